Background: an optimization exercise with open tools, aiming at a short achievable clock period and few clock cycles. Do not read the settings as production practice. Where RTL was checked, it was by simulation tests only, not by an equivalence proof against the original. The runs stand in the order in which they began. Some may have run side by side, so a run need not build on the results above it, and the first need not be the original design. The series may have gaps, and a smaller design here may also do less where the tests do not look. Function not checked in runs 2 to 6: the RTL went through the layout flow alone.

--- run.sh ---
#!/bin/bash
# synth_recipe.tcl (not shown) runs the flow's synth.tcl, then flattens the netlist and writes it again
# the make line also repeats each setting of config.mk as NAME=value (left out here)
make -C /OpenROAD-flow-scripts/flow DESIGN_CONFIG=/design/flow/config.mk WORK_HOME=/design/flow/orfs CLKGATE_MAP_FILE= SYNTH_SCRIPT=/design/flow/synth_recipe.tcl finish
--- design.v ---
module add1(input a,
            input b,
            input c,
            output s,
            output k);
  wire a_xor_b;
  wire and_t;
  wire and_b;
  assign a_xor_b=a ^ b;
  assign s=a_xor_b ^ c;
  assign and_t=a_xor_b & c;
  assign and_b=a & b;
  assign k=and_t | and_b;
endmodule
module dff (
  input clk, 
  input reset,
  input d,
  output reg q, 
  output q_);
  assign q_ = ~q;
  always @(posedge clk)
  begin
    if (reset) begin
      q <= 1'b0;
    end else begin
      q <= d;
    end
  end
endmodule
module jkff (
  input      clk,
  input      reset,
  input      j,
  input      k,
  output reg q,
  output     q_
);
  assign q_ = ~q;
  always @(posedge clk) begin
    if (reset) begin
      q<=0;
    end else begin
      case({j,k})
        2'b00 : q <=    q;
        2'b01 : q <= 1'b0;
        2'b10 : q <= 1'b1;
        2'b11 : q <=   ~q;
      endcase
    end
  end
endmodule
module SN74x02 #(parameter N=4) (
  input  [N-1:0] a,
  input  [N-1:0] b,
  output [N-1:0] y
);
  assign y=~(a|b);
endmodule
module SN74x08 #(parameter N=4) (
  input  [N-1:0] a,
  input  [N-1:0] b,
  output [N-1:0] y
);
  assign y=a & b;
endmodule
module SN74x86 #(parameter N=4) (
  input  [N-1:0] a,
  input  [N-1:0] b,
  output [N-1:0] y
);
  assign y=a^b;
endmodule
module SN74x157 #(
  parameter N=4
) (
  input  [N-1:0] p0,
  input  [N-1:0] p1,
  input          sel,
  input          g_,
  output [N-1:0] y
);
  wire sel0=~sel;
  wire sel1= sel;
  wire g=~g_;
  wire [N-1:0] int0;
  wire [N-1:0] int1;
  assign int0=(p0 & {N{sel0 & g}});
  assign int1=(p1 & {N{sel1 & g}});
  assign y=int0 | int1;
endmodule
module SN74x163 #(parameter N=4) (
  input  [N-1:0] d,
  input          load_,
  input          clk,
  input          clr_,
  input          p,
  input          t,
  output [N-1:0] q,
  output         rco,
  output [N-1:0] j,
  output [N-1:0] k,
  output [N-1:0] top,
  output [N-1:0] mid,
  output [N-1:0] bot,
  output         ttop,
  output [N  :0] tmid,
  output [N-1:0] q_,
  output         en
);
  genvar i;
  generate
    for(i=0;i<N;i=i+1) begin
      jkff jk(
        .j(j[i]),
        .k(k[i]),
        .clk(clk),
        .reset(1'b0),
        .q(q[i]),
        .q_(q_[i])
      );
    end
  endgenerate
   and  (en     ,p    ,t);
  nand  (ttop   ,load_,clr_);
  assign tmid[0]=en;
  generate
    for(i=0;i<N;i=i+1) begin
      and  (tmid[i+1],q[i],tmid[i]);
    end
  endgenerate
  assign rco=tmid[N];
  generate
    for(i=0;i<N;i=i+1) begin
      nand(top[i],ttop   ,bot[i]);
       or (mid[i],tmid[i],ttop  );
      nand(bot[i],d[i]   ,clr_  ,ttop);
    end
  endgenerate
  assign j = top & mid;
  assign k = mid & bot;
endmodule
module SN74x173 #(parameter N=4) (
              input  [N-1:0] d,
              input          m,
              input          n,
              input          g1_,
              input          g2_,
              input          clk,
              input          clr,
              output [N-1:0] q,
              output clk_,
              output in_en,
              output in_en_,
              output out_en,
              output [N-1:0] q_int,
              output [N-1:0] d_int,
              output [N-1:0] top,
              output [N-1:0] bot);
  assign out_en=(~m)&(~n);  
  assign in_en=(~g1_)&(~g2_);  
  assign in_en_=~in_en;
  assign clk_=~clk;
  genvar i;
  generate 
    for (i=0; i<N; i=i+1) begin
      dff flipflop(.d(d_int[i]),
                   .q(q_int[i]),
                   .clk(clk),
                   .reset(clr));
    end
  endgenerate
  assign top=q_int & {N{in_en_}};  
  assign bot=d     & {N{in_en }};  
  assign d_int=top | bot;
  assign q=out_en?q_int:{N{1'b0}};
endmodule
module SN74x283 #(parameter N=4) (
              input  [N-1:0] a,
              input  [N-1:0] b,
              input          c,
              output [N-1:0] s,
              output         k);
  wire [N:0]     w_CARRY;
  assign w_CARRY[0] = c;        
  genvar             ii;
  generate 
    for (ii=0; ii<N; ii=ii+1) 
      begin
        add1 full_adder_inst
            ( 
              .a(a[ii]),
              .b(b[ii]),
              .c(w_CARRY[ii]),
              .s(s[ii]),
              .k(w_CARRY[ii+1])
              );
      end
  endgenerate
  assign k = w_CARRY[N];
endmodule
module bus_interface #(
  parameter N=8
) (
  input  [N-1:0] a,
  input          g,
  output [N-1:0] y
);
  assign y=g?a:{N{1'b0}};
endmodule
module ram_chip #(
  parameter N=4,
  parameter A=4,
  parameter DEPTH = 1<<A  
) (
  input              clk,
  input      [A-1:0] a, 
  input              we,
  input      [N-1:0] d,
  output     [N-1:0] o
);
  reg [N-1:0] memory_array [0:DEPTH-1]; 
  always @(posedge clk)
  begin
    if(we) memory_array[a] <= d;
  end
  assign o=memory_array[a];
endmodule
module ALU #(
  parameter N=8
) (
  input  [N-1:0] a,
  input  [N-1:0] b,
  input          eo,
  input          su,
  output [N-1:0] s_int,
  output [N-1:0] bus,
  output         cf);
  wire [N-1:0] b_int;
  assign b_int=b ^ {N{su}};
  SN74x283 #(.N(N)) u21(
        .a(a    ),
        .b(b_int),
        .c(su   ),
        .s(s_int),
        .k(cf   ));
  bus_interface #(.N(N)) u17(.a(s_int),
                             .y(bus  ),
                             .g(eo   ));
endmodule
module ZeroDet #(
  parameter N=8
) (
  input [N-1:0] s,
  output        zf
);
  wire [N-1:0] tree_int;
  assign tree_int[0]=s[0];
  genvar i;
  generate
    for(i=0;i<N-1;i=i+1) begin
      assign tree_int[i+1]=tree_int[i] | s[i+1];
    end
  endgenerate
  assign zf=~tree_int[N-1];
endmodule
module ALUFlags #(
  parameter N=8
) (
  input  [N-1:0] a,
  input  [N-1:0] b,
  input          eo,
  input          su,
  input          fi_,
  input          clk,
  input          clr,
  output [N-1:0] s_int,
  output [N-1:0] bus,
  output         cf,
  output         zf,
  output         cf_int,
  output         zf_int
);
  ALU #(.N(N)) alu (
    .a(a),
    .b(b),
    .eo(eo),
    .su(su),
    .s_int(s_int),
    .bus(bus),
    .cf(cf_int)
  );
  ZeroDet #(.N(N)) zeroDet (
    .s(s_int),
    .zf(zf_int)
  );
  SN74x173 #(.N(2)) flagReg (
    .d({cf_int,zf_int}),
    .q({cf    ,zf    }),
    .m(1'b0),.n(1'b0),
    .g1_(fi_),.g2_(fi_),
    .clk(clk),.clr(clr)
  );
endmodule
module register #(
  parameter N=8
) (
  input  [N-1:0] bus,
  output [N-1:0] bus_out,
  input          clk,
  input          clr,
  input          i_,
  input          o,
  output [N-1:0] val
);
  SN74x173 #(N) u12(
    .d(bus),
    .q(val),
    .m(1'b0),.n(1'b0),
    .g1_(i_),.g2_(i_),
    .clk(clk),.clr(clr));
  bus_interface #(.N(N)) u17(.a(val),
                             .y(bus_out),
                             .g(o));
endmodule
module memory_address_register #(
  parameter A=4
) (
  input  [A-1:0] bus,
  input          mi_,
  input          clk,
  input          clr,
  output [A-1:0] a,    
  input  [A-1:0] sw_mar,  
  input          prog,
  output [A-1:0] q
);
  SN74x173 #(.N(A)) u34(
    .d(bus),
    .q(q),
    .m(1'b0),
    .n(1'b0),
    .g1_(mi_),
    .g2_(mi_),
    .clk(clk),
    .clr(clr)
  );
  SN74x157 #(.N(A)) u33(
    .p0(sw_mar),
    .p1(q),
    .sel(prog),
    .g_(1'b0),
    .y(a)
  );
endmodule
module random_access_memory #(
  parameter N=8,
  parameter A=4
) (
  input  [A-1:0] a,
  input  [N-1:0] bus,
  output [N-1:0] bus_out,
  input          ro,    
  input          prog,  
  input          clk,
  input          ri,    
  input  [N-1:0] sw_dat,
  input          sw4,   
  output [N-1:0] memval
);
  wire [N-1:0] mux2mem; 
  wire [N-1:0] mem2inv;
  wire         we;
  assign we=prog?ri:~sw4;
  ram_chip #(
    .A(A),
    .N(N)
  ) u12(
    .o(memval),
    .d(mux2mem),
    .clk(clk),
    .we(we),
    .a(a)
  );
  SN74x157 #(
    .N(N)
  ) u27(
    .p0(sw_dat),
    .p1(bus   ),
    .y(mux2mem),
    .sel(prog),
    .g_(1'b0)
  );
  bus_interface #(.N(N)) u30 (
    .a(memval),
    .g(ro),
    .y(bus_out)
  );
endmodule
module program_counter #(
  parameter A=4
) (  
  input  [A-1:0] bus,
  output [A-1:0] bus_out,
  input          clr_,
  input          clk,
  input          ce,
  input          j_,
  input          co,
  output [A-1:0] pcval
);
  SN74x163 #(.N(A)) u35(
    .clk(clk),
    .clr_(clr_),
    .p(ce),
    .t(ce),
    .load_(j_),
    .d(bus),
    .q(pcval)
  );
  bus_interface #(.N(A)) u36(
    .a(pcval),
    .g(co),
    .y(bus_out)
  );
endmodule
module control_unit #(  
  parameter N=8,
  parameter A=4,
  parameter O=N-A,
  parameter MAXPHASE=4,
  parameter T=$clog2(MAXPHASE+1)
) (
  input          clk_, 
  output         clr,
  input          sw8,  
  input          cf,
  input          zf,
  input  [O-1:0] ir,
  output         hlt,  
  output         mi,   
  output         ri,   
  output         ro,   
  output         io,   
  output         ii,   
  output         ai,   
  output         ao,   
  output         eo,   
  output         su,   
  output         bi,   
  output         oi,   
  output         ce,   
  output         co,   
  output         j,    
  output         fi,   
  output [T-1:0] t     
);
  wire                  phase_reset;
  wire                  rco;
  SN74x163 #(.N(T)) u48 (
    .clk(clk_),
    .clr_(~(clr|phase_reset)),
    .p(~hlt),  
    .t(1'b1),
    .load_(1'b1),
    .d({T{1'b1}}),
    .q(t),
	 .rco(rco)
  );
  assign clr=sw8;
  assign phase_reset=(t==MAXPHASE);
  assign hlt=    (t==2  & (ir==15)                                    );
  assign mi =    (t==0                                                )|
                 (t==2  & (ir== 1|ir== 2|ir== 3|ir== 4|ir== 5)        );
  assign ri =    (t==3  & (ir== 4)                                    );  
  assign ro =    (t==1                                                )|
                 (t==3  & (ir== 1|ir== 2|ir== 3)                      );
  assign io =    (t==2  & (ir== 1|ir== 2|ir== 3|ir== 4|ir== 5|ir== 6|ir==7|ir==8) );
  assign ii =    (t==1                                                );  
  assign ai =    (t==2  & (ir== 5)                                    )|
                 (t==3  & (ir== 1)                                    )|
                 (t==4  & (ir== 2|ir== 3)                             );
  assign ao =    (t==2  & (ir==14)                                    )|
                 (t==3  & (ir== 4)                                    );
  assign eo =    (t==4  & (ir== 2|ir== 3)                             );  
  assign su =    (t==4  & (ir== 3)                                    );  
  assign bi =    (t==3  & (ir== 2|ir== 3|ir== 4)                      );  
  assign oi =    (t==2  & (ir==14)                                    );  
  assign ce =    (t==1                                                );
  assign co =    (t==0                                                );
  assign j  =    (t==2  & (ir== 6|(ir==7&cf)|(ir==8&zf))              );  
  assign fi =    (t==4  & (ir== 2|ir== 3)                             );  
endmodule
module computer #(
  parameter N=8,    
  parameter A=4     
) (
  input          clk,
  input  [N-1:0] sw_dat,
  input  [A-1:0] sw_mar,
  input          prog,  
  input          sw4,   
  input          sw8,   
  output [N-1:0] aval,
  output [N-1:0] bval,
  output [N-1:0] irval,
  output [N-1:0] oval,
  output [N-1:0] aluval,
  output [A-1:0] marval,
  output [N-1:0] memval,
  output [A-1:0] pcval,
  output [N-1:0] outval,
  output [N-1:0] bus,
  output         cf,
  output         zf,
  output [2:0]   t,
  output         hlt,  
  output         mi,   
  output         ri,   
  output         ro,   
  output         io,   
  output         ii,   
  output         ai,   
  output         ao,   
  output         eo,   
  output         su,   
  output         bi,   
  output         oi,   
  output         ce,   
  output         co,   
  output         j,    
  output         fi,   
  output         clr
);
  wire [N-1:0] a_bus, b_bus, ir_bus, o_bus, alu_bus, ram_bus;
  wire [A-1:0] pc_bus;
  assign bus=a_bus|alu_bus|ram_bus|(ir_bus&{{(N-A){1'b0}},{A{1'b1}}})|{{(N-A){1'b0}},pc_bus};
  assign outval=oval;
  register #(.N(N)) a (
    .bus(bus),
    .bus_out(a_bus),
    .val(aval),
    .clk(clk),
    .clr(clr),
    .i_(~ai),
    .o(ao)
  );
  register #(.N(N)) b (
    .bus(bus),
    .bus_out(b_bus),
    .val(bval),
    .clk(clk),
    .clr(clr),
    .i_(~bi),
    .o(1'b0)  
  );
  register #(.N(N)) ir (
    .bus(bus),
    .bus_out(ir_bus),
    .val(irval),
    .clk(clk),
    .clr(clr),
    .i_(~ii),
    .o(io)
  );
  register #(.N(N)) o (
    .bus(bus),
    .bus_out(o_bus),
    .val(oval),
    .clk(clk),
    .clr(clr),
    .i_(~oi),
    .o(1'b0) 
  );
  ALUFlags #(.N(N)) alu (
    .a(aval),
    .b(bval),
    .eo(eo),
    .su(su),
    .fi_(~fi),
    .clk(clk),
    .clr(clr),
    .s_int(aluval),
    .bus(alu_bus),
    .cf(cf),
    .zf(zf)
  );
  memory_address_register #(.A(A)) mar (
    .bus(bus[A-1:0]),
    .mi_(~mi),
    .clk(clk),
    .clr(clr),
    .a(marval),
    .sw_mar(sw_mar),  
    .prog(prog)
  );
  random_access_memory #(.N(N),.A(A)) ram (
    .a(marval),
    .bus(bus),
    .bus_out(ram_bus),
    .ro(ro),
    .prog(prog),
    .clk(clk),
    .ri(ri),
    .sw_dat(sw_dat),
    .sw4(sw4),
    .memval(memval)
  );
  program_counter #(.A(A)) pc (  
    .bus(bus[A-1:0]),
    .bus_out(pc_bus),
    .clr_(~clr),
    .clk(clk),
    .ce(ce),
    .j_(~j),
    .co(co),
    .pcval(pcval)
  );
  control_unit #(.N(N),.A(A)) control (
    .clk_(clk),  
    .clr(clr),
    .sw8(sw8),
    .ir(irval[N-1:A]),
    .cf(cf),
    .zf(zf),
    .hlt(hlt),
    .mi(mi),  
    .ri(ri),  
    .ro(ro),  
    .io(io),  
    .ii(ii),  
    .ai(ai),  
    .ao(ao),  
    .eo(eo),  
    .su(su),  
    .bi(bi),  
    .oi(oi),  
    .ce(ce),  
    .co(co),  
    .j(j),   
    .fi(fi),
    .t(t)
  );
endmodule
module sap1 (
  input        clk,
  input        sw8,     
  input        prog,    
  input        sw4,     
  input  [3:0] sw_mar,  
  input  [7:0] sw_dat,  
  output [7:0] oval,    
  output       out_valid,  
  output       hlt,     
  output [7:0] memval   
);
  wire oi;
  reg  out_valid_q;
  computer #(.N(8),.A(4)) cpu (
    .clk(clk),
    .sw_dat(sw_dat),
    .sw_mar(sw_mar),
    .prog(prog),
    .sw4(sw4),
    .sw8(sw8),
    .oval(oval),
    .memval(memval),
    .hlt(hlt),
    .oi(oi),
    .aval(),.bval(),.irval(),.aluval(),.marval(),.pcval(),.outval(),.bus(),
    .cf(),.zf(),.t(),.mi(),.ri(),.ro(),.io(),.ii(),.ai(),.ao(),.eo(),.su(),
    .bi(),.ce(),.co(),.j(),.fi(),.clr()
  );
  always @(posedge clk) out_valid_q <= oi & ~sw8;
  assign out_valid=out_valid_q;
endmodule
--- constraint.sdc ---
create_clock -name core_clock -period 5.5 [get_ports {clk}]
set_input_delay 1.1000 -clock core_clock [delete_from_list [all_inputs] [get_ports {clk}]]
set_output_delay 1.1000 -clock core_clock [all_outputs]
set_load 0.01 [all_outputs]
--- config.mk ---
export PLATFORM = sky130hd
export DESIGN_NAME = sap1
export DESIGN_NICKNAME = sap1
export VERILOG_FILES = /design/flow/design.v
export SDC_FILE = /design/flow/constraint.sdc
export NUM_CORES = 8
export LEC_CHECK = 0
export CAP_MARGIN = 20
export CORE_MARGIN = 2
export CORE_UTILIZATION = 40
export SLEW_MARGIN = 20
==> results of run 1 <==
## per-layer routing
layer / vias to the layer above / routed length, um
met5: - / 0
met4: 0 / 540
met3: 45 / 1476
met2: 233 / 12550
met1: 3494 / 10430
li1: 3177 / -
## cell type report
cell class,instances,area share [%]
clock inverter,15,1.850
sequential,174,46.44
tap,285,3.424
clock buffer,17,4.085
inverter,42,1.514
timing repair buffer,83,6.944
multi-input combinational,494,35.74
## path summary, 6_finish.rpt
path / startpoint / end
setup / recovery: flop / cpu.ram.u12.memory_array[6][7]
hold / removal: flop / flop
setup reg to reg: flop / cpu.ram.u12.memory_array[6][7]
hold reg to reg: flop / flop
## logic make-up after synthesis
logic type | count (synthesis) | share of synthesized area [%]
simple gates | 257 | 17.71
compound gates | 199 | 17.97
flops | 174 | 52.92
buf+inv | 124 | 6.519
mux | 22 | 2.492
xor+xnor | 9 | 0.8628
fa+ha+maj | 7 | 1.534
## metrics by stage
step / util, % / hold slack [ns] / std cells / instance area (um^2)
finish: 46.28 / 0.4737 / 1110 / 10420
global route: 46.28 / 0.4944 / 1110 / 10420
CTS: 46.28 / 0.4771 / 1110 / 10420
detailed placement: 43.54 / 0.4614 / 1078 / 9797
global placement: 43.54 / 0.4440 / 1078 / 9797
floorplan: - / 0.4263 / 792 / 9143
## placed cells by master, fill, tap and decap left out, types with 26 or more instances in the layout
cell / n
edfxtp_1: 135
nor2_1: 61
buf_4: 49
nand2_1: 48
nand4b_1: 47
o41ai_1: 44
inv_1: 40
dfxtp_1: 37
clkdlybuf4s50_1: 31
and4b_1: 29
o21a_1: 26
## Yosys cell counts (all sizes together), types with 7 or more instances
cell type,count
o41ai,47
o22ai,12
inv,42
o21ai,17
nand4,26
o21a,26
a221o,8
mux2i,19
edfxtp,135
a22o,9
fa,7
nand4b,47
nand2,48
nor3b,7
a211oi,10
clkbuf,36
dfxtp,39
nor2,61
a32oi,7
a21oi,7
a41o,22
and4b,29
buf,46
## worst reg2reg max path: cells and delay by family (launching register included)
kind	cells	cell delay [ns]
compound gates	3	0.41
fa+ha+maj	7	2.69
buf+inv	6	0.80
flops	1	0.52
simple gates	4	0.48
==> results.py, run 1 <==
metrics = {
    "clocking": {
        "post_cts_buffers": 0,
        "clockBufferDepth": 2,
        "cts_buffers": 17,
        "clock_latency_ns": 0.44,
        "cts_tree": "built",
        "htreeDepth": 4,
        "cts-resized-gates": 0,
        "clk_pin_slew_worst_paths_ns": 0.08,
        "clock_sinks": 174,
        "root_buffer": "clkbuf_16",
        "ctsHoldBuffers": 0,
    },
    "layout": {
        "fill_cells": 1992,
        "finalNetCount": 835,
        "multi_input_area_um2": 3722,
        "diodes": 0,
        "regArea_um2": 4837,
        "synthToLayoutAreaGrowth_pct": 14.00,
        "final_layout_size_suffix_gt1_share_pct": 13.82,
    },
    "critical_path": {
        "cp_cell_sequence": "nor3b_1 > and2_1 > nand2_1 > buf_4 > o21ai_0 > fa_1 > fa_1 > fa_1 > fa_1 > inv_1 > fa_1 > inv_1 > fa_1 > inv_1 > fa_1 > o2bb2ai_1 > buf_4 > nor2_1 > o22ai_2 > buf_4",
        "required_ns": 5.76,
        "cpLargestDelayFamily": "adder cells",
        "path_class": "reg2reg",
        "reg2reg_slack_ns": 0.40,
        "crit_slowest_cell": "dfxtp_1",
        "cp_common_cell": "fa_1",
        "path_max_fanout": 16,
        "critical_path_depth": 20,
        "arrival_ns": 5.36,
        "cp-end-kind": "flop",
        "cp_slowest_stage_delay_ns": 0.52,
        "startpoint_type": "flop",
        "r2r_cells": 20,
        "path_buf_inv": 6,
    },
    "synthesis": {
        "syn_area_per_cell_um2": 11.54,
        "synthFlopType": "edfxtp_1",
        "synth.cell_area_um2": 9136,
        "ys_types": 69,
        "synth_seq_cells": 174,
        "yosys_warnings": 4,
        "netlist_instances": 792,
        "synth_edf_count": 135,
        "synth_top_area_share_pct": 44.37,
        "yosys.area.top_type": "edfxtp_1",
        "synthTopCellsByArea": "edfxtp_1 44%, dfxtp_1 8.5%, nand4b_1 4.5%",
        "async_reset_ff_share_pct": 0,
        "ys_seq_area_share_pct": 52.92,
    },
    "sta": {
        "max_freq_mhz": 196.0,
        "drv_slew": 0,
        "setup-tns-final_ns": 0,
        "setup_viol": 0,
        "skew_ns": 0.01640,
        "slew_headroom_pct": 30.44,
        "final_hold_viol_count": 0,
        "max_slew.worst_pin.slew_ns": 1.035,
        "timing.final.ws_setup_ns": 0.3985,
        "fin_crit_ns": 5.102,
        "rsz0062_at_grt": "false",
        "post-route-period-util_pct": 92.75,
    },
    "die": {
        "die_area_um2": 24070,
        "core_area_um2": 22500,
        "die_h_um": 155.1,
        "row_count": 55,
        "start_util_pct": 40.60,
        "die_w_um": 155.1,
        "io_pins": 34,
    },
    "grt": {
        "grt_pass1_vias": 6927,
        "grt_antenna_before_repair": 0,
        "grtUsageTotal_pct": 21.19,
        "grt_max_degree": 60,
        "use_met3_pct": 3.621,
        "grt-busiest-layer": "met2",
        "grtUsageMet2_pct": 36.78,
        "grt_use_met1_pct": 26.89,
        "grt.overflow.total": 0,
        "grt_pass1_wl_mm": 39.14,
    },
    "routing": {
        "drtIter0Drc": 554,
        "vias_per_cell": 6.260,
        "wire_per_inst_um": 22.52,
        "route.detailed.drc": 0,
        "final_antenna_net_count": 0,
        "firstDrtPassIters": 5,
        "wl_mm": 25.00,
        "vias": 6949,
    },
    "flow_run": {
        "max_cap_viol_count": 0,
    },
    "placed_design": {
        "place_ws_ns": 0.4641,
        "gp_congestion": 0.8548,
        "dpl.hpwl_mm": 16.53,
        "port_buffers": 33,
    },
    "min_path": {
        "min_path_cells": 2,
        "hp-class": "reg2reg",
    },
    "run_status": {
        "status": "timing/DRC/antenna clean",
    },
}
Testbench counts, summed over its fixed seeds: cycles 61,435.
Power of run 1 is not shown: the default activity estimate is doubtful for this run.
==> run 2, diff against run 1 <==
==> design.v (replaced) <==
module sap1 (
  input        clk,
  input        sw8,     
  input        prog,    
  input        sw4,     
  input  [3:0] sw_mar,  
  input  [7:0] sw_dat,  
  output [7:0] oval,    
  output       out_valid,  
  output       hlt,     
  output [7:0] memval   
);
  reg [7:0] mem [0:15];
  reg [7:0] ir;
  reg [3:0] pc;
  reg [7:0] a;
  reg       cf, zf;
  reg [7:0] oval_q;
  reg       outv_q;
  reg       hlt_q;
  reg [7:0] memval_q;
  wire [3:0] op = ir[7:4];
  wire [3:0] n  = ir[3:0];
  wire       run = ~sw8 & ~hlt_q;
  wire [7:0] opnd = mem[n];
  wire       is_sub = (op == 4'd3);
  wire [8:0] sum = {1'b0, a} + {1'b0, opnd ^ {8{is_sub}}} + {8'd0, is_sub};
  wire taken = (op == 4'd6) | (op == 4'd7 & cf) | (op == 4'd8 & zf);
  wire [3:0] npc = taken ? n : pc;
  wire store = run & prog & (op == 4'd4);
  wire [7:0] fetched = (store && n == npc) ? a : mem[npc];
  integer i;
  always @(posedge clk) begin
    memval_q <= mem[sw_mar];
    if (~prog & ~sw4) mem[sw_mar] <= sw_dat;
    else if (store) mem[n] <= a;
  end
  always @(posedge clk) begin
    if (sw8) begin
      a <= 8'd0; cf <= 1'b0; zf <= 1'b0;
      oval_q <= 8'd0; outv_q <= 1'b0; hlt_q <= 1'b0;
      pc <= 4'd1;
      ir <= mem[0];
    end else begin
      outv_q <= 1'b0;
      if (~hlt_q) begin
        case (op)
          4'd1: a <= opnd;
          4'd2, 4'd3: begin a <= sum[7:0]; cf <= sum[8]; zf <= (sum[7:0] == 8'd0); end
          4'd5: a <= {4'd0, n};
          4'd14: begin oval_q <= a; outv_q <= 1'b1; end
          4'd15: hlt_q <= 1'b1;
          default: ;
        endcase
        if (op != 4'd15) begin
          ir <= fetched;
          pc <= npc + 4'd1;
        end
      end
    end
  end
  assign oval = oval_q;
  assign out_valid = outv_q;
  assign hlt = hlt_q;
  assign memval = memval_q;
endmodule
==> run 2 against run 1 <==
  * Still clean on timing, DRC and antenna
  * Synthesized area grew 5.9%
  * Critical endpoint is now zf
  * Register-to-register slack gained 1.0 ns
  * Count of clock-buffer cells in the layout grew 1
  * Worst setup slack gained 1.0 ns
  * Utilization shrank 0.45 points
  * Highest routed layer unchanged
==> results.py, run 2 <==
metrics = {
    "layout": {
        "layout_common_cells": "136 x edfxtp_1, 99 x nand2_1, 79 x mux4_2, 47 x nor2_1, 35 x dfxtp_1",
        "regArea_um2": 4806,
        "finalNetCount": 786,
        "largest_reg_flops": 128,
        "final_layout_size_suffix_gt1_share_pct": 20.28,
        "regMostFlops": "mem",
        "synthToLayoutAreaGrowth_pct": 11.82,
        "diodes": 0,
        "multi_input_area_um2": 4544,
        "fill_cells": 2066,
        "final_common_cell": "edfxtp_1",
    },
    "grt": {
        "grt_pass1_vias": 6843,
        "grtUsageTotal_pct": 23.31,
        "grt_pass1_wl_mm": 44.35,
        "grt_max_degree": 51,
        "grt.overflow.total": 0,
        "grt_antenna_before_repair": 0,
    },
    "sta": {
        "drv_slew": 0,
        "setup_viol": 0,
        "post-route-period-util_pct": 74.09,
        "final_hold_viol_count": 0,
        "rsz0062_at_grt": "false",
        "max_freq_mhz": 245.4,
        "setup-tns-final_ns": 0,
        "slew_headroom_pct": 26.61,
        "timing.final.ws_setup_ns": 1.425,
        "max_slew.worst_pin.slew_ns": 1.097,
        "hold_ws_ns": 0.4959,
        "skew_ns": 0.008704,
        "fin_crit_ns": 4.075,
    },
    "die": {
        "row_count": 56,
        "core_area_um2": 23610,
        "die_area_um2": 25450,
        "die_w_um": 159.5,
        "io_pins": 34,
        "start_util_pct": 40.99,
        "die_h_um": 159.5,
    },
    "synthesis": {
        "synthTopCellsByArea": "edfxtp_1 42%, mux4_2 18%, dfxtp_1 7.4%",
        "yosys.area.top_type": "edfxtp_1",
        "synth.cell_area_um2": 9678,
        "synth_top_area_share_pct": 42.20,
        "synth_seq_cells": 172,
        "synthFlopType": "edfxtp_1",
        "ys_types": 69,
        "synth_edf_count": 136,
        "ys_seq_area_share_pct": 49.64,
        "async_reset_ff_share_pct": 0,
        "yosys_warnings": 1,
        "syn_area_per_cell_um2": 12.84,
        "yosysMostFrequentCell": "edfxtp_1",
        "synth_common_cells": "136 x edfxtp_1, 99 x nand2_1, 79 x mux4_2, 50 x nor2_1, 36 x dfxtp_1",
        "netlist_instances": 754,
    },
    "clocking": {
        "clockBufferDepth": 2,
        "root_buffer": "clkbuf_16",
        "clock_sinks": 172,
        "htreeDepth": 4,
        "clk_pin_slew_worst_paths_ns": 0.07,
        "clock_latency_ns": 0.45,
        "cts-resized-gates": 0,
        "ctsHoldBuffers": 0,
        "cts_tree": "built",
        "post_cts_buffers": 0,
        "cts_buffers": 17,
    },
    "routing": {
        "vias": 7138,
        "route.detailed.drc": 0,
        "final_antenna_net_count": 0,
        "wl_mm": 29.53,
        "drt-met1-wl_mm": 11.89,
        "wl_met3_mm": 2.837,
        "wire_per_inst_um": 27.02,
        "drtIter0Drc": 892,
        "vias_per_cell": 6.531,
        "wl_met2_mm": 14.19,
        "routed.top_layer": "met4",
        "firstDrtPassIters": 6,
    },
    "critical_path": {
        "cp_slowest_stage_delay_ns": 0.61,
        "cp_cell_sequence": "buf_4 > mux4_2 > mux4_2 > xnor2_1 > ha_1 > nand2_1 > o21ai_0 > o21a_1 > nor2_1 > xnor2_1 > nor4_1 > nand2_1 > o21ai_0",
        "arrival_ns": 4.44,
        "startpoint_type": "flop",
        "required_ns": 5.87,
        "cp-end-kind": "flop",
        "path_max_fanout": 21,
        "crit_slowest_cell": "mux4_2",
        "path_class": "reg2reg",
    },
    "placed_design": {
        "dpl.hpwl_mm": 20.45,
        "place_ws_ns": 1.326,
        "port_buffers": 33,
        "gp_congestion": 0.9085,
    },
    "run_status": {
        "status": "timing/DRC/antenna clean",
    },
    "min_path": {
        "hp-class": "reg2reg",
    },
    "flow_run": {
        "max_cap_viol_count": 0,
    },
}
[run 2: changes by cell type in the layout (fill, tap and decap cells not counted), moves of 16 or more]
cell	previous run	this run
a21oi_1	7	28
a221oi_1	0	16
a31oi_1	0	19
a41o_1	22	2
and3_1	0	21
and4b_1	29	0
buf_4	49	14
inv_1	40	7
mux4_2	0	79
nand2_1	48	99
nand4b_1	47	1
o21a_1	26	2
o41ai_1	44	0
[run 2: cell type report]
cell class	instances	share of cell area (%)
timing repair buffer	47	3.977
inverter	10	0.3700
clock buffer	18	3.966
tap	319	3.688
sequential	172	44.41
clock inverter	14	1.596
multi-input combinational	513	41.99
[run 2: metal layers]
| layer | track usage, % | vias to the layer above |
|---|---|---|
| met5 | 0 | - |
| met4 | 7.562 | 0 |
| met1 | 31.86 | 3611 |
| met3 | 4.637 | 49 |
| li1 | - | 3023 |
| met2 | 37.52 | 455 |
[run 2: through the flow]
| step | cell area, um^2 | std cells | util (%) |
|---|---|---|---|
| detailed placement | 10210 | 1061 | 43.26 |
| global placement | 10210 | 1061 | 43.25 |
| CTS | 10820 | 1093 | 45.81 |
| floorplan | 9678 | 754 | - |
| finish | 10820 | 1093 | 45.83 |
| global route | 10820 | 1093 | 45.83 |
[run 2: cell families (layout without fill, tap and decap cells)]
kind of cell	after synthesis	after routing	synth area share, %
and+or+nand+nor	232	232	11.45
DFF	172	172	49.64
AOI/OAI and AO/OA	151	151	11.71
muxes	101	101	20.66
buffers and inverters	69	89	3.478
xor gates and xnor gates	20	20	1.810
adders and majority gates	9	9	1.241
[run 2: path summary, 6_finish.rpt]
path             start        end  slack (ns)  depth (start not counted)
max reg2reg       flop         zf        1.42                         13
min          oval_q[6]  oval_q[6]        0.50                          2
min reg2reg  oval_q[6]  oval_q[6]        0.50                          2
max               flop         zf        1.42                         13
[run 2: worst max-delay path, delay by kind of cell, from the launching register on]
kind	cells	cell delay (ns)
muxes	2	1.16
DFF	1	0.58
AOI/OAI and AO/OA	3	0.52
and+or+nand+nor	4	0.51
buffers and inverters	1	0.50
adders and majority gates	1	0.41
xor gates and xnor gates	2	0.30
Power of run 2 is not shown: the default activity estimate is doubtful for this run.
==> run 3, diff against run 2 <==
--- a/config.mk
+++ b/config.mk
@@ -5,7 +5,10 @@
 export SDC_FILE = /design/flow/constraint.sdc
 export NUM_CORES = 8
 export LEC_CHECK = 0
+export ABC_CLOCK_PERIOD_IN_PS = 2000
 export CAP_MARGIN = 20
 export CORE_MARGIN = 2
 export CORE_UTILIZATION = 40
+export SETUP_SLACK_MARGIN = 3.5
 export SLEW_MARGIN = 20
+export TNS_END_PERCENT = 100
==> run 3 against run 2 <==
  * Still clean on timing, DRC and antenna
  * Critical path depth shrank 1
  * Utilization grew 14 points
  * Fmax grew 10%
  * Worst setup slack gained 0.38 ns
  * Highest routed layer unchanged
==> results.py, run 3 <==
metrics = {
    "layout": {
        "final_layout_size_suffix_gt1_share_pct": 53.82,
        "synthToLayoutAreaGrowth_pct": 47.19,
        "finalNetCount": 941,
        "final_common_cell": "edfxtp_1",
        "regMostFlops": "mem",
        "diodes": 0,
        "fin_util_pct": 60.33,
        "largest_reg_flops": 128,
        "layout_common_cells": "136 x edfxtp_1, 79 x mux4_2, 72 x nand2_1, 66 x buf_4, 61 x buf_6",
        "fill_cells": 1704,
    },
    "synthesis": {
        "ys_types": 69,
        "synthFlopType": "edfxtp_1",
        "yosysMostFrequentCell": "edfxtp_1",
        "netlist_instances": 754,
        "ys_seq_area_share_pct": 49.64,
        "synth_edf_count": 136,
        "synth.cell_area_um2": 9678,
        "yosys_warnings": 1,
        "synth_common_cells": "136 x edfxtp_1, 99 x nand2_1, 79 x mux4_2, 50 x nor2_1, 36 x dfxtp_1",
        "synth_seq_cells": 172,
        "synthTopCellsByArea": "edfxtp_1 42%, mux4_2 18%, dfxtp_1 7.4%",
        "syn_area_per_cell_um2": 12.84,
        "async_reset_ff_share_pct": 0,
        "yosys.area.top_type": "edfxtp_1",
        "synth_top_area_share_pct": 42.20,
    },
    "sta": {
        "max_freq_mhz": 270.5,
        "setup-tns-final_ns": 0,
        "max_slew.worst_pin.slew_ns": 0.7497,
        "fin_crit_ns": 3.697,
        "rsz0062_at_grt": "true",
        "drv_slew": 0,
        "slew_headroom_pct": 49.74,
        "skew_ns": 0.008008,
        "final_hold_viol_count": 0,
        "post-route-period-util_pct": 67.23,
        "setup_viol": 0,
    },
    "die": {
        "die_w_um": 159.5,
        "core_area_um2": 23610,
        "die_h_um": 159.5,
        "row_count": 56,
        "start_util_pct": 40.99,
        "io_pins": 34,
        "die_area_um2": 25450,
    },
    "routing": {
        "wire_per_inst_um": 31.58,
        "firstDrtPassIters": 5,
        "drtIter0Drc": 1404,
        "final_antenna_net_count": 0,
        "wl_mm": 39.41,
        "vias": 8520,
        "route.detailed.drc": 0,
        "vias_per_cell": 6.827,
    },
    "flow_run": {
        "max_cap_viol_count": 0,
    },
    "clocking": {
        "clk_pin_slew_worst_paths_ns": 0.07,
        "root_buffer": "clkbuf_16",
        "ctsHoldBuffers": 0,
        "clockBufferDepth": 2,
        "clock_sinks": 172,
        "clock_latency_ns": 0.45,
        "cts_buffers": 17,
        "cts_tree": "built",
        "htreeDepth": 4,
    },
    "critical_path": {
        "path_max_fanout": 5,
        "crit_slowest_cell": "mux4_2",
        "startpoint_type": "flop",
        "cp_cell_sequence": "buf_12 > mux4_2 > mux4_2 > xnor2_2 > ha_1 > buf_4 > buf_4 > xor2_1 > or4_1 > nor4_2 > nand2_1 > o21ai_1",
        "arrival_ns": 4.07,
        "cp-end-kind": "flop",
        "path_buf_inv": 3,
        "cp_slowest_stage_delay_ns": 0.60,
        "cpLargestDelayFamily": "multiplexers",
        "required_ns": 5.87,
        "path_class": "reg2reg",
    },
    "grt": {
        "grt_pass1_wl_mm": 56.44,
        "grt_antenna_before_repair": 0,
        "grt_max_degree": 36,
        "grtUsageTotal_pct": 30.33,
        "grt.overflow.total": 0,
        "grt_pass1_vias": 8439,
    },
    "min_path": {
        "hp-class": "reg2reg",
    },
    "placed_design": {
        "gp_congestion": 0.9150,
        "dpl.hpwl_mm": 20.70,
        "port_buffers": 33,
    },
    "run_status": {
        "status": "timing/DRC/antenna clean",
    },
}
[run 3: per-layer routing]
layer  track usage (%)  wire length [um]  vias up
li1                  -                 -     3361
met1             38.90             13720     4256
met2             46.38             17900      728
met3             9.065              5192      175
met4             16.36              2607        0
met5                 0                 0        -
[run 3: worst register-to-register path: cells and delay by family (launching register included)]
family / cells / cell delay, ns
simple gates: 3 / 0.83
compound gates: 1 / 0.14
flops: 1 / 0.42
xor+xnor: 2 / 0.33
fa+ha+maj: 1 / 0.37
mux: 2 / 1.09
buf+inv: 3 / 0.45
[run 3: timing repair]
action	4_1_cts	5_1_grt
gates resized for setup	317	78
buffers inserted	119	16
gates cloned	17	2
endpoints found under the setup margin	317	311
pin swaps	86	47
[run 3: cell type report]
class	count	area, um^2	area share, %
timing repair inverter	3	37.54	0.2635
tap	319	399.1	2.802
inverter	10	62.56	0.4392
clock inverter	15	198.9	1.397
multi-input combinational	521	6003	42.14
clock buffer	17	425.4	2.986
sequential	172	4832	33.92
timing repair buffer	191	2286	16.05
[run 3: final timing paths]
check / start / endpoint / slack (ns) / cells after the start
hold reg to reg: zf / zf / 0.48 / 2
setup reg to reg: flop / zf / 1.80 / 12
setup / recovery: flop / zf / 1.80 / 12
hold / removal: zf / zf / 0.48 / 2
[run 3: logic make-up (layout without fill, tap and decap cells)]
group           after synthesis  after routing  share of synthesized area, %
simple gates                232            240                         11.45
compound gates              151            151                         11.71
mux                         101            101                         20.66
fa+ha+maj                     9              9                         1.241
flops                       172            172                         49.64
xor+xnor                     20             20                         1.810
buf+inv                      69            236                         3.478
[run 3: metrics by stage]
stage,hold WS [ns],cell area (um^2),worst slack (ns),std cells
6_report,0.4849,14240,1.803,1248
5_1_grt,0.4933,14240,1.750,1248
4_1_cts,0.4927,13620,1.957,1230
3_5_place_dp,0.4832,10750,1.449,1062
3_3_place_gp,0.4651,10750,1.447,1062
2_1_floorplan,0.4360,10410,2.000,754
Power of run 3 is not shown: the default activity estimate is doubtful for this run.
==> run 4, diff against run 3 <==
==> design.v (replaced) <==
module sap1_bd #(parameter I = 0) (
  input  [31:0]      w,     
  input  [3:0]       pr,    
  output [149-1:0]   d
);
  function [15:0] oh;
    input integer v;
    begin
      oh = 16'd1 << (v % 16);
    end
  endfunction
  function [15:0] dec4;
    input [3:0] v;
    integer j;
    begin
      for (j = 0; j < 16; j = j + 1) dec4[j] = (v == j);
    end
  endfunction
  wire [15:0] ah  [0:4];
  wire [15:0] tg  [0:3];
  wire [3:0]  nf  [0:3];
  wire [3:0]  isj, isjmp, isc, isjc, islda, isldi, isalu, issub, issta, isout, ishlt;
  genvar k;
  generate
    for (k = 0; k < 4; k = k + 1) begin : dc
      wire [3:0] op = w[8*k+4 +: 4];
      assign nf[k]    = w[8*k +: 4];
      assign tg[k]    = dec4(nf[k]);
      assign isjmp[k] = (op == 4'd6);
      assign isjc[k]  = (op == 4'd7);
      assign isc[k]   = (op == 4'd7) | (op == 4'd8);
      assign isj[k]   = isjmp[k] | isc[k];
      assign islda[k] = (op == 4'd1);
      assign isalu[k] = (op == 4'd2) | (op == 4'd3);
      assign issub[k] = (op == 4'd3);
      assign issta[k] = (op == 4'd4);
      assign isldi[k] = (op == 4'd5);
      assign isout[k] = (op == 4'd14);
      assign ishlt[k] = (op == 4'd15);
    end
    for (k = 0; k < 5; k = k + 1) begin : ad
      assign ah[k] = oh(I + k);
    end
  endgenerate
  wire sm01 = issta[0] & (nf[0] == (I + 1) % 16);
  wire sm0  = issta[0] & ((nf[0] == (I + 1) % 16) | (nf[0] == (I + 2) % 16) | (nf[0] == (I + 3) % 16));
  wire sm1  = issta[1] & ((nf[1] == (I + 2) % 16) | (nf[1] == (I + 3) % 16));
  wire x0 = ~isj[0];
  wire x1 = x0 & ~ishlt[0] & ~isj[1] & ~(isalu[0] & isalu[1]) & ~(isout[0] & isout[1])
               & ~(isout[0] & ishlt[1]) & ~sm01;
  wire nojp = (x0 & sm0) | (x1 & sm1);
  wire lda0 = x0 & islda[0], ldi0 = x0 & isldi[0], alu0 = x0 & isalu[0];
  wire sta0 = x0 & issta[0], out0 = x0 & isout[0], hlt0 = x0 & ishlt[0];
  wire lda1 = x1 & islda[1], ldi1 = x1 & isldi[1], alu1 = x1 & isalu[1];
  wire sta1 = x1 & issta[1], out1 = x1 & isout[1], hlt1 = x1 & ishlt[1];
  wire ld0 = lda0 | ldi0, ld1 = lda1 | ldi1;
  wire byp = sta0 & (nf[0] == nf[1]);
  wire [15:0] pa_sel = ld1 ? ((lda1 & ~byp) ? tg[1] : 16'd0) : (lda0 ? tg[0] : 16'd0);
  wire        pa_a   = lda1 & byp;
  wire        pa_imm = ld1 ? ldi1 : ldi0;
  wire [3:0]  imm    = ld1 ? nf[1] : nf[0];
  wire        in1_pa = alu1 & ld0;
  wire [15:0] s1_sel = in1_pa & lda0 ? tg[0] : 16'd0;
  wire        s1_a   = ~in1_pa;
  wire        s1_imm = in1_pa & ldi0;
  wire [15:0] pb_sel = alu1 ? (byp ? 16'd0 : tg[1]) : (alu0 ? tg[0] : 16'd0);
  wire        pb_a   = alu1 & byp;
  wire        alu    = alu0 | alu1;
  wire        sub    = alu1 ? issub[1] : issub[0];
  wire        v0_pa  = ld0;
  wire        v0_sum = alu0;
  wire        a_pa   = ld1 | (ld0 & ~alu1);
  wire        a_sum  = alu1 | (alu0 & ~ld1);
  wire [15:0] we     = (sta0 ? tg[0] : 16'd0) | (sta1 ? tg[1] : 16'd0);
  wire [15:0] wv0    = sta1 ? tg[1] : 16'd0;
  wire        out    = out0 | out1;
  wire        out_v0 = out1;
  wire        hlt    = hlt0 | hlt1;
  wire q0 = ~x0, q1 = x0 & ~x1, q2 = x1;
  wire [15:0] jn   [0:2];
  wire [15:0] jalt [0:2];
  generate
    for (k = 0; k < 3; k = k + 1) begin : jp
      wire taken  = isjmp[k] | (isc[k] & pr[k]);
      wire follow = isc[k] & ~pr[k] & isjmp[k+1];
      assign jn[k]   = (~isj[k] | nojp) ? ah[k] : taken ? tg[k] : follow ? tg[k+1] : ah[k+1];
      assign jalt[k] = pr[k] ? ah[k+1] : tg[k];
    end
  endgenerate
  wire [15:0] nxt    = q0 ? jn[0] : q1 ? jn[1] : jn[2];
  wire        c_en   = ~hlt & ~nojp & (q0 ? isc[0] : q1 ? isc[1] : isc[2]);
  wire        c_jc   = q0 ? isjc[0] : q1 ? isjc[1] : isjc[2];
  wire        c_pred = q0 ? pr[0] : q1 ? pr[1] : pr[2];
  wire [15:0] c_alt  = q0 ? jalt[0] : q1 ? jalt[1] : jalt[2];
  wire [15:0] c_addr = q0 ? ah[0] : q1 ? ah[1] : ah[2];
  assign d = {nxt, pa_sel, s1_sel, pb_sel, we, wv0, c_alt, c_addr,
              pa_a, pa_imm, s1_a, s1_imm, pb_a, alu, sub, a_pa, a_sum, v0_pa, v0_sum,
              out, out_v0, hlt, c_en, c_jc, c_pred, imm};
endmodule
module sap1 (
  input        clk,
  input        sw8,     
  input        prog,    
  input        sw4,     
  input  [3:0] sw_mar,  
  input  [7:0] sw_dat,  
  output [7:0] oval,    
  output       out_valid,  
  output       hlt,     
  output [7:0] memval   
);
  reg [7:0]     mem [0:15];
  reg [149-1:0] bd  [0:15];    
  reg [15:0]    pc;            
  reg [15:0]    pred;          
  reg [7:0]     a;
  reg           cf, zf;
  reg [7:0]     oval_q;
  reg           outv_q;
  reg           hlt_q;
  reg [7:0]     memval_q;
  reg           mis_q;         
  reg [15:0]    alt_q;         
  reg [15:0]    wr_q;          
  reg           bv;            
  reg [149-1:0] b;             
  integer i;
  genvar gi;
  generate
    for (gi = 0; gi < 16; gi = gi + 1) begin : dg
      wire [149-1:0] d;
      sap1_bd #(.I(gi)) u (
        .w({mem[(gi+3)%16], mem[(gi+2)%16], mem[(gi+1)%16], mem[gi]}),
        .pr({pred[(gi+3)%16], pred[(gi+2)%16], pred[(gi+1)%16], pred[gi]}),
        .d(d));
      always @(posedge clk) bd[gi] <= d;
    end
  endgenerate
  wire [15:0] b_nxt    = b[148:133];
  wire [15:0] b_pa_sel = b[132:117];
  wire [15:0] b_s1_sel = b[116:101];
  wire [15:0] b_pb_sel = b[100:85];
  wire [15:0] b_we     = b[84:69];
  wire [15:0] b_wv0    = b[68:53];
  wire [15:0] b_c_alt  = b[52:37];
  wire [15:0] b_c_addr = b[36:21];
  wire b_pa_a = b[20], b_pa_imm = b[19], b_s1_a = b[18], b_s1_imm = b[17], b_pb_a = b[16];
  wire b_alu = b[15], b_sub = b[14], b_a_pa = b[13], b_a_sum = b[12], b_v0_pa = b[11];
  wire b_v0_sum = b[10], b_out = b[9], b_out_v0 = b[8], b_hlt = b[7], b_c_en = b[6];
  wire b_c_jc = b[5], b_c_pred = b[4];
  wire [3:0] b_imm = b[3:0];
  wire run = ~sw8 & ~hlt_q & bv & ~mis_q;
  reg  [7:0] pa, p1, p2;
  always @* begin
    pa = ({8{b_pa_a}} & a) | ({8{b_pa_imm}} & {4'd0, b_imm});
    p1 = ({8{b_s1_a}} & a) | ({8{b_s1_imm}} & {4'd0, b_imm});
    p2 = {8{b_pb_a}} & a;
    for (i = 0; i < 16; i = i + 1) begin
      pa = pa | ({8{b_pa_sel[i]}} & mem[i]);
      p1 = p1 | ({8{b_s1_sel[i]}} & mem[i]);
      p2 = p2 | ({8{b_pb_sel[i]}} & mem[i]);
    end
  end
  wire [8:0] sum = {1'b0, p1} + {1'b0, p2 ^ {8{b_sub}}} + {8'd0, b_sub};
  wire       cf_n = sum[8];
  wire       zf_n = (sum[7:0] == 8'd0);
  wire [7:0] v0 = b_v0_pa ? pa : b_v0_sum ? sum[7:0] : a;
  wire [7:0] a_n = b_a_pa ? pa : b_a_sum ? sum[7:0] : a;
  wire       flag = b_alu ? (b_c_jc ? cf_n : zf_n) : (b_c_jc ? cf : zf);
  wire       mis = run & b_c_en & (flag != b_c_pred);
  wire [15:0] pcx = mis_q ? alt_q : pc;
  reg  [149-1:0] fsel;
  always @* begin
    fsel = {149{1'b0}};
    for (i = 0; i < 16; i = i + 1) fsel = fsel | ({149{pcx[i]}} & bd[i]);
  end
  wire [15:0] win = pcx | {pcx[14:0], pcx[15]} | {pcx[13:0], pcx[15:14]} | {pcx[12:0], pcx[15:13]};
  wire        loadw = ~prog & ~sw4;
  wire [15:0] ldw = loadw ? (16'd1 << sw_mar) : 16'd0;
  wire [15:0] stw = run ? b_we : 16'd0;
  wire        stale = |((stw | wr_q) & win);
  wire        stale0 = |(ldw[3:0] | wr_q[3:0]);
  always @(posedge clk) begin
    memval_q <= mem[sw_mar];
    wr_q <= ldw | stw;
    for (i = 0; i < 16; i = i + 1) begin
      if (ldw[i]) mem[i] <= sw_dat;
      else if (stw[i]) mem[i] <= b_wv0[i] ? v0 : a;
    end
  end
  always @(posedge clk) begin
    mis_q <= mis;
    alt_q <= b_c_alt;
    if (sw8) begin
      a <= 8'd0; cf <= 1'b0; zf <= 1'b0;
      oval_q <= 8'd0; outv_q <= 1'b0; hlt_q <= 1'b0;
      pred <= 16'd0;
    end else begin
      outv_q <= run & b_out;
      if (run) begin
        a <= a_n;
        if (b_alu) begin cf <= cf_n; zf <= zf_n; end
        if (b_out) oval_q <= b_out_v0 ? v0 : a;
        if (b_hlt) hlt_q <= 1'b1;
        if (b_c_en) pred <= (pred & ~b_c_addr) | (b_c_addr & {16{flag}});
      end
    end
  end
  always @(posedge clk) begin
    if (sw8) begin
      bv <= ~stale0;
      pc <= stale0 ? 16'd1 : bd[0][148:133];
      b  <= bd[0];
    end else if (~hlt_q) begin
      bv <= ~stale;
      pc <= stale ? pcx : fsel[148:133];
      b  <= fsel;
    end
  end
  assign oval = oval_q;
  assign out_valid = outv_q;
  assign hlt = hlt_q;
  assign memval = memval_q;
endmodule
--- a/config.mk
+++ b/config.mk
@@ -9,6 +9,6 @@
 export CAP_MARGIN = 20
 export CORE_MARGIN = 2
 export CORE_UTILIZATION = 40
-export SETUP_SLACK_MARGIN = 3.5
+export SETUP_SLACK_MARGIN = 3.2
 export SLEW_MARGIN = 20
 export TNS_END_PERCENT = 100
==> run 4 against run 3 <==
  * The run now fails in 5_1_grt
  * Synthesized area rose to 11 times the previous value
  * Synthesized cell count rose to 15 times the previous value
==> results.py, run 4 <==
metrics = {
    "run_status": {
        "haltStage": "5_1_grt",
        "status": "stopped before the end",
        "firstError": "[ERROR GRT-0116] Global routing finished with congestion. Check the congestion regions in the DRC Viewer.",
    },
    "synthesis": {
        "netlist_instances": 11320,
        "async_reset_ff_share_pct": 0,
        "syn_area_per_cell_um2": 9.238,
        "synth_seq_cells": 2531,
        "synth_common_cells": "2,253 x dfxtp_1, 1,343 x nor2_1, 1,034 x clkbuf_1, 901 x o22ai_1, 821 x nand2_1",
        "synthFlopType": "dfxtp_1",
        "synth_edf_count": 278,
        "synth_top_area_share_pct": 43.13,
        "synth.cell_area_um2": 104600,
        "ys_types": 115,
        "yosys.area.top_type": "dfxtp_1",
        "synthTopCellsByArea": "dfxtp_1 43%, edfxtp_1 8.0%, o22ai_1 5.4%",
        "yosysMostFrequentCell": "dfxtp_1",
        "ys_seq_area_share_pct": 51.11,
        "yosys_warnings": 19,
    },
    "clocking": {
        "root_buffer": "clkbuf_16",
        "clock_sinks": 2531,
        "clockBufferDepth": 4,
        "htreeDepth": 5,
        "cts_buffers": 283,
        "ctsHoldBuffers": 0,
    },
    "placed_design": {
        "gp_congestion": 1.256,
        "port_buffers": 33,
        "dpl.hpwl_mm": 616.3,
        "place_area_um2": 112800,
        "place_inst": 14382,
    },
    "die": {
        "die_h_um": 515.3,
        "die_w_um": 515.3,
        "start_util_pct": 40.26,
        "row_count": 187,
        "io_pins": 34,
    },
    "grt": {
        "grt_pass1_vias": 156612,
        "grt_max_degree": 79,
        "grt.overflow.total": 3845,
        "grt_pass1_wl_mm": 1699,
        "grtUsageTotal_pct": 92.23,
    },
}
-- run 4: per-layer routing --
| metal | GRT usage, % | overflow |
|---|---|---|
| met1 | 92.42 | 469 |
| met2 | 98.44 | 1643 |
| met3 | 87.76 | 579 |
| met4 | 89.01 | 1044 |
| met5 | 76.60 | 110 |
-- run 4: metrics by stage --
stage	worst slack [ns]	utilization (%)
2_1_floorplan	1.977	-
3_3_place_gp	0.5499	43.41
4_1_cts	1.107	62.88
3_5_place_dp	0.7875	43.44
-- run 4: kinds of logic after synthesis --
| family | count (synthesis) | share of synthesized area [%] |
|---|---|---|
| AOI/OAI and AO/OA | 3742 | 25.95 |
| and+or+nand+nor | 3301 | 14.27 |
| adders and majority gates | 8 | 0.1029 |
| DFF | 2531 | 51.11 |
| muxes | 271 | 2.788 |
| buffers and inverters | 1392 | 5.150 |
| xor gates and xnor gates | 75 | 0.6282 |
-- run 4: worst max path at each step --
stage / from / endpoint / slack (ns)
after floorplan: b[89] / flop / 1.98
after global placement: b[109] / flop / 0.55
after CTS: b[109] / flop / 1.11
after detailed placement: b[97] / flop / 0.79
-- run 4: what timing repair did --
action	4_1_cts
endpoints found under the setup margin	2747
gates resized for setup	5101
pin swaps	1072
cloned	280
setup buffers	1281
==> run 5, diff against run 4 <==
==> design.v (replaced) <==
module sap1_bd #(parameter I = 0) (
  input  [31:0] w,     
  input  [3:0]  pr,    
  output [55:0] d
);
  function [15:0] oh;
    input integer v;
    begin
      oh = 16'd1 << (v % 16);
    end
  endfunction
  function [15:0] dec4;
    input [3:0] v;
    integer j;
    begin
      for (j = 0; j < 16; j = j + 1) dec4[j] = (v == j);
    end
  endfunction
  wire [3:0]  nf  [0:3];
  wire [15:0] tg  [0:3];
  wire [3:0]  isj, isjmp, isc, isjc, islda, isldi, isalu, issub, issta, isout, ishlt;
  genvar k;
  generate
    for (k = 0; k < 4; k = k + 1) begin : dc
      wire [3:0] op = w[8*k+4 +: 4];
      assign nf[k]    = w[8*k +: 4];
      assign tg[k]    = dec4(nf[k]);
      assign isjmp[k] = (op == 4'd6);
      assign isjc[k]  = (op == 4'd7);
      assign isc[k]   = (op == 4'd7) | (op == 4'd8);
      assign isj[k]   = isjmp[k] | isc[k];
      assign islda[k] = (op == 4'd1);
      assign isalu[k] = (op == 4'd2) | (op == 4'd3);
      assign issub[k] = (op == 4'd3);
      assign issta[k] = (op == 4'd4);
      assign isldi[k] = (op == 4'd5);
      assign isout[k] = (op == 4'd14);
      assign ishlt[k] = (op == 4'd15);
    end
  endgenerate
  wire sm01 = issta[0] & (nf[0] == (I + 1) % 16);
  wire sm0  = issta[0] & ((nf[0] == (I + 1) % 16) | (nf[0] == (I + 2) % 16) | (nf[0] == (I + 3) % 16));
  wire sm1  = issta[1] & ((nf[1] == (I + 2) % 16) | (nf[1] == (I + 3) % 16));
  wire x0 = ~isj[0];
  wire x1 = x0 & ~ishlt[0] & ~isj[1] & ~(isalu[0] & isalu[1]) & ~(isout[0] & isout[1])
               & ~(isout[0] & ishlt[1]) & ~sm01;
  wire nojp = (x0 & sm0) | (x1 & sm1);
  wire lda0 = x0 & islda[0], ldi0 = x0 & isldi[0], alu0 = x0 & isalu[0];
  wire sta0 = x0 & issta[0], out0 = x0 & isout[0], hlt0 = x0 & ishlt[0];
  wire lda1 = x1 & islda[1], ldi1 = x1 & isldi[1], alu1 = x1 & isalu[1];
  wire sta1 = x1 & issta[1], out1 = x1 & isout[1], hlt1 = x1 & ishlt[1];
  wire ld0 = lda0 | ldi0, ld1 = lda1 | ldi1;
  wire byp = sta0 & (nf[0] == nf[1]);
  wire pa_mem = ld1 ? (lda1 & ~byp) : lda0;
  wire pa_s1  = ld1;
  wire pa_a   = lda1 & byp;
  wire pa_imm = ld1 ? ldi1 : ldi0;
  wire in1_pa = alu1 & ld0;
  wire s1_mem = in1_pa & lda0;
  wire s1_imm = in1_pa & ldi0;
  wire pb_mem = alu1 ? ~byp : alu0;
  wire pb_s1  = alu1;
  wire pb_a   = alu1 & byp;
  wire alu    = alu0 | alu1;
  wire sub    = alu1 ? issub[1] : issub[0];
  wire v0_pa  = ld0;
  wire v0_sum = alu0;
  wire a_pa   = ld1 | (ld0 & ~alu1);
  wire a_sum  = alu1 | (alu0 & ~ld1);
  wire out    = out0 | out1;
  wire hlt    = hlt0 | hlt1;
  wire q0 = ~x0, q1 = x0 & ~x1, q2 = x1;
  wire [15:0] jn [0:2];
  wire [3:0]  ja [0:2];
  generate
    for (k = 0; k < 3; k = k + 1) begin : jp
      wire taken  = isjmp[k] | (isc[k] & pr[k]);
      wire follow = isc[k] & ~pr[k] & isjmp[k+1];
      assign jn[k] = (~isj[k] | nojp) ? oh(I + k) : taken ? tg[k] : follow ? tg[k+1] : oh(I + k + 1);
      assign ja[k] = pr[k] ? (I + k + 1) % 16 : nf[k];
    end
  endgenerate
  wire [15:0] nxt    = q0 ? jn[0] : q1 ? jn[1] : jn[2];
  wire        c_en   = ~hlt & ~nojp & (q0 ? isc[0] : q1 ? isc[1] : isc[2]);
  wire        c_jc   = q0 ? isjc[0] : q1 ? isjc[1] : isjc[2];
  wire        c_pred = q0 ? pr[0] : q1 ? pr[1] : pr[2];
  wire [3:0]  c_alt  = q0 ? ja[0] : q1 ? ja[1] : ja[2];
  wire [3:0]  c_addr = (I + (q1 ? 1 : q2 ? 2 : 0)) % 16;
  assign d = {nxt, nf[1], nf[0], c_alt, c_addr,
              pa_mem, pa_s1, pa_a, pa_imm, s1_mem, s1_imm, in1_pa, pb_mem, pb_s1, pb_a,
              alu, sub, v0_pa, v0_sum, a_pa, a_sum, sta0, sta1, out0, out1, hlt,
              c_en, c_jc, c_pred};
endmodule
module sap1_add8 (
  input  [7:0] x,
  input  [7:0] y,
  input        ci,
  output [7:0] s,
  output       co,
  output       z
);
  wire [7:0] p = x ^ y;
  wire [7:0] g0 = (x & y) | {7'd0, p[0] & ci};
  wire [7:0] g1, p1, g2, p2, g3;
  genvar i;
  generate
    for (i = 0; i < 8; i = i + 1) begin : ks
      if (i >= 1) begin
        assign g1[i] = g0[i] | (p[i] & g0[i-1]);
        assign p1[i] = p[i] & p[i-1];
      end else begin
        assign g1[i] = g0[i];
        assign p1[i] = p[i];
      end
      if (i >= 2) begin
        assign g2[i] = g1[i] | (p1[i] & g1[i-2]);
        assign p2[i] = p1[i] & p1[i-2];
      end else begin
        assign g2[i] = g1[i];
        assign p2[i] = p1[i];
      end
      if (i >= 4) assign g3[i] = g2[i] | (p2[i] & g2[i-4]);
      else        assign g3[i] = g2[i];
    end
  endgenerate
  wire [8:0] c = {g3, ci};
  assign s  = p ^ c[7:0];
  assign co = c[8];
  wire [7:0] need = {x[6:0] | y[6:0], ci};
  assign z = ~|(p ^ need);
endmodule
module sap1_e1 (
  input  [55:0]  d,
  input  [127:0] memf,      
  input  [15:0]  st_v,      
  input  [15:0]  st_a,      
  output [7:0]   opa,
  output [7:0]   op1,
  output [7:0]   op2,
  output [3:0]   sa, s1, s2,    
  output [2:0]   asel,      
  output [2:0]   vsel,      
  output [2:0]   osel,      
  output [3:0]   fsel,      
  output [15:0]  wa,        
  output [15:0]  wv,        
  output [15:0]  alt,
  output [15:0]  caddr,
  output         sub, alu, out, hlt, c_en, c_pred
);
  function [15:0] dec4;
    input [3:0] v;
    integer j;
    begin
      for (j = 0; j < 16; j = j + 1) dec4[j] = (v == j);
    end
  endfunction
  wire [15:0] nxt = d[55:40];
  wire [3:0]  nf1 = d[39:36], nf0 = d[35:32], c_alt = d[31:28], c_addr = d[27:24];
  wire pa_mem = d[23], pa_s1 = d[22], pa_a = d[21], pa_imm = d[20], s1_mem = d[19], s1_imm = d[18];
  wire in1_pa = d[17], pb_mem = d[16], pb_s1 = d[15], pb_a = d[14];
  assign alu = d[13];
  assign sub = d[12];
  wire v0_pa = d[11], v0_sum = d[10], a_pa = d[9], a_sum = d[8], sta0 = d[7], sta1 = d[6];
  wire out0 = d[5], out1 = d[4];
  assign hlt = d[3];
  assign c_en = d[2];
  wire c_jc = d[1];
  assign c_pred = d[0];
  assign out = out0 | out1;
  wire [15:0] t0 = dec4(nf0), t1 = dec4(nf1);
  wire [15:0] pa_sel = pa_mem ? (pa_s1 ? t1 : t0) : 16'd0;
  wire [15:0] s1_sel = s1_mem ? t0 : 16'd0;
  wire [15:0] pb_sel = pb_mem ? (pb_s1 ? t1 : t0) : 16'd0;
  wire [3:0]  imm    = pa_s1 ? nf1 : nf0;
  reg [7:0] ra, r1, r2;
  integer i;
  always @* begin
    ra = {8{pa_imm}} & {4'd0, imm};
    r1 = {8{s1_imm}} & {4'd0, nf0};
    r2 = 8'd0;
    for (i = 0; i < 16; i = i + 1) begin
      ra = ra | ({8{pa_sel[i]}} & memf[8*i +: 8]);
      r1 = r1 | ({8{s1_sel[i]}} & memf[8*i +: 8]);
      r2 = r2 | ({8{pb_sel[i]}} & memf[8*i +: 8]);
    end
  end
  assign opa  = ra;
  assign op1  = r1;
  assign op2 = r2;
  wire ha1 = |(pa_sel & st_v), ha0 = |(pa_sel & st_a);
  wire h11 = |(s1_sel & st_v), h10 = |(s1_sel & st_a);
  wire h21 = |(pb_sel & st_v), h20 = |(pb_sel & st_a);
  assign sa = pa_a ? 4'b1000 : ha1 ? 4'b0100 : ha0 ? 4'b0010 : 4'b0001;
  assign s1 = ~in1_pa ? 4'b1000 : h11 ? 4'b0100 : h10 ? 4'b0010 : 4'b0001;
  assign s2 = pb_a ? 4'b1000 : h21 ? 4'b0100 : h20 ? 4'b0010 : 4'b0001;
  assign asel = {a_pa, a_sum, ~a_pa & ~a_sum};
  assign vsel = {v0_pa, v0_sum, ~v0_pa & ~v0_sum};
  assign osel = out1 ? {v0_pa, v0_sum, ~v0_pa & ~v0_sum} : 3'b001;
  assign fsel = {alu & c_jc, alu & ~c_jc, ~alu & c_jc, ~alu & ~c_jc};
  assign wa   = (sta0 ? t0 : 16'd0) & ~(sta1 ? t1 : 16'd0);
  assign wv   = sta1 ? t1 : 16'd0;
  assign alt  = dec4(c_alt);
  assign caddr = dec4(c_addr);
endmodule
module sap1 (
  input        clk,
  input        sw8,     
  input        prog,    
  input        sw4,     
  input  [3:0] sw_mar,  
  input  [7:0] sw_dat,  
  output [7:0] oval,    
  output       out_valid,  
  output       hlt,     
  output [7:0] memval   
);
  function [15:0] dec4;
    input [3:0] v;
    integer j;
    begin
      for (j = 0; j < 16; j = j + 1) dec4[j] = (v == j);
    end
  endfunction
  function [15:0] win4;   
    input [15:0] x;
    begin
      win4 = x | {x[14:0], x[15]} | {x[13:0], x[15:14]} | {x[12:0], x[15:13]};
    end
  endfunction
  reg [7:0]   mem [0:15];
  reg [55:0]  bd  [0:15];    
  reg [15:0]  pc;            
  reg [15:0]  pred;          
  reg [7:0]   a;
  reg         cf, zf;
  reg [7:0]   oval_q;
  reg         outv_q;
  reg         hlt_q;
  reg [7:0]   memval_q;
  reg         mis_q;         
  reg [15:0]  alt_q;         
  reg [15:0]  wr_q;          
  reg         pu_q, pf_q;    
  reg [15:0]  pa_q;          
  reg         ldv_q;         
  reg [15:0]  lda_q;
  reg [7:0]   ldd_q;
  reg [7:0]   sd1_q;         
  reg         dv_q;          
  reg [15:0]  dva_q;
  reg         bv1;
  reg [55:0]  b1;
  reg         bv2;
  reg [7:0]   px, py, pl;    
  reg [3:0]   fsel;
  reg [2:0]   asel, vsel, osel;
  reg [15:0]  e_wa, e_wv, e_alt, e_caddr;
  reg         e_sub, e_alu, e_out, e_hlt, e_c_en, e_c_pred;
  integer i;
  genvar gi;
  wire        loadw = ~prog & ~sw4;
  wire [15:0] ldw = ldv_q ? lda_q : 16'd0;
  wire [15:0] dstw = dv_q ? dva_q : 16'd0;
  wire [127:0] memf;
  generate
    for (gi = 0; gi < 16; gi = gi + 1) begin : mf
      assign memf[8*gi +: 8] = ldw[gi] ? ldd_q : dstw[gi] ? sd1_q : mem[gi];
    end
  endgenerate
  generate
    for (gi = 0; gi < 16; gi = gi + 1) begin : dg
      wire [55:0] d;
      sap1_bd #(.I(gi)) u (
        .w({mem[(gi+3)%16], mem[(gi+2)%16], mem[(gi+1)%16], mem[gi]}),
        .pr({pred[(gi+3)%16], pred[(gi+2)%16], pred[(gi+1)%16], pred[gi]}),
        .d(d));
      always @(posedge clk) bd[gi] <= d;
    end
  endgenerate
  wire run2 = ~sw8 & ~hlt_q & bv2 & ~mis_q;
  wire [7:0] sum;
  wire       cf_n, zf_n;
  sap1_add8 add (.x(px), .y(py), .ci(e_sub), .s(sum), .co(cf_n), .z(zf_n));
  wire [7:0] pa  = pl;
  wire [7:0] a_n = ({8{asel[2]}} & pa) | ({8{asel[1]}} & sum) | ({8{asel[0]}} & a);
  wire [7:0] v0  = ({8{vsel[2]}} & pa) | ({8{vsel[1]}} & sum) | ({8{vsel[0]}} & a);
  wire [7:0] ov  = ({8{osel[2]}} & pa) | ({8{osel[1]}} & sum) | ({8{osel[0]}} & a);
  wire       flag = (fsel[3] & cf_n) | (fsel[2] & zf_n) | (fsel[1] & cf) | (fsel[0] & zf);
  wire       mis = run2 & e_c_en & (flag ^ e_c_pred);
  wire [15:0] stw = run2 ? e_wa : 16'd0;
  wire        run2f = ~hlt_q & bv2 & ~mis_q;
  wire [7:0]  n_opa, n_op1, n_op2;
  wire [3:0]  n_sa, n_s1, n_s2, n_fsel;
  wire [2:0]  n_asel, n_vsel, n_osel;
  wire [15:0] n_wa, n_wv, n_alt, n_caddr;
  wire        n_sub, n_alu, n_out, n_hlt, n_c_en, n_c_pred;
  sap1_e1 e1n (.d(b1), .memf(memf), .st_v(run2f ? e_wv : 16'd0), .st_a(run2f ? e_wa : 16'd0),
    .opa(n_opa), .op1(n_op1), .op2(n_op2), .sa(n_sa), .s1(n_s1), .s2(n_s2),
    .asel(n_asel), .vsel(n_vsel), .osel(n_osel), .fsel(n_fsel), .wa(n_wa), .wv(n_wv),
    .alt(n_alt), .caddr(n_caddr), .sub(n_sub), .alu(n_alu), .out(n_out), .hlt(n_hlt),
    .c_en(n_c_en), .c_pred(n_c_pred));
  wire [7:0]  r_opa, r_op1, r_op2;
  wire [3:0]  r_sa, r_s1, r_s2, r_fsel;
  wire [2:0]  r_asel, r_vsel, r_osel;
  wire [15:0] r_wa, r_wv, r_alt, r_caddr;
  wire        r_sub, r_alu, r_out, r_hlt, r_c_en, r_c_pred;
  sap1_e1 e1r (.d(bd[0]), .memf(memf), .st_v(16'd0), .st_a(16'd0),
    .opa(r_opa), .op1(r_op1), .op2(r_op2), .sa(r_sa), .s1(r_s1), .s2(r_s2),
    .asel(r_asel), .vsel(r_vsel), .osel(r_osel), .fsel(r_fsel), .wa(r_wa), .wv(r_wv),
    .alt(r_alt), .caddr(r_caddr), .sub(r_sub), .alu(r_alu), .out(r_out), .hlt(r_hlt),
    .c_en(r_c_en), .c_pred(r_c_pred));
  wire [7:0] an_h = run2f ? a_n : a;           
  wire [7:0] xn = {8{n_sub}};
  wire [7:0] sumx = sum;
  wire [7:0] anx = run2f ? (({8{asel[2]}} & (pa ^ xn)) | ({8{asel[1]}} & (sumx ^ xn)) | ({8{asel[0]}} & (a ^ xn))) : (a ^ xn);
  wire [7:0] v0x = ({8{vsel[2]}} & (pa ^ xn)) | ({8{vsel[1]}} & (sumx ^ xn)) | ({8{vsel[0]}} & (a ^ xn));
  wire [7:0] n_px = ({8{n_s1[3]}} & an_h) | ({8{n_s1[2]}} & v0) | ({8{n_s1[1]}} & a) | ({8{n_s1[0]}} & n_op1);
  wire [7:0] n_py = ({8{n_s2[3]}} & anx) | ({8{n_s2[2]}} & v0x) | ({8{n_s2[1]}} & (a ^ xn)) | ({8{n_s2[0]}} & (n_op2 ^ xn));
  wire [7:0] n_pl = ({8{n_sa[3]}} & an_h) | ({8{n_sa[2]}} & v0) | ({8{n_sa[1]}} & a) | ({8{n_sa[0]}} & n_opa);
  wire [15:0] pcx = mis_q ? alt_q : pc;
  wire [15:0] bd0_nxt = bd[0][55:40];
  reg  [55:0] fpick, rpick;
  always @* begin
    fpick = 56'd0;
    rpick = 56'd0;
    for (i = 0; i < 16; i = i + 1) begin
      fpick = fpick | ({56{pcx[i]}} & bd[i]);
      rpick = rpick | ({56{bd0_nxt[i]}} & bd[i]);
    end
  end
  function [15:0] stores;
    input [55:0] d;
    begin
      stores = (d[7] ? dec4(d[35:32]) : 16'd0) | (d[6] ? dec4(d[39:36]) : 16'd0);
    end
  endfunction
  wire [15:0] wpend = wr_q | ldw | dstw | (run2f ? (e_wa | e_wv) : 16'd0)
                    | ((bv1 & ~mis_q) ? stores(b1) : 16'd0);
  wire        stale = |(wpend & win4(pcx));
  wire        rst_bad = loadw | |((wr_q | ldw | dstw) & (win4(16'd1) | win4(bd0_nxt)))
                      | |(stores(bd[0]) & win4(bd0_nxt));
  always @(posedge clk) begin
    memval_q <= memf[8*sw_mar +: 8];
    ldv_q <= loadw;
    lda_q <= dec4(sw_mar);
    ldd_q <= sw_dat;
    wr_q  <= ldw | stw | dstw;
    for (i = 0; i < 16; i = i + 1) begin
      if (ldw[i]) mem[i] <= ldd_q;
      else if (stw[i]) mem[i] <= a;
      else if (dstw[i]) mem[i] <= sd1_q;
    end
    if (pu_q) pred <= (pred & ~pa_q) | (pa_q & {16{pf_q}});
    if (sw8) pred <= 16'd0;
    pu_q <= run2 & e_c_en;
    pf_q <= flag;
    pa_q <= e_caddr;
    mis_q <= ~sw8 & mis;
    alt_q <= e_alt;
    sd1_q <= v0;
    dv_q  <= run2 & |e_wv;
    dva_q <= e_wv;
  end
  always @(posedge clk) begin
    if (sw8) begin
      a <= 8'd0; cf <= 1'b0; zf <= 1'b0;
      oval_q <= 8'd0; outv_q <= 1'b0; hlt_q <= 1'b0;
    end else begin
      outv_q <= run2 & e_out;
      if (run2) begin
        a <= a_n;
        if (e_alu) begin cf <= cf_n; zf <= zf_n; end
        if (e_out) oval_q <= ov;
        if (e_hlt) hlt_q <= 1'b1;
      end
    end
  end
  always @(posedge clk) begin
    if (sw8) begin
      bv2 <= ~rst_bad;
      bv1 <= ~rst_bad;
      pc  <= rst_bad ? 16'd1 : rpick[55:40];
      b1  <= rpick;
      px <= r_s1[3] ? 8'd0 : r_op1;
      py <= (r_s2[3] ? 8'd0 : r_op2) ^ {8{r_sub}};
      pl <= r_sa[3] ? 8'd0 : r_opa;
      fsel <= r_fsel;
      asel <= r_asel; vsel <= r_vsel; osel <= r_osel;
      e_wa <= r_wa; e_wv <= r_wv; e_alt <= r_alt; e_caddr <= r_caddr;
      e_sub <= r_sub; e_alu <= r_alu; e_out <= r_out; e_hlt <= r_hlt;
      e_c_en <= r_c_en; e_c_pred <= r_c_pred;
    end else begin
      bv2 <= bv1 & ~mis_q;
      bv1 <= ~stale;
      pc  <= stale ? pcx : fpick[55:40];
      b1  <= fpick;
      px <= n_px; py <= n_py; pl <= n_pl;
      fsel <= n_fsel;
      asel <= n_asel; vsel <= n_vsel; osel <= n_osel;
      e_wa <= n_wa; e_wv <= n_wv; e_alt <= n_alt; e_caddr <= n_caddr;
      e_sub <= n_sub; e_alu <= n_alu; e_out <= n_out; e_hlt <= n_hlt;
      e_c_en <= n_c_en; e_c_pred <= n_c_pred;
    end
  end
  assign oval = oval_q;
  assign out_valid = outv_q;
  assign hlt = hlt_q;
  assign memval = memval_q;
endmodule
--- a/config.mk
+++ b/config.mk
@@ -8,7 +8,6 @@
 export ABC_CLOCK_PERIOD_IN_PS = 2000
 export CAP_MARGIN = 20
 export CORE_MARGIN = 2
-export CORE_UTILIZATION = 40
-export SETUP_SLACK_MARGIN = 3.2
+export CORE_UTILIZATION = 50
+export SETUP_SLACK_MARGIN = 2.9
 export SLEW_MARGIN = 20
-export TNS_END_PERCENT = 100
==> run 5 against run 4 <==
  * Synthesized area fell by 31%
  * The flow again stops in 5_1_grt
  * Synthesized cell count fell by 22%
==> results.py, run 5 <==
metrics = {
    "run_status": {
        "status": "stopped before the end",
        "haltStage": "5_1_grt",
        "firstError": "[ERROR GRT-0116] Global routing finished with congestion. Check the congestion regions in the DRC Viewer.",
    },
    "clocking": {
        "htreeDepth": 4,
        "clockBufferDepth": 3,
        "ctsHoldBuffers": 0,
        "root_buffer": "clkbuf_16",
        "clock_sinks": 1249,
        "cts_buffers": 138,
    },
    "die": {
        "io_pins": 34,
        "row_count": 139,
        "die_w_um": 384.2,
        "die_h_um": 384.2,
        "start_util_pct": 50.37,
    },
    "grt": {
        "grt_pass1_wl_mm": 988.9,
        "grt.overflow.total": 4313,
        "grt_pass1_vias": 109832,
        "grt_max_degree": 90,
        "grtUsageTotal_pct": 90.49,
    },
    "synthesis": {
        "yosysMostFrequentCell": "dfxtp_1",
        "synth.cell_area_um2": 72280,
        "ys_types": 129,
        "yosys.area.top_type": "dfxtp_1",
        "synthTopCellsByArea": "dfxtp_1 35%, a22oi_1 5.7%, nand3_1 4.4%",
        "synth_top_area_share_pct": 34.60,
        "synthFlopType": "dfxtp_1",
        "synth_common_cells": "1,249 x dfxtp_1, 649 x nand2_1, 638 x nand3_1, 637 x nor2_1, 548 x a22oi_1",
        "yosys_warnings": 22,
        "async_reset_ff_share_pct": 0,
        "ys_seq_area_share_pct": 34.60,
        "syn_area_per_cell_um2": 8.152,
        "synth_seq_cells": 1249,
        "netlist_instances": 8866,
        "synth_edf_count": 0,
    },
    "placed_design": {
        "port_buffers": 33,
        "gp_congestion": 1.285,
        "dpl.hpwl_mm": 405.4,
    },
}
-- run 5: changes by cell type after synthesis, moves of 107 or more --
cell	change
nand3_1	+366
dfxtp_1	-1004
clkbuf_1	-498
nand2_1	-172
a22o_1	-244
nor2_1	-706
edfxtp_1	-278
a21oi_1	-107
a221oi_1	-254
o22ai_1	-545
a22oi_1	+127
-- run 5: cell families after synthesis --
logic type                 share of synthesized area (%)
AOI/OAI and AO/OA                                  33.14
xor gates and xnor gates                           1.340
adders and majority gates                         0.2978
buffers and inverters                              5.593
DFF                                                34.60
muxes                                              2.624
other                                            0.01039
and+or+nand+nor                                    22.39
-- run 5: metrics by stage --
| stage | instance area, um^2 | hold WS (ns) | worst slack [ns] | cells |
|---|---|---|---|---|
| global placement | 75360 | 0.3096 | 1.177 | 10446 |
| detailed placement | 75390 | 0.3132 | 1.175 | 10446 |
| CTS | 92340 | 0.3049 | 2.430 | 11210 |
| floorplan | 72320 | 0.3096 | 2.803 | 8869 |
-- run 5: routing by layer --
metal	GRT overflow	global-route usage [%]
met1	150	88.80
met2	2700	103.6
met3	200	80.66
met4	1216	89.43
met5	47	59.94
-- run 5: worst min-delay path by stage --
| stage | endpoint | slack [ns] | cells past startpoint |
|---|---|---|---|
| after detailed placement | alt_q[14] | 0.31 | 0 |
| after global placement | pa_q[0] | 0.31 | 0 |
| after CTS | pa_q[7] | 0.30 | 0 |
| after floorplan | alt_q[0] | 0.31 | 0 |
-- run 5: timing repair --
item | CTS
gates resized for setup | 1733
pin swaps | 272
cloned | 40
buffers inserted | 475
endpoints found under the setup margin | 903
==> run 6, diff against run 5 <==
==> design.v (replaced) <==
module sap1_bd #(parameter I = 0) (
  input  [6*30-1:0] w,     
  input  [5:0]  pr,    
  output [100-1:0] d
);
  function [15:0] oh;
    input integer v;
    begin
      oh = 16'd1 << (v % 16);
    end
  endfunction
  function [15:0] dec4;
    input [3:0] v;
    integer j;
    begin
      for (j = 0; j < 16; j = j + 1) dec4[j] = (v == j);
    end
  endfunction
  wire [3:0]  nf  [0:5];
  wire [15:0] tg  [0:5];
  wire [5:0]  isj, isjmp, isc, isjc, islda, isldi, isalu, issub, issta, isout, ishlt, isrd, later;
  genvar k;
  generate
    for (k = 0; k < 6; k = k + 1) begin : dc
      wire [30-1:0] x = w[30*k +: 30];
      assign tg[k] = x[29:14];
      assign {isjmp[k], isjc[k], isc[k], islda[k], isalu[k], issub[k], issta[k], isldi[k],
              isout[k], ishlt[k]} = x[13:4];
      assign nf[k]    = x[3:0];
      assign isj[k]   = isjmp[k] | isc[k];
      assign isrd[k]  = islda[k] | isalu[k];
      assign later[k] = |(tg[k] & ((k < 1 ? oh(I+1) : 16'd0) | (k < 2 ? oh(I+2) : 16'd0)
                                 | (k < 3 ? oh(I+3) : 16'd0) | (k < 4 ? oh(I+4) : 16'd0)
                                 | (k < 5 ? oh(I+5) : 16'd0)));
    end
  endgenerate
  wire [4:0] take;     
  wire [4:0] cont;     
  wire [15:0]  stb [0:4];   
  wire [4:0] alub, outb;
  assign cont[0] = 1'b1;
  assign stb[0]  = 16'd0;
  assign alub[0] = 1'b0;
  assign outb[0] = 1'b0;
  generate
    for (k = 0; k < 4; k = k + 1) begin : sl
      assign take[k] = cont[k] & ~isj[k] & ~(isalu[k] & alub[k]) & ~(isout[k] & outb[k])
                       & ~(ishlt[k] & outb[k]) & ~(isrd[k] & |(stb[k] & tg[k]));
      assign cont[k+1] = take[k] & ~ishlt[k] & ~(issta[k] & later[k]);
      assign stb[k+1]  = stb[k] | (issta[k] ? tg[k] : 16'd0);
      assign alub[k+1] = alub[k] | isalu[k];
      assign outb[k+1] = outb[k] | isout[k];
    end
  endgenerate
  assign take[4] = 1'b0;
  wire [4:0] atq;    
  wire [4:0] isq;    
  generate
    for (k = 0; k <= 4; k = k + 1) begin : qq
      assign isq[k] = (k == 0 ? 1'b1 : take[k-1]) & ~take[k];
      assign atq[k] = (k == 0 ? 1'b1 : cont[k]) & ~take[k];
    end
  endgenerate
  wire [15:0] jn [0:4];
  wire [3:0]  ja [0:4];
  wire [4:0] jc, jjc, jpr;
  generate
    for (k = 0; k <= 4; k = k + 1) begin : jp
      wire taken  = isjmp[k] | (isc[k] & pr[k]);
      wire follow = isc[k] & ~pr[k] & isjmp[k+1];
      assign jn[k]  = ~(atq[k] & isj[k]) ? oh(I + k) : taken ? tg[k] : follow ? tg[k+1] : oh(I + k + 1);
      assign ja[k]  = pr[k] ? (I + k + 1) % 16 : nf[k];
      assign jc[k]  = atq[k] & isc[k];
      assign jjc[k] = isjc[k];
      assign jpr[k] = pr[k];
    end
  endgenerate
  reg [15:0] nxt;
  reg [3:0]  c_alt, c_addr;
  reg        c_en, c_jc, c_pred;
  integer m;
  always @* begin
    nxt = 16'd0; c_alt = 4'd0; c_addr = 4'd0; c_en = 1'b0; c_jc = 1'b0; c_pred = 1'b0;
    for (m = 0; m <= 4; m = m + 1) begin
      nxt    = nxt    | ({16{isq[m]}} & jn[m]);
      c_alt  = c_alt  | ({4{isq[m]}} & ja[m]);
      c_addr = c_addr | ({4{isq[m]}} & ((I + m) % 16));
      c_en   = c_en   | (isq[m] & jc[m]);
      c_jc   = c_jc   | (isq[m] & jjc[m]);
      c_pred = c_pred | (isq[m] & jpr[m]);
    end
  end
  wire [23:0] kinds;
  wire [15:0] nfs;
  generate
    for (k = 0; k < 4; k = k + 1) begin : fo
      assign kinds[6*k +: 6] = {6{take[k]}} & {islda[k], isldi[k], isalu[k], issta[k], isout[k], ishlt[k]};
      assign nfs[4*k +: 4]   = nf[k];
    end
  endgenerate
  wire sub = |(take[4-1:0] & isalu[4-1:0] & issub[4-1:0]);
  reg [15:0] used, upto;
  always @* begin
    used = 16'd0;
    upto = 16'd0;
    for (m = 0; m <= 4; m = m + 1) begin
      if (isq[m]) used = upto | (atq[m] ? oh(I+m) : 16'd0)
                       | ((atq[m] & isc[m] & ~pr[m]) ? oh(I+m+1) : 16'd0);
      upto = upto | oh(I+m);
    end
  end
  wire [15:0] stm = (take[0] & issta[0] ? tg[0] : 16'd0) | (take[1] & issta[1] ? tg[1] : 16'd0)
                  | (take[2] & issta[2] ? tg[2] : 16'd0) | (take[3] & issta[3] ? tg[3] : 16'd0);
  assign d = {stm, used, nxt, nfs, kinds, sub, c_en, c_jc, c_pred, c_alt, c_addr};
endmodule
module sap1_add8 (
  input  [7:0] x,
  input  [7:0] y,
  input        ci,
  output [7:0] s,
  output       co,
  output       z
);
  wire [7:0] p = x ^ y;
  wire [7:0] g0 = (x & y) | {7'd0, p[0] & ci};
  wire [7:0] g1, p1, g2, p2, g3;
  genvar i;
  generate
    for (i = 0; i < 8; i = i + 1) begin : ks
      if (i >= 1) begin
        assign g1[i] = g0[i] | (p[i] & g0[i-1]);
        assign p1[i] = p[i] & p[i-1];
      end else begin
        assign g1[i] = g0[i];
        assign p1[i] = p[i];
      end
      if (i >= 2) begin
        assign g2[i] = g1[i] | (p1[i] & g1[i-2]);
        assign p2[i] = p1[i] & p1[i-2];
      end else begin
        assign g2[i] = g1[i];
        assign p2[i] = p1[i];
      end
      if (i >= 4) assign g3[i] = g2[i] | (p2[i] & g2[i-4]);
      else        assign g3[i] = g2[i];
    end
  endgenerate
  wire [8:0] c = {g3, ci};
  assign s  = p ^ c[7:0];
  assign co = c[8];
  wire [7:0] need = {x[6:0] | y[6:0], ci};
  assign z = ~|(p ^ need);
endmodule
module sap1_e1 (
  input  [100-1:0] d,
  input  [127:0]   memf,      
  input            ev,        
  input  [63:0]    ews,       
  input  [23:0]    esrc,      
  input  [5:0]     efin,      
  input  [63:0]    pws,       
  output [31:0]    rd,        
  output [55:0]    rsel,      
  output [13:0]    xsel,      
  output [13:0]    ysel,      
  output [23:0]    src,       
  output [5:0]     fin,       
  output [5:0]     osel,      
  output [63:0]    ws,        
  output [15:0]    wm,        
  output [3:0]     fsel,      
  output [15:0]    alt,
  output [15:0]    caddr,
  output           sub, alu, out, hlt, c_en, c_pred
);
  function [15:0] dec4;
    input [3:0] v;
    integer j;
    begin
      for (j = 0; j < 16; j = j + 1) dec4[j] = (v == j);
    end
  endfunction
  wire [3:0]  nf [0:3];
  wire [3:0]  lda, ldi, isalu, sta, iso, ish;
  genvar k;
  generate
    for (k = 0; k < 4; k = k + 1) begin : un
      assign nf[k] = d[36 + 4*k +: 4];
      assign {lda[k], ldi[k], isalu[k], sta[k], iso[k], ish[k]} = d[12 + 6*k +: 6];
    end
  endgenerate
  assign wm     = d[99:84];
  assign sub    = d[11];
  assign c_en   = d[10];
  wire   c_jc   = d[9];
  assign c_pred = d[8];
  assign alt    = dec4(d[7:4]);
  assign caddr  = dec4(d[3:0]);
  assign alu = |isalu;
  assign out = |iso;
  assign hlt = |ish;
  assign fsel = {alu & c_jc, alu & ~c_jc, ~alu & c_jc, ~alu & ~c_jc};
  wire [5:0] sv [0:4];
  assign sv[0] = 6'b000001;
  generate
    for (k = 0; k < 4; k = k + 1) begin : sr
      assign sv[k+1] = isalu[k] ? 6'b100000 : (lda[k] | ldi[k]) ? (6'b000010 << k) : sv[k];
    end
  endgenerate
  assign src  = {sv[3], sv[2], sv[1], sv[0]};
  assign fin  = sv[4];
  assign osel = ({6{iso[0]}} & sv[0]) | ({6{iso[1]}} & sv[1]) | ({6{iso[2]}} & sv[2]) | ({6{iso[3]}} & sv[3]);
  wire [5:0] xs = ({6{isalu[0]}} & sv[0]) | ({6{isalu[1]}} & sv[1]) | ({6{isalu[2]}} & sv[2]) | ({6{isalu[3]}} & sv[3]);
  generate
    for (k = 0; k < 16; k = k + 1) begin : st
      wire [3:0] s;
      assign s[0] = sta[0] & (nf[0] == k);
      assign s[1] = sta[1] & (nf[1] == k);
      assign s[2] = sta[2] & (nf[2] == k);
      assign s[3] = sta[3] & (nf[3] == k);
      assign ws[4*k +: 4] = {s[3], s[2] & ~s[3], s[1] & ~s[2] & ~s[3], s[0] & ~s[1] & ~s[2] & ~s[3]};
    end
  endgenerate
  reg  [31:0] r;
  reg  [55:0] rs;
  integer i, wi;
  reg  [15:0] t;
  reg  [3:0]  hs;      
  reg  [3:0]  hp;      
  reg  [5:0]  hv;
  always @* begin
    r = 32'd0;
    rs = 56'd0;
    for (i = 0; i < 4; i = i + 1) begin
      t = (lda[i] | isalu[i]) ? dec4(nf[i]) : 16'd0;
      hs = 4'd0;
      hp = 4'd0;
      for (wi = 0; wi < 16; wi = wi + 1) begin
        r[8*i +: 8] = r[8*i +: 8] | ({8{t[wi]}} & memf[8*wi +: 8]);
        hs = hs | ({4{t[wi] & ev}} & ews[4*wi +: 4]);
        hp = hp | ({4{t[wi]}} & pws[4*wi +: 4]);
      end
      if (ldi[i]) r[8*i +: 8] = {4'd0, nf[i]};
      hv = ({6{hs[0]}} & esrc[0 +: 6]) | ({6{hs[1]}} & esrc[6 +: 6])
         | ({6{hs[2]}} & esrc[12 +: 6]) | ({6{hs[3]}} & esrc[18 +: 6]);
      rs[14*i +: 14] = (|hs) ? {8'd0, hv} : (|hp) ? {4'd0, hp, 6'd0} : (14'd1 << (10 + i));
    end
  end
  assign rd   = r;
  assign rsel = rs;
  wire [13:0] inv = ev ? {8'd0, efin} : 14'd1;
  assign xsel = (xs[0] ? inv : 14'd0) | (xs[1] ? rs[0 +: 14] : 14'd0) | (xs[2] ? rs[14 +: 14] : 14'd0)
              | (xs[3] ? rs[28 +: 14] : 14'd0);
  assign ysel = (isalu[0] ? rs[0 +: 14] : 14'd0) | (isalu[1] ? rs[14 +: 14] : 14'd0)
              | (isalu[2] ? rs[28 +: 14] : 14'd0) | (isalu[3] ? rs[42 +: 14] : 14'd0);
endmodule
module sap1 (
  input        clk,
  input        sw8,     
  input        prog,    
  input        sw4,     
  input  [3:0] sw_mar,  
  input  [7:0] sw_dat,  
  output [7:0] oval,    
  output       out_valid,  
  output       hlt,     
  output [7:0] memval   
);
  function [15:0] dec4;
    input [3:0] v;
    integer j;
    begin
      for (j = 0; j < 16; j = j + 1) dec4[j] = (v == j);
    end
  endfunction
  function [30-1:0] wdec;
    input [7:0] v;
    reg [3:0] op;
    begin
      op = v[7:4];
      wdec = {dec4(v[3:0]), op == 4'd6, op == 4'd7, (op == 4'd7) | (op == 4'd8), op == 4'd1,
              (op == 4'd2) | (op == 4'd3), op == 4'd3, op == 4'd4, op == 4'd5, op == 4'd14,
              op == 4'd15, v[3:0]};
    end
  endfunction
  reg [7:0]   mem [0:15];
  reg [30-1:0] dw [0:15];   
  reg [100-1:0] bd [0:15];   
  reg [15:0]  pc;            
  reg [15:0]  pred;          
  reg [7:0]   a;
  reg         cf, zf;
  reg [7:0]   oval_q;
  reg         outv_q;
  reg         hlt_q;
  reg [7:0]   memval_q;
  reg         mis_q;         
  reg [15:0]  alt_q;         
  reg [15:0]  wr_q;          
  reg         pu_q, pf_q;    
  reg [15:0]  pa_q;          
  reg [15:0]  lda_q;         
  reg [7:0]   ldd_q;
  reg [31:0]  sd;            
  reg [63:0]  pw;            
  reg [15:0]  pwm;           
  reg         bv1;
  reg [100-1:0] b1;
  reg         bv2;
  reg [31:0]  rr;            
  reg [7:0]   px, py;        
  reg [23:0]  e_src;
  reg [5:0]   e_fin, e_osel;
  reg [63:0]  e_ws;
  reg [15:0]  e_wm;
  reg [3:0]   fsel;
  reg [15:0]  e_alt, e_caddr;
  reg         e_sub, e_alu, e_out, e_hlt, e_c_en, e_c_pred;
  integer i, j;
  genvar gi;
  wire        loadw = ~prog & ~sw4;
  wire [127:0] memq;
  generate
    for (gi = 0; gi < 16; gi = gi + 1) begin : mq
      assign memq[8*gi +: 8] = mem[gi];
    end
  endgenerate
  reg [7:0] wv [0:15];
  always @* begin
    for (i = 0; i < 16; i = i + 1) begin
      wv[i] = ({8{pw[4*i]}} & sd[7:0]) | ({8{pw[4*i+1]}} & sd[15:8]) | ({8{pw[4*i+2]}} & sd[23:16])
            | ({8{pw[4*i+3]}} & sd[31:24]);
      if (lda_q[i]) wv[i] = ldd_q;
    end
  end
  generate
    for (gi = 0; gi < 16; gi = gi + 1) begin : dg
      wire [100-1:0] d;
      sap1_bd #(.I(gi)) u (
        .w({dw[(gi+5)%16], dw[(gi+4)%16], dw[(gi+3)%16], dw[(gi+2)%16], dw[(gi+1)%16], dw[gi]}),
        .pr({pred[(gi+5)%16], pred[(gi+4)%16], pred[(gi+3)%16], pred[(gi+2)%16], pred[(gi+1)%16], pred[gi]}),
        .d(d));
      always @(posedge clk) bd[gi] <= d;
    end
  endgenerate
  wire run2  = ~sw8 & ~hlt_q & bv2 & ~mis_q;
  wire run2f = ~hlt_q & bv2 & ~mis_q;
  wire [7:0] sum;
  wire       cf_n, zf_n;
  sap1_add8 add (.x(px), .y(py), .ci(e_sub), .s(sum), .co(cf_n), .z(zf_n));
  wire [47:0] vals = {sum, rr, a};
  function [7:0] pick6;
    input [5:0]  s;
    input [47:0] v;
    integer q;
    begin
      pick6 = 8'd0;
      for (q = 0; q < 6; q = q + 1) pick6 = pick6 | ({8{s[q]}} & v[8*q +: 8]);
    end
  endfunction
  wire [7:0] a_n = pick6(e_fin, vals);
  wire [7:0] ov  = pick6(e_osel, vals);
  wire [31:0] sd_n = {pick6(e_src[18 +: 6], vals), pick6(e_src[12 +: 6], vals),
                      pick6(e_src[6 +: 6], vals), pick6(e_src[0 +: 6], vals)};
  wire       flag = (fsel[3] & cf_n) | (fsel[2] & zf_n) | (fsel[1] & cf) | (fsel[0] & zf);
  wire       mis = run2 & e_c_en & (flag ^ e_c_pred);
  wire [31:0] n_rd;
  wire [55:0] n_rsel;
  wire [13:0] n_xsel, n_ysel;
  wire [23:0] n_src;
  wire [5:0]  n_fin, n_osel;
  wire [63:0] n_ws;
  wire [15:0] n_wm;
  wire [3:0]  n_fsel;
  wire [15:0] n_alt, n_caddr;
  wire        n_sub, n_alu, n_out, n_hlt, n_c_en, n_c_pred;
  sap1_e1 e1n (.d(b1), .memf(memq), .ev(run2f), .ews(e_ws), .esrc(e_src), .efin(e_fin), .pws(pw),
    .rd(n_rd), .rsel(n_rsel), .xsel(n_xsel), .ysel(n_ysel), .src(n_src), .fin(n_fin),
    .osel(n_osel), .ws(n_ws), .wm(n_wm), .fsel(n_fsel), .alt(n_alt), .caddr(n_caddr),
    .sub(n_sub), .alu(n_alu), .out(n_out), .hlt(n_hlt), .c_en(n_c_en), .c_pred(n_c_pred));
  function [7:0] pick14;
    input [13:0] s;
    input [47:0] v;
    input [31:0] p;
    input [31:0] r;
    integer q;
    begin
      pick14 = 8'd0;
      for (q = 0; q < 6; q = q + 1) pick14 = pick14 | ({8{s[q]}} & v[8*q +: 8]);
      for (q = 0; q < 4; q = q + 1) pick14 = pick14 | ({8{s[6+q]}} & p[8*q +: 8]);
      for (q = 0; q < 4; q = q + 1) pick14 = pick14 | ({8{s[10+q]}} & r[8*q +: 8]);
    end
  endfunction
  wire [31:0] n_rr = {pick14(n_rsel[42 +: 14], vals, sd, n_rd), pick14(n_rsel[28 +: 14], vals, sd, n_rd),
                      pick14(n_rsel[14 +: 14], vals, sd, n_rd), pick14(n_rsel[0 +: 14], vals, sd, n_rd)};
  wire [7:0]  n_px = pick14(n_xsel, vals, sd, n_rd);
  wire [7:0]  n_py = pick14(n_ysel, vals, sd, n_rd) ^ {8{n_sub}};
  wire [15:0] pcx = mis_q ? alt_q : pc;
  reg  [100-1:0] fpick;
  always @* begin
    fpick = {100{1'b0}};
    for (i = 0; i < 16; i = i + 1) fpick = fpick | ({100{pcx[i]}} & bd[i]);
  end
  wire [15:0] wpend = wr_q | lda_q | pwm | (run2f ? e_wm : 16'd0) | ((bv1 & ~mis_q) ? b1[99:84] : 16'd0);
  reg  [15:0] stl;
  always @* for (i = 0; i < 16; i = i + 1) stl[i] = |(wpend & bd[i][83:68]);
  wire        stale = |(stl & pcx);
  wire        rst_bad = loadw | stl[0];
  always @(posedge clk) begin
    memval_q <= mem[sw_mar];
    if (lda_q[sw_mar]) memval_q <= ldd_q;
    if (pw[4*sw_mar +: 4] != 4'd0) memval_q <= wv[sw_mar];
    lda_q <= loadw ? dec4(sw_mar) : 16'd0;
    ldd_q <= sw_dat;
    wr_q  <= lda_q | pwm;
    for (i = 0; i < 16; i = i + 1)
      if (lda_q[i] | pwm[i]) begin
        mem[i] <= wv[i];
        dw[i]  <= wdec(wv[i]);
      end
    if (pu_q) pred <= (pred & ~pa_q) | (pa_q & {16{pf_q}});
    if (sw8) pred <= 16'd0;
    pu_q <= run2 & e_c_en;
    pf_q <= flag;
    pa_q <= e_caddr;
    mis_q <= ~sw8 & mis;
    alt_q <= e_alt;
    sd <= sd_n;
    pw <= run2 ? e_ws : 64'd0;
    pwm <= run2 ? e_wm : 16'd0;
  end
  always @(posedge clk) begin
    if (sw8) begin
      a <= 8'd0; cf <= 1'b0; zf <= 1'b0;
      oval_q <= 8'd0; outv_q <= 1'b0; hlt_q <= 1'b0;
    end else begin
      outv_q <= run2 & e_out;
      if (run2) begin
        a <= a_n;
        if (e_alu) begin cf <= cf_n; zf <= zf_n; end
        if (e_out) oval_q <= ov;
        if (e_hlt) hlt_q <= 1'b1;
      end
    end
  end
  always @(posedge clk) begin
    if (sw8) begin
      bv2 <= 1'b0;
      bv1 <= ~rst_bad;
      pc  <= rst_bad ? 16'd1 : bd[0][67:52];
      b1  <= bd[0];
    end else begin
      bv2 <= bv1 & ~mis_q;
      bv1 <= ~stale;
      pc  <= stale ? pcx : fpick[67:52];
      b1  <= fpick;
    end
    rr <= n_rr; px <= n_px; py <= n_py;
    e_src <= n_src; e_fin <= n_fin; e_osel <= n_osel; e_ws <= n_ws; e_wm <= n_wm; fsel <= n_fsel;
    e_alt <= n_alt; e_caddr <= n_caddr;
    e_sub <= n_sub; e_alu <= n_alu; e_out <= n_out; e_hlt <= n_hlt;
    e_c_en <= n_c_en; e_c_pred <= n_c_pred;
  end
  assign oval = oval_q;
  assign out_valid = outv_q;
  assign hlt = hlt_q;
  assign memval = memval_q;
endmodule
--- a/config.mk
+++ b/config.mk
@@ -8,6 +8,6 @@
 export ABC_CLOCK_PERIOD_IN_PS = 2000
 export CAP_MARGIN = 20
 export CORE_MARGIN = 2
-export CORE_UTILIZATION = 50
+export CORE_UTILIZATION = 30
 export SETUP_SLACK_MARGIN = 2.9
 export SLEW_MARGIN = 20
==> run 6 against run 5 <==
  * The run again fails in 5_1_grt
  * Synthesized cell count increased by 44%
  * Synthesized area up 61%
==> results.py, run 6 <==
metrics = {
    "run_status": {
        "status": "stopped before the end",
        "haltStage": "5_1_grt",
        "firstError": "[ERROR GRT-0232] Routing congestion too high. Check the congestion heatmap in the GUI.",
    },
    "synthesis": {
        "yosys.area.top_type": "dfxtp_1",
        "synthAdderAreaFrac_pct": 0.1854,
        "async_reset_ff_share_pct": 0,
        "ys_seq_area_share_pct": 44.27,
        "synthFlopType": "dfxtp_1",
        "synth_compound_area_share_pct": 30.66,
        "synth_seq_cells": 2294,
        "yosysMostFrequentCell": "dfxtp_1",
        "synth_xor_area_share_pct": 0.1660,
        "yosys.area_share.simple_pct": 17.74,
        "synth_top_area_share_pct": 30.19,
        "synth_common_cells": "1,750 x dfxtp_1, 1,219 x a22oi_1, 1,158 x clkbuf_1, 955 x nor2_1, 953 x nand2_1",
        "synthMuxAreaShare_pct": 1.804,
        "synth_top_family_by_area": "compound AO/OA/AOI/OAI gates",
        "netlist_instances": 12745,
        "ys_types": 107,
        "yosys_warnings": 22,
        "syn_area_per_cell_um2": 9.105,
        "synth.cell_area_um2": 116000,
        "synthTopCellsByArea": "dfxtp_1 30%, edfxtp_1 14%, a22oi_1 7.9%",
        "synth_edf_count": 544,
    },
    "placed_design": {
        "port_buffers": 33,
        "dpl.hpwl_mm": 792.8,
        "gp_congestion": 1.217,
    },
    "clocking": {
        "clock_sinks": 2294,
        "cts_buffers": 278,
        "ctsHoldBuffers": 0,
        "htreeDepth": 5,
        "root_buffer": "clkbuf_16",
        "clockBufferDepth": 4,
    },
    "die": {
        "start_util_pct": 30.11,
        "row_count": 228,
        "die_h_um": 626.0,
        "io_pins": 34,
        "die_w_um": 626.0,
    },
    "grt": {
        "grtUsageTotal_pct": 58.89,
        "grt_max_degree": 69,
        "grt.overflow.total": 1,
    },
}
## run 6: worst min-delay path by stage
stage | startpoint | to | depth (start not counted)
floorplan | e_alt[0] | alt_q[0] | 0
CTS | e_caddr[0] | pa_q[0] | 0
detailed placement | e_alt[0] | alt_q[0] | 0
global placement | e_alt[7] | alt_q[7] | 0
## run 6: repair_timing
item	CTS
gates resized for setup	3157
pin swaps	688
setup endpoints to repair	1499
cloned	118
buffers inserted	1407
## run 6: cells by family after synthesis
| kind of cell | after synthesis |
|---|---|
| compound gates | 4564 |
| xor+xnor | 22 |
| simple gates | 4099 |
| mux | 181 |
| buf+inv | 1568 |
| fa+ha+maj | 16 |
| other cells | 1 |
| flops | 2294 |
## run 6: layer usage
layer / GRT overflow / track usage [%]
met1: 0 / 61.81
met2: 0 / 69.50
met3: 1 / 48.61
met4: 0 / 51.35
met5: 0 / 30.25
## run 6: through the flow
stage | worst slack (ns) | instance area [um^2] | utilization [%] | hold slack (ns) | std cells
2_1_floorplan | 2.207 | 120600 | - | 0.3096 | 12764
3_5_place_dp | 0.5248 | 132000 | 34.24 | 0.3121 | 17950
4_1_cts | 1.787 | 169300 | 43.93 | 0.3215 | 19975
3_3_place_gp | 0.5357 | 131800 | 34.19 | 0.3104 | 17934
==> run 7, diff against run 6 <==
==> design.v (replaced) <==
module sap1_bd1 #(parameter I = 0) (
  input  [4*30-1:0] w,     
  output [4:0] d
);
  function [15:0] oh;
    input integer v;
    begin
      oh = 16'd1 << (v % 16);
    end
  endfunction
  wire [3:0]  nf  [0:3];
  wire [15:0] tg  [0:3];
  wire [3:0]  isj, isjmp, isc, isjc, islda, isldi, isalu, issub, issta, isout, ishlt, isrd, later;
  genvar k;
  generate
    for (k = 0; k < 4; k = k + 1) begin : dc
      wire [30-1:0] x = w[30*k +: 30];
      assign tg[k] = x[29:14];
      assign {isjmp[k], isjc[k], isc[k], islda[k], isalu[k], issub[k], issta[k], isldi[k],
              isout[k], ishlt[k]} = x[13:4];
      assign nf[k]    = x[3:0];
      assign isj[k]   = isjmp[k] | isc[k];
      assign isrd[k]  = islda[k] | isalu[k];
      assign later[k] = issta[k] & |(tg[k] & ((k < 1 ? oh(I+1) : 16'd0) | (k < 2 ? oh(I+2) : 16'd0)
                                 | (k < 3 ? oh(I+3) : 16'd0)));
    end
  endgenerate
  function cf;
    input integer j, m;
    begin
      cf = issta[j] & isrd[m] & (nf[j] == nf[m]);
    end
  endfunction
  wire t0 = ~isj[0];
  wire t1 = t0 & ~ishlt[0] & ~later[0] & ~isj[1] & ~(isalu[0] & isalu[1]) & ~(isout[0] & isout[1])
               & ~(isout[0] & ishlt[1]) & ~cf(0, 1);
  wire [2:0] isq = {t1, t0 & ~t1, ~t0};
  wire [2:0] jp = isq & {~ishlt[1] & ~later[1], ~ishlt[0] & ~later[0], 1'b1};
  assign d = {jp, t1, t0};
endmodule
module sap1_bd #(parameter I = 0) (
  input  [4*30-1:0] w,     
  input  [3:0]  pr,         
  input  [4:0]  s,          
  output [33-1:0] d
);
  function [15:0] oh;
    input integer v;
    begin
      oh = 16'd1 << (v % 16);
    end
  endfunction
  wire [3:0]  nf  [0:3];
  wire [15:0] tg  [0:3];
  wire [3:0]  isj, isjmp, isc, isjc, islda, isldi, isalu, issub, issta, isout, ishlt, isrd, later;
  genvar k;
  generate
    for (k = 0; k < 4; k = k + 1) begin : dc
      wire [30-1:0] x = w[30*k +: 30];
      assign tg[k] = x[29:14];
      assign {isjmp[k], isjc[k], isc[k], islda[k], isalu[k], issub[k], issta[k], isldi[k],
              isout[k], ishlt[k]} = x[13:4];
      assign nf[k]    = x[3:0];
      assign isj[k]   = isjmp[k] | isc[k];
      assign isrd[k]  = islda[k] | isalu[k];
      assign later[k] = issta[k] & |(tg[k] & ((k < 1 ? oh(I+1) : 16'd0) | (k < 2 ? oh(I+2) : 16'd0)
                                 | (k < 3 ? oh(I+3) : 16'd0)));
    end
  endgenerate
  wire t0 = s[0], t1 = s[1];
  wire [2:0] isq = {t1, t0 & ~t1, ~t0};
  wire [2:0] jp = s[4:2];
  reg [15:0] nxt;
  reg [3:0]  c_alt, c_addr;
  reg [3:0]  use4;
  reg        c_en, c_jc, c_pred;
  integer m;
  always @* begin
    nxt = 16'd0; c_alt = 4'd0; c_addr = 4'd0; c_en = 1'b0; c_jc = 1'b0; c_pred = 1'b0; use4 = 4'd0;
    for (m = 0; m <= 2; m = m + 1) begin
      if (isq[m]) begin
        c_addr = (I + m) % 16;
        c_jc   = isjc[m];
        c_pred = pr[m];
        c_alt  = pr[m] ? (I + m + 1) % 16 : nf[m];
        c_en   = jp[m] & isc[m];
        if (jp[m] & isj[m])
          nxt = (isjmp[m] | (isc[m] & pr[m])) ? tg[m] : (isc[m] & isjmp[m+1]) ? tg[m+1] : oh(I + m + 1);
        else
          nxt = oh(I + m);
        use4 = (4'b1111 >> (4 - m)) | ((jp[m] ? 4'd1 : 4'd0) << m)
             | (((jp[m] & isc[m] & ~pr[m]) ? 4'd1 : 4'd0) << (m + 1));
      end
    end
  end
  assign d = {nxt, t1, t0, use4, c_en, c_jc, c_pred, c_alt, c_addr};
endmodule
module sap1_add8 (
  input  [7:0] x,
  input  [7:0] y,
  input        ci,
  output [7:0] s,
  output       co,
  output       z
);
  wire [7:0] p = x ^ y;
  wire [7:0] g0 = (x & y) | {7'd0, p[0] & ci};
  wire [7:0] g1, p1, g2, p2, g3;
  genvar i;
  generate
    for (i = 0; i < 8; i = i + 1) begin : ks
      if (i >= 1) begin
        assign g1[i] = g0[i] | (p[i] & g0[i-1]);
        assign p1[i] = p[i] & p[i-1];
      end else begin
        assign g1[i] = g0[i];
        assign p1[i] = p[i];
      end
      if (i >= 2) begin
        assign g2[i] = g1[i] | (p1[i] & g1[i-2]);
        assign p2[i] = p1[i] & p1[i-2];
      end else begin
        assign g2[i] = g1[i];
        assign p2[i] = p1[i];
      end
      if (i >= 4) assign g3[i] = g2[i] | (p2[i] & g2[i-4]);
      else        assign g3[i] = g2[i];
    end
  endgenerate
  wire [8:0] c = {g3, ci};
  assign s  = p ^ c[7:0];
  assign co = c[8];
  wire [7:0] need = {x[6:0] | y[6:0], ci};
  assign z = ~|(p ^ need);
endmodule
module sap1_f (
  input  [15:0]     s,
  input  [33-1:0]  d,       
  input  [2*30-1:0] w,     
  output [177-1:0]  b
);
  function [15:0] dec4;
    input [3:0] v;
    integer j;
    begin
      for (j = 0; j < 16; j = j + 1) dec4[j] = (v == j);
    end
  endfunction
  wire [1:0] tk = d[16:15];
  wire [55:0] sl [0:1];
  wire [1:0]  sub, sta, isalu, isld;
  wire [15:0] stw [0:1];
  wire [15:0] tt  [0:1];
  genvar k;
  generate
    for (k = 0; k < 2; k = k + 1) begin : s1
      wire [30-1:0] x = w[30*k +: 30];
      wire [3:0] nf = x[3:0];
      wire [15:0] t = x[29:14];
      wire lda = tk[k] & x[10];
      wire ldi = tk[k] & x[6];
      wire alu = tk[k] & x[9];
      wire st  = tk[k] & x[7];
      wire out = tk[k] & x[5];
      wire hl  = tk[k] & x[4];
      assign sub[k] = alu & x[8];
      assign isalu[k] = alu;
      assign isld[k] = lda | ldi;
      assign tt[k] = t;
      assign sta[k] = st;
      assign stw[k] = st ? t : 16'd0;
      assign sl[k] = {stw[k], (lda | alu) ? t : 16'd0, nf, 14'd0, lda, ldi, alu, st, out, hl};
    end
  endgenerate
  assign b = {isalu[0] ? tt[0] : isalu[1] ? tt[1] : 16'd0, isalu[1] & isld[0],
              s, d[14:11], |sub, d[10:0], stw[0] | stw[1], sl[1], sl[0]};
endmodule
module sap1_e1 (
  input  [177-1:0] b,
  input  [127:0]   memf,      
  input            ev,        
  input  [31:0]    ews,       
  input  [7:0]     esrc,      
  input  [3:0]     efin,      
  input  [31:0]    pws,       
  output [23:0]    rd,        
  output [17:0]    rsel,      
  output [8:0]     xsel,      
  output [8:0]     ysel,      
  output [7:0]     src,       
  output [3:0]     fin,       
  output [3:0]     osel,      
  output [31:0]    ws,        
  output [15:0]    wm,        
  output [3:0]     fsel,      
  output [15:0]    alt,
  output [15:0]    caddr,
  output [15:0]    used,      
  output           sub, alu, out, hlt, c_en, c_pred
);
  function [15:0] dec4;
    input [3:0] v;
    integer j;
    begin
      for (j = 0; j < 16; j = j + 1) dec4[j] = (v == j);
    end
  endfunction
  wire [15:0] start = b[159:144];
  wire [3:0]  u4    = b[143:140];
  assign sub    = b[139];
  assign c_en   = b[138];
  wire   c_jc   = b[137];
  assign c_pred = b[136];
  assign alt    = dec4(b[135:132]);
  assign caddr  = dec4(b[131:128]);
  assign wm     = b[127:112];
  wire [15:0] ys    = b[176:161];
  wire        x_r0  = b[160];
  wire [15:0] ssel [0:1];
  wire [15:0] rs1  [0:1];
  wire [3:0]  nf   [0:1];
  wire [1:0]  lda, ldi, isalu, sta, iso, ish;
  genvar k;
  generate
    for (k = 0; k < 2; k = k + 1) begin : un
      wire [55:0] x = b[56*k +: 56];
      assign ssel[k] = x[55:40];
      assign rs1[k]  = x[39:24];
      assign nf[k]   = x[23:20];
      assign {lda[k], ldi[k], isalu[k], sta[k], iso[k], ish[k]} = x[5:0];
    end
  endgenerate
  assign alu = |isalu;
  assign out = |iso;
  assign hlt = |ish;
  assign fsel = {alu & c_jc, alu & ~c_jc, ~alu & c_jc, ~alu & ~c_jc};
  wire [15:0] r1 = {start[14:0], start[15]};
  wire [15:0] r2 = {r1[14:0], r1[15]};
  wire [15:0] r3 = {r2[14:0], r2[15]};
  assign used = (u4[0] ? start : 16'd0) | (u4[1] ? r1 : 16'd0) | (u4[2] ? r2 : 16'd0)
              | (u4[3] ? r3 : 16'd0);
  wire [3:0] sv [0:2];
  assign sv[0] = 4'b0001;
  generate
    for (k = 0; k < 2; k = k + 1) begin : sr
      assign sv[k+1] = isalu[k] ? 4'b1000 : (lda[k] | ldi[k]) ? (4'b0010 << k) : sv[k];
    end
  endgenerate
  assign src  = {sv[1], sv[0]};
  assign fin  = sv[2];
  assign osel = ({4{iso[0]}} & sv[0]) | ({4{iso[1]}} & sv[1]);
  generate
    for (k = 0; k < 16; k = k + 1) begin : st
      wire [1:0] s = {ssel[1][k], ssel[0][k]};
      assign ws[2*k +: 2] = {s[1], s[0] & ~s[1]};
    end
  endgenerate
  reg  [23:0] r;
  reg  [17:0] rs;
  reg  [8:0]  ysl;
  integer i, wi;
  reg  [15:0] t;
  reg  [1:0]  hs;      
  reg  [1:0]  hp;      
  reg  [3:0]  hv;
  always @* begin
    r = 24'd0;
    rs = 18'd0;
    ysl = 9'd0;
    for (i = 0; i < 3; i = i + 1) begin
      t = (i == 2) ? ys : rs1[i];
      hs = 2'd0;
      hp = 2'd0;
      for (wi = 0; wi < 16; wi = wi + 1) begin
        r[8*i +: 8] = r[8*i +: 8] | ({8{t[wi]}} & memf[8*wi +: 8]);
        hs = hs | ({2{t[wi] & ev}} & ews[2*wi +: 2]);
        hp = hp | ({2{t[wi]}} & pws[2*wi +: 2]);
      end
      if (i < 2 && ldi[i]) r[8*i +: 8] = {4'd0, nf[i]};
      hv = ({4{hs[0]}} & esrc[0 +: 4]) | ({4{hs[1]}} & esrc[4 +: 4]);
      if (i < 2) rs[9*i +: 9] = (|hs) ? {5'd0, hv} : (|hp) ? {3'd0, hp, 4'd0} : (9'd1 << (6 + i));
      else       ysl = (|hs) ? {5'd0, hv} : (|hp) ? {3'd0, hp, 4'd0} : 9'b100000000;
    end
  end
  assign rd   = r;
  assign rsel = rs;
  wire [8:0] inv = ev ? {5'd0, efin} : 9'd1;
  assign xsel = x_r0 ? rs[0 +: 9] : inv;
  assign ysel = ysl;
endmodule
module sap1 (
  input        clk,
  input        sw8,     
  input        prog,    
  input        sw4,     
  input  [3:0] sw_mar,  
  input  [7:0] sw_dat,  
  output [7:0] oval,    
  output       out_valid,  
  output       hlt,     
  output [7:0] memval   
);
  function [15:0] dec4;
    input [3:0] v;
    integer j;
    begin
      for (j = 0; j < 16; j = j + 1) dec4[j] = (v == j);
    end
  endfunction
  function [30-1:0] wdec;
    input [7:0] v;
    reg [3:0] op;
    begin
      op = v[7:4];
      wdec = {dec4(v[3:0]), op == 4'd6, op == 4'd7, (op == 4'd7) | (op == 4'd8), op == 4'd1,
              (op == 4'd2) | (op == 4'd3), op == 4'd3, op == 4'd4, op == 4'd5, op == 4'd14,
              op == 4'd15, v[3:0]};
    end
  endfunction
  reg [7:0]   mem [0:15];
  reg [30-1:0] dw [0:15];   
  reg [4:0]   bs [0:15];     
  reg [33-1:0] bd [0:15];   
  reg [15:0]  pc;            
  reg [15:0]  pcw_n;         
  reg         rsv_q;         
  reg [15:0]  rs_q;          
  reg [15:0]  pred;          
  reg [7:0]   a;
  reg         cf, zf;
  reg [7:0]   oval_q;
  reg         outv_q;
  reg         hlt_q;
  reg [7:0]   memval_q;
  reg         mis_q;         
  reg [15:0]  alt_q;         
  reg [15:0]  wr_q, wr_qq, wr_qqq;   
  reg         pu_q, pf_q;    
  reg [15:0]  pa_q;          
  reg [15:0]  lda_q;         
  reg [7:0]   ldd_q;
  reg [15:0]  sd;            
  reg [31:0]  pw;            
  reg [15:0]  pwm;           
  reg         bv1;
  reg [177-1:0] b1;
  reg         bv2;
  reg [15:0]  rr;            
  reg [7:0]   px, py;        
  reg [7:0]   e_src;
  reg [3:0]   e_fin, e_osel;
  reg [31:0]  e_ws;
  reg [15:0]  e_wm;
  reg [3:0]   fsel;
  reg [15:0]  e_alt, e_caddr;
  reg         e_sub, e_alu, e_out, e_hlt, e_c_en, e_c_pred;
  integer i, j;
  genvar gi;
  wire        loadw = ~prog & ~sw4;
  wire [127:0] memq;
  generate
    for (gi = 0; gi < 16; gi = gi + 1) begin : mq
      assign memq[8*gi +: 8] = mem[gi];
    end
  endgenerate
  reg [7:0] wv [0:15];
  always @* begin
    for (i = 0; i < 16; i = i + 1) begin
      wv[i] = ({8{pw[2*i]}} & sd[7:0]) | ({8{pw[2*i+1]}} & sd[15:8]);
      if (lda_q[i]) wv[i] = ldd_q;
    end
  end
  generate
    for (gi = 0; gi < 16; gi = gi + 1) begin : dg
      wire [33-1:0] d;
      wire [4:0] ds;
      sap1_bd1 #(.I(gi)) u1 (
        .w({dw[(gi+3)%16], dw[(gi+2)%16], dw[(gi+1)%16], dw[gi]}),
        .d(ds));
      sap1_bd #(.I(gi)) u (
        .w({dw[(gi+3)%16], dw[(gi+2)%16], dw[(gi+1)%16], dw[gi]}),
        .pr({pred[(gi+3)%16], pred[(gi+2)%16], pred[(gi+1)%16], pred[gi]}),
        .s(bs[gi]), .d(d));
      always @(posedge clk) begin
        bs[gi] <= ds;
        bd[gi] <= d;
      end
    end
  endgenerate
  wire run2  = ~sw8 & ~hlt_q & bv2 & ~mis_q;
  wire run2f = ~hlt_q & bv2 & ~mis_q;
  wire [7:0] sum;
  wire       cf_n, zf_n;
  sap1_add8 add (.x(px), .y(py), .ci(e_sub), .s(sum), .co(cf_n), .z(zf_n));
  wire [31:0] vals = {sum, rr, a};
  function [7:0] pick4;
    input [3:0]  s;
    input [31:0] v;
    integer q;
    begin
      pick4 = 8'd0;
      for (q = 0; q < 4; q = q + 1) pick4 = pick4 | ({8{s[q]}} & v[8*q +: 8]);
    end
  endfunction
  wire [7:0] a_n = pick4(e_fin, vals);
  wire [7:0] ov  = pick4(e_osel, vals);
  wire [15:0] sd_n = {pick4(e_src[4 +: 4], vals), pick4(e_src[0 +: 4], vals)};
  wire       flag = (fsel[3] & cf_n) | (fsel[2] & zf_n) | (fsel[1] & cf) | (fsel[0] & zf);
  wire       mis = run2 & e_c_en & (flag ^ e_c_pred);
  wire [23:0] n_rd;
  wire [17:0] n_rsel;
  wire [8:0]  n_xsel, n_ysel;
  wire [7:0]  n_src;
  wire [3:0]  n_fin, n_osel;
  wire [31:0] n_ws;
  wire [15:0] n_wm, n_alt, n_caddr, n_used;
  wire [3:0]  n_fsel;
  wire        n_sub, n_alu, n_out, n_hlt, n_c_en, n_c_pred;
  sap1_e1 e1n (.b(b1), .memf(memq), .ev(run2f), .ews(e_ws), .esrc(e_src), .efin(e_fin), .pws(pw),
    .rd(n_rd), .rsel(n_rsel), .xsel(n_xsel), .ysel(n_ysel), .src(n_src), .fin(n_fin),
    .osel(n_osel), .ws(n_ws), .wm(n_wm), .fsel(n_fsel), .alt(n_alt), .caddr(n_caddr),
    .used(n_used), .sub(n_sub), .alu(n_alu), .out(n_out), .hlt(n_hlt), .c_en(n_c_en),
    .c_pred(n_c_pred));
  wire stale1 = bv1 & ~mis_q & |((wr_qqq | wr_qq | wr_q | lda_q | pwm | (run2f ? e_wm : 16'd0)) & n_used);
  function [7:0] pick9;
    input [8:0]  s;
    input [31:0] v;
    input [15:0] p;
    input [23:0] r;
    integer q;
    begin
      pick9 = 8'd0;
      for (q = 0; q < 4; q = q + 1) pick9 = pick9 | ({8{s[q]}} & v[8*q +: 8]);
      for (q = 0; q < 2; q = q + 1) pick9 = pick9 | ({8{s[4+q]}} & p[8*q +: 8]);
      for (q = 0; q < 3; q = q + 1) pick9 = pick9 | ({8{s[6+q]}} & r[8*q +: 8]);
    end
  endfunction
  wire [15:0] n_rr = {pick9(n_rsel[9 +: 9], vals, sd, n_rd), pick9(n_rsel[0 +: 9], vals, sd, n_rd)};
  wire [7:0]  n_px = pick9(n_xsel, vals, sd, n_rd);
  wire [7:0]  n_py = pick9(n_ysel, vals, sd, n_rd) ^ {8{n_sub}};
  reg  [33-1:0] fd, ad;
  reg  [2*30-1:0] fw, aw;
  always @* begin
    fd = {33{1'b0}};
    fw = {2*30{1'b0}};
    ad = {33{1'b0}};
    aw = {2*30{1'b0}};
    for (i = 0; i < 16; i = i + 1) begin
      fd = fd | ({33{pc[i]}} & bd[i]);
      fw = fw | ({2*30{~pcw_n[i]}} & {dw[(i+1)%16], dw[i]});
      ad = ad | ({33{alt_q[i]}} & bd[i]);
      aw = aw | ({2*30{alt_q[i]}} & {dw[(i+1)%16], dw[i]});
    end
  end
  wire [177-1:0] fb, ab, rb;
  sap1_f fn (.s(pc), .d(fd), .w(fw), .b(fb));
  sap1_f fa (.s(alt_q), .d(ad), .w(aw), .b(ab));
  sap1_f f0 (.s(16'd1), .d(bd[0]), .w({dw[1], dw[0]}), .b(rb));
  always @(posedge clk) begin
    memval_q <= mem[sw_mar];
    if (lda_q[sw_mar] | (pw[2*sw_mar +: 2] != 2'd0)) memval_q <= wv[sw_mar];
    lda_q <= loadw ? dec4(sw_mar) : 16'd0;
    ldd_q <= sw_dat;
    wr_q  <= lda_q | pwm;
    wr_qq <= wr_q;
    wr_qqq <= wr_qq;
    for (i = 0; i < 16; i = i + 1)
      if (lda_q[i] | pwm[i]) begin
        mem[i] <= wv[i];
        dw[i]  <= wdec(wv[i]);
      end
    if (pu_q) pred <= (pred & ~pa_q) | (pa_q & {16{pf_q}});
    if (sw8) pred <= 16'd0;
    pu_q <= run2 & e_c_en;
    pf_q <= flag;
    pa_q <= e_caddr;
    mis_q <= ~sw8 & mis;
    alt_q <= e_alt;
    sd <= sd_n;
    pw <= run2 ? e_ws : 32'd0;
    pwm <= run2 ? e_wm : 16'd0;
  end
  always @(posedge clk) begin
    if (sw8) begin
      a <= 8'd0; cf <= 1'b0; zf <= 1'b0;
      oval_q <= 8'd0; outv_q <= 1'b0; hlt_q <= 1'b0;
    end else begin
      outv_q <= run2 & e_out;
      if (run2) begin
        a <= a_n;
        if (e_alu) begin cf <= cf_n; zf <= zf_n; end
        if (e_out) oval_q <= ov;
        if (e_hlt) hlt_q <= 1'b1;
      end
    end
  end
  always @(posedge clk) begin
    rs_q <= b1[159:144];
    if (sw8) begin
      bv2 <= 1'b0;
      bv1 <= 1'b1;
      rsv_q <= 1'b0;
      pc  <= bd[0][32:17];
      pcw_n <= ~bd[0][32:17];
      b1  <= rb;
    end else begin
      bv2 <= bv1 & ~mis_q & ~stale1;
      bv1 <= mis_q | (~stale1 & ~rsv_q);
      rsv_q <= stale1;
      pc  <= mis_q ? ad[32:17] : rsv_q ? rs_q : fd[32:17];
      pcw_n <= ~(mis_q ? ad[32:17] : rsv_q ? rs_q : fd[32:17]);
      b1  <= mis_q ? ab : fb;
    end
    rr <= n_rr; px <= n_px; py <= n_py;
    e_src <= n_src; e_fin <= n_fin; e_osel <= n_osel; e_ws <= n_ws; e_wm <= n_wm; fsel <= n_fsel;
    e_alt <= n_alt; e_caddr <= n_caddr;
    e_sub <= n_sub; e_alu <= n_alu; e_out <= n_out; e_hlt <= n_hlt;
    e_c_en <= n_c_en; e_c_pred <= n_c_pred;
  end
  assign oval = oval_q;
  assign out_valid = outv_q;
  assign hlt = hlt_q;
  assign memval = memval_q;
endmodule
--- a/config.mk
+++ b/config.mk
@@ -6,8 +6,8 @@
 export NUM_CORES = 8
 export LEC_CHECK = 0
 export ABC_CLOCK_PERIOD_IN_PS = 2000
-export CAP_MARGIN = 20
+export CAP_MARGIN = 40
 export CORE_MARGIN = 2
 export CORE_UTILIZATION = 30
-export SETUP_SLACK_MARGIN = 2.9
-export SLEW_MARGIN = 20
+export SETUP_SLACK_MARGIN = 3.0
+export SLEW_MARGIN = 30
==> run 7 against run 6 <==
  * The run now finishes clean
  * Synthesized area is 25% lower
  * Synthesized cell count decreased by 24%
==> results.py, run 7 <==
metrics = {
    "layout": {
        "fin_cells": 14136,
        "synthToLayoutAreaGrowth_pct": 26.76,
        "fill_cells": 28438,
        "finalNetCount": 10148,
        "final_common_cell": "dfxtp_1",
        "reg_top3": "bd: 510 flops, dw: 464 flops, b1: 147 flops",
        "regMostFlops": "bd",
        "layout_common_cells": "983 x dfxtp_1, 812 x buf_4, 782 x nand2_1, 732 x nor2_1, 716 x a22oi_1",
        "fin_area_um2": 109800,
        "final_layout_size_suffix_gt1_share_pct": 22.20,
        "largest_reg_flops": 510,
    },
    "synthesis": {
        "synth.cell_area_um2": 86580,
        "yosys.area.top_type": "dfxtp_1",
        "synthMuxAreaShare_pct": 1.171,
        "synthAdderAreaFrac_pct": 0.2486,
        "synth_common_cells": "1,135 x dfxtp_1, 793 x nand2_1, 767 x nor2_1, 734 x a22oi_1, 678 x clkbuf_1",
        "synth_edf_count": 544,
        "synthFlopType": "dfxtp_1",
        "yosys_warnings": 46,
        "synth_compound_area_share_pct": 30.86,
        "syn_area_per_cell_um2": 8.972,
        "async_reset_ff_share_pct": 0,
        "synth_top_family_by_area": "compound AO/OA/AOI/OAI gates",
        "synth_top_area_share_pct": 26.24,
        "synth_seq_cells": 1679,
        "yosys.area_share.simple_pct": 16.10,
        "synth_xor_area_share_pct": 0.7486,
        "ys_seq_area_share_pct": 45.11,
        "yosysMostFrequentCell": "dfxtp_1",
        "netlist_instances": 9650,
        "synthTopCellsByArea": "dfxtp_1 26%, edfxtp_1 19%, a22oi_1 6.4%",
        "ys_types": 98,
    },
    "sta": {
        "final_hold_viol_count": 0,
        "rsz0062_at_grt": "true",
        "setup-tns-final_ns": 0,
        "slew_headroom_pct": 27.44,
        "fin_crit_ns": 2.797,
        "drv_slew": 0,
        "skew_ns": 0.08624,
        "post-route-period-util_pct": 50.85,
        "setup_viol": 0,
        "max_slew.worst_pin.slew_ns": 1.081,
        "hold_ws_ns": 0.3131,
        "max_freq_mhz": 357.6,
    },
    "clocking": {
        "cts_buffers": 192,
        "clock_latency_ns": 0.99,
        "clk_pin_slew_worst_paths_ns": 0.07,
        "cts_tree": "built",
        "clockBufferDepth": 4,
        "htreeDepth": 4,
        "clock_sinks": 1679,
        "root_buffer": "clkbuf_16",
    },
    "die": {
        "die_h_um": 541.2,
        "core_area_um2": 287700,
        "die_w_um": 541.2,
        "row_count": 197,
        "io_pins": 34,
        "die_area_um2": 292900,
        "start_util_pct": 30.10,
    },
    "placed_design": {
        "gp_congestion": 1.192,
        "place_area_um2": 93490,
        "place_inst": 13174,
        "port_buffers": 33,
        "dpl.hpwl_mm": 517.0,
    },
    "critical_path": {
        "required_ns": 6.33,
        "startpoint_type": "flop",
        "cp-end-kind": "flop",
        "path_max_fanout": 11,
        "path_class": "reg2reg",
        "arrival_ns": 3.63,
    },
    "grt": {
        "grt_antenna_before_repair": 85,
        "grt_pass1_wl_mm": 921.3,
        "grt_pass1_vias": 92672,
        "grtUsageTotal_pct": 46.76,
        "grt_max_degree": 80,
        "grt.overflow.total": 0,
    },
    "routing": {
        "route.detailed.drc": 0,
        "firstDrtPassIters": 17,
        "final_antenna_net_count": 0,
        "vias": 106033,
        "drtIter0Drc": 25263,
        "vias_per_cell": 7.501,
        "wire_per_inst_um": 51.47,
        "wl_mm": 727.6,
    },
    "min_path": {
        "hp-class": "reg2reg",
    },
    "run_status": {
        "status": "timing/DRC/antenna clean",
    },
    "flow_run": {
        "max_cap_viol_count": 0,
    },
}
run 7: cell count changes after synthesis, moves of 133 or more:
cell | before | now
nand2_1 | 953 | 793
o221ai_1 | 345 | 63
a32oi_1 | 140 | 7
nand4_1 | 298 | 127
a22oi_1 | 1219 | 734
nand3_1 | 468 | 335
a222oi_1 | 308 | 54
dfxtp_1 | 1750 | 1135
and2_1 | 415 | 20
nor2_1 | 955 | 767
clkbuf_1 | 1158 | 678
run 7: repair_timing:
action	4_1_cts	5_1_grt
buffers inserted	277	204
hold buffers	0	0
hold endpoints to repair	0	0
resized for setup	747	496
pin swaps	78	148
cloned	11	12
setup endpoints to repair	573	283
run 7: cells by family after synthesis:
kind of cell / count (synthesis)
adders and majority gates: 16
DFF: 1679
and+or+nand+nor: 2914
other: 1
muxes: 95
AOI/OAI and AO/OA: 3621
xor gates and xnor gates: 74
buffers and inverters: 1250
run 7: worst paths after layout:
| path | slack (ns) | cells past startpoint | startpoint | endpoint |
|---|---|---|---|---|
| worst max-delay path | 2.70 | 8 | dw[9][0] | px[0] |
| worst min-delay path | 0.31 | 0 | e_caddr[15] | pa_q[15] |
| worst max register to register | 2.70 | 8 | dw[9][0] | px[0] |
| worst min register to register | 0.31 | 0 | e_caddr[15] | pa_q[15] |
run 7: metal layers:
metal	track usage (%)	share of wire [%]	wire length, um	up-vias
met5	2.893	0.31	2242	-
met1	54.34	35	253300	51136
met2	60.50	36	262400	12595
met3	29.26	18	132100	4085
li1	-	-	-	38118
met4	35.37	11	77560	99
run 7: cell type report:
type	count	area [um^2]	area share [%]
Multi-Input combinational cell	6732	46040	41.95
Sequential cell	1679	39420	35.92
Timing Repair Buffer	1174	11460	10.44
Clock buffer	261	5465	4.980
Tap cell	3781	4731	4.311
Inverter	337	1366	1.245
Clock inverter	94	1071	0.9759
Antenna cell	78	195.2	0.1778
run 7: metrics by stage:
step	setup WS (ns)	utilization (%)
after floorplan	2.624	-
after global placement	1.222	32.03
after detailed placement	1.307	32.50
after CTS	2.777	36.60
after global routing	2.810	38.10
final	2.703	38.15
run 7: critical path, stage by stage, from the launching register on:
cell      delay [ns]
edfxtp_1        0.38
buf_4           0.33
a22o_1          0.27
a221oi_1        0.27
nand4_1         0.31
mux2i_2         0.36
nor3_2          0.07
a221o_1         0.33
a221o_1         0.35
Testbench counts for the RTL of run 7, summed over its fixed seeds: cycles 8,794.
Power of run 7 is not shown: the default activity estimate is doubtful for this run.
==> run 8, diff against run 7 <==
--- a/design.v
+++ b/design.v
@@ -33,7 +33,7 @@
   endfunction
   wire t0 = ~isj[0];
   wire t1 = t0 & ~ishlt[0] & ~later[0] & ~isj[1] & ~(isalu[0] & isalu[1]) & ~(isout[0] & isout[1])
-               & ~(isout[0] & ishlt[1]) & ~cf(0, 1);
+               & ~(isout[0] & ishlt[1]) & ~(isalu[0] & isout[1]) & ~cf(0, 1);
   wire [2:0] isq = {t1, t0 & ~t1, ~t0};
   wire [2:0] jp = isq & {~ishlt[1] & ~later[1], ~ishlt[0] & ~later[0], 1'b1};
   assign d = {jp, t1, t0};
@@ -403,8 +403,8 @@
     end
   endfunction
   wire [7:0] a_n = pick4(e_fin, vals);
-  wire [7:0] ov  = pick4(e_osel, vals);
-  wire [15:0] sd_n = {pick4(e_src[4 +: 4], vals), pick4(e_src[0 +: 4], vals)};
+  wire [7:0] ov  = pick4(e_osel & 4'b0111, vals);    
+  wire [15:0] sd_n = {pick4(e_src[4 +: 4], vals), a};
   wire       flag = (fsel[3] & cf_n) | (fsel[2] & zf_n) | (fsel[1] & cf) | (fsel[0] & zf);
   wire       mis = run2 & e_c_en & (flag ^ e_c_pred);
   wire [23:0] n_rd;
--- a/config.mk
+++ b/config.mk
@@ -6,8 +6,8 @@
 export NUM_CORES = 8
 export LEC_CHECK = 0
 export ABC_CLOCK_PERIOD_IN_PS = 2000
-export CAP_MARGIN = 40
+export CAP_MARGIN = 25
 export CORE_MARGIN = 2
 export CORE_UTILIZATION = 30
 export SETUP_SLACK_MARGIN = 3.0
-export SLEW_MARGIN = 30
+export SLEW_MARGIN = 20
==> run 8 against run 7 <==
  * Utilization decreased by 0.35 points
  * Highest routed layer unchanged
  * Via count decreased by 1.4%
  * Worst setup slack got worse by 0.011 ns
  * Routed wire length decreased by 0.43%
  * Final cell count decreased by 0.71%
  * Flip-flop and latch count decreased by 1
  * Die area decreased by 0.38%
  * Non-clock buffer count decreased by 125
  * Global-route usage increased by 0.34 points
  * Synthesized cell count increased by 0.65%
  * First-iteration DRC count decreased by 1.5%
==> results.py, run 8 <==
metrics = {
    "critical_path": {
        "path_max_fanout": 4,
        "arrival_ns": 3.60,
        "cpLargestDelayFamily": "compound AO/OA/AOI/OAI gates",
        "cp_slowest_stage_delay_ns": 0.53,
        "required_ns": 6.29,
        "cp-end-kind": "flop",
        "path_buf_inv": 1,
        "startpoint_type": "flop",
        "cp_cell_sequence": "fa_2 > inv_2 > fa_2 > nor2b_2 > o21ai_2 > a21boi_2 > or4_1 > and3_4 > o211ai_1 > xor2_1",
        "crit_slowest_cell": "o211ai_1",
        "path_class": "reg2reg",
        "cp_common_cell": "fa_2",
    },
    "sta": {
        "setup_viol": 0,
        "final_hold_viol_count": 0,
        "drv_slew": 0,
        "setup-tns-final_ns": 0,
        "max_slew.worst_pin.slew_ns": 1.241,
        "max_freq_mhz": 356.2,
        "rsz0062_at_grt": "true",
        "post-route-period-util_pct": 51.04,
        "slew_headroom_pct": 17.25,
        "fin_crit_ns": 2.807,
        "skew_ns": 0.1082,
    },
    "grt": {
        "grt_pass1_vias": 92223,
        "grt_pass1_wl_mm": 923.2,
        "grt.overflow.total": 0,
        "grtUsageTotal_pct": 47.10,
        "grt_antenna_before_repair": 70,
        "grt_max_degree": 84,
    },
    "placed_design": {
        "gp_congestion": 1.120,
        "port_buffers": 33,
        "dpl.hpwl_mm": 521.3,
    },
    "synthesis": {
        "synth_seq_cells": 1678,
        "yosys_warnings": 46,
        "netlist_instances": 9713,
        "yosysMostFrequentCell": "dfxtp_1",
        "synth_edf_count": 544,
        "synthFlopType": "dfxtp_1",
        "synth_top_area_share_pct": 26.32,
        "yosys.area.top_type": "dfxtp_1",
        "synth_common_cells": "1,134 x dfxtp_1, 979 x nand2_1, 782 x a22oi_1, 776 x nor2_1, 752 x clkbuf_1",
        "synth.cell_area_um2": 86250,
        "syn_area_per_cell_um2": 8.880,
        "synthTopCellsByArea": "dfxtp_1 26%, edfxtp_1 19%, a22oi_1 6.8%",
        "async_reset_ff_share_pct": 0,
        "ys_types": 79,
        "ys_seq_area_share_pct": 45.26,
    },
    "routing": {
        "wire_per_inst_um": 51.62,
        "route.detailed.drc": 0,
        "vias_per_cell": 7.451,
        "firstDrtPassIters": 15,
        "drtIter0Drc": 24880,
        "final_antenna_net_count": 0,
        "wl_mm": 724.5,
        "vias": 104582,
    },
    "layout": {
        "reg_top3": "bd: 510 flops, dw: 472 flops, b1: 147 flops",
        "final_layout_size_suffix_gt1_share_pct": 20.93,
        "layout_common_cells": "997 x dfxtp_1, 974 x nand2_1, 776 x buf_4, 758 x a22oi_1, 744 x nor2_1",
        "synthToLayoutAreaGrowth_pct": 25.22,
        "largest_reg_flops": 510,
        "multi_input_area_um2": 45730,
        "regArea_um2": 39370,
        "finalNetCount": 10077,
        "final_common_cell": "dfxtp_1",
        "fill_cells": 28591,
        "regMostFlops": "bd",
    },
    "die": {
        "die_w_um": 540.2,
        "core_area_um2": 285700,
        "start_util_pct": 30.19,
        "die_area_um2": 291800,
        "io_pins": 34,
        "row_count": 196,
        "die_h_um": 540.2,
    },
    "clocking": {
        "ctsHoldBuffers": 0,
        "clock_sinks": 1678,
        "clockBufferDepth": 4,
        "root_buffer": "clkbuf_16",
        "htreeDepth": 4,
        "cts_buffers": 193,
        "clock_latency_ns": 0.99,
        "cts_tree": "built",
        "clk_pin_slew_worst_paths_ns": 0.06,
    },
    "run_status": {
        "status": "timing/DRC/antenna clean",
    },
    "flow_run": {
        "max_cap_viol_count": 0,
    },
    "min_path": {
        "hp-class": "reg2reg",
    },
}
-- run 8: cell count changes in the layout (fill, tap and decap cells not counted), sizes merged, moves of 25 or more --
cell | previous run | this run
a22oi | 734 | 782
nand2 | 793 | 980
nand4 | 127 | 176
o22ai | 175 | 121
a31oi | 168 | 102
and3 | 145 | 116
a21oi | 263 | 238
o22a | 99 | 60
o21ai | 611 | 637
buf | 1141 | 1025
a221oi | 544 | 572
inv | 325 | 287
-- run 8: cells by family (layout without fill, tap and decap cells) --
logic type	Yosys count	count (layout)	synth area share, %
buf+inv	1205	1686	5.330
compound gates	3548	3549	30.35
mux	93	93	1.163
flops	1678	1678	45.26
xor+xnor	82	82	0.8326
other cells	1	77	0.004348
simple gates	3090	3093	16.81
fa+ha+maj	16	16	0.2495
-- run 8: timing repair --
item                                   in CTS  in global routing
setup buffers                             334                132
endpoints found under the hold margin       0                  0
setup endpoints to repair                 879                319
resized for setup                         805                448
pin swaps                                  75                150
cloned                                      8                  9
-- run 8: layer usage --
metal	wire length (um)	global-route usage [%]
met5	1625	2.022
met4	69270	33.51
met3	129600	28.61
met2	264800	61.04
met1	259200	56.04
-- run 8: per-stage QoR --
stage / cell area [um^2] / worst slack, ns / std cells / hold WS [ns] / util (%)
after floorplan: 86310 / 2.345 / 9720 / 0.3096 / -
after global placement: 92000 / 0.8748 / 13099 / 0.3105 / 32.20
after detailed placement: 92310 / 0.9436 / 13125 / 0.3125 / 32.31
after CTS: 104700 / 2.744 / 13822 / 0.3055 / 36.66
after global routing: 107900 / 2.653 / 13978 / 0.3197 / 37.75
final: 108000 / 2.693 / 14036 / 0.2931 / 37.80
-- run 8: final timing paths --
kind	startpoint	end	slack [ns]	depth (start not counted)
max	e_sub	py[6]	2.69	10
min reg2reg	e_caddr[12]	pa_q[12]	0.29	0
max reg2reg	e_sub	py[6]	2.69	10
min	e_caddr[12]	pa_q[12]	0.29	0
-- run 8: cell type report --
type	instances	area share [%]
Inverter	282	1.028
Multi-Input combinational cell	6841	42.34
Tap cell	3762	4.358
Antenna cell	69	0.1599
Clock inverter	93	1.065
Sequential cell	1678	36.45
Timing Repair Buffer	1049	9.469
Clock buffer	262	5.127
Testbench counts for the RTL of run 8, summed over its fixed seeds: cycles 8,794.
Power of run 8 is not shown: the default activity estimate is doubtful for this run.
==> run 9, diff against run 8 <==
--- a/design.v
+++ b/design.v
@@ -42,7 +42,7 @@
   input  [4*30-1:0] w,     
   input  [3:0]  pr,         
   input  [4:0]  s,          
-  output [33-1:0] d
+  output [49-1:0] d
 );
   function [15:0] oh;
     input integer v;
@@ -93,7 +93,9 @@
       end
     end
   end
-  assign d = {nxt, t1, t0, use4, c_en, c_jc, c_pred, c_alt, c_addr};
+  wire [15:0] used = (use4[0] ? oh(I) : 16'd0) | (use4[1] ? oh(I+1) : 16'd0)
+                   | (use4[2] ? oh(I+2) : 16'd0) | (use4[3] ? oh(I+3) : 16'd0);
+  assign d = {used, nxt, t1, t0, use4, c_en, c_jc, c_pred, c_alt, c_addr};
 endmodule
 module sap1_add8 (
   input  [7:0] x,
@@ -135,9 +137,9 @@
 endmodule
 module sap1_f (
   input  [15:0]     s,
-  input  [33-1:0]  d,       
+  input  [49-1:0]  d,       
   input  [2*30-1:0] w,     
-  output [177-1:0]  b
+  output [193-1:0]  b
 );
   function [15:0] dec4;
     input [3:0] v;
@@ -172,11 +174,11 @@
       assign sl[k] = {stw[k], (lda | alu) ? t : 16'd0, nf, 14'd0, lda, ldi, alu, st, out, hl};
     end
   endgenerate
-  assign b = {isalu[0] ? tt[0] : isalu[1] ? tt[1] : 16'd0, isalu[1] & isld[0],
+  assign b = {d[48:33], isalu[0] ? tt[0] : isalu[1] ? tt[1] : 16'd0, isalu[1] & isld[0],
               s, d[14:11], |sub, d[10:0], stw[0] | stw[1], sl[1], sl[0]};
 endmodule
 module sap1_e1 (
-  input  [177-1:0] b,
+  input  [193-1:0] b,
   input  [127:0]   memf,      
   input            ev,        
   input  [31:0]    ews,       
@@ -237,8 +239,7 @@
   wire [15:0] r1 = {start[14:0], start[15]};
   wire [15:0] r2 = {r1[14:0], r1[15]};
   wire [15:0] r3 = {r2[14:0], r2[15]};
-  assign used = (u4[0] ? start : 16'd0) | (u4[1] ? r1 : 16'd0) | (u4[2] ? r2 : 16'd0)
-              | (u4[3] ? r3 : 16'd0);
+  assign used = b[192:177];
   wire [3:0] sv [0:2];
   assign sv[0] = 4'b0001;
   generate
@@ -320,10 +321,12 @@
   reg [7:0]   mem [0:15];
   reg [30-1:0] dw [0:15];   
   reg [4:0]   bs [0:15];     
-  reg [33-1:0] bd [0:15];   
+  reg [49-1:0] bd [0:15];   
   reg [15:0]  pc;            
   reg [15:0]  pcw_n;         
   reg         rsv_q;         
+  reg         rst_q;         
+  reg [49-1:0] bd0_q;       
   reg [15:0]  rs_q;          
   reg [15:0]  pred;          
   reg [7:0]   a;
@@ -343,7 +346,7 @@
   reg [31:0]  pw;            
   reg [15:0]  pwm;           
   reg         bv1;
-  reg [177-1:0] b1;
+  reg [193-1:0] b1;
   reg         bv2;
   reg [15:0]  rr;            
   reg [7:0]   px, py;        
@@ -372,7 +375,7 @@
   end
   generate
     for (gi = 0; gi < 16; gi = gi + 1) begin : dg
-      wire [33-1:0] d;
+      wire [49-1:0] d;
       wire [4:0] ds;
       sap1_bd1 #(.I(gi)) u1 (
         .w({dw[(gi+3)%16], dw[(gi+2)%16], dw[(gi+1)%16], dw[gi]}),
@@ -421,6 +424,28 @@
     .osel(n_osel), .ws(n_ws), .wm(n_wm), .fsel(n_fsel), .alt(n_alt), .caddr(n_caddr),
     .used(n_used), .sub(n_sub), .alu(n_alu), .out(n_out), .hlt(n_hlt), .c_en(n_c_en),
     .c_pred(n_c_pred));
+  wire [127:0] memf_ld;
+  generate
+    for (gi = 0; gi < 16; gi = gi + 1) begin : ml
+      assign memf_ld[8*gi +: 8] = lda_q[gi] ? ldd_q : mem[gi];
+    end
+  endgenerate
+  wire [23:0] r_rd;
+  wire [17:0] r_rsel;
+  wire [8:0]  r_xsel, r_ysel;
+  wire [7:0]  r_src;
+  wire [3:0]  r_fin, r_osel;
+  wire [31:0] r_ws;
+  wire [15:0] r_wm, r_alt, r_caddr, r_used;
+  wire [3:0]  r_fsel;
+  wire        r_sub, r_alu, r_out, r_hlt, r_c_en, r_c_pred;
+  sap1_e1 e1r (.b(rb), .memf(memf_ld), .ev(1'b0), .ews(32'd0), .esrc(8'd0), .efin(4'd0), .pws(32'd0),
+    .rd(r_rd), .rsel(r_rsel), .xsel(r_xsel), .ysel(r_ysel), .src(r_src), .fin(r_fin),
+    .osel(r_osel), .ws(r_ws), .wm(r_wm), .fsel(r_fsel), .alt(r_alt), .caddr(r_caddr),
+    .used(r_used), .sub(r_sub), .alu(r_alu), .out(r_out), .hlt(r_hlt), .c_en(r_c_en),
+    .c_pred(r_c_pred));
+  wire stale0 = loadw | |((wr_qqq | wr_qq | wr_q | lda_q) & bd0_q[48:33]);
+  wire fast = rst_q & ~stale0;
   wire stale1 = bv1 & ~mis_q & |((wr_qqq | wr_qq | wr_q | lda_q | pwm | (run2f ? e_wm : 16'd0)) & n_used);
   function [7:0] pick9;
     input [8:0]  s;
@@ -438,24 +463,27 @@
   wire [15:0] n_rr = {pick9(n_rsel[9 +: 9], vals, sd, n_rd), pick9(n_rsel[0 +: 9], vals, sd, n_rd)};
   wire [7:0]  n_px = pick9(n_xsel, vals, sd, n_rd);
   wire [7:0]  n_py = pick9(n_ysel, vals, sd, n_rd) ^ {8{n_sub}};
-  reg  [33-1:0] fd, ad;
+  wire [15:0] r_rr = {pick9(r_rsel[9 +: 9], 32'd0, 16'd0, r_rd), pick9(r_rsel[0 +: 9], 32'd0, 16'd0, r_rd)};
+  wire [7:0]  r_px = pick9(r_xsel, 32'd0, 16'd0, r_rd);
+  wire [7:0]  r_py = pick9(r_ysel, 32'd0, 16'd0, r_rd) ^ {8{r_sub}};
+  reg  [49-1:0] fd, ad;
   reg  [2*30-1:0] fw, aw;
   always @* begin
-    fd = {33{1'b0}};
+    fd = {49{1'b0}};
     fw = {2*30{1'b0}};
-    ad = {33{1'b0}};
+    ad = {49{1'b0}};
     aw = {2*30{1'b0}};
     for (i = 0; i < 16; i = i + 1) begin
-      fd = fd | ({33{pc[i]}} & bd[i]);
+      fd = fd | ({49{pc[i]}} & bd[i]);
       fw = fw | ({2*30{~pcw_n[i]}} & {dw[(i+1)%16], dw[i]});
-      ad = ad | ({33{alt_q[i]}} & bd[i]);
+      ad = ad | ({49{alt_q[i]}} & bd[i]);
       aw = aw | ({2*30{alt_q[i]}} & {dw[(i+1)%16], dw[i]});
     end
   end
-  wire [177-1:0] fb, ab, rb;
+  wire [193-1:0] fb, ab, rb;
   sap1_f fn (.s(pc), .d(fd), .w(fw), .b(fb));
   sap1_f fa (.s(alt_q), .d(ad), .w(aw), .b(ab));
-  sap1_f f0 (.s(16'd1), .d(bd[0]), .w({dw[1], dw[0]}), .b(rb));
+  sap1_f f0 (.s(16'd1), .d(bd0_q), .w({dw[1], dw[0]}), .b(rb));
   always @(posedge clk) begin
     memval_q <= mem[sw_mar];
     if (lda_q[sw_mar] | (pw[2*sw_mar +: 2] != 2'd0)) memval_q <= wv[sw_mar];
@@ -464,18 +492,19 @@
     wr_q  <= lda_q | pwm;
     wr_qq <= wr_q;
     wr_qqq <= wr_qq;
-    for (i = 0; i < 16; i = i + 1)
-      if (lda_q[i] | pwm[i]) begin
-        mem[i] <= wv[i];
-        dw[i]  <= wdec(wv[i]);
-      end
+    for (i = 0; i < 16; i = i + 1) begin
+      if (lda_q[i] | pwm[i]) mem[i] <= wv[i];
+      dw[i] <= wdec((lda_q[i] | pwm[i]) ? wv[i] : mem[i]);
+    end
     if (pu_q) pred <= (pred & ~pa_q) | (pa_q & {16{pf_q}});
     if (sw8) pred <= 16'd0;
     pu_q <= run2 & e_c_en;
     pf_q <= flag;
     pa_q <= e_caddr;
     mis_q <= ~sw8 & mis;
-    alt_q <= e_alt;
+    alt_q <= sw8 ? bd[0][32:17] : e_alt;
+    bd0_q <= bd[0];
+    rst_q <= sw8;
     sd <= sd_n;
     pw <= run2 ? e_ws : 32'd0;
     pwm <= run2 ? e_wm : 16'd0;
@@ -495,27 +524,32 @@
     end
   end
   always @(posedge clk) begin
-    rs_q <= b1[159:144];
+    rs_q <= sw8 ? 16'd1 : b1[159:144];
     if (sw8) begin
-      bv2 <= 1'b0;
-      bv1 <= 1'b1;
-      rsv_q <= 1'b0;
-      pc  <= bd[0][32:17];
-      pcw_n <= ~bd[0][32:17];
-      b1  <= rb;
+      bv2 <= fast;
+      bv1 <= fast;
+      rsv_q <= ~fast;
     end else begin
       bv2 <= bv1 & ~mis_q & ~stale1;
       bv1 <= mis_q | (~stale1 & ~rsv_q);
       rsv_q <= stale1;
-      pc  <= mis_q ? ad[32:17] : rsv_q ? rs_q : fd[32:17];
-      pcw_n <= ~(mis_q ? ad[32:17] : rsv_q ? rs_q : fd[32:17]);
-      b1  <= mis_q ? ab : fb;
-    end
-    rr <= n_rr; px <= n_px; py <= n_py;
-    e_src <= n_src; e_fin <= n_fin; e_osel <= n_osel; e_ws <= n_ws; e_wm <= n_wm; fsel <= n_fsel;
-    e_alt <= n_alt; e_caddr <= n_caddr;
-    e_sub <= n_sub; e_alu <= n_alu; e_out <= n_out; e_hlt <= n_hlt;
-    e_c_en <= n_c_en; e_c_pred <= n_c_pred;
+    end
+    pc  <= (mis_q | sw8) ? ad[32:17] : rsv_q ? rs_q : fd[32:17];
+    pcw_n <= ~((mis_q | sw8) ? ad[32:17] : rsv_q ? rs_q : fd[32:17]);
+    b1  <= (mis_q | sw8) ? ab : fb;
+    if (sw8) begin
+      rr <= r_rr; px <= r_px; py <= r_py;
+      e_src <= r_src; e_fin <= r_fin; e_osel <= r_osel; e_ws <= r_ws; e_wm <= r_wm; fsel <= r_fsel;
+      e_alt <= r_alt; e_caddr <= r_caddr;
+      e_sub <= r_sub; e_alu <= r_alu; e_out <= r_out; e_hlt <= r_hlt;
+      e_c_en <= r_c_en; e_c_pred <= r_c_pred;
+    end else begin
+      rr <= n_rr; px <= n_px; py <= n_py;
+      e_src <= n_src; e_fin <= n_fin; e_osel <= n_osel; e_ws <= n_ws; e_wm <= n_wm; fsel <= n_fsel;
+      e_alt <= n_alt; e_caddr <= n_caddr;
+      e_sub <= n_sub; e_alu <= n_alu; e_out <= n_out; e_hlt <= n_hlt;
+      e_c_en <= n_c_en; e_c_pred <= n_c_pred;
+    end
   end
   assign oval = oval_q;
   assign out_valid = outv_q;
--- a/config.mk
+++ b/config.mk
@@ -6,8 +6,8 @@
 export NUM_CORES = 8
 export LEC_CHECK = 0
 export ABC_CLOCK_PERIOD_IN_PS = 2000
-export CAP_MARGIN = 25
+export CAP_MARGIN = 40
 export CORE_MARGIN = 2
 export CORE_UTILIZATION = 30
 export SETUP_SLACK_MARGIN = 3.0
-export SLEW_MARGIN = 20
+export SLEW_MARGIN = 30
==> run 9 against run 8 <==
  * Via count grew 7.2%
  * Worst setup slack improved by 0.014 ns
  * Non-clock buffer count grew 6
  * Synthesized area up 0.35%
  * Register-to-register slack is essentially flat
  * Critical path depth down 1
  * Synthesized cell count grew 8.2%
  * Utilization rose by 0.18 points
  * First-iteration DRC count up 1.9%
==> results.py, run 9 <==
metrics = {
    "grt": {
        "grt_max_degree": 138,
        "grt.overflow.total": 0,
        "grt_pass1_vias": 98627,
        "grtUsageTotal_pct": 50.03,
        "grt_pass1_wl_mm": 983.6,
        "grt_antenna_before_repair": 105,
    },
    "sta": {
        "timing.final.ws_setup_ns": 2.706,
        "setup-tns-final_ns": 0,
        "setup_viol": 0,
        "max_slew.worst_pin.slew_ns": 1.160,
        "max_freq_mhz": 358.0,
        "skew_ns": 0.1248,
        "drv_slew": 0,
        "post-route-period-util_pct": 50.79,
        "fin_crit_ns": 2.794,
        "rsz0062_at_grt": "true",
        "slew_headroom_pct": 22.06,
        "final_hold_viol_count": 0,
    },
    "synthesis": {
        "synth_top_area_share_pct": 39.46,
        "synth_common_cells": "1,706 x dfxtp_1, 1,019 x a22oi_1, 890 x nor2_1, 741 x nand2_1, 737 x clkbuf_1",
        "yosys.area.top_type": "dfxtp_1",
        "async_reset_ff_share_pct": 0,
        "synthTopCellsByArea": "dfxtp_1 39%, a22oi_1 8.8%, a221oi_1 4.1%",
        "synthFlopType": "dfxtp_1",
        "synth.cell_area_um2": 86550,
        "ys_seq_area_share_pct": 39.46,
        "synth_edf_count": 0,
        "netlist_instances": 10506,
        "syn_area_per_cell_um2": 8.238,
        "yosysMostFrequentCell": "dfxtp_1",
        "synth_seq_cells": 1706,
        "yosys_warnings": 46,
        "ys_types": 91,
    },
    "routing": {
        "vias_per_cell": 7.549,
        "firstDrtPassIters": 27,
        "final_antenna_net_count": 0,
        "wire_per_inst_um": 52.69,
        "route.detailed.drc": 0,
        "wl_mm": 782.7,
        "vias": 112138,
        "drtIter0Drc": 25364,
    },
    "layout": {
        "fin_util_pct": 37.99,
        "synthToLayoutAreaGrowth_pct": 26.25,
        "finalNetCount": 10831,
        "layout_common_cells": "1,542 x dfxtp_1, 1,005 x a22oi_1, 856 x nor2_1, 702 x nand2_1, 676 x buf_4",
        "reg_top3": "bd: 510 flops, dw: 480 flops, b1: 159 flops",
        "largest_reg_flops": 510,
        "regMostFlops": "bd",
        "final_layout_size_suffix_gt1_share_pct": 21.74,
        "final_common_cell": "dfxtp_1",
    },
    "clocking": {
        "cts_buffers": 193,
        "htreeDepth": 4,
        "clock_latency_ns": 1.00,
        "clk_pin_slew_worst_paths_ns": 0.06,
        "root_buffer": "clkbuf_16",
        "clockBufferDepth": 4,
        "ctsHoldBuffers": 0,
        "clock_sinks": 1706,
        "cts_tree": "built",
    },
    "critical_path": {
        "r2r_cells": 9,
        "crit-reg2reg-launch": "pcw_n[7]",
        "timing.rr.end": "b1[38]",
        "reg2reg_slack_ns": 2.71,
        "startpoint_type": "flop",
        "path_max_fanout": 14,
        "required_ns": 6.26,
        "arrival_ns": 3.56,
        "path_class": "reg2reg",
        "cp-end-kind": "flop",
    },
    "die": {
        "die_area_um2": 292800,
        "die_w_um": 541.1,
        "row_count": 197,
        "io_pins": 34,
        "die_h_um": 541.1,
        "core_area_um2": 287700,
        "start_util_pct": 30.09,
    },
    "min_path": {
        "holdCritStartpoint": "wr_qq[1]",
        "holdPathEnd": "wr_qqq[1]",
        "min_path_cells": 0,
        "hp-class": "reg2reg",
    },
    "flow_run": {
        "max_cap_viol_count": 0,
    },
    "placed_design": {
        "dpl.hpwl_mm": 554.9,
        "gp_congestion": 1.171,
        "port_buffers": 33,
        "place_ws_ns": 1.181,
    },
    "run_status": {
        "status": "timing/DRC/antenna clean",
    },
}
-- run 9: cell count changes in the layout (fill, tap and decap cells not counted), moves of 205 or more --
cell and change:
mux2_2 +209, nand2_1 -272, a22oi_1 +247, inv_1 +205, dfxtp_1 +545, edfxtp_1 -544
-- run 9: kinds of logic after synthesis --
family / Yosys count / share of synthesized area (%)
compound gates: 3943 / 32.59
xor+xnor: 72 / 0.7286
fa+ha+maj: 16 / 0.2486
buf+inv: 1491 / 6.627
flops: 1706 / 39.46
mux: 321 / 4.103
other cells: 1 / 0.004333
simple gates: 2956 / 16.24
-- run 9: per-stage QoR --
stage | cell area (um^2) | cells | hold WS, ns
CTS | 104400 | 14531 | 0.3135
global placement | 92540 | 13907 | 0.3107
global route | 109000 | 14756 | 0.3222
finish | 109300 | 14854 | 0.3090
detailed placement | 93620 | 14000 | 0.3121
floorplan | 86680 | 10513 | 0.3096
-- run 9: cell type report --
class                   count  area, um^2
clock buffers             273        5584
inverters                 521        2088
multi-input cells        7322       50100
repair buffers           1055       10860
fillers                 29364      178400
clock inverters            81        1081
well taps                3781        4731
flip-flops and latches   1706       34540
diodes                    115       287.8
-- run 9: per-layer routing --
layer	up-vias	GRT usage, %	part of all wire (%)
met5	-	3.978	0.28
met4	93	46.73	13
met3	4964	30.75	18
met2	13000	64.39	36
met1	53609	55.30	34
li1	40472	-	-
-- run 9: timing repair --
| item | 4_1_cts | 5_1_grt |
|---|---|---|
| gates resized for setup | 719 | 561 |
| setup buffers | 164 | 159 |
| pin swaps | 82 | 162 |
| endpoints found under the setup margin | 639 | 373 |
| cloned | 13 | 20 |
-- run 9: how the worst max path moves through the flow --
stage | from | to | slack (ns)
2_1_floorplan | sw_mar[0] | memval_q[3] | 2.78
3_3_place_gp | sw_mar[0] | memval_q[2] | 0.99
3_5_place_dp | sw_mar[0] | memval_q[2] | 1.18
4_1_cts | ldd_q[2] | py[2] | 2.78
5_1_grt | e_sub | py[7] | 2.75
6_report | pcw_n[7] | b1[38] | 2.71
-- run 9: critical path: stages, from the launching register on --
cell     delay [ns]
dfxtp_4        0.51
inv_4          0.28
buf_4          0.30
a22o_1         0.24
nor4_4         0.32
a31oi_1        0.13
buf_4          0.20
nor2_4         0.28
buf_12         0.20
o22ai_2        0.08
Testbench counts for the RTL of run 9, summed over its fixed seeds: cycles 8,666.
Power of run 9 is not shown: the default activity estimate is doubtful for this run.
==> run 10, diff against run 9 <==
--- a/config.mk
+++ b/config.mk
@@ -9,5 +9,6 @@
 export CAP_MARGIN = 40
 export CORE_MARGIN = 2
 export CORE_UTILIZATION = 30
+export GPL_ROUTABILITY_DRIVEN = 0
 export SETUP_SLACK_MARGIN = 3.0
 export SLEW_MARGIN = 30
==> run 10 against run 9 <==
  * The flow now stops in 5_1_grt
  * Synthesized cell count did not move
  * Synthesized area did not move
==> results.py, run 10 <==
metrics = {
    "synthesis": {
        "syn_area_per_cell_um2": 8.238,
        "async_reset_ff_share_pct": 0,
        "synth_top_area_share_pct": 39.46,
        "yosys.area.top_type": "dfxtp_1",
        "synth_xor_area_share_pct": 0.7286,
        "synth_compound_area_share_pct": 32.59,
        "yosysMostFrequentCell": "dfxtp_1",
        "ys_seq_area_share_pct": 39.46,
        "synthTopCellsByArea": "dfxtp_1 39%, a22oi_1 8.8%, a221oi_1 4.1%",
        "netlist_instances": 10506,
        "yosys.area_share.simple_pct": 16.24,
        "synth_edf_count": 0,
        "ys_types": 91,
        "synthMuxAreaShare_pct": 4.103,
        "yosys_warnings": 46,
        "synthAdderAreaFrac_pct": 0.2486,
        "synth_top_family_by_area": "compound AO/OA/AOI/OAI gates",
        "synth.cell_area_um2": 86550,
        "synth_seq_cells": 1706,
        "synth_common_cells": "1,706 x dfxtp_1, 1,019 x a22oi_1, 890 x nor2_1, 741 x nand2_1, 737 x clkbuf_1",
        "synthFlopType": "dfxtp_1",
    },
    "clocking": {
        "clock_sinks": 1706,
        "root_buffer": "clkbuf_16",
        "ctsHoldBuffers": 0,
        "htreeDepth": 4,
        "cts_buffers": 172,
        "clockBufferDepth": 3,
    },
    "die": {
        "die_w_um": 541.1,
        "start_util_pct": 30.09,
        "die_h_um": 541.1,
        "row_count": 197,
        "io_pins": 34,
    },
    "placed_design": {
        "place_area_um2": 92540,
        "dpl.hpwl_mm": 456.3,
        "port_buffers": 33,
    },
    "run_status": {
        "haltStage": "5_1_grt",
        "status": "stopped before the end",
        "firstError": "[ERROR GRT-0232] Routing congestion too high. Check the congestion heatmap in the GUI.",
    },
    "grt": {
        "grt_max_degree": 108,
        "grt.overflow.total": 3,
        "grtUsageTotal_pct": 47.28,
    },
}
## run 10: metrics by stage
stage | hold WS, ns | setup WS [ns] | cells
after detailed placement | 0.3121 | 1.371 | 13879
after CTS | 0.3046 | 2.784 | 14316
after floorplan | 0.3096 | 2.778 | 10513
after global placement | 0.3107 | 1.387 | 13800
## run 10: metal layers
metal / GRT overflow / track usage, %
met5: 3 / 32.43
met4: 0 / 42.26
met3: 0 / 45.17
met2: 0 / 52.61
met1: 0 / 47.33
## run 10: logic make-up after synthesis
family	Yosys count
other	1
buffers and inverters	1491
multiplexers	321
XOR/XNOR	72
flip-flops	1706
adder cells (fa/ha/maj)	16
AO/OA/AOI/OAI	3943
AND/OR/NAND/NOR	2956
## run 10: repair_timing
action                                  CTS
gates resized for setup                 532
gates cloned                             13
setup buffers                           112
endpoints found under the setup margin  450
pin swaps                                66
## run 10: worst max path at each step
stage | startpoint | endpoint | slack, ns | cells after the start
3_5_place_dp | sw_mar[2] | memval_q[0] | 1.37 | 9
2_1_floorplan | sw_mar[0] | memval_q[3] | 2.78 | 9
3_3_place_gp | sw_mar[0] | memval_q[5] | 1.39 | 8
4_1_cts | px[0] | py[7] | 2.78 | 8
==> run 11, diff against run 10 <==
--- a/config.mk
+++ b/config.mk
@@ -6,9 +6,8 @@
 export NUM_CORES = 8
 export LEC_CHECK = 0
 export ABC_CLOCK_PERIOD_IN_PS = 2000
-export CAP_MARGIN = 40
+export CAP_MARGIN = 25
 export CORE_MARGIN = 2
 export CORE_UTILIZATION = 30
-export GPL_ROUTABILITY_DRIVEN = 0
 export SETUP_SLACK_MARGIN = 3.0
-export SLEW_MARGIN = 30
+export SLEW_MARGIN = 20
==> run 11 against run 10 <==
  * Now clean on timing, DRC and antenna
  * Synthesized area unchanged
  * Synthesized cell count did not move
==> results.py, run 11 <==
metrics = {
    "critical_path": {
        "endpoint": "px[4]",
        "path_class": "reg2reg",
        "cp_slowest_stage_delay_ns": 0.93,
        "required_ns": 6.27,
        "path_max_fanout": 5,
        "r2r_cells": 7,
        "timing.rr.end": "px[4]",
        "crit_slowest_cell": "o41ai_4",
        "cp-end-kind": "flop",
        "crit-reg2reg-launch": "e_ws[1]",
        "startpoint_type": "flop",
        "critPathLaunch": "e_ws[1]",
        "arrival_ns": 3.68,
        "reg2reg_slack_ns": 2.59,
        "cp_cell_sequence": "a22oi_2 > nand2_2 > o41ai_4 > a21oi_4 > mux2_4 > nor2b_4 > a2111o_1",
    },
    "synthesis": {
        "ys_types": 91,
        "synth.cell_area_um2": 86550,
        "yosys.area.top_type": "dfxtp_1",
        "yosys_warnings": 46,
        "netlist_instances": 10506,
        "synth_common_cells": "1,706 x dfxtp_1, 1,019 x a22oi_1, 890 x nor2_1, 741 x nand2_1, 737 x clkbuf_1",
        "async_reset_ff_share_pct": 0,
        "synthFlopType": "dfxtp_1",
        "synthTopCellsByArea": "dfxtp_1 39%, a22oi_1 8.8%, a221oi_1 4.1%",
        "synth_top_area_share_pct": 39.46,
        "synth_edf_count": 0,
        "ys_seq_area_share_pct": 39.46,
        "syn_area_per_cell_um2": 8.238,
        "synth_seq_cells": 1706,
        "yosysMostFrequentCell": "dfxtp_1",
    },
    "die": {
        "io_pins": 34,
        "start_util_pct": 30.09,
        "core_area_um2": 287700,
        "row_count": 197,
        "die_w_um": 541.1,
        "die_h_um": 541.1,
        "die_area_um2": 292800,
    },
    "clocking": {
        "ctsHoldBuffers": 0,
        "clock_latency_ns": 0.99,
        "cts_buffers": 194,
        "clk_pin_slew_worst_paths_ns": 0.07,
        "clockBufferDepth": 4,
        "clock_sinks": 1706,
        "cts_tree": "built",
        "root_buffer": "clkbuf_16",
        "htreeDepth": 4,
    },
    "sta": {
        "setup_viol": 0,
        "drv_slew": 0,
        "post-route-period-util_pct": 52.99,
        "slew_headroom_pct": 7.338,
        "skew_ns": 0.1190,
        "max_freq_mhz": 343.1,
        "setup-tns-final_ns": 0,
        "final_hold_viol_count": 0,
        "fin_crit_ns": 2.914,
        "rsz0062_at_grt": "true",
        "max_slew.worst_pin.slew_ns": 1.388,
        "hold_ws_ns": 0.3122,
    },
    "layout": {
        "synthToLayoutAreaGrowth_pct": 25.67,
        "fin_area_um2": 108800,
        "final_common_cell": "dfxtp_1",
        "final_layout_size_suffix_gt1_share_pct": 21.93,
        "fin_util_pct": 37.81,
        "layout_common_cells": "1,527 x dfxtp_1, 1,001 x a22oi_1, 852 x nor2_1, 698 x nand2_1, 675 x buf_4",
        "regMostFlops": "bd",
        "reg_top3": "bd: 510 flops, dw: 480 flops, b1: 159 flops",
        "finalNetCount": 10754,
        "largest_reg_flops": 510,
    },
    "routing": {
        "vias_per_cell": 7.551,
        "firstDrtPassIters": 22,
        "wire_per_inst_um": 52.60,
        "vias": 111505,
        "drtIter0Drc": 24941,
        "wl_mm": 776.8,
        "route.detailed.drc": 0,
        "final_antenna_net_count": 0,
    },
    "grt": {
        "grtUsageTotal_pct": 50.00,
        "grt_pass1_vias": 98441,
        "grt_max_degree": 138,
        "grt.overflow.total": 0,
        "grt_pass1_wl_mm": 983.3,
        "grt_antenna_before_repair": 97,
    },
    "placed_design": {
        "dpl.hpwl_mm": 552.8,
        "port_buffers": 33,
        "place_area_um2": 92720,
        "gp_congestion": 1.171,
    },
    "run_status": {
        "status": "timing/DRC/antenna clean",
    },
    "min_path": {
        "hp-class": "reg2reg",
        "holdCritStartpoint": "wr_qq[14]",
    },
    "flow_run": {
        "max_cap_viol_count": 0,
    },
}
run 11: metrics by stage:
stage | std cells | worst slack (ns)
final | 14767 | 2.586
after global routing | 14680 | 2.700
after CTS | 14520 | 2.767
after detailed placement | 13922 | 1.123
after global placement | 13907 | 0.9870
after floorplan | 10513 | 2.778
run 11: worst min-delay path by stage:
| stage | end | slack (ns) | cells after the start |
|---|---|---|---|
| after floorplan | pa_q[0] | 0.31 | 0 |
| after global placement | pa_q[9] | 0.31 | 0 |
| after detailed placement | pa_q[4] | 0.31 | 0 |
| after CTS | wr_qqq[14] | 0.33 | 0 |
| after global routing | pa_q[5] | 0.33 | 0 |
| final | wr_qqq[14] | 0.31 | 0 |
run 11: cells by family after synthesis:
kind of cell,share of synthesized area [%]
AND/OR/NAND/NOR,16.24
XOR/XNOR,0.7286
buffers and inverters,6.627
multiplexers,4.103
flip-flops,39.46
other,0.004333
adder cells (fa/ha/maj),0.2486
AO/OA/AOI/OAI,32.59
run 11: repair_timing:
item / 4_1_cts / 5_1_grt
gates resized for setup: 849 / 530
setup buffers: 231 / 130
cloned: 11 / 8
pin swaps: 114 / 190
setup endpoints to repair: 724 / 365
run 11: layout make-up:
cell class,count,area [um^2]
Antenna cell,104,260.3
Clock buffer,278,5604
Clock inverter,78,1129
Fill cell,29401,178900
Inverter,521,2108
Multi-Input combinational cell,7319,50410
Sequential cell,1706,34550
Tap cell,3781,4731
Timing Repair Buffer,980,9987
run 11: layer usage:
layer,GRT usage [%],vias up,wire length [um]
li1,-,40255,-
met5,4.044,-,1924
met2,64.33,13093,279700
met4,47.05,70,97340
met3,30.38,4730,136100
met1,55.38,53357,261800
run 11: worst max-delay path, delay by kind of cell, from the launching register on:
kind | cells | cell delay (ns)
AO/OA/AOI/OAI | 4 | 1.72
flip-flops | 1 | 0.41
multiplexers | 1 | 0.35
AND/OR/NAND/NOR | 2 | 0.27
Power of run 11 is not shown: the default activity estimate is doubtful for this run.

separate check: timing with driven ports:
The results above use ideal ports. As a check the final layouts listed here were re-extracted and re-timed, cells and wires unchanged. Step 1: set_driving_cell puts a clkbuf_16 on clk and a buf_2 on each other input, an assumption about the parent block. Step 2 also shifts input and output timing later by t, the mid clock arrival at the registers, as if the neighbouring blocks saw the same clock. a / b / c = ideal / step 1 / step 2; a / b = the first two.
| run | t (ns) | slack for setup (ns) | worst slew at a driven data input, ns | cell pins on the clock port's net |
|---|---|---|---|---|
| run 1 | 0.479 | 0.398 / 0.398 / 0.398 | 0.06 | 1 |
| run 2 | 0.490 | 1.425 / 1.425 / 1.362 | 0.03 | 1 |
| run 3 | 0.489 | 1.803 / 1.803 / 1.803 | 0.20 | 1 |
| run 7 | 1.054 | 2.703 / 2.703 / 1.927 | 0.17 | 1 |
| run 8 | 1.044 | 2.693 / 2.693 / 1.933 | 0.08 | 1 |
| run 9 | 1.062 | 2.706 / 2.706 / 1.892 | 0.14 | 1 |
| run 11 | 1.042 | 2.586 / 2.586 / 1.855 | 0.14 | 1 |
After both steps every run listed still meets setup and hold. The setup slack of run 9, which loses most, moves by 0.000 ns with the drivers and by -0.814 ns with both steps.
